Context: an optimization exercise on an open-source flow, tuned for small area. The choices shown serve that exercise and are no tape-out recipe.
At most, simulation tests tie the RTL to the original design; equivalence was not proved.
Order is by start time. A run may have started before the one above it ended, and the first run may already hold edits.
Not every run is shown, and edits may drop behaviour that the tests do not exercise.
Only the layout flow was run in runs 8 to 11; the RTL was not checked for function there.
Power is estimated from default activity; no workload was simulated. The clock port is modelled as an ideal driver; clocking choices that lean on that would not hold on a real chip.

$ cat flow/design.v
`timescale 1ns/10fs
module baud_generator(
  input            clk    ,
  input            rst_n  ,       
  input  [15:0]    baud_config_i ,
  output reg       en_16x_baud_o
);
  reg    [15:0]    baud_count;
  always @(posedge clk or negedge rst_n) begin
    if(!rst_n) begin
      en_16x_baud_o <= 1'b0;
      baud_count    <= 16'd0;
    end
    else if(baud_count == (baud_config_i-1)) begin
      baud_count    <= 16'd0;
      en_16x_baud_o <= 1'b1;
    end
    else begin
      baud_count    <= baud_count + 1;
      en_16x_baud_o <= 1'b0;
    end
  end
endmodule
`timescale 1ns/10fs
module bbfifo_16x8_mem (
  input                clk  ,
  input                rst_n,   
  input                wen_i   , 
  input   [7:0]        wdata_i , 
  input   [3:0]        waddr_i , 
  input   [3:0]        raddr_i , 
  output reg  [7:0]    rdata_o  
);
  reg  [7:0]       mregs0 ;
  reg  [7:0]       mregs1 ;
  reg  [7:0]       mregs2 ;
  reg  [7:0]       mregs3 ;  
  reg  [7:0]       mregs4 ;
  reg  [7:0]       mregs5 ;  
  reg  [7:0]       mregs6 ;
  reg  [7:0]       mregs7 ;  
  reg  [7:0]       mregs8 ;
  reg  [7:0]       mregs9 ;
  reg  [7:0]       mregsa ;
  reg  [7:0]       mregsb ;  
  reg  [7:0]       mregsc ;
  reg  [7:0]       mregsd ;  
  reg  [7:0]       mregse ;
  reg  [7:0]       mregsf ;
  always @(*) begin
    case (raddr_i[3:0])                        
      4'h0 :  rdata_o = mregs0 ;            
      4'h1 :  rdata_o = mregs1 ;            
      4'h2 :  rdata_o = mregs2 ;            
      4'h3 :  rdata_o = mregs3 ;            
      4'h4 :  rdata_o = mregs4 ;            
      4'h5 :  rdata_o = mregs5 ;            
      4'h6 :  rdata_o = mregs6 ;            
      4'h7 :  rdata_o = mregs7 ;            
      4'h8 :  rdata_o = mregs8 ;            
      4'h9 :  rdata_o = mregs9 ;            
      4'ha :  rdata_o = mregsa ;            
      4'hb :  rdata_o = mregsb ;            
      4'hc :  rdata_o = mregsc ;            
      4'hd :  rdata_o = mregsd ;            
      4'he :  rdata_o = mregse ;            
      4'hf :  rdata_o = mregsf ;            
    endcase                                    
  end  
  always @(posedge clk or negedge rst_n) begin
    if(!rst_n) begin
      mregs0  <= 8'h0 ;            
      mregs1  <= 8'h0 ;            
      mregs2  <= 8'h0 ;            
      mregs3  <= 8'h0 ;            
      mregs4  <= 8'h0 ;            
      mregs5  <= 8'h0 ;            
      mregs6  <= 8'h0 ;            
      mregs7  <= 8'h0 ;            
      mregs8  <= 8'h0 ;            
      mregs9  <= 8'h0 ;            
      mregsa  <= 8'h0 ;            
      mregsb  <= 8'h0 ;            
      mregsc  <= 8'h0 ;            
      mregsd  <= 8'h0 ;            
      mregse  <= 8'h0 ;            
      mregsf  <= 8'h0 ;                  
    end
    else if(wen_i == 1'b1) begin
      case (waddr_i[3:0])
        4'h0 :  mregs0  <= wdata_i ;
        4'h1 :  mregs1  <= wdata_i ;
        4'h2 :  mregs2  <= wdata_i ;
        4'h3 :  mregs3  <= wdata_i ;
        4'h4 :  mregs4  <= wdata_i ;
        4'h5 :  mregs5  <= wdata_i ;
        4'h6 :  mregs6  <= wdata_i ;
        4'h7 :  mregs7  <= wdata_i ;
        4'h8 :  mregs8  <= wdata_i ;
        4'h9 :  mregs9  <= wdata_i ;
        4'ha :  mregsa  <= wdata_i ;
        4'hb :  mregsb  <= wdata_i ;
        4'hc :  mregsc  <= wdata_i ;
        4'hd :  mregsd  <= wdata_i ;
        4'he :  mregse  <= wdata_i ;
        4'hf :  mregsf  <= wdata_i ;  
      endcase  
    end  
  end
endmodule
`timescale 1ns/10fs
module bbfifo_16x8(
  input          clk   ,
  input          rst_n ,       
  input          read_i    ,       
  input          write_i   ,       
  input  [7:0]   data_in_i ,
  output [7:0]   data_out_o      ,    
  output         data_present_o  ,
  output         full_o    ,
  output         hfull_o   ,   
  output         afull_o   ,   
  output         aempty_o      
);
reg [4:0] rptr;
reg [4:0] wptr;
wire  full ;
wire  empty;
wire  hfull;
wire  aempty;
wire  afull ;
assign full_o     = full;
assign hfull_o    = hfull;
assign data_present_o = ~empty;
assign afull_o  = afull;
assign aempty_o = aempty;
bbfifo_16x8_mem bbfifo_16x8_mem (
  .clk        (clk ),
  .rst_n      (rst_n ),    
  .wen_i      (write_i&(~full) ), 
  .wdata_i    (data_in_i ), 
  .waddr_i    (wptr[3:0] ), 
  .raddr_i    (rptr[3:0] ), 
  .rdata_o    (data_out_o )
);
always @(posedge clk or negedge rst_n)
  if(!rst_n)	
  	rptr <= 5'b0;
  else if(read_i && (!empty))
  	rptr <= rptr + 5'b1;
always @(posedge clk or negedge rst_n)
  if(!rst_n)
	  wptr <= 5'b0;
  else if(write_i && (!full))
  	wptr <= wptr + 5'b1;
assign full      = ((wptr[3:0] == rptr[3:0]) && (wptr[4] != rptr[4]));
assign empty     = (wptr[4:0] == rptr[4:0]);
wire [4:0] rptr_pl1 = rptr + 5'b1;
wire [4:0] wptr_pl8 = wptr + 5'h8;
wire [4:0] wptr_pl1 = wptr + 5'b1;
assign hfull    = ((wptr_pl8[3:0] == rptr[3:0]) && (wptr_pl8[4] != rptr[4]));   
assign afull  = ((wptr_pl1[3:0] == rptr[3:0]) && (wptr_pl1[4] != rptr[4]));
assign aempty = (wptr[4:0] == rptr_pl1[4:0]);
endmodule
`timescale 1ns/10fs
module kcuart_rx(
  input            clk    ,
  input            rst_n  ,       
  input            msb_first_i      ,    
  input            parity_en_i      ,    
  input            start_polarity_i ,    
  input            en_16x_baud_i ,
  input            serial_in_i   ,
  output reg [7:0] data_out_o  ,
  output reg       data_strobe_o      
);
  wire [3:0] bit_count_p1;
  reg  [3:0] bit_count;
  wire [3:0] baud_count_p1;
  reg  [3:0] baud_count;
  reg        serial_in_d1, serial_in_d2, serial_in_d3;
  wire       calculated_parity;
  reg        start_bit, stop_bit;
  wire       mismatch_parity;
  reg  [8:0] received_data;
  wire [7:0] par_data;
  reg        rx_active;
  reg        stop_condtion;
  wire       break_condition;
  wire       start_polarity = start_polarity_i;
  wire       stop_polarity = ~start_polarity;
  always @(posedge clk or negedge rst_n) begin
    if(!rst_n)
      {serial_in_d1, serial_in_d2, serial_in_d3} <= 3'b0;
    else
      {serial_in_d1, serial_in_d2, serial_in_d3} <= {serial_in_i, serial_in_d1, serial_in_d2};
  end
  wire   serial_negedge = (serial_in_d2 == 1'b0 && serial_in_d3 == 1'b1);
  wire   serial_posedge = (serial_in_d2 == 1'b1 && serial_in_d3 == 1'b0);
  wire   start_condition = (start_polarity == 1'b0) ? (serial_negedge == 1'b1 && bit_count[3:0] == 4'd0 && rx_active == 1'b0)
                                                    : (serial_posedge == 1'b1 && bit_count[3:0] == 4'd0 && rx_active == 1'b0);    
  always @(posedge clk or negedge rst_n) begin
    if(!rst_n)
      rx_active <= 1'b0;
    else if(start_condition == 1'b1)
      rx_active <= 1'b1;
    else if(bit_count == 4'd1 && start_bit != start_polarity)   
      rx_active <= 1'b0;
    else if(stop_condtion == 1'b1)
      rx_active <= 1'b0;
  end
  assign baud_count_p1 = baud_count + 1;
  always @(posedge clk or negedge rst_n) begin
    if(!rst_n)
      baud_count <= 4'd0;
    else if(en_16x_baud_i == 1'b1 && rx_active == 1'b1)
      baud_count <= baud_count_p1;
    else if(rx_active == 1'b0)
      baud_count <= 4'd0;
  end
  wire [3:0] bit_num = (parity_en_i == 1'b0) ? 10 : 11;
  assign bit_count_p1 = bit_count + 1;
  always @(posedge clk or negedge rst_n) begin
    if(!rst_n)
      bit_count <= 4'd0;
    else if(en_16x_baud_i == 1'b1 && baud_count == 4'd15 && rx_active == 1'b1) begin
      if(bit_count < (bit_num - 1))
        bit_count <= bit_count_p1;
      else if(bit_count >= (bit_num - 1))
        bit_count <= 4'd0;
    end
    else if(rx_active == 1'b0)
      bit_count <= 4'd0;
  end
  always @(posedge clk or negedge rst_n) begin
    if(!rst_n)
      stop_condtion <= 0;
    else 
      stop_condtion <= (baud_count == 4'd8 && bit_count == (bit_num - 1) && en_16x_baud_i == 1'b1) ? 1 : 0; 
  end
  always @(posedge clk or negedge rst_n) begin
    if(!rst_n) begin
      received_data <= 9'h0;
      start_bit     <= 1'b1;
      stop_bit      <= 1'b1;
    end
    else if(en_16x_baud_i == 1'b1 && baud_count == 4'd8 && rx_active == 1'b1) begin
      case(bit_count)
        4'd0:  start_bit        <= serial_in_d3 ;  
        4'd1:  received_data[0] <= serial_in_d3 ;
        4'd2:  received_data[1] <= serial_in_d3 ;
        4'd3:  received_data[2] <= serial_in_d3 ;
        4'd4:  received_data[3] <= serial_in_d3 ;
        4'd5:  received_data[4] <= serial_in_d3 ;
        4'd6:  received_data[5] <= serial_in_d3 ;
        4'd7:  received_data[6] <= serial_in_d3 ;
        4'd8:  received_data[7] <= serial_in_d3 ;
        4'd9:  
          if(parity_en_i == 1'b1)
            received_data[8] <= serial_in_d3 ; 
          else
            stop_bit         <= serial_in_d3 ;
        4'd10: 
          if(parity_en_i == 1'b1)
            stop_bit <= serial_in_d3 ;
      endcase
    end
    else if(rx_active == 1'b0) begin
      received_data <= 9'h0;
      start_bit     <= start_polarity;
      stop_bit      <= stop_polarity;
    end
  end
  assign break_condition = (stop_bit != stop_polarity && bit_count == (bit_num - 1)) ? 1 : 0;
  assign par_data[7:0] = (msb_first_i == 1'b0) ? received_data[7:0] : {received_data[0], received_data[1], received_data[2],
                           received_data[3], received_data[4], received_data[5], received_data[6], received_data[7]};
  assign calculated_parity = ^received_data[7:0];
  assign mismatch_parity = (parity_en_i == 1'b1 && calculated_parity != received_data[8]) ? 1'b1 : 1'b0;
  always @(posedge clk or negedge rst_n) begin
    if(!rst_n) 
      data_strobe_o <= 1'b0;
    else 
      data_strobe_o <= (stop_condtion == 1'b1 && break_condition == 1'b0 && mismatch_parity == 1'b0);
  end
  always @(posedge clk or negedge rst_n) begin
    if(!rst_n) 
      data_out_o <= 8'h0;
    else if(stop_condtion == 1'b1)
      data_out_o <= par_data[7:0];
  end
endmodule
`timescale 1ns/10fs
module kcuart_tx(
  input          clk     ,
  input          rst_n   ,       
  input          msb_first_i      ,     
  input          parity_en_i      ,     
  input          start_polarity_i ,     
  input  [7:0]   data_in_i        ,
  input          send_character_i ,
  input          en_16x_baud_i   ,
  output reg     serial_out_o     ,
  output reg     tx_complete_o      
);
  wire [3:0]      bit_count_p1;
  reg  [3:0]      bit_count;
  wire [3:0]      baud_count_p1;
  reg  [3:0]      baud_count;
  wire       start_polarity = start_polarity_i;
  wire       stop_polarity = ~start_polarity;
  assign baud_count_p1 = baud_count + 1;
  always @(posedge clk or negedge rst_n) begin
    if(!rst_n)
      baud_count <= 4'd0;
    else if(send_character_i == 1'b0)
      baud_count <= 4'd0;
    else if(en_16x_baud_i == 1'b1)
      baud_count <= baud_count_p1;
  end
  wire [3:0] bit_num = (parity_en_i == 1'b0) ? 10 : 11;
  assign bit_count_p1 = bit_count + 1;
  always @(posedge clk or negedge rst_n) begin
    if(!rst_n)
      bit_count <= 4'd0;
    else if(en_16x_baud_i == 1'b1 && baud_count == 4'd15) begin
      if(bit_count < (bit_num - 1) && send_character_i == 1'b1)
        bit_count <= bit_count_p1;
      else if(send_character_i == 1'b0 || bit_count >= (bit_num - 1))
        bit_count <= 4'd0;
    end
  end
  wire         parity_bit = ^data_in_i[7:0];
  wire [8:0]   data_sent = (msb_first_i == 1'b0) ? {parity_bit, data_in_i[7:0]} : {parity_bit, data_in_i[0], data_in_i[1],
                                  data_in_i[2], data_in_i[3], data_in_i[4], data_in_i[5], data_in_i[6], data_in_i[7]};
  always @(posedge clk or negedge rst_n) begin
    if(!rst_n)
      serial_out_o <= 1'b1;
    else if(en_16x_baud_i == 1'b1) begin
      if(baud_count == 4'b0 && send_character_i == 1'b1) 
        case(bit_count)
          4'd0:  serial_out_o <= start_polarity;  
          4'd1:  serial_out_o <= data_sent[0];
          4'd2:  serial_out_o <= data_sent[1];
          4'd3:  serial_out_o <= data_sent[2];
          4'd4:  serial_out_o <= data_sent[3];
          4'd5:  serial_out_o <= data_sent[4];
          4'd6:  serial_out_o <= data_sent[5];
          4'd7:  serial_out_o <= data_sent[6];
          4'd8:  serial_out_o <= data_sent[7];
          4'd9:  
            if(parity_en_i == 1'b1) 
              serial_out_o <= data_sent[8];
            else
              serial_out_o <= stop_polarity;    
          default: serial_out_o <= stop_polarity;
        endcase
      else if(send_character_i == 1'b0)
        serial_out_o <= stop_polarity;
    end
  end
  always @(posedge clk or negedge rst_n) begin
    if(!rst_n)
      tx_complete_o <= 1'b0;
    else if(en_16x_baud_i == 1'b1) begin
      if(bit_count == (bit_num - 1) && baud_count == 4'd15)
        tx_complete_o <= 1'b1;
      else
        tx_complete_o <= 1'b0;
    end
    else
      tx_complete_o <= 1'b0;
  end
endmodule
`timescale 1ns/10fs
module uart_rx(
  input          clk      ,
  input          rst_n    ,       
  input          msb_first_i       ,       
  input          parity_en_i       ,       
  input          start_polarity_i  ,       
  input          serial_in_i       ,
  output [7:0]   data_out_o        ,
  input          read_buffer_i     ,
  input          reset_buffer_i    ,                     
  input          en_16x_baud_i    ,
  output         buffer_data_present_o ,
  output         buffer_full_o         ,
  output         buffer_hfull_o    ,
  output         buffer_afull_o,
  output         buffer_aempty_o    
);
  wire  reset_buffer_n = rst_n & (~reset_buffer_i);
  wire  [7:0] rx_data;
  wire  data_strobe;
  bbfifo_16x8 bbfifo_16x8(
    .clk              (clk),
    .rst_n            (reset_buffer_n),      
    .read_i           (read_buffer_i),      
    .write_i          (data_strobe),      
    .data_in_i        (rx_data),
    .data_out_o       (data_out_o ),    
    .data_present_o   (buffer_data_present_o),
    .full_o           (buffer_full_o),
    .hfull_o          (buffer_hfull_o),
    .afull_o          (buffer_afull_o),
    .aempty_o         (buffer_aempty_o)    
  );                                
  kcuart_rx kcuart_rx(
    .clk              (clk)    ,
    .rst_n            (rst_n)  ,    
    .parity_en_i      (parity_en_i),    
    .msb_first_i      (msb_first_i),                          
    .start_polarity_i (start_polarity_i),
    .serial_in_i      (serial_in_i ),
    .en_16x_baud_i    (en_16x_baud_i ),
    .data_out_o       (rx_data ),
    .data_strobe_o    (data_strobe )  
  );
endmodule
`timescale 1ns/10fs
module uart_tx(
  input          clk      ,
  input          rst_n    ,       
  input          msb_first_i       ,    
  input          parity_en_i       ,    
  input          start_polarity_i  ,    
  input  [7:0]   data_in_i         ,
  input          write_buffer_i    ,       
  input          reset_buffer_i    ,       
  input          en_16x_baud_i    ,
  output         serial_out_o        ,
  output         buffer_full_o       ,
  output         buffer_hfull_o  ,
  output         buffer_afull_o,
  output         buffer_aempty_o  
);
  wire  reset_buffer_n = rst_n & (~reset_buffer_i);
  wire  tx_complete;
  wire  data_present;
  wire  [7:0] fifo_dout;
  bbfifo_16x8 bbfifo_16x8(
    .clk              (clk),
    .rst_n            (reset_buffer_n),      
    .read_i           (tx_complete),      
    .write_i          (write_buffer_i),      
    .data_in_i        (data_in_i),
    .data_out_o       (fifo_dout),    
    .data_present_o   (data_present),
    .full_o           (buffer_full_o),
    .hfull_o          (buffer_hfull_o),
    .afull_o          (buffer_afull_o),
    .aempty_o         (buffer_aempty_o)
  );                                
  kcuart_tx kcuart_tx(
    .clk              (clk),
    .rst_n            (rst_n),    
    .parity_en_i      (parity_en_i),    
    .msb_first_i      (msb_first_i),                          
    .start_polarity_i (start_polarity_i),
    .data_in_i        (fifo_dout),
    .send_character_i (data_present),
    .en_16x_baud_i    (en_16x_baud_i),
    .serial_out_o     (serial_out_o),
    .tx_complete_o    (tx_complete)  
  );
endmodule
`timescale 1ns/10fs
module uart_regs(
  input                bus2ip_clk      ,
  input                bus2ip_rst_n    ,
  input  [15:0]        bus2ip_addr_i   ,
  input  [15:0]        bus2ip_data_i   ,
  input                bus2ip_rd_ce_i  ,     
  input                bus2ip_wr_ce_i  ,     
  output reg [15:0]    ip2bus_data_o   ,
  input                rx_buffer_data_present_i ,
  input                rx_buffer_full_i         ,
  input                rx_buffer_hfull_i    ,
  input                rx_buffer_afull_i  ,
  input                rx_buffer_aempty_i ,
  input                tx_buffer_full_i       ,
  input                tx_buffer_hfull_i  ,
  input                tx_buffer_afull_i,
  input                tx_buffer_aempty_i,
  output reg           parity_en_o         ,       
  output reg           msb_first_o         ,       
  output reg           start_polarity_o    ,       
  output reg           reset_buffer_o      ,       
  output reg [15:0]    baud_config_o
);
  parameter BASEADDR = 4'h0;
  reg    reset_buffer, reset_buffer_d1, reset_buffer_d2;
  always @(*) begin
    ip2bus_data_o[15:0] = 16'h0;
    if(bus2ip_rd_ce_i == 1'b1 && bus2ip_addr_i[15:12] == BASEADDR) begin
      case(bus2ip_addr_i[11:0])
        12'h000:    ip2bus_data_o[15:0] = baud_config_o[15:0]; 
        12'h001:    ip2bus_data_o[15:0] = {13'b0, parity_en_o, msb_first_o, start_polarity_o};
        12'h003:    ip2bus_data_o[15:0] = {7'b0, rx_buffer_data_present_i, rx_buffer_full_i, rx_buffer_hfull_i,
	               rx_buffer_afull_i, rx_buffer_aempty_i,	tx_buffer_full_i, tx_buffer_hfull_i, 
		       tx_buffer_afull_i, tx_buffer_aempty_i};
        default:    ip2bus_data_o = 16'h0;
      endcase
    end
  end
  always @(posedge bus2ip_clk or negedge bus2ip_rst_n) begin
    if(!bus2ip_rst_n) begin
      baud_config_o[15:0] <= 16'd68;          
      parity_en_o         <= 1'b0;
      msb_first_o         <= 1'b0;
      start_polarity_o    <= 1'b0;
      reset_buffer        <= 1'b0;
    end
    else if(bus2ip_wr_ce_i == 1'b1 && bus2ip_addr_i[15:12] == BASEADDR) begin
      case(bus2ip_addr_i[11:0])
        12'h000:   baud_config_o[15:0]        <= bus2ip_data_i[15:0];
        12'h001:   {parity_en_o, msb_first_o, start_polarity_o} <= bus2ip_data_i[2:0] ;
        12'h002:   reset_buffer               <= bus2ip_data_i[0]   ;
      endcase
    end
    else
      reset_buffer       <= 1'b0;
  end
  always @(posedge bus2ip_clk or negedge bus2ip_rst_n) begin
    if(!bus2ip_rst_n) begin
      {reset_buffer_d1, reset_buffer_d2} <= 2'b0;
      reset_buffer_o  <= 1'b0;
    end
    else begin
      {reset_buffer_d1, reset_buffer_d2} <= {reset_buffer, reset_buffer_d1};
      reset_buffer_o  <= (reset_buffer | reset_buffer_d1) & (~reset_buffer_d2);
    end
  end
endmodule
`timescale 1ns/10fs
module bus_master(
  input                  clk               ,
  input                  rst_n             ,       
  input                  en_16x_baud_i        ,
  input  [7:0]           rx_data_out_i            ,
  output                 rx_read_buffer_o         ,
  input                  rx_buffer_data_present_i ,
  input                  rx_buffer_full_i         ,
  input                  rx_buffer_hfull_i    ,
  input                  rx_buffer_afull_i  ,
  input                  rx_buffer_aempty_i ,
  output reg [7:0]       tx_data_in_o           ,
  output reg             tx_write_buffer_o      ,       
  input                  tx_buffer_full_i       ,
  input                  tx_buffer_hfull_i  ,  
  input                  tx_buffer_afull_i,
  input                  tx_buffer_aempty_i,  
  output                 bus2ip_clk      ,
  output                 bus2ip_rst_n    ,
  output  [15:0]         bus2ip_addr_o   ,
  output  [15:0]         bus2ip_data_o   ,
  output                 bus2ip_rd_ce_o  ,     
  output                 bus2ip_wr_ce_o  ,     
  input   [15:0]         ip2bus_data_i
);
  parameter SOF = 8'haa;
  parameter EOF = 8'hd5;
  parameter TIMEOUT_VALUE = 12'd3200;   
  wire          get_sof_p1;
  reg           get_sof_done;
  wire          get_eof_p1;
  reg           get_eof_done;
  wire [7:0]    rx_data;
  reg  [11:0]   baud_timer;
  reg  [5:0]    byte_count;
  reg  [5:0]    expected_count;
  always @(posedge clk or negedge rst_n) begin
    if(!rst_n)
      baud_timer <= 12'd0;
    else if(rx_buffer_data_present_i == 1'b1 || get_eof_done == 1'b1)
      baud_timer <= 12'd0;
    else if(en_16x_baud_i == 1'b1 && baud_timer < TIMEOUT_VALUE)
      baud_timer <= baud_timer + 1;
  end
  wire baud_timeout = (baud_timer == TIMEOUT_VALUE) ? 1 : 0;
  assign rx_data[7:0] = (rx_buffer_data_present_i == 1'b1) ? rx_data_out_i[7:0] : 8'h0;
  assign get_sof_p1 = (rx_data[7:0] == SOF) ? 1 : 0;
  assign get_eof_p1 = (rx_data[7:0] == EOF && byte_count == expected_count) ? 1 : 0;
  always @(posedge clk or negedge rst_n) begin
    if(!rst_n) 
      get_sof_done <= 1'b0;
    else if(baud_timeout == 1'b1 || (get_eof_done == 1'b0 && get_eof_p1 == 1'b1))
      get_sof_done <= 1'b0;
    else if(get_sof_p1 == 1'b1)
      get_sof_done <= 1'b1;
  end 
  always @(posedge clk or negedge rst_n) begin
    if(!rst_n) 
      get_eof_done <= 1'b0;
    else if(get_sof_done == 1'b0 && get_sof_p1 == 1'b1)
      get_eof_done <= 1'b0;
    else if(get_eof_p1 == 1'b1)
      get_eof_done <= 1'b1;
  end
  always @(posedge clk or negedge rst_n) begin
    if(!rst_n) 
      byte_count <= 6'd0;
    else if(get_sof_done == 1'b0 && get_sof_p1 == 1'b1)
      byte_count <= 6'd1;
    else if(rx_buffer_data_present_i == 1'b1 && get_eof_p1 == 1'b0 && get_eof_done == 1'b0)
      byte_count <= byte_count + 1;
    else if(baud_timeout == 1'b1 || get_eof_done == 1'b1)
      byte_count <= 6'd0;
  end
  wire [3:0]    opcode;
  reg           write_reg;
  reg           read_reg;
  reg  [3:0]    burst_len;  
  wire [4:0]    burst_len_p1;
  reg  [15:0]   base_addr;
  assign opcode[3:0] = rx_data_out_i[7:4];
  assign burst_len_p1 = burst_len + 1;
  always @(posedge clk or negedge rst_n) begin
    if(!rst_n) begin
      write_reg <= 1'b0;
      read_reg  <= 1'b0;
    end
    else if(get_sof_done == 1'b0 && get_sof_p1 == 1'b1) begin
      write_reg <= 1'b0;
      read_reg  <= 1'b0;
    end
    else if(byte_count[5:0] == 6'd1 && rx_buffer_data_present_i == 1'b1) begin
      if(opcode[3:0] == 4'b0000)
        read_reg  <= 1'b1;
      else 
        read_reg  <= 1'b0;
      if(opcode[3:0] == 4'b0001)
        write_reg <= 1'b1;
      else
        write_reg <= 1'b0;
    end
  end
  always @(posedge clk or negedge rst_n) begin
    if(!rst_n) 
      burst_len[3:0] <= 4'h0;
    else if(get_sof_done == 1'b0 && get_sof_p1 == 1'b1)
      burst_len[3:0] <= 4'h0;
    else if(byte_count[5:0] == 6'd1 && rx_buffer_data_present_i == 1'b1)
      burst_len[3:0] <= rx_data_out_i[3:0];
  end
  always @(posedge clk or negedge rst_n) begin
    if(!rst_n) 
      base_addr[15:0] <= 16'h0;
    else if(get_sof_done == 1'b0 && get_sof_p1 == 1'b1)
      base_addr[15:0] <= 16'h0;
    else if(byte_count[5:0] == 6'd2 && rx_buffer_data_present_i == 1'b1)
      base_addr[15:8] <= rx_data_out_i[7:0];
    else if(byte_count[5:0] == 6'd3 && rx_buffer_data_present_i == 1'b1)
      base_addr[7:0] <= rx_data_out_i[7:0];
  end
  always @(posedge clk or negedge rst_n) begin
    if(!rst_n) 
      expected_count[5:0] <= 6'd63;
    else if(read_reg == 1'b1)
      expected_count[5:0] <= 6'd5;
    else if(write_reg == 1'b1)
      expected_count[5:0] <= 6'd5 + {burst_len_p1, 1'b0};
  end
  reg  [15:0]  write_data0;
  reg  [15:0]  write_data1;
  reg  [15:0]  write_data2;
  reg  [15:0]  write_data3;
  reg  [15:0]  write_data4;
  reg  [15:0]  write_data5;
  reg  [15:0]  write_data6;
  reg  [15:0]  write_data7;
  reg  [15:0]  write_data8;
  reg  [15:0]  write_data9;
  reg  [15:0]  write_dataa;
  reg  [15:0]  write_datab;
  reg  [15:0]  write_datac;
  reg  [15:0]  write_datad;
  reg  [15:0]  write_datae;
  reg  [15:0]  write_dataf;
  always @(posedge clk or negedge rst_n) begin
    if(!rst_n) begin
      write_data0 <= 16'h0;
      write_data1 <= 16'h0;
      write_data2 <= 16'h0;
      write_data3 <= 16'h0;
      write_data4 <= 16'h0;
      write_data5 <= 16'h0;
      write_data6 <= 16'h0;
      write_data7 <= 16'h0;
      write_data8 <= 16'h0;
      write_data9 <= 16'h0;
      write_dataa <= 16'h0;
      write_datab <= 16'h0;
      write_datac <= 16'h0;
      write_datad <= 16'h0;
      write_datae <= 16'h0;
      write_dataf <= 16'h0;
    end 
    else if(get_sof_done == 1'b0 && get_sof_p1 == 1'b1) begin
      write_data0 <= 16'h0;
      write_data1 <= 16'h0;
      write_data2 <= 16'h0;
      write_data3 <= 16'h0;
      write_data4 <= 16'h0;
      write_data5 <= 16'h0;
      write_data6 <= 16'h0;
      write_data7 <= 16'h0;
      write_data8 <= 16'h0;
      write_data9 <= 16'h0;
      write_dataa <= 16'h0;
      write_datab <= 16'h0;
      write_datac <= 16'h0;
      write_datad <= 16'h0;
      write_datae <= 16'h0;
      write_dataf <= 16'h0;
    end
    else if(rx_buffer_data_present_i == 1'b1 && write_reg == 1'b1) begin
      case(byte_count[5:0])
        6'd4:     write_data0[15:8] <= rx_data_out_i;  
        6'd5:     write_data0[7:0]  <= rx_data_out_i;
        6'd6:     write_data1[15:8] <= rx_data_out_i;  
        6'd7:     write_data1[7:0]  <= rx_data_out_i;
        6'd8:     write_data2[15:8] <= rx_data_out_i;  
        6'd9:     write_data2[7:0]  <= rx_data_out_i;
        6'd10:    write_data3[15:8] <= rx_data_out_i;  
        6'd11:    write_data3[7:0]  <= rx_data_out_i;
        6'd12:    write_data4[15:8] <= rx_data_out_i;  
        6'd13:    write_data4[7:0]  <= rx_data_out_i;
        6'd14:    write_data5[15:8] <= rx_data_out_i;  
        6'd15:    write_data5[7:0]  <= rx_data_out_i;
        6'd16:    write_data6[15:8] <= rx_data_out_i;  
        6'd17:    write_data6[7:0]  <= rx_data_out_i;
        6'd18:    write_data7[15:8] <= rx_data_out_i;  
        6'd19:    write_data7[7:0]  <= rx_data_out_i;
        6'd20:    write_data8[15:8] <= rx_data_out_i;  
        6'd21:    write_data8[7:0]  <= rx_data_out_i;
        6'd22:    write_data9[15:8] <= rx_data_out_i;  
        6'd23:    write_data9[7:0]  <= rx_data_out_i;
        6'd24:    write_dataa[15:8] <= rx_data_out_i;  
        6'd25:    write_dataa[7:0]  <= rx_data_out_i;
        6'd26:    write_datab[15:8] <= rx_data_out_i;  
        6'd27:    write_datab[7:0]  <= rx_data_out_i;
        6'd28:    write_datac[15:8] <= rx_data_out_i;  
        6'd29:    write_datac[7:0]  <= rx_data_out_i;
        6'd30:    write_datad[15:8] <= rx_data_out_i;  
        6'd31:    write_datad[7:0]  <= rx_data_out_i;
        6'd32:    write_datae[15:8] <= rx_data_out_i;  
        6'd33:    write_datae[7:0]  <= rx_data_out_i;
        6'd34:    write_dataf[15:8] <= rx_data_out_i;  
        6'd35:    write_dataf[7:0]  <= rx_data_out_i;
      endcase
    end
  end
  reg  [7:0]  calculated_fcs;
  wire [7:0]  received_fcs = rx_data_out_i;
  reg         fcs_matched;
  always @(posedge clk or negedge rst_n) begin
    if(!rst_n) 
      calculated_fcs <= 8'h0;
    else if(get_sof_done == 1'b0 && get_sof_p1 == 1'b1)
      calculated_fcs <= 8'h0;
    else if(byte_count > 0 && rx_buffer_data_present_i == 1'b1)
      calculated_fcs <= calculated_fcs ^ rx_data_out_i;
  end
  always @(posedge clk or negedge rst_n) begin
    if(!rst_n) 
      fcs_matched <= 1'b0;
    else if(get_sof_done == 1'b0 && get_sof_p1 == 1'b1)
      fcs_matched <= 1'b0;
    else if(byte_count == (expected_count-1) && rx_buffer_data_present_i == 1'b1)
      fcs_matched <= (calculated_fcs[7:0] == received_fcs[7:0]);
  end
  reg         write_in_progress;
  reg  [3:0]  write_count;
  reg         write_toggle;   
  reg  [15:0] write_addr;
  reg         write_enable;
  reg  [15:0] write_data; 
  always @(posedge clk or negedge rst_n) begin
    if(!rst_n) 
      write_in_progress <= 1'b0;
    else if(fcs_matched == 1'b1 && write_reg == 1'b1 && get_eof_done == 1'b0 && get_eof_p1 == 1'b1)
      write_in_progress <= 1'b1;
    else if(write_count == burst_len && write_toggle == 1'b1)
      write_in_progress <= 1'b0;
  end
  always @(posedge clk or negedge rst_n) begin
    if(!rst_n) 
      write_toggle <= 1'b0;
    else if(get_sof_done == 1'b0 && get_sof_p1 == 1'b1)
      write_toggle <= 1'b0;
    else if(write_in_progress == 1'b1)
      write_toggle <= ~write_toggle;
  end
  always @(posedge clk or negedge rst_n) begin
    if(!rst_n) 
      write_count <= 4'h0;
    else if(get_sof_done == 1'b0 && get_sof_p1 == 1'b1)
      write_count <= 4'h0;
    else if(write_in_progress == 1'b1 && write_toggle == 1'b1)
      write_count <= write_count + 1;
  end
  always @(posedge clk or negedge rst_n) begin
    if(!rst_n) 
      write_addr <= 16'h0;
    else
      write_addr <= base_addr + {12'h0, write_count};
  end
  always @(posedge clk or negedge rst_n) begin
    if(!rst_n) 
      write_enable <= 1'b0;
    else if(write_in_progress == 1'b1)
      write_enable <= 1'b1;
    else
      write_enable <= 1'b0;
  end
  always @(posedge clk or negedge rst_n) begin
    if(!rst_n) 
      write_data <= 16'h0;
    else if(write_in_progress == 1'b1)
      case(write_count)
        4'h0:    write_data <= write_data0;
        4'h1:    write_data <= write_data1;
        4'h2:    write_data <= write_data2;
        4'h3:    write_data <= write_data3;
        4'h4:    write_data <= write_data4;
        4'h5:    write_data <= write_data5;
        4'h6:    write_data <= write_data6;
        4'h7:    write_data <= write_data7;
        4'h8:    write_data <= write_data8;
        4'h9:    write_data <= write_data9;
        4'ha:    write_data <= write_dataa;
        4'hb:    write_data <= write_datab;
        4'hc:    write_data <= write_datac;
        4'hd:    write_data <= write_datad;
        4'he:    write_data <= write_datae;
        4'hf:    write_data <= write_dataf;
      endcase
  end
  reg         read_in_progress;
  reg  [3:0]  read_count;
  reg         read_toggle;   
  reg  [15:0] read_addr;
  reg         read_enable;
  reg  [15:0] read_data0; 
  reg  [15:0] read_data1;
  reg  [15:0] read_data2;
  reg  [15:0] read_data3;
  reg  [15:0] read_data4;
  reg  [15:0] read_data5;
  reg  [15:0] read_data6;
  reg  [15:0] read_data7;
  reg  [15:0] read_data8;
  reg  [15:0] read_data9;
  reg  [15:0] read_dataa;
  reg  [15:0] read_datab;
  reg  [15:0] read_datac;
  reg  [15:0] read_datad;
  reg  [15:0] read_datae;
  reg  [15:0] read_dataf;
  always @(posedge clk or negedge rst_n) begin
    if(!rst_n) 
      read_in_progress <= 1'b0;
    else if(fcs_matched == 1'b1 && read_reg == 1'b1 && get_eof_done == 1'b0 && get_eof_p1 == 1'b1)
      read_in_progress <= 1'b1;
    else if(read_count == burst_len && read_toggle == 1'b1)
      read_in_progress <= 1'b0;
  end
  always @(posedge clk or negedge rst_n) begin
    if(!rst_n) 
      read_toggle <= 1'b0;
    else if(get_sof_done == 1'b0 && get_sof_p1 == 1'b1)
      read_toggle <= 1'b0;
    else if(read_in_progress == 1'b1)
      read_toggle <= ~read_toggle;
  end
  always @(posedge clk or negedge rst_n) begin
    if(!rst_n) 
      read_count <= 4'h0;
    else if(get_sof_done == 1'b0 && get_sof_p1 == 1'b1)
      read_count <= 4'h0;
    else if(read_in_progress == 1'b1 && read_toggle == 1'b1)
      read_count <= read_count + 1;
  end
  always @(posedge clk or negedge rst_n) begin
    if(!rst_n) 
      read_addr <= 16'h0;
    else
      read_addr <= base_addr + {12'h0, read_count};
  end
  always @(posedge clk or negedge rst_n) begin
    if(!rst_n) 
      read_enable <= 1'b0;
    else if(read_in_progress == 1'b1)
      read_enable <= 1'b1;
    else
      read_enable <= 1'b0;
  end
  reg         read_in_progress_d1, read_in_progress_d2;
  reg  [3:0]  read_count_d1, read_count_d2;
  reg         read_toggle_d1, read_toggle_d2;   
  always @(posedge clk or negedge rst_n) begin
    if(!rst_n) begin
      {read_in_progress_d1, read_in_progress_d2} <= 2'b0;
      {read_count_d1, read_count_d2}             <= 8'h0;
      {read_toggle_d1, read_toggle_d2}           <= 2'b0;
    end
    else begin
      {read_in_progress_d1, read_in_progress_d2} <= {read_in_progress, read_in_progress_d1};
      {read_count_d1, read_count_d2}             <= {read_count, read_count_d1}            ;
      {read_toggle_d1, read_toggle_d2}           <= {read_toggle, read_toggle_d1}          ;
    end
  end
  always @(posedge clk or negedge rst_n) begin
    if(!rst_n) begin
      read_data0 <= 16'h0;
      read_data1 <= 16'h0;
      read_data2 <= 16'h0;
      read_data3 <= 16'h0;
      read_data4 <= 16'h0;
      read_data5 <= 16'h0;
      read_data6 <= 16'h0;
      read_data7 <= 16'h0;
      read_data8 <= 16'h0;
      read_data9 <= 16'h0;
      read_dataa <= 16'h0;
      read_datab <= 16'h0;
      read_datac <= 16'h0;
      read_datad <= 16'h0;
      read_datae <= 16'h0;
      read_dataf <= 16'h0;
    end
    else if(read_in_progress_d2 == 1'b1 && read_toggle_d2 == 1'b0) begin
      case(read_count_d2)
        4'h0:    read_data0 <= ip2bus_data_i;
        4'h1:    read_data1 <= ip2bus_data_i;
        4'h2:    read_data2 <= ip2bus_data_i;
        4'h3:    read_data3 <= ip2bus_data_i;
        4'h4:    read_data4 <= ip2bus_data_i;
        4'h5:    read_data5 <= ip2bus_data_i;
        4'h6:    read_data6 <= ip2bus_data_i;
        4'h7:    read_data7 <= ip2bus_data_i;
        4'h8:    read_data8 <= ip2bus_data_i;
        4'h9:    read_data9 <= ip2bus_data_i;
        4'ha:    read_dataa <= ip2bus_data_i;
        4'hb:    read_datab <= ip2bus_data_i;
        4'hc:    read_datac <= ip2bus_data_i;
        4'hd:    read_datad <= ip2bus_data_i;
        4'he:    read_datae <= ip2bus_data_i;
        4'hf:    read_dataf <= ip2bus_data_i;
      endcase
    end
  end
  reg    get_eof_done_d1;
  always @(posedge clk or negedge rst_n) begin
    if(!rst_n) 
      get_eof_done_d1 <= 1'b0;
    else
      get_eof_done_d1 <= get_eof_done;
  end
  assign rx_read_buffer_o = (write_in_progress || read_in_progress || (get_eof_done & (~get_eof_done_d1))) ? 1'b0 : rx_buffer_data_present_i;
  reg         tx_start;
  reg         tx_in_progress;
  reg  [5:0]  tx_count; 
  reg  [3:0]  tx_burst_len, tx_burst_len_z1;
  reg  [15:0] tx_base_addr, tx_base_addr_z1;
  wire [4:0] tx_burst_len_p1 = tx_burst_len_z1 + 1;
  wire [5:0] tx_byte_len = {tx_burst_len_p1, 1'b0};
  always @(posedge clk or negedge rst_n) begin
    if(!rst_n) begin
      tx_start <= 1'b0;
      tx_burst_len <= 4'h0;
      tx_base_addr <= 16'h0;
    end
    else if(read_in_progress_d2 == 1'b1 && read_in_progress_d1 == 1'b0) begin
      tx_start <= 1'b1;
      tx_burst_len <= burst_len;
      tx_base_addr <= base_addr;
    end
    else if(tx_in_progress == 1'b0) begin
      tx_start <= 1'b0;
      tx_burst_len <= 4'h0;
      tx_base_addr <= 16'h0;
    end
  end
  always @(posedge clk or negedge rst_n) begin
    if(!rst_n) begin
      tx_in_progress <= 1'b0;
      tx_burst_len_z1 <= 4'h0;
      tx_base_addr_z1 <= 16'h0;
    end
    else if(tx_start == 1'b1 && tx_in_progress == 1'b0) begin
      tx_in_progress <= 1'b1;
      tx_burst_len_z1 <= tx_burst_len;
      tx_base_addr_z1 <= tx_base_addr;
    end
    else if(tx_count == (tx_byte_len+5) && tx_buffer_full_i == 1'b0 && tx_buffer_afull_i == 1'b0) begin
      tx_in_progress <= 1'b0;
      tx_burst_len_z1 <= 4'h0;
      tx_base_addr_z1 <= 16'h0;
    end
  end
  wire [5:0] tx_count_p1 = tx_count + 1;
  always @(posedge clk or negedge rst_n) begin
    if(!rst_n) 
      tx_count <= 6'h0;
    else if(tx_in_progress == 1'b1 && tx_buffer_full_i == 1'b0 && tx_buffer_afull_i == 1'b0)
      tx_count <= tx_count_p1;
    else if(tx_in_progress == 1'b0)
      tx_count <= 6'h0;
  end
  reg   [7:0]   tx_data_in_p1;
  reg   [7:0]   tx_fcs;
  always @(*) begin
    tx_data_in_p1 = 8'h0;
    if(tx_in_progress == 1'b1 && tx_buffer_full_i == 1'b0 && tx_buffer_afull_i == 1'b0) begin
      case(tx_count)
        6'd0   :  tx_data_in_p1 = 8'haa;
        6'd1   :  tx_data_in_p1 = {4'b0, tx_burst_len_z1};
        6'd2   :  tx_data_in_p1 = tx_base_addr_z1[15:8];
        6'd3   :  tx_data_in_p1 = tx_base_addr_z1[7:0];
        6'd4   :  tx_data_in_p1 = read_data0[15:8];
        6'd5   :  tx_data_in_p1 = read_data0[7:0];
        6'd6   :  tx_data_in_p1 = read_data1[15:8];
        6'd7   :  tx_data_in_p1 = read_data1[7:0];
        6'd8   :  tx_data_in_p1 = read_data2[15:8];
        6'd9   :  tx_data_in_p1 = read_data2[7:0];
        6'd10  :  tx_data_in_p1 = read_data3[15:8];
        6'd11  :  tx_data_in_p1 = read_data3[7:0];
        6'd12  :  tx_data_in_p1 = read_data4[15:8];
        6'd13  :  tx_data_in_p1 = read_data4[7:0];
        6'd14  :  tx_data_in_p1 = read_data5[15:8];
        6'd15  :  tx_data_in_p1 = read_data5[7:0];
        6'd16  :  tx_data_in_p1 = read_data6[15:8];
        6'd17  :  tx_data_in_p1 = read_data6[7:0];
        6'd18  :  tx_data_in_p1 = read_data7[15:8];
        6'd19  :  tx_data_in_p1 = read_data7[7:0];
        6'd20  :  tx_data_in_p1 = read_data8[15:8];
        6'd21  :  tx_data_in_p1 = read_data8[7:0];
        6'd22  :  tx_data_in_p1 = read_data9[15:8];
        6'd23  :  tx_data_in_p1 = read_data9[7:0];
        6'd24  :  tx_data_in_p1 = read_dataa[15:8];
        6'd25  :  tx_data_in_p1 = read_dataa[7:0];
        6'd26  :  tx_data_in_p1 = read_datab[15:8];
        6'd27  :  tx_data_in_p1 = read_datab[7:0];
        6'd28  :  tx_data_in_p1 = read_datac[15:8];
        6'd29  :  tx_data_in_p1 = read_datac[7:0];
        6'd30  :  tx_data_in_p1 = read_datad[15:8];
        6'd31  :  tx_data_in_p1 = read_datad[7:0];
        6'd32  :  tx_data_in_p1 = read_datae[15:8];
        6'd33  :  tx_data_in_p1 = read_datae[7:0];
        6'd34  :  tx_data_in_p1 = read_dataf[15:8];
        6'd35  :  tx_data_in_p1 = read_dataf[7:0];
      endcase
    end
  end
  reg  tx_in_progress_d1;
  always @(posedge clk or negedge rst_n) begin
    if(!rst_n) 
      tx_in_progress_d1 <= 0;
    else
      tx_in_progress_d1 <= tx_in_progress;
   end
  always @(posedge clk or negedge rst_n) begin
    if(!rst_n) 
      tx_fcs <= 8'h0;
    else if(tx_in_progress == 1'b1 && tx_in_progress_d1 == 1'b1 && tx_buffer_full_i == 1'b0 && tx_buffer_afull_i == 1'b0)
      tx_fcs <= tx_data_in_p1[7:0] ^ tx_fcs;
    else if(tx_in_progress == 1'b0)
      tx_fcs <= 8'h0;
  end
  always @(posedge clk or negedge rst_n) begin
    if(!rst_n) 
      tx_data_in_o <= 8'h0;
    else if(tx_in_progress == 1'b1 && tx_buffer_full_i == 1'b0 && tx_buffer_afull_i == 1'b0 && tx_count == (tx_byte_len+4))
      tx_data_in_o <= tx_fcs;
    else if(tx_in_progress == 1'b1 && tx_buffer_full_i == 1'b0 && tx_buffer_afull_i == 1'b0 && tx_count == (tx_byte_len+5))
      tx_data_in_o <= 8'hd5;
    else
      tx_data_in_o <= tx_data_in_p1;
  end
  always @(posedge clk or negedge rst_n) begin
    if(!rst_n) 
      tx_write_buffer_o <= 1'b0;
    else if(tx_in_progress == 1'b1 && tx_buffer_full_i == 1'b0 && tx_buffer_afull_i == 1'b0)
      tx_write_buffer_o <= 1'b1;
    else 
      tx_write_buffer_o <= 1'b0;
  end
  reg write_in_progress_d1;
  always @(posedge clk or negedge rst_n) begin
    if(!rst_n) 
      write_in_progress_d1 <= 0;
    else
      write_in_progress_d1 <= write_in_progress;
  end
  assign bus2ip_clk     = clk; 
  assign bus2ip_rst_n   = rst_n;
  assign bus2ip_addr_o  = (write_in_progress == 1'b1 || write_in_progress_d1 == 1'b1) ? write_addr : read_addr;
  assign bus2ip_data_o  = write_data;
  assign bus2ip_rd_ce_o = read_enable;
  assign bus2ip_wr_ce_o = write_enable;
endmodule
`timescale 1ns/10fs
module uart_core(
  input                  clk     ,
  input                  rst_n   ,       
  input                  serial_in_i     ,
  output                 serial_out_o    ,  
  output  [15:0]         bus2ip_addr_o   ,
  output  [15:0]         bus2ip_data_o   ,
  output                 bus2ip_rd_ce_o  ,     
  output                 bus2ip_wr_ce_o  ,     
  input   [15:0]         ip2bus_data_i
);
  wire          parity_en ; 
  wire          msb_first ; 
  wire          start_polarity;
  wire          en_16x_baud;
  wire          reset_buffer;
  wire [7:0]    rx_data_out ;
  wire          rx_read_buffer;
  wire          rx_buffer_data_present;
  wire          rx_buffer_full;
  wire          rx_buffer_hfull;
  wire          rx_buffer_afull;
  wire          rx_buffer_aempty;  
  wire  [7:0]   tx_data_in         ; 
  wire          tx_write_buffer    ; 
  wire          tx_buffer_full     ; 
  wire          tx_buffer_hfull;
  wire          tx_buffer_afull;
  wire          tx_buffer_aempty; 
  wire  [15:0]  baud_config  ;
  wire          bus2ip_clk   ;
  wire          bus2ip_rst_n ;
  wire  [15:0]  bus2ip_addr  ; 
  wire  [15:0]  bus2ip_data  ; 
  wire          bus2ip_rd_ce ; 
  wire          bus2ip_wr_ce ; 
  wire  [15:0]  ip2bus_data  ; 
  uart_rx uart_rx(
    .clk                   (clk ),
    .rst_n                 (rst_n ),     
    .parity_en_i           (parity_en ),     
    .msb_first_i           (msb_first ),     
    .start_polarity_i      (start_polarity),
    .serial_in_i           (serial_in_i ),
    .data_out_o            (rx_data_out ),
    .read_buffer_i         (rx_read_buffer ),
    .reset_buffer_i        (reset_buffer ),                     
    .en_16x_baud_i         (en_16x_baud ),
    .buffer_data_present_o (rx_buffer_data_present ),
    .buffer_full_o         (rx_buffer_full ),
    .buffer_hfull_o        (rx_buffer_hfull ),
    .buffer_afull_o        (rx_buffer_afull ),
    .buffer_aempty_o       (rx_buffer_aempty )     
  );
  uart_tx uart_tx(
    .clk                   (clk ) , 
    .rst_n                 (rst_n ) , 
    .parity_en_i           (parity_en ) , 
    .msb_first_i           (msb_first ) , 
    .start_polarity_i      (start_polarity),
    .data_in_i             (tx_data_in ) , 
    .write_buffer_i        (tx_write_buffer ) , 
    .reset_buffer_i        (reset_buffer ) , 
    .en_16x_baud_i         (en_16x_baud ) , 
    .serial_out_o          (serial_out_o ) , 
    .buffer_full_o         (tx_buffer_full ) , 
    .buffer_hfull_o        (tx_buffer_hfull ),
    .buffer_afull_o        (tx_buffer_afull ),
    .buffer_aempty_o       (tx_buffer_aempty )         
  );
 baud_generator  baud_generator(
    .clk                   (clk )   ,
    .rst_n                 (rst_n)  ,
    .baud_config_i         (baud_config )  ,
    .en_16x_baud_o         (en_16x_baud )
  );
 uart_regs  uart_regs(
    .bus2ip_clk            (bus2ip_clk   ),
    .bus2ip_rst_n          (bus2ip_rst_n ),
    .bus2ip_addr_i         (bus2ip_addr  ),
    .bus2ip_data_i         (bus2ip_data  ),
    .bus2ip_rd_ce_i        (bus2ip_rd_ce ),
    .bus2ip_wr_ce_i        (bus2ip_wr_ce ),
    .ip2bus_data_o         (ip2bus_data  ),
    .rx_buffer_data_present_i (rx_buffer_data_present  ) ,
    .rx_buffer_full_i         (rx_buffer_full          ) ,
    .rx_buffer_hfull_i        (rx_buffer_hfull     ) ,
    .rx_buffer_afull_i        (rx_buffer_afull  ) ,
    .rx_buffer_aempty_i       (rx_buffer_aempty ) ,    
    .tx_buffer_full_i         (tx_buffer_full          ) ,
    .tx_buffer_hfull_i        (tx_buffer_hfull     ) ,
    .tx_buffer_afull_i        (tx_buffer_afull),
    .tx_buffer_aempty_i       (tx_buffer_aempty),   
    .parity_en_o            (parity_en    ) ,     
    .msb_first_o            (msb_first    ) ,    
    .start_polarity_o       (start_polarity),
    .reset_buffer_o         (reset_buffer ) ,   
    .baud_config_o          (baud_config  ) 
  );
 bus_master  bus_master(
    .clk                    (clk        ),
    .rst_n                  (rst_n      ),      
    .en_16x_baud_i          (en_16x_baud   ),
    .rx_data_out_i           (rx_data_out            ) ,
    .rx_read_buffer_o        (rx_read_buffer         ) ,
    .rx_buffer_data_present_i(rx_buffer_data_present ) ,
    .rx_buffer_full_i        (rx_buffer_full         ) ,
    .rx_buffer_hfull_i       (rx_buffer_hfull    ) ,
    .rx_buffer_afull_i       (rx_buffer_afull  ) ,
    .rx_buffer_aempty_i      (rx_buffer_aempty ) ,
    .tx_data_in_o            (tx_data_in          ) ,
    .tx_write_buffer_o       (tx_write_buffer     ) ,
    .tx_buffer_full_i        (tx_buffer_full      ) ,
    .tx_buffer_hfull_i       (tx_buffer_hfull ) , 
    .tx_buffer_afull_i       (tx_buffer_afull),
    .tx_buffer_aempty_i      (tx_buffer_aempty),   
    .bus2ip_clk              (bus2ip_clk    ) ,
    .bus2ip_rst_n            (bus2ip_rst_n  ) ,
    .bus2ip_addr_o           (bus2ip_addr   ) ,
    .bus2ip_data_o           (bus2ip_data   ) ,
    .bus2ip_rd_ce_o          (bus2ip_rd_ce  ) ,  
    .bus2ip_wr_ce_o          (bus2ip_wr_ce  ) , 
    .ip2bus_data_i           (ip2bus_data_i ) 
  );
  assign bus2ip_addr_o   = bus2ip_addr; 
  assign bus2ip_data_o   = bus2ip_data; 
  assign bus2ip_rd_ce_o  = bus2ip_rd_ce;    
  assign bus2ip_wr_ce_o  = bus2ip_wr_ce;    
endmodule
$ cat flow/run.sh
#!/bin/bash
# synth_recipe.tcl (not shown) runs the flow's synth.tcl, then flattens the netlist and writes it again
# the make line also repeats each setting of config.mk as NAME=value (left out here)
make -C /OpenROAD-flow-scripts/flow DESIGN_CONFIG=/design/flow/config.mk WORK_HOME=/design/flow/orfs CLKGATE_MAP_FILE= SYNTH_SCRIPT=/design/flow/synth_recipe.tcl finish
$ cat flow/config.mk
export PLATFORM = sky130hd
export DESIGN_NAME = uart_core
export DESIGN_NICKNAME = uart_core
export VERILOG_FILES = /design/flow/design.v
export SDC_FILE = /design/flow/constraint.sdc
export NUM_CORES = 4
export LEC_CHECK = 0
export CAP_MARGIN = 20
export CORE_MARGIN = 2
export CORE_UTILIZATION = 40
export SLEW_MARGIN = 20
$ cat flow/constraint.sdc
create_clock -name core_clock -period 8.0 [get_ports {clk}]
set_input_delay 1.6000 -clock core_clock [delete_from_list [all_inputs] [get_ports {clk}]]
set_output_delay 1.6000 -clock core_clock [all_outputs]
set_load 0.01 [all_outputs]
==> metrics.md, run 1 <==
| Metric | Value |
|---|---|
| Delay-heaviest family, CP | simple AND/OR/NAND/NOR gates |
| Clock share of power | 0.491 |
| Switching Share | 0.2190 |
| Antenna violations before repair | 1 |
| Comb pwr share | 0.017 |
| Outcome | finished clean |
| Layout Skew | 0.03717 ns |
| Fmax | 0.1891 GHz |
| Dpl ws | 2.819 ns |
| Synthesized Nets | 4460 |
| Root Driver | clkbuf_16 |
| Design area | 0.05575 mm^2 |
| HP Class | flop to flop |
| Worst slew margin | 0.2083 |
| Avg Vias per Cell | 5.840 |
| Post-synth EDFFs | 0 |
| First-pass GRT wire length | 218300 um |
| Synth cell count leaders | 1057 x dfrtp_1, 560 x mux2_2, 436 x nand2_1 |
| CTS max path bufs | 3 |
| Std-Cell Rows | 129 |
| Biggest cell delay along the critical path | 0.71 ns |
| ANT cells | 0 |
| Area Overhead vs Synth | 12.37% |
| Seq cells post-synth | 1067 |
| Worst skew pair latency | 0.74 ns |
| Htree depth | 3 |
| Tmin final | 5.287 ns |
| Fin Hold WS | 0.3481 ns |
| Worst Setup Path Type | flop to flop |
| WL per Instance | 23.49 um |
| Top_reg_cell synth | dfrtp_1 |
| Vias in the first global route | 34410 |
| Cell taking the most area after synthesis | dfrtp_1 |
| Internal power | 8.688 mW |
| Cell mode on critical path | buf_4 |
| Post-synthesis cell type count | 85 |
| Sw power | 2.436 mW |
| Filler instances | 11440 |
| CP Buf/Inv Count | 3 |
| GP Congestion | 0.8603 |
| Die width | 356.2 um |
| Final HPWL DP | 89130 um |
| Die Height | 356.2 um |
| Critical Path, Cell by Cell | inv_1 > ha_1 > or3_1 > or2_1 > o21ai_0 > o22ai_4 > buf_4 > nand2_1 > or4_1 > nor2_4 > buf_4 > nor2_1 |
| GRT Util Overall | 0.2228 |
| CP Data Arrival Time | 5.84 ns |
| Count leader, synth | dfrtp_1 |
| Final WS setup | 2.713 ns |
| Post-CTS Resized | 0 |
| Avg Inst Size Synth | 11.33 um^2 |
| Core Area | 0.1233 mm^2 |
| CP Capture Type | flop |
| VDD IR max | 181.9 uV |
| Vias | 35320 |
| Power Density | 199.5 mW/mm^2 |
| Layout cells sized above 1 | 0.2040 |
| Static Leak | 26.16 nW |
| TritonCTS clock tree | done |
| Seq/Total Area, Yosys | 0.5384 |
| Synthesized area | 0.04962 mm^2 |
| Max-cap viol count | 0 |
| Num ports | 54 |
| TNS Setup | 0 ns |
| CP Launch Type | flop |
| Hold buffer count at cts | 0 |
| Cts bufs inserted | 110 |
| Worst EP required | 8.56 ns |
| Worst-path clk slew | 0.06 ns |
| CTS sink cnt | 1067 |
| Final worst-path cycle share | 0.6609 |
| Final-report hold violation count | 0 |
| Initial DRT Pass Iterations | 7 |
| Placed Instance Area | 0.05174 mm^2 |
| Share of the synthesized area in the top cell type | 0.5331 |
| Antenna-violating nets left | 0 |
| Post-route core utilization | 0.4521 |
| Unrepaired setup endpoints after global routing | false |
| Post-Route WL | 142100 um |
| Critical Path Slowest Stage Cell | ha_1 |
| Ys Warns | 7 |
| Residual DRC | 0 |
| Fin. max-slew vios | 0 |
| Final setup fails | 0 |
| Critical Path Fanout Max | 65 |
| Die area | 0.1269 mm^2 |
| Seq pwr share | 0.492 |
| Largest net degree at the start of global routing | 160 |
| Asr flop ratio synth | 1.000 |
| Initial core utilization | 0.4023 |
| Post-CTS Setup Bufs | 0 |
| Nets | 4398 |
| Synth Instances | 4378 |
| IO buf count | 53 |
| Synth area leaders | dfrtp_1 53%, mux2_2 13%, mux2i_1 3.4%, nand2_1 3.3%, a22oi_1 2.7% |
| Drt first-iter violations | 3240 |
| Worst-margin pin slew | 1.183 ns |
| GRT overflow | 0 |
## stage by stage
step | std cells | power, mW
global route | 6048 | 11.50
floorplan | 4378 | 5.637
detailed placement | 5834 | 5.769
finish | 6048 | 11.12
CTS | 6041 | 11.23
global placement | 5832 | 5.765
## worst paths after layout
kind                                                  start                                            end  slack (ns)  cells after the start
min in group asynchronous          uart_regs.reset_buffer_o  uart_tx.bbfifo_16x8.bbfifo_16x8_mem.mregsc[4]        0.39                      1
worst max register to register  uart_rx.bbfifo_16x8.rptr[1]                      bus_master.write_dataa[5]        2.71                     12
max in group asynchronous                             rst_n                      bus_master.write_datac[5]        5.24                      3
worst min register to register  bus_master.read_count_d1[0]                    bus_master.read_count_d2[0]        0.35                      0
worst min-delay path            bus_master.read_count_d1[0]                    bus_master.read_count_d2[0]        0.35                      0
worst max-delay path            uart_rx.bbfifo_16x8.rptr[1]                      bus_master.write_dataa[5]        2.71                     12
## power by group through the flow
stage	Combinational (mW)	Sequential, mW	Clock (mW)
floorplan	0.0777	5.56	0
global placement	0.196	5.57	0
detailed placement	0.199	5.57	0
CTS	0.199	5.47	5.56
global route	0.221	5.47	5.80
finish	0.191	5.47	5.46
## cells by family after synthesis
logic type,Yosys count,synth area share
DFF,1067,0.5384
buffers and inverters,376,0.03031
and+or+nand+nor,1220,0.1141
AOI/OAI and AO/OA,743,0.1079
adders and majority gates,63,0.01619
xor gates and xnor gates,178,0.03142
muxes,731,0.1616
## cell type report
| cell class | count | area (um^2) | share of cell area |
|---|---|---|---|
| Clock buffer | 153 | 3206 | 0.05750 |
| Clock inverter | 54 | 670.6 | 0.01203 |
| Inverter | 60 | 225.2 | 0.004039 |
| Multi-Input combinational cell | 2935 | 21560 | 0.3868 |
| Sequential cell | 1067 | 26710 | 0.4792 |
| Tap cell | 1637 | 2048 | 0.03674 |
| Timing Repair Buffer | 142 | 1326 | 0.02379 |
## routing by layer
| layer | up-vias | track usage | wire [um] |
|---|---|---|---|
| li1 | 15720 | - | - |
| met1 | 18230 | 0.3265 | 65020 |
| met2 | 1134 | 0.3406 | 64110 |
| met3 | 249 | 0.03647 | 8925 |
| met4 | 0 | 0.06295 | 4043 |
| met5 | - | 0 | 0 |
## cells in the final DEF (no fill, tap or decap), types with 29 or more instances in the layout
cell type        instances
o21ai_0                 79
nand3_1                176
buf_4                   75
mux2_2                 560
a22oi_1                181
o22ai_1                147
and2_1                  29
xor2_1                  78
a22o_1                  51
clkdlybuf4s50_1         52
nand4_1                 70
xnor2_1                100
nor2_1                 309
a221oi_1                57
mux2i_1                171
clkbuf_16              111
dfrtp_1               1056
a222oi_1                34
inv_1                   58
ha_1                    61
a21oi_1                 62
nand2_1                436
==> run 2: changes to the inputs <==
==> flow/design.v (replaced) <==
`timescale 1ns/10fs
module baud_generator(
  input            clk    ,
  input            rst_n  ,       
  input  [15:0]    baud_config_i ,
  output reg       en_16x_baud_o
);
  reg    [15:0]    baud_count;
  wire   [15:0]    baud_count_p1 = baud_count + 16'd1;
  always @(posedge clk or negedge rst_n) begin
    if(!rst_n) begin
      en_16x_baud_o <= 1'b0;
      baud_count    <= 16'd0;
    end
    else if(baud_count_p1 == baud_config_i) begin
      baud_count    <= 16'd0;
      en_16x_baud_o <= 1'b1;
    end
    else begin
      baud_count    <= baud_count_p1;
      en_16x_baud_o <= 1'b0;
    end
  end
endmodule
`timescale 1ns/10fs
module bbfifo_16x8_mem (
  input                clk  ,
  input                wen_i   , 
  input   [7:0]        wdata_i , 
  input   [3:0]        waddr_i , 
  input   [3:0]        raddr_i , 
  output  [7:0]        rdata_o  
);
  reg  [7:0]       mregs [0:15];
  assign rdata_o = mregs[raddr_i];
  always @(posedge clk) begin
    if(wen_i == 1'b1)
      mregs[waddr_i] <= wdata_i;
  end
endmodule
`timescale 1ns/10fs
module bbfifo_16x8(
  input          clk   ,
  input          rst_n ,       
  input          read_i    ,       
  input          write_i   ,       
  input  [7:0]   data_in_i ,
  output [7:0]   data_out_o      ,    
  output         data_present_o  ,
  output         full_o    ,
  output         afull_o       
);
reg [4:0] rptr;
reg [4:0] wptr;
wire  full ;
wire  empty;
assign full_o     = full;
assign data_present_o = ~empty;
bbfifo_16x8_mem bbfifo_16x8_mem (
  .clk        (clk ),
  .wen_i      (write_i&(~full) ), 
  .wdata_i    (data_in_i ), 
  .waddr_i    (wptr[3:0] ), 
  .raddr_i    (rptr[3:0] ), 
  .rdata_o    (data_out_o )
);
always @(posedge clk or negedge rst_n)
  if(!rst_n)	
  	rptr <= 5'b0;
  else if(read_i && (!empty))
  	rptr <= rptr + 5'b1;
always @(posedge clk or negedge rst_n)
  if(!rst_n)
	  wptr <= 5'b0;
  else if(write_i && (!full))
  	wptr <= wptr + 5'b1;
wire [4:0] diff = wptr - rptr;
assign full    = (diff == 5'd16);
assign empty   = (diff == 5'd0);
assign afull_o = (diff == 5'd15);
endmodule
`timescale 1ns/10fs
module kcuart_rx(
  input            clk    ,
  input            rst_n  ,       
  input            msb_first_i      ,    
  input            parity_en_i      ,    
  input            start_polarity_i ,    
  input            en_16x_baud_i ,
  input            serial_in_i   ,
  output reg [7:0] data_out_o  ,
  output reg       data_strobe_o      
);
  wire [3:0] bit_count_p1;
  reg  [3:0] bit_count;
  wire [3:0] baud_count_p1;
  reg  [3:0] baud_count;
  reg        serial_in_d1, serial_in_d2, serial_in_d3;
  wire       calculated_parity;
  reg        start_bit, stop_bit;
  wire       mismatch_parity;
  reg  [8:0] received_data;
  wire [7:0] par_data;
  reg        rx_active;
  reg        stop_condtion;
  wire       break_condition;
  wire       start_polarity = start_polarity_i;
  wire       stop_polarity = ~start_polarity;
  always @(posedge clk or negedge rst_n) begin
    if(!rst_n)
      {serial_in_d1, serial_in_d2, serial_in_d3} <= 3'b0;
    else
      {serial_in_d1, serial_in_d2, serial_in_d3} <= {serial_in_i, serial_in_d1, serial_in_d2};
  end
  wire   serial_negedge = (serial_in_d2 == 1'b0 && serial_in_d3 == 1'b1);
  wire   serial_posedge = (serial_in_d2 == 1'b1 && serial_in_d3 == 1'b0);
  wire   start_condition = (start_polarity == 1'b0) ? (serial_negedge == 1'b1 && bit_count[3:0] == 4'd0 && rx_active == 1'b0)
                                                    : (serial_posedge == 1'b1 && bit_count[3:0] == 4'd0 && rx_active == 1'b0);    
  always @(posedge clk or negedge rst_n) begin
    if(!rst_n)
      rx_active <= 1'b0;
    else if(start_condition == 1'b1)
      rx_active <= 1'b1;
    else if(bit_count == 4'd1 && start_bit != start_polarity)   
      rx_active <= 1'b0;
    else if(stop_condtion == 1'b1)
      rx_active <= 1'b0;
  end
  assign baud_count_p1 = baud_count + 1;
  always @(posedge clk or negedge rst_n) begin
    if(!rst_n)
      baud_count <= 4'd0;
    else if(en_16x_baud_i == 1'b1 && rx_active == 1'b1)
      baud_count <= baud_count_p1;
    else if(rx_active == 1'b0)
      baud_count <= 4'd0;
  end
  wire [3:0] bit_num = (parity_en_i == 1'b0) ? 10 : 11;
  assign bit_count_p1 = bit_count + 1;
  always @(posedge clk or negedge rst_n) begin
    if(!rst_n)
      bit_count <= 4'd0;
    else if(en_16x_baud_i == 1'b1 && baud_count == 4'd15 && rx_active == 1'b1) begin
      if(bit_count < (bit_num - 1))
        bit_count <= bit_count_p1;
      else if(bit_count >= (bit_num - 1))
        bit_count <= 4'd0;
    end
    else if(rx_active == 1'b0)
      bit_count <= 4'd0;
  end
  always @(posedge clk or negedge rst_n) begin
    if(!rst_n)
      stop_condtion <= 0;
    else 
      stop_condtion <= (baud_count == 4'd8 && bit_count == (bit_num - 1) && en_16x_baud_i == 1'b1) ? 1 : 0; 
  end
  always @(posedge clk or negedge rst_n) begin
    if(!rst_n) begin
      received_data <= 9'h0;
      start_bit     <= 1'b1;
      stop_bit      <= 1'b1;
    end
    else if(en_16x_baud_i == 1'b1 && baud_count == 4'd8 && rx_active == 1'b1) begin
      case(bit_count)
        4'd0:  start_bit        <= serial_in_d3 ;  
        4'd1:  received_data[0] <= serial_in_d3 ;
        4'd2:  received_data[1] <= serial_in_d3 ;
        4'd3:  received_data[2] <= serial_in_d3 ;
        4'd4:  received_data[3] <= serial_in_d3 ;
        4'd5:  received_data[4] <= serial_in_d3 ;
        4'd6:  received_data[5] <= serial_in_d3 ;
        4'd7:  received_data[6] <= serial_in_d3 ;
        4'd8:  received_data[7] <= serial_in_d3 ;
        4'd9:  
          if(parity_en_i == 1'b1)
            received_data[8] <= serial_in_d3 ; 
          else
            stop_bit         <= serial_in_d3 ;
        4'd10: 
          if(parity_en_i == 1'b1)
            stop_bit <= serial_in_d3 ;
      endcase
    end
    else if(rx_active == 1'b0) begin
      received_data <= 9'h0;
      start_bit     <= start_polarity;
      stop_bit      <= stop_polarity;
    end
  end
  assign break_condition = (stop_bit != stop_polarity && bit_count == (bit_num - 1)) ? 1 : 0;
  assign par_data[7:0] = (msb_first_i == 1'b0) ? received_data[7:0] : {received_data[0], received_data[1], received_data[2],
                           received_data[3], received_data[4], received_data[5], received_data[6], received_data[7]};
  assign calculated_parity = ^received_data[7:0];
  assign mismatch_parity = (parity_en_i == 1'b1 && calculated_parity != received_data[8]) ? 1'b1 : 1'b0;
  always @(posedge clk or negedge rst_n) begin
    if(!rst_n) 
      data_strobe_o <= 1'b0;
    else 
      data_strobe_o <= (stop_condtion == 1'b1 && break_condition == 1'b0 && mismatch_parity == 1'b0);
  end
  always @(posedge clk) begin
    if(stop_condtion == 1'b1)
      data_out_o <= par_data[7:0];
  end
endmodule
`timescale 1ns/10fs
module kcuart_tx(
  input          clk     ,
  input          rst_n   ,       
  input          msb_first_i      ,     
  input          parity_en_i      ,     
  input          start_polarity_i ,     
  input  [7:0]   data_in_i        ,
  input          send_character_i ,
  input          en_16x_baud_i   ,
  output reg     serial_out_o     ,
  output reg     tx_complete_o      
);
  wire [3:0]      bit_count_p1;
  reg  [3:0]      bit_count;
  wire [3:0]      baud_count_p1;
  reg  [3:0]      baud_count;
  wire       start_polarity = start_polarity_i;
  wire       stop_polarity = ~start_polarity;
  assign baud_count_p1 = baud_count + 1;
  always @(posedge clk or negedge rst_n) begin
    if(!rst_n)
      baud_count <= 4'd0;
    else if(send_character_i == 1'b0)
      baud_count <= 4'd0;
    else if(en_16x_baud_i == 1'b1)
      baud_count <= baud_count_p1;
  end
  wire [3:0] bit_num = (parity_en_i == 1'b0) ? 10 : 11;
  assign bit_count_p1 = bit_count + 1;
  always @(posedge clk or negedge rst_n) begin
    if(!rst_n)
      bit_count <= 4'd0;
    else if(en_16x_baud_i == 1'b1 && baud_count == 4'd15) begin
      if(bit_count < (bit_num - 1) && send_character_i == 1'b1)
        bit_count <= bit_count_p1;
      else if(send_character_i == 1'b0 || bit_count >= (bit_num - 1))
        bit_count <= 4'd0;
    end
  end
  wire         parity_bit = ^data_in_i[7:0];
  wire [8:0]   data_sent = (msb_first_i == 1'b0) ? {parity_bit, data_in_i[7:0]} : {parity_bit, data_in_i[0], data_in_i[1],
                                  data_in_i[2], data_in_i[3], data_in_i[4], data_in_i[5], data_in_i[6], data_in_i[7]};
  always @(posedge clk or negedge rst_n) begin
    if(!rst_n)
      serial_out_o <= 1'b1;
    else if(en_16x_baud_i == 1'b1) begin
      if(baud_count == 4'b0 && send_character_i == 1'b1) 
        case(bit_count)
          4'd0:  serial_out_o <= start_polarity;  
          4'd1:  serial_out_o <= data_sent[0];
          4'd2:  serial_out_o <= data_sent[1];
          4'd3:  serial_out_o <= data_sent[2];
          4'd4:  serial_out_o <= data_sent[3];
          4'd5:  serial_out_o <= data_sent[4];
          4'd6:  serial_out_o <= data_sent[5];
          4'd7:  serial_out_o <= data_sent[6];
          4'd8:  serial_out_o <= data_sent[7];
          4'd9:  
            if(parity_en_i == 1'b1) 
              serial_out_o <= data_sent[8];
            else
              serial_out_o <= stop_polarity;    
          default: serial_out_o <= stop_polarity;
        endcase
      else if(send_character_i == 1'b0)
        serial_out_o <= stop_polarity;
    end
  end
  always @(posedge clk or negedge rst_n) begin
    if(!rst_n)
      tx_complete_o <= 1'b0;
    else if(en_16x_baud_i == 1'b1) begin
      if(bit_count == (bit_num - 1) && baud_count == 4'd15)
        tx_complete_o <= 1'b1;
      else
        tx_complete_o <= 1'b0;
    end
    else
      tx_complete_o <= 1'b0;
  end
endmodule
`timescale 1ns/10fs
module uart_rx(
  input          clk      ,
  input          rst_n    ,       
  input          msb_first_i       ,       
  input          parity_en_i       ,       
  input          start_polarity_i  ,       
  input          serial_in_i       ,
  output [7:0]   data_out_o        ,
  input          read_buffer_i     ,
  input          reset_buffer_i    ,                     
  input          en_16x_baud_i    ,
  output reg     buffer_data_present_o
);
  wire  reset_buffer_n = rst_n & (~reset_buffer_i);
  wire  data_strobe;
  always @(posedge clk or negedge reset_buffer_n) begin
    if(!reset_buffer_n)
      buffer_data_present_o <= 1'b0;
    else if(data_strobe)
      buffer_data_present_o <= 1'b1;
    else if(read_buffer_i)
      buffer_data_present_o <= 1'b0;
  end
  kcuart_rx kcuart_rx(
    .clk              (clk)    ,
    .rst_n            (rst_n)  ,    
    .parity_en_i      (parity_en_i),    
    .msb_first_i      (msb_first_i),                          
    .start_polarity_i (start_polarity_i),
    .serial_in_i      (serial_in_i ),
    .en_16x_baud_i    (en_16x_baud_i ),
    .data_out_o       (data_out_o ),
    .data_strobe_o    (data_strobe )  
  );
endmodule
`timescale 1ns/10fs
module uart_tx(
  input          clk      ,
  input          rst_n    ,       
  input          msb_first_i       ,    
  input          parity_en_i       ,    
  input          start_polarity_i  ,    
  input  [7:0]   data_in_i         ,
  input          write_buffer_i    ,       
  input          reset_buffer_i    ,       
  input          en_16x_baud_i    ,
  output         serial_out_o        ,
  output         buffer_full_o       ,
  output         buffer_afull_o
);
  wire  reset_buffer_n = rst_n & (~reset_buffer_i);
  wire  tx_complete;
  wire  data_present;
  wire  [7:0] fifo_dout;
  bbfifo_16x8 bbfifo_16x8(
    .clk              (clk),
    .rst_n            (reset_buffer_n),      
    .read_i           (tx_complete),      
    .write_i          (write_buffer_i),      
    .data_in_i        (data_in_i),
    .data_out_o       (fifo_dout),    
    .data_present_o   (data_present),
    .full_o           (buffer_full_o),
    .afull_o          (buffer_afull_o)
  );                                
  kcuart_tx kcuart_tx(
    .clk              (clk),
    .rst_n            (rst_n),    
    .parity_en_i      (parity_en_i),    
    .msb_first_i      (msb_first_i),                          
    .start_polarity_i (start_polarity_i),
    .data_in_i        (fifo_dout),
    .send_character_i (data_present),
    .en_16x_baud_i    (en_16x_baud_i),
    .serial_out_o     (serial_out_o),
    .tx_complete_o    (tx_complete)  
  );
endmodule
`timescale 1ns/10fs
module uart_regs(
  input                bus2ip_clk      ,
  input                bus2ip_rst_n    ,
  input  [15:0]        bus2ip_addr_i   ,
  input  [15:0]        bus2ip_data_i   ,
  input                bus2ip_wr_ce_i  ,     
  output reg           parity_en_o         ,       
  output reg           msb_first_o         ,       
  output reg           start_polarity_o    ,       
  output reg           reset_buffer_o      ,       
  output reg [15:0]    baud_config_o
);
  parameter BASEADDR = 4'h0;
  reg    reset_buffer, reset_buffer_d1, reset_buffer_d2;
  always @(posedge bus2ip_clk or negedge bus2ip_rst_n) begin
    if(!bus2ip_rst_n) begin
      baud_config_o[15:0] <= 16'd68;          
      parity_en_o         <= 1'b0;
      msb_first_o         <= 1'b0;
      start_polarity_o    <= 1'b0;
      reset_buffer        <= 1'b0;
    end
    else if(bus2ip_wr_ce_i == 1'b1 && bus2ip_addr_i[15:12] == BASEADDR) begin
      case(bus2ip_addr_i[11:0])
        12'h000:   baud_config_o[15:0]        <= bus2ip_data_i[15:0];
        12'h001:   {parity_en_o, msb_first_o, start_polarity_o} <= bus2ip_data_i[2:0] ;
        12'h002:   reset_buffer               <= bus2ip_data_i[0]   ;
      endcase
    end
    else
      reset_buffer       <= 1'b0;
  end
  always @(posedge bus2ip_clk or negedge bus2ip_rst_n) begin
    if(!bus2ip_rst_n) begin
      {reset_buffer_d1, reset_buffer_d2} <= 2'b0;
      reset_buffer_o  <= 1'b0;
    end
    else begin
      {reset_buffer_d1, reset_buffer_d2} <= {reset_buffer, reset_buffer_d1};
      reset_buffer_o  <= (reset_buffer | reset_buffer_d1) & (~reset_buffer_d2);
    end
  end
endmodule
`timescale 1ns/10fs
module bus_master(
  input                  clk               ,
  input                  rst_n             ,       
  input                  en_16x_baud_i        ,
  input  [7:0]           rx_data_out_i            ,
  output                 rx_read_buffer_o         ,
  input                  rx_buffer_data_present_i ,
  output reg [7:0]       tx_data_in_o           ,
  output reg             tx_write_buffer_o      ,       
  input                  tx_buffer_full_i       ,
  input                  tx_buffer_afull_i,
  output  [15:0]         bus2ip_addr_o   ,
  output  [15:0]         bus2ip_data_o   ,
  output                 bus2ip_rd_ce_o  ,     
  output                 bus2ip_wr_ce_o  ,     
  input   [15:0]         ip2bus_data_i
);
  parameter SOF = 8'haa;
  parameter EOF = 8'hd5;
  parameter TIMEOUT_VALUE = 12'd3200;   
  wire          present = rx_buffer_data_present_i;
  wire          get_sof_p1;
  reg           get_sof_done;
  wire          get_eof_p1;
  reg           get_eof_done;
  reg  [11:0]   baud_timer;
  reg  [5:0]    byte_count;
  reg  [5:0]    expected_count;
  wire [5:0]    byte_count_p1 = byte_count + 6'd1;
  always @(posedge clk or negedge rst_n) begin
    if(!rst_n)
      baud_timer <= 12'd0;
    else if(present == 1'b1 || get_eof_done == 1'b1)
      baud_timer <= 12'd0;
    else if(en_16x_baud_i == 1'b1 && baud_timer < TIMEOUT_VALUE)
      baud_timer <= baud_timer + 12'd1;
  end
  wire baud_timeout = (baud_timer == TIMEOUT_VALUE);
  assign get_sof_p1 = present && (rx_data_out_i == SOF);
  assign get_eof_p1 = present && (rx_data_out_i == EOF) && (byte_count == expected_count);
  wire   sof = (get_sof_done == 1'b0 && get_sof_p1 == 1'b1);
  always @(posedge clk or negedge rst_n) begin
    if(!rst_n)
      get_sof_done <= 1'b0;
    else if(baud_timeout == 1'b1 || (get_eof_done == 1'b0 && get_eof_p1 == 1'b1))
      get_sof_done <= 1'b0;
    else if(get_sof_p1 == 1'b1)
      get_sof_done <= 1'b1;
  end
  always @(posedge clk or negedge rst_n) begin
    if(!rst_n)
      get_eof_done <= 1'b0;
    else if(sof)
      get_eof_done <= 1'b0;
    else if(get_eof_p1 == 1'b1)
      get_eof_done <= 1'b1;
  end
  always @(posedge clk or negedge rst_n) begin
    if(!rst_n)
      byte_count <= 6'd0;
    else if(sof)
      byte_count <= 6'd1;
    else if(present == 1'b1 && get_eof_p1 == 1'b0 && get_eof_done == 1'b0)
      byte_count <= byte_count_p1;
    else if(baud_timeout == 1'b1 || get_eof_done == 1'b1)
      byte_count <= 6'd0;
  end
  wire [3:0]    opcode = rx_data_out_i[7:4];
  reg           write_reg;
  reg           read_reg;
  reg  [3:0]    burst_len;  
  reg  [15:0]   base_addr;
  always @(posedge clk or negedge rst_n) begin
    if(!rst_n) begin
      write_reg <= 1'b0;
      read_reg  <= 1'b0;
    end
    else if(sof) begin
      write_reg <= 1'b0;
      read_reg  <= 1'b0;
    end
    else if(byte_count == 6'd1 && present == 1'b1) begin
      read_reg  <= (opcode == 4'b0000);
      write_reg <= (opcode == 4'b0001);
    end
  end
  always @(posedge clk) begin
    if(byte_count == 6'd1 && present == 1'b1)
      burst_len <= rx_data_out_i[3:0];
  end
  always @(posedge clk) begin
    if(byte_count == 6'd2 && present == 1'b1)
      base_addr[15:8] <= rx_data_out_i;
    if(byte_count == 6'd3 && present == 1'b1)
      base_addr[7:0]  <= rx_data_out_i;
  end
  always @(posedge clk or negedge rst_n) begin
    if(!rst_n)
      expected_count <= 6'd63;
    else if(read_reg == 1'b1)
      expected_count <= 6'd5;
    else if(write_reg == 1'b1)
      expected_count <= {1'b0, burst_len, 1'b1} + 6'd6;
  end
  reg  [7:0]   wdata_hi [0:15];
  reg  [7:0]   wdata_lo [0:15];
  wire [5:0]   wpos = byte_count - 6'd4;
  always @(posedge clk) begin
    if(present == 1'b1 && write_reg == 1'b1 && !sof && byte_count >= 6'd4 && byte_count <= 6'd35) begin
      if(wpos[0] == 1'b0)
        wdata_hi[wpos[4:1]] <= rx_data_out_i;
      else
        wdata_lo[wpos[4:1]] <= rx_data_out_i;
    end
  end
  reg  [7:0]  calculated_fcs;
  reg         fcs_matched;
  always @(posedge clk or negedge rst_n) begin
    if(!rst_n)
      calculated_fcs <= 8'h0;
    else if(sof)
      calculated_fcs <= 8'h0;
    else if(byte_count != 6'd0 && present == 1'b1)
      calculated_fcs <= calculated_fcs ^ rx_data_out_i;
  end
  always @(posedge clk or negedge rst_n) begin
    if(!rst_n)
      fcs_matched <= 1'b0;
    else if(sof)
      fcs_matched <= 1'b0;
    else if(byte_count_p1 == expected_count && present == 1'b1)
      fcs_matched <= (calculated_fcs == rx_data_out_i);
  end
  reg         write_in_progress;
  reg  [4:0]  write_step;
  reg         write_enable;
  always @(posedge clk or negedge rst_n) begin
    if(!rst_n)
      write_in_progress <= 1'b0;
    else if(fcs_matched == 1'b1 && write_reg == 1'b1 && get_eof_done == 1'b0 && get_eof_p1 == 1'b1)
      write_in_progress <= 1'b1;
    else if(write_step == {burst_len, 1'b1})
      write_in_progress <= 1'b0;
  end
  always @(posedge clk or negedge rst_n) begin
    if(!rst_n)
      write_step <= 5'd0;
    else if(sof)
      write_step <= 5'd0;
    else if(write_in_progress == 1'b1)
      write_step <= write_step + 5'd1;
  end
  always @(posedge clk or negedge rst_n) begin
    if(!rst_n)
      write_enable <= 1'b0;
    else
      write_enable <= write_in_progress;
  end
  reg         read_in_progress;
  reg  [4:0]  read_step;
  reg         read_enable;
  reg         read_enable_d1;
  reg  [15:0] read_data [0:15];
  always @(posedge clk or negedge rst_n) begin
    if(!rst_n)
      read_in_progress <= 1'b0;
    else if(fcs_matched == 1'b1 && read_reg == 1'b1 && get_eof_done == 1'b0 && get_eof_p1 == 1'b1)
      read_in_progress <= 1'b1;
    else if(read_step == {burst_len, 1'b1})
      read_in_progress <= 1'b0;
  end
  always @(posedge clk or negedge rst_n) begin
    if(!rst_n)
      read_step <= 5'd0;
    else if(sof)
      read_step <= 5'd0;
    else if(read_in_progress == 1'b1)
      read_step <= read_step + 5'd1;
  end
  always @(posedge clk or negedge rst_n) begin
    if(!rst_n) begin
      read_enable    <= 1'b0;
      read_enable_d1 <= 1'b0;
    end
    else begin
      read_enable    <= read_in_progress;
      read_enable_d1 <= read_enable;
    end
  end
  wire [4:0]  write_step_m1 = write_step - 5'd1;
  wire [4:0]  read_step_m1  = read_step - 5'd1;
  always @(posedge clk) begin
    if(read_enable == 1'b1 && read_step[0] == 1'b0)
      read_data[read_step_m1[4:1]] <= ip2bus_data_i;
  end
  reg    get_eof_done_d1;
  always @(posedge clk or negedge rst_n) begin
    if(!rst_n)
      get_eof_done_d1 <= 1'b0;
    else
      get_eof_done_d1 <= get_eof_done;
  end
  assign rx_read_buffer_o = (write_in_progress || read_in_progress || (get_eof_done & (~get_eof_done_d1))) ? 1'b0 : present;
  reg         tx_start;
  reg         tx_in_progress;
  reg  [5:0]  tx_count;
  reg  [3:0]  tx_burst_len, tx_burst_len_z1;
  reg  [15:0] tx_base_addr, tx_base_addr_z1;
  wire [5:0]  tx_last = {1'b0, tx_burst_len_z1, 1'b1} + 6'd6;    
  wire        tx_ok = (tx_buffer_full_i == 1'b0 && tx_buffer_afull_i == 1'b0);
  wire        read_done = (read_enable_d1 == 1'b1 && read_enable == 1'b0);
  always @(posedge clk or negedge rst_n) begin
    if(!rst_n)
      tx_start <= 1'b0;
    else if(read_done)
      tx_start <= 1'b1;
    else if(tx_in_progress == 1'b0)
      tx_start <= 1'b0;
  end
  always @(posedge clk) begin
    if(read_done) begin
      tx_burst_len <= burst_len;
      tx_base_addr <= base_addr;
    end
  end
  always @(posedge clk or negedge rst_n) begin
    if(!rst_n)
      tx_in_progress <= 1'b0;
    else if(tx_start == 1'b1 && tx_in_progress == 1'b0)
      tx_in_progress <= 1'b1;
    else if(tx_count == tx_last && tx_ok)
      tx_in_progress <= 1'b0;
  end
  always @(posedge clk) begin
    if(tx_start == 1'b1 && tx_in_progress == 1'b0) begin
      tx_burst_len_z1 <= tx_burst_len;
      tx_base_addr_z1 <= tx_base_addr;
    end
  end
  always @(posedge clk or negedge rst_n) begin
    if(!rst_n)
      tx_count <= 6'h0;
    else if(tx_in_progress == 1'b1 && tx_ok)
      tx_count <= tx_count + 6'd1;
    else if(tx_in_progress == 1'b0)
      tx_count <= 6'h0;
  end
  wire [3:0]  tx_word = tx_count[4:1] - 4'd2;
  wire [15:0] tx_rd   = read_data[tx_word];
  reg  [7:0]  tx_byte;
  always @(*) begin
    case(tx_count)
      6'd0   :  tx_byte = 8'haa;
      6'd1   :  tx_byte = {4'b0, tx_burst_len_z1};
      6'd2   :  tx_byte = tx_base_addr_z1[15:8];
      6'd3   :  tx_byte = tx_base_addr_z1[7:0];
      default:  tx_byte = tx_count[0] ? tx_rd[7:0] : tx_rd[15:8];
    endcase
  end
  reg  tx_in_progress_d1;
  reg  [7:0] tx_fcs;
  always @(posedge clk or negedge rst_n) begin
    if(!rst_n)
      tx_in_progress_d1 <= 0;
    else
      tx_in_progress_d1 <= tx_in_progress;
   end
  always @(posedge clk or negedge rst_n) begin
    if(!rst_n)
      tx_fcs <= 8'h0;
    else if(tx_in_progress == 1'b1 && tx_in_progress_d1 == 1'b1 && tx_ok)
      tx_fcs <= tx_byte ^ tx_fcs;
    else if(tx_in_progress == 1'b0)
      tx_fcs <= 8'h0;
  end
  always @(posedge clk) begin
    if(tx_count == tx_last - 6'd1)
      tx_data_in_o <= tx_fcs;
    else if(tx_count == tx_last)
      tx_data_in_o <= 8'hd5;
    else
      tx_data_in_o <= tx_byte;
  end
  always @(posedge clk or negedge rst_n) begin
    if(!rst_n)
      tx_write_buffer_o <= 1'b0;
    else
      tx_write_buffer_o <= tx_in_progress && tx_ok;
  end
  wire [3:0]  bus_word = write_enable ? write_step_m1[4:1] : read_step_m1[4:1];
  assign bus2ip_addr_o  = base_addr + {12'h0, bus_word};
  assign bus2ip_data_o  = {wdata_hi[write_step_m1[4:1]], wdata_lo[write_step_m1[4:1]]};
  assign bus2ip_rd_ce_o = read_enable;
  assign bus2ip_wr_ce_o = write_enable;
endmodule
`timescale 1ns/10fs
module uart_core(
  input                  clk     ,
  input                  rst_n   ,       
  input                  serial_in_i     ,
  output                 serial_out_o    ,  
  output  [15:0]         bus2ip_addr_o   ,
  output  [15:0]         bus2ip_data_o   ,
  output                 bus2ip_rd_ce_o  ,     
  output                 bus2ip_wr_ce_o  ,     
  input   [15:0]         ip2bus_data_i
);
  wire          parity_en ; 
  wire          msb_first ; 
  wire          start_polarity;
  wire          en_16x_baud;
  wire          reset_buffer;
  wire [7:0]    rx_data_out ;
  wire          rx_read_buffer;
  wire          rx_buffer_data_present;
  wire  [7:0]   tx_data_in         ; 
  wire          tx_write_buffer    ; 
  wire          tx_buffer_full     ; 
  wire          tx_buffer_afull;
  wire  [15:0]  baud_config  ;
  uart_rx uart_rx(
    .clk                   (clk ),
    .rst_n                 (rst_n ),     
    .parity_en_i           (parity_en ),     
    .msb_first_i           (msb_first ),     
    .start_polarity_i      (start_polarity),
    .serial_in_i           (serial_in_i ),
    .data_out_o            (rx_data_out ),
    .read_buffer_i         (rx_read_buffer ),
    .reset_buffer_i        (reset_buffer ),                     
    .en_16x_baud_i         (en_16x_baud ),
    .buffer_data_present_o (rx_buffer_data_present )
  );
  uart_tx uart_tx(
    .clk                   (clk ) , 
    .rst_n                 (rst_n ) , 
    .parity_en_i           (parity_en ) , 
    .msb_first_i           (msb_first ) , 
    .start_polarity_i      (start_polarity),
    .data_in_i             (tx_data_in ) , 
    .write_buffer_i        (tx_write_buffer ) , 
    .reset_buffer_i        (reset_buffer ) , 
    .en_16x_baud_i         (en_16x_baud ) , 
    .serial_out_o          (serial_out_o ) , 
    .buffer_full_o         (tx_buffer_full ) , 
    .buffer_afull_o        (tx_buffer_afull )
  );
  baud_generator  baud_generator(
    .clk                   (clk )   ,
    .rst_n                 (rst_n)  ,
    .baud_config_i         (baud_config )  ,
    .en_16x_baud_o         (en_16x_baud )
  );
  uart_regs  uart_regs(
    .bus2ip_clk            (clk   ),
    .bus2ip_rst_n          (rst_n ),
    .bus2ip_addr_i         (bus2ip_addr_o  ),
    .bus2ip_data_i         (bus2ip_data_o  ),
    .bus2ip_wr_ce_i        (bus2ip_wr_ce_o ),
    .parity_en_o           (parity_en    ) ,     
    .msb_first_o           (msb_first    ) ,    
    .start_polarity_o      (start_polarity),
    .reset_buffer_o        (reset_buffer ) ,   
    .baud_config_o         (baud_config  ) 
  );
  bus_master  bus_master(
    .clk                     (clk        ),
    .rst_n                   (rst_n      ),      
    .en_16x_baud_i           (en_16x_baud   ),
    .rx_data_out_i           (rx_data_out            ) ,
    .rx_read_buffer_o        (rx_read_buffer         ) ,
    .rx_buffer_data_present_i(rx_buffer_data_present ) ,
    .tx_data_in_o            (tx_data_in          ) ,
    .tx_write_buffer_o       (tx_write_buffer     ) ,
    .tx_buffer_full_i        (tx_buffer_full      ) ,
    .tx_buffer_afull_i       (tx_buffer_afull),
    .bus2ip_addr_o           (bus2ip_addr_o   ) ,
    .bus2ip_data_o           (bus2ip_data_o   ) ,
    .bus2ip_rd_ce_o          (bus2ip_rd_ce_o  ) ,  
    .bus2ip_wr_ce_o          (bus2ip_wr_ce_o  ) , 
    .ip2bus_data_i           (ip2bus_data_i ) 
  );
endmodule
==> run 2 against run 1 <==
Net effect: count of clock-buffer cells in the layout down 33; still clean; critical path depth up 1; sequential share of layout area up 13 points; synthesized cell count down 52%; critical endpoint is now bus2ip_addr_o[14]; die area down 26%.
==> metrics.md, run 2 <==
| Metric | Value |
|---|---|
| Outcome | finished clean |
| Most common cell after layout, fill and taps aside | edfxtp_1 |
| Final setup fails | 0 |
| CTS sink cnt | 872 |
| Layout Skew | 0.03184 ns |
| Die Height | 306.6 um |
| Synth cell count leaders | 708 x edfxtp_1, 166 x mux4_2, 164 x nor2_1 |
| Final worst-path cycle share | 0.7598 |
| Most frequent cells in the layout | 708 x edfxtp_1, 166 x mux4_2, 145 x nor2_1, 143 x dfrtp_1, 96 x nand2_1 |
| GRT Util Overall | 0.1752 |
| HP Class | flop to flop |
| Final HPWL DP | 49990 um |
| Worst slew margin | 0.2264 |
| IO buf count | 53 |
| Post-CTS Resized | 0 |
| Largest net degree at the start of global routing | 79 |
| Ys Warns | 8 |
| FF/Latch Area | 0.02534 mm^2 |
| Layout cells sized above 1 | 0.1870 |
| Asr flop ratio synth | 0.1789 |
| Placed cells | 3304 |
| Seq cells post-synth | 872 |
| Top_reg_cell synth | edfxtp_1 |
| Cts bufs inserted | 92 |
| Multi-input logic area | 0.01076 mm^2 |
| Worst EP required | 6.40 ns |
| Synth area leaders | edfxtp_1 58%, mux4_2 10%, dfrtp_1 10%, xnor2_1 2.2%, ha_1 1.8% |
| Initial DRT Pass Iterations | 5 |
| CP Capture Type | output port |
| Num ports | 54 |
| Seq/Total Area, Yosys | 0.6916 |
| Avg Vias per Cell | 5.493 |
| Hold buffer count at cts | 0 |
| Post-synth EDFFs | 708 |
| Vias | 19100 |
| Antenna violations before repair | 2 |
| Die area | 0.09403 mm^2 |
| Count leader, synth | edfxtp_1 |
| Nets | 2297 |
| Post-CTS Setup Bufs | 0 |
| GP Congestion | 0.8081 |
| Worst skew pair latency | 0.67 ns |
| TNS Setup | 0 ns |
| Worst-margin pin slew | 1.156 ns |
| Synthesized area | 0.03664 mm^2 |
| Max-cap viol count | 0 |
| WL per Instance | 23.41 um |
| Synth Instances | 2118 |
| Critical Path Fanout Max | 35 |
| Cell taking the most area after synthesis | edfxtp_1 |
| Residual DRC | 0 |
| Post-Route WL | 81390 um |
| Fin. max-slew vios | 0 |
| Std-Cell Rows | 110 |
| Initial core utilization | 0.4051 |
| Final-report hold violation count | 0 |
| Die width | 306.6 um |
| Htree depth | 3 |
| CTS max path bufs | 3 |
| Max reg flops | 256 |
| Unrepaired setup endpoints after global routing | false |
| Tmin final | 6.078 ns |
| Avg Inst Size Synth | 17.30 um^2 |
| Worst-path clk slew | 0.06 ns |
| CP Data Arrival Time | 4.48 ns |
| Layout Cells excl Fill | 3477 |
| Area Overhead vs Synth | 13.66% |
| TritonCTS clock tree | done |
| First-pass GRT wire length | 123600 um |
| Antenna-violating nets left | 0 |
| Drt first-iter violations | 1717 |
| Filler instances | 7585 |
| Worst Setup Path Type | flop to output port |
| Root Driver | clkbuf_16 |
| Fmax | 0.1645 GHz |
| CP Launch Type | flop |
| Core Area | 0.09042 mm^2 |
| Synthesized Nets | 2192 |
| Post-synthesis cell type count | 81 |
| Share of the synthesized area in the top cell type | 0.5803 |
| GRT overflow | 0 |
| Vias in the first global route | 19630 |
run 2: layout make-up:
cell class | count | area share
Timing Repair Buffer | 99 | 0.02133
Inverter | 57 | 0.005138
Antenna cell | 1 | 0.00006010
Clock inverter | 51 | 0.01202
Clock buffer | 120 | 0.05901
Tap cell | 1176 | 0.03534
Sequential cell | 872 | 0.6086
Multi-Input combinational cell | 1101 | 0.2585
run 2: per-stage QoR:
step	worst slack (ns)	hold slack, ns	util	instance area (um^2)
floorplan	3.029	0.3312	-	36640
global placement	2.661	0.3394	0.4274	38650
detailed placement	2.583	0.3404	0.4274	38650
CTS	1.820	0.3535	0.4601	41610
global route	1.544	0.3635	0.4605	41640
finish	1.922	0.3498	0.4605	41640
run 2: kinds of logic after synthesis:
family | share of synthesized area
buffers and inverters | 0.01752
AO/OA/AOI/OAI | 0.02766
AND/OR/NAND/NOR | 0.06533
flip-flops | 0.6916
adder cells (fa/ha/maj) | 0.01919
XOR/XNOR | 0.03887
multiplexers | 0.1398
run 2: worst max-delay path, stage by stage, from the launching register on:
cell and delay, ns:
dfrtp_1 0.45, inv_1 0.12, ha_4 0.77, mux2i_1 0.20, ha_1 0.25, inv_1 0.07
fa_1 0.19, nor2b_1 0.06, o21a_1 0.17, or2_2 0.40, nand3_1 0.14, xor2_1 0.27
inv_1 0.20, clkdlybuf4s50_1 0.53
run 2: worst paths after layout:
path / startpoint / end / slack [ns] / depth (start not counted)
max: bus_master.write_step[0] / bus2ip_addr_o[14] / 1.92 / 13
min: uart_rx.kcuart_rx.serial_in_d1 / uart_rx.kcuart_rx.serial_in_d2 / 0.35 / 0
max reg2reg: bus_master.write_step[0] / uart_regs.baud_config_o[8] / 3.01 / 15
min reg2reg: uart_rx.kcuart_rx.serial_in_d1 / uart_rx.kcuart_rx.serial_in_d2 / 0.35 / 0
max in group asynchronous: rst_n / bus_master.tx_count[1] / 5.74 / 2
min in group asynchronous: uart_regs.reset_buffer_o / uart_rx.buffer_data_present_o / 0.42 / 1
run 2: metal layers:
metal | part of all wire | vias up | track usage
li1 | - | 8441 | -
met2 | 0.49 | 532 | 0.2862
met5 | 0 | - | 0
met3 | 0.058 | 124 | 0.03088
met1 | 0.43 | 10000 | 0.2415
met4 | 0.023 | 0 | 0.05176
Power of run 2 is not shown: the default activity estimate is doubtful for this run.
==> run 3: changes to the inputs <==
--- a/flow/design.v
+++ b/flow/design.v
@@ -514,17 +514,41 @@
     else if(write_reg == 1'b1)
       expected_count <= {1'b0, burst_len, 1'b1} + 6'd6;
   end
-  reg  [7:0]   wdata_hi [0:15];
-  reg  [7:0]   wdata_lo [0:15];
+  reg  [15:0]  wring [0:15];
+  reg  [3:0]   wphase;
+  reg          wpend;
+  reg          wpend_hi;
+  reg  [3:0]   wpend_word;
   wire [5:0]   wpos = byte_count - 6'd4;
+  wire         wcapture = present == 1'b1 && write_reg == 1'b1 && !sof && byte_count >= 6'd4 && byte_count <= 6'd35;
+  wire         winsert  = wpend && (wpend_word == wphase);
+  always @(posedge clk or negedge rst_n) begin
+    if(!rst_n)
+      wphase <= 4'd0;
+    else
+      wphase <= wphase + 4'd1;
+  end
+  always @(posedge clk or negedge rst_n) begin
+    if(!rst_n)
+      wpend <= 1'b0;
+    else if(wcapture)
+      wpend <= 1'b1;
+    else if(winsert)
+      wpend <= 1'b0;
+  end
   always @(posedge clk) begin
-    if(present == 1'b1 && write_reg == 1'b1 && !sof && byte_count >= 6'd4 && byte_count <= 6'd35) begin
-      if(wpos[0] == 1'b0)
-        wdata_hi[wpos[4:1]] <= rx_data_out_i;
-      else
-        wdata_lo[wpos[4:1]] <= rx_data_out_i;
+    if(wcapture) begin
+      wpend_hi   <= ~wpos[0];
+      wpend_word <= wpos[4:1];
     end
   end
+  integer k;
+  always @(posedge clk) begin
+    for(k = 0; k < 15; k = k + 1)
+      wring[k] <= wring[k+1];
+    wring[15][15:8] <= (winsert && wpend_hi)  ? rx_data_out_i : wring[0][15:8];
+    wring[15][7:0]  <= (winsert && !wpend_hi) ? rx_data_out_i : wring[0][7:0];
+  end
   reg  [7:0]  calculated_fcs;
   reg         fcs_matched;
   always @(posedge clk or negedge rst_n) begin
@@ -701,7 +725,8 @@
   end
   wire [3:0]  bus_word = write_enable ? write_step_m1[4:1] : read_step_m1[4:1];
   assign bus2ip_addr_o  = base_addr + {12'h0, bus_word};
-  assign bus2ip_data_o  = {wdata_hi[write_step_m1[4:1]], wdata_lo[write_step_m1[4:1]]};
+  wire [3:0]  wring_pos = write_step_m1[4:1] - wphase;
+  assign bus2ip_data_o  = wring[wring_pos];
   assign bus2ip_rd_ce_o = read_enable;
   assign bus2ip_wr_ce_o = write_enable;
 endmodule
==> run 3 against run 2 <==
Net effect: clock skew increased by 0.017 ns; die area decreased by 5.3%; first-iteration DRC count decreased by 11%; worst setup slack got worse by 0.96 ns; maximum frequency decreased by 14%; critical endpoint is now bus2ip_data_o[3]; highest routed layer unchanged.
==> metrics.md, run 3 <==
| Metric | Value |
|---|---|
| First-pass GRT wire length | 122700 um |
| Largest net degree at the start of global routing | 70 |
| ANT cells | 0 |
| Htree depth | 3 |
| Final HPWL DP | 50660 um |
| Cts bufs inserted | 92 |
| Count leader, synth | edfxtp_1 |
| GRT Util Overall | 0.1768 |
| CP Data Arrival Time | 5.44 ns |
| Unrepaired setup endpoints after global routing | false |
| CP Launch Point | bus_master.write_step[0] |
| TritonCTS clock tree | done |
| Synth Area in Adders | 0.02194 |
| Std-Cell Rows | 107 |
| Synthesized area | 0.03467 mm^2 |
| Antenna violations before repair | 0 |
| Fin Hold WS | 0.3191 ns |
| Antenna-violating nets left | 0 |
| Share of the synthesized area in the top cell type | 0.3959 |
| Worst-path clk slew | 0.06 ns |
| TNS Setup | 0 ns |
| Residual DRC | 0 |
| Most frequent cells in the layout | 457 x edfxtp_1, 264 x dfxtp_1, 148 x dfrtp_1, 145 x nor2_1, 121 x nand2_1 |
| Worst Setup Path Type | flop to output port |
| Worst slew margin | 0.2831 |
| Most common cell after layout, fill and taps aside | edfxtp_1 |
| WL per Instance | 21.39 um |
| CTS sink cnt | 882 |
| Synthesized Nets | 2465 |
| RR Endpoint | uart_regs.baud_config_o[4] |
| Tmin final | 7.038 ns |
| GRT overflow | 0 |
| Fmax | 0.1421 GHz |
| Post-CTS Setup Bufs | 0 |
| Drt first-iter violations | 1526 |
| Layout cells sized above 1 | 0.1612 |
| Cell taking the most area after synthesis | edfxtp_1 |
| Filler instances | 7395 |
| Biggest cell delay along the critical path | 0.84 ns |
| Worst EP required | 6.40 ns |
| Ys Warns | 9 |
| Top_reg_cell synth | edfxtp_1 |
| Avg Vias per Cell | 5.415 |
| IO buf count | 53 |
| Max-cap viol count | 0 |
| Synth Area in Simple Gates | 0.07684 |
| Die Height | 298.4 um |
| Nets | 2536 |
| Synth Instances | 2387 |
| Critical Path, Cell by Cell | inv_1 > ha_1 > ha_2 > clkinv_1 > nor2_1 > buf_4 > a221oi_1 > a21oi_1 > a211oi_1 > o21ai_0 > clkdlybuf4s50_1 |
| Initial core utilization | 0.4052 |
| CP Capture Type | output port |
| Final worst-path cycle share | 0.8798 |
| Avg Inst Size Synth | 14.52 um^2 |
| Die width | 298.4 um |
| R2R Setup Slk | 3.30 ns |
| Critical Path Fanout Max | 34 |
| GP Congestion | 0.8560 |
| Worst-margin pin slew | 1.075 ns |
| Post-route core utilization | 0.4649 |
| Num ports | 54 |
| Vias | 19940 |
| Asr flop ratio synth | 0.1825 |
| Post-Route WL | 78750 um |
| Seq cells post-synth | 882 |
| CP Depth | 11 |
| Post-synth EDFFs | 457 |
| Seq/Total Area, Yosys | 0.6649 |
| Root Driver | clkbuf_16 |
| Main combinational cell family by area after synthesis | multiplexers |
| Delay-heaviest family, CP | buffers and inverters |
| Synth area leaders | edfxtp_1 40%, dfxtp_1 15%, dfrtp_1 11%, mux4_2 6.6%, mux2i_1 2.3% |
| Mux contribution to synthesized area | 0.1097 |
| Critical Path Slowest Stage Cell | clkinv_1 |
| Final-report hold violation count | 0 |
| Synth cell count leaders | 457 x edfxtp_1, 264 x dfxtp_1, 161 x nor2_1 |
| Post-Synth XOR/XNOR Area | 0.04331 |
| Hold buffer count at cts | 0 |
| Worst skew pair latency | 0.66 ns |
| Fin. max-slew vios | 0 |
| Vias in the first global route | 20680 |
| CP Buf/Inv Count | 4 |
| Core Area | 0.08555 mm^2 |
| Final setup fails | 0 |
| Reg2reg path depth | 15 |
| Synth Area in Compound Gates | 0.06071 |
| CP endpoint | bus2ip_data_o[3] |
| Initial DRT Pass Iterations | 7 |
| Outcome | finished clean |
| Area Overhead vs Synth | 14.74% |
| Post-CTS Resized | 0 |
| Layout Skew | 0.04847 ns |
| Post-synthesis cell type count | 80 |
| Worst R2R Start | bus_master.write_step[0] |
| HP Class | flop to flop |
| CP Launch Type | flop |
| Die area | 0.08904 mm^2 |
| CTS max path bufs | 3 |
-- run 3: cell count changes in the layout (fill, tap and decap cells not counted), sizes merged, moves of 19 or more --
cell and delta:
a21oi +50, a221oi +30, a31oi +19, dfxtp +256, edfxtp -251, mux2 +33
mux2i +38, mux4 -88, nand2 +25, o21ai +38
-- run 3: worst min path at each step --
stage,from,to,cells after the start
after floorplan,bus_master.wring[7][12],bus_master.wring[6][12],0
after global placement,uart_regs.reset_buffer_o,uart_rx.buffer_data_present_o,2
after detailed placement,bus_master.wring[6][6],bus_master.wring[5][6],0
after CTS,bus_master.wring[2][10],bus_master.wring[1][10],0
after global routing,bus_master.wring[2][10],bus_master.wring[1][10],0
final,bus_master.wring[2][10],bus_master.wring[1][10],0
-- run 3: final cells by class --
class,count,area [um^2],area share
timing repair buffer,94,849.6,0.02136
multi-input combinational,1327,10930,0.2749
sequential,882,23060,0.5797
clock inverter,46,580.6,0.01460
inverter,61,229.0,0.005757
clock buffer,128,2694,0.06773
tap,1144,1431,0.03599
-- run 3: metal layers --
metal / vias up / GRT usage / wire length, um
li1: 9034 / - / -
met1: 10230 / 0.2353 / 34320
met2: 526 / 0.2918 / 38150
met3: 148 / 0.02690 / 3516
met4: 0 / 0.07011 / 2758
met5: - / 0 / 0
-- run 3: stage by stage --
step                cells  instance area, um^2  setup WS, ns
global route         3682                39770        0.6932
detailed placement   3507                36490         1.669
finish               3682                39770        0.9617
global placement     3507                36490         1.674
CTS                  3681                39760        0.9706
floorplan            2387                34670         3.298
-- run 3: logic make-up after synthesis --
| logic type | count (synthesis) |
|---|---|
| simple gates | 544 |
| compound gates | 312 |
| flops | 882 |
| buf+inv | 178 |
| fa+ha+maj | 59 |
| xor+xnor | 169 |
| mux | 243 |
Power of run 3 is not shown: the default activity estimate is doubtful for this run.
==> run 4: changes to the inputs <==
--- a/flow/config.mk
+++ b/flow/config.mk
@@ -5,7 +5,10 @@
 export SDC_FILE = /design/flow/constraint.sdc
 export NUM_CORES = 4
 export LEC_CHECK = 0
+export ABC_AREA = 1
 export CAP_MARGIN = 20
 export CORE_MARGIN = 2
-export CORE_UTILIZATION = 40
+export CORE_UTILIZATION = 55
+export CTS_BUF_LIST = sky130_fd_sc_hd__clkbuf_4 sky130_fd_sc_hd__clkbuf_8
+export CTS_CLUSTER_SIZE = 24
 export SLEW_MARGIN = 20
==> run 4 against run 3 <==
Net effect: via count increased by 31%; flip-flop and latch count stayed put; still clean; global-route usage rose by 9.6 points; worst hold slack worse by 0.017 ns.
==> metrics.md, run 4 <==
| Metric | Value |
|---|---|
| Worst slew margin | 0.2706 |
| Final WS setup | 0.7901 ns |
| Worst-path clk slew | 0.06 ns |
| Antenna violations before repair | 1 |
| Initial core utilization | 0.5548 |
| GP Congestion | 0.8785 |
| Area Overhead vs Synth | 12.53% |
| Tmin final | 7.210 ns |
| WL per Instance | 19.06 um |
| Critical Path Fanout Max | 15 |
| Cts bufs inserted | 141 |
| Nets | 3926 |
| Share of the synthesized area in the top cell type | 0.3769 |
| Die width | 261.3 um |
| Multi-input logic area | 0.01109 mm^2 |
| Critical Path, Cell by Cell | inv_1 > ha_1 > ha_1 > fa_1 > inv_1 > nor2_1 > inv_1 > nor2_2 > nand2_1 > nand2_1 > inv_1 > nand2_1 > nor2_1 > a21boi_0 > clkdlybuf4s50_1 |
| TNS Setup | 0 ns |
| Unrepaired setup endpoints after global routing | false |
| Layout cells sized above 1 | 0.09430 |
| Post-Route WL | 92090 um |
| Count leader, synth | nand2_1 |
| Worst skew pair latency | 0.78 ns |
| IO buf count | 53 |
| Biggest cell delay along the critical path | 0.88 ns |
| GRT Util Overall | 0.2731 |
| Post-synthesis cell type count | 64 |
| Worst Setup Path Type | flop to output port |
| Layout Skew | 0.03553 ns |
| Worst EP required | 6.40 ns |
| Asr flop ratio synth | 0.1825 |
| Most frequent cells in the layout | 1026 x nand2_1, 472 x inv_1, 457 x edfxtp_1, 285 x nand3_1, 264 x dfxtp_1 |
| Synth area leaders | edfxtp_1 38%, dfxtp_1 15%, nand2_1 11%, dfrtp_1 10%, inv_1 4.9% |
| Synth Instances | 3723 |
| Initial DRT Pass Iterations | 6 |
| Seq cells post-synth | 882 |
| Final-report hold violation count | 0 |
| Design area | 0.04097 mm^2 |
| Cell mode on critical path | inv_1 |
| Synth cell count leaders | 1026 x nand2_1, 472 x inv_1, 457 x edfxtp_1 |
| Die Height | 261.3 um |
| Vias in the first global route | 25420 |
| Htree depth | 4 |
| CP Launch Type | flop |
| Avg Inst Size Synth | 9.779 um^2 |
| Critical Path Slowest Stage Cell | nor2_2 |
| Dpl ws | 1.644 ns |
| Top_reg_cell synth | edfxtp_1 |
| Fmax | 0.1387 GHz |
| Post-CTS Resized | 0 |
| Outcome | finished clean |
| Ys Warns | 9 |
| Die area | 0.06827 mm^2 |
| CTS max path bufs | 3 |
| GRT overflow | 0 |
| Final HPWL DP | 57530 um |
| CP Capture Type | output port |
| HP Class | flop to async pin |
| First-pass GRT wire length | 142100 um |
| Placed Instance Area | 0.03794 mm^2 |
| Max-cap viol count | 0 |
| CTS sink cnt | 882 |
| Core Area | 0.06563 mm^2 |
| Std-Cell Rows | 94 |
| Fin. max-slew vios | 0 |
| Num ports | 54 |
| Synthesized Nets | 3801 |
| Avg Vias per Cell | 5.403 |
| Cell taking the most area after synthesis | edfxtp_1 |
| Antenna-violating nets left | 0 |
| Filler instances | 5479 |
| TritonCTS clock tree | done |
| Drt first-iter violations | 2213 |
| Most common cell after layout, fill and taps aside | nand2_1 |
| Largest net degree at the start of global routing | 93 |
| FF/Latch Area | 0.02306 mm^2 |
| Post-synth EDFFs | 457 |
| Synthesized area | 0.03641 mm^2 |
| Final worst-path cycle share | 0.9012 |
| Final setup fails | 0 |
| Residual DRC | 0 |
| Hold buffer count at cts | 0 |
| Root Driver | clkbuf_8 |
| Post-CTS Setup Bufs | 0 |
| Vias | 26110 |
| Worst-margin pin slew | 1.090 ns |
| Seq/Total Area, Yosys | 0.6331 |
| CP Data Arrival Time | 5.61 ns |
run 4: critical path: cells and delay by family (launching register included):
| kind | cells | cell delay [ns] |
|---|---|---|
| fa+ha+maj | 3 | 1.21 |
| simple gates | 6 | 1.78 |
| compound gates | 1 | 0.30 |
| buf+inv | 5 | 1.13 |
| flops | 1 | 0.39 |
run 4: final timing paths:
check | from | to | slack [ns] | cells after the start
max | bus_master.write_step[1] | bus2ip_data_o[1] | 0.79 | 15
max in group asynchronous | rst_n | bus_master.tx_count[1] | 5.58 | 2
max reg2reg | bus_master.write_step[1] | uart_regs.baud_config_o[7] | 3.50 | 17
min reg2reg | uart_regs.reset_buffer_o | uart_tx.bbfifo_16x8.wptr[1] | 0.30 | 2
min in group core_clock | bus_master.wring[1][10] | bus_master.wring[0][10] | 0.32 | 0
min | uart_regs.reset_buffer_o | uart_tx.bbfifo_16x8.wptr[1] | 0.30 | 2
run 4: logic make-up (layout without fill, tap and decap cells):
family	after synthesis	in the layout	share of synthesized area
muxes	1	1	0.0003093
xor gates and xnor gates	98	98	0.02357
AOI/OAI and AO/OA	384	384	0.06554
and+or+nand+nor	1698	1698	0.1931
other	0	2	0
DFF	882	882	0.6331
adders and majority gates	59	59	0.02089
buffers and inverters	601	844	0.06354
run 4: area by class of cell:
type | count | share of cell area
sequential | 882 | 0.5628
inverter | 485 | 0.04450
multi-input combinational | 2240 | 0.2708
clock buffer | 220 | 0.06688
timing repair buffer | 98 | 0.02153
clock inverter | 41 | 0.007055
antenna | 2 | 0.0001222
tap | 864 | 0.02639
run 4: through the flow:
| stage | hold WS [ns] | util | cells |
|---|---|---|---|
| after floorplan | 0.3308 | - | 3723 |
| after global placement | 0.3269 | 0.5777 | 4568 |
| after detailed placement | 0.3269 | 0.5780 | 4569 |
| after CTS | 0.2973 | 0.6242 | 4830 |
| after global routing | 0.3111 | 0.6243 | 4832 |
| final | 0.3020 | 0.6243 | 4832 |
run 4: routing by layer:
layer,routed length (um),track usage
met3,5625,0.04646
met4,2805,0.1050
met2,43110,0.4399
met1,40540,0.3728
met5,0,0
Power of run 4 is not shown: the default activity estimate is doubtful for this run.
==> run 5: changes to the inputs <==
==> flow/flow/run.sh (new file) <==
#!/bin/bash
set -o pipefail
export CTS_ARGS="-sink_clustering_enable -repair_clock_nets -dont_use_dummy_load"
export BUFFER_PORTS_ARGS="-buffer_cell sky130_fd_sc_hd__buf_1"
bash standard.sh > standard.log 2>&1
==> flow/standard.sh (new file) <==
#!/bin/bash
# synth_recipe.tcl (not shown) runs the flow's synth.tcl, then flattens the netlist and writes it again
# the make line also repeats each setting of config.mk as NAME=value (left out here)
make -C /OpenROAD-flow-scripts/flow DESIGN_CONFIG=/design/flow/config.mk WORK_HOME=/design/flow/orfs CLKGATE_MAP_FILE= SYNTH_SCRIPT=/design/flow/synth_recipe.tcl "${@:-finish}"
==> flow/config.mk (replaced) <==
export PLATFORM = sky130hd
export DESIGN_NAME = uart_core
export DESIGN_NICKNAME = uart_core
export VERILOG_FILES = /design/flow/design.v
export SDC_FILE = /design/flow/constraint.sdc
export NUM_CORES = 4
export LEC_CHECK = 0
export CAP_MARGIN = 20
export CORE_MARGIN = 2
export CORE_UTILIZATION = 40
export SLEW_MARGIN = 20
removed: flow/run.sh
==> run 5 against run 4 <==
Net effect: worst hold slack got worse by 0.016 ns; flip-flop and latch count unchanged; still clean on timing, DRC and antenna; non-clock buffer count down 8; worst setup slack improved by 0.87 ns.
==> metrics.md, run 5 <==
| Metric | Value |
|---|---|
| Avg Inst Size Synth | 14.52 um^2 |
| Worst-margin pin slew | 1.121 ns |
| CTS sink cnt | 882 |
| Synthesized area | 0.03467 mm^2 |
| Htree depth | 3 |
| Final-report hold violation count | 0 |
| Hold buffer count at cts | 0 |
| Synth cell count leaders | 457 x edfxtp_1, 264 x dfxtp_1, 161 x nor2_1 |
| Worst EP required | 6.40 ns |
| Post-CTS Resized | 0 |
| Std-Cell Rows | 107 |
| Post-synthesis cell type count | 80 |
| Seq cells post-synth | 882 |
| GRT Util Overall | 0.1746 |
| GRT busiest layer | met2 |
| GRT overflow | 0 |
| Antenna violations before repair | 1 |
| Synth Instances | 2387 |
| Die area | 0.08904 mm^2 |
| Avg Vias per Cell | 5.450 |
| Layout cells sized above 1 | 0.1414 |
| Max-cap viol count | 0 |
| Seq/Total Area, Yosys | 0.6649 |
| GP Congestion | 0.8548 |
| Worst skew pair latency | 0.67 ns |
| Drt first-iter violations | 1475 |
| Met2 Use GR | 0.2949 |
| Initial DRT Pass Iterations | 9 |
| TritonCTS clock tree | done |
| Cell taking the most area after synthesis | edfxtp_1 |
| Fmax | 0.1577 GHz |
| Core Area | 0.08555 mm^2 |
| Asr flop ratio synth | 0.1825 |
| Outcome | finished clean |
| First-pass GRT wire length | 121000 um |
| Met3 Track Usage GR | 0.02530 |
| Nets | 2534 |
| Synthesized Nets | 2465 |
| CP Data Arrival Time | 4.74 ns |
| Layout Skew | 0.09239 ns |
| Num ports | 54 |
| Vias in the first global route | 20460 |
| Final HPWL DP | 50320 um |
| Residual DRC | 0 |
| Synth area leaders | edfxtp_1 40%, dfxtp_1 15%, dfrtp_1 11%, mux4_2 6.6%, mux2i_1 2.3% |
| Critical Path Fanout Max | 19 |
| Final setup fails | 0 |
| Antenna-violating nets left | 0 |
| CTS max path bufs | 3 |
| Count leader, synth | edfxtp_1 |
| Most common cell after layout, fill and taps aside | edfxtp_1 |
| HP Class | flop to flop |
| Fin. max-slew vios | 0 |
| Final worst-path cycle share | 0.7928 |
| Die width | 298.4 um |
| Post-CTS Setup Bufs | 0 |
| Cts bufs inserted | 94 |
| Area Overhead vs Synth | 11.07% |
| TNS Setup | 0 ns |
| Die Height | 298.4 um |
| CP Capture Type | output port |
| CP Launch Type | flop |
| Worst-path clk slew | 0.06 ns |
| WL per Instance | 21.65 um |
| Share of the synthesized area in the top cell type | 0.3959 |
| Top_reg_cell synth | edfxtp_1 |
| IO buf count | 53 |
| Ys Warns | 9 |
| GRT met1 Usage | 0.2307 |
| Most frequent cells in the layout | 457 x edfxtp_1, 264 x dfxtp_1, 148 x dfrtp_1, 145 x nor2_1, 121 x nand2_1 |
| Post-Route WL | 77910 um |
| Initial core utilization | 0.4052 |
| Tmin final | 6.342 ns |
| Worst Setup Path Type | flop to output port |
| Unrepaired setup endpoints after global routing | false |
| Worst slew margin | 0.2509 |
| Root Driver | clkbuf_16 |
| Vias | 19610 |
| Post-synth EDFFs | 457 |
| Largest net degree at the start of global routing | 152 |
==> run 5: cell types whose count changed in the layout (fill, tap and decap cells not counted), sizes merged, moves of 30 or more <==
cell           delta
o21ai            -59
nand2           -905
inv             -429
xnor2            +56
clkdlybuf4s50    -52
buf              +43
mux2             +61
nor2            -124
o221ai           -30
clkbuf          -125
and2             +37
nand3           -235
mux4            +103
mux2i            +78
==> run 5: cells by family after synthesis <==
logic type | Yosys count | share of synthesized area
xor+xnor | 169 | 0.04331
flops | 882 | 0.6649
buf+inv | 178 | 0.02259
fa+ha+maj | 59 | 0.02194
simple gates | 544 | 0.07684
compound gates | 312 | 0.06071
mux | 243 | 0.1097
==> run 5: cell type report <==
cell class	instances	area (um^2)
diodes	1	2.502
clock buffers	94	2352
fillers	7471	47040
inverters	61	229.0
multi-input cells	1327	10940
flip-flops and latches	882	23060
well taps	1144	1431
repair buffers	90	493.0
==> run 5: through the flow <==
stage                     hold WS (ns)  cells  area, um^2  setup slack, ns    util
after CTS                       0.2839   3598       38490            1.528  0.4499
final                           0.2858   3599       38500            1.658  0.4501
after floorplan                 0.3232   2387       34670            3.298       -
after global routing            0.2991   3599       38500            1.362  0.4501
after detailed placement        0.3218   3504       36130            2.192  0.4224
after global placement          0.3160   3504       36130            2.252  0.4224
==> run 5: routing by layer <==
layer / part of all wire / up-vias
met5: 0 / -
met4: 0.030 / 0
met3: 0.043 / 152
met2: 0.49 / 495
met1: 0.43 / 10020
li1: - / 8945
==> run 5: worst paths after layout <==
path | slack (ns) | depth (start not counted) | startpoint | endpoint
min in group asynchronous | 0.30 | 2 | uart_regs.reset_buffer_o | uart_tx.bbfifo_16x8.wptr[4]
max in group asynchronous | 5.93 | 4 | rst_n | uart_tx.bbfifo_16x8.rptr[0]
hold reg to reg | 0.29 | 0 | bus_master.wring[10][6] | bus_master.wring[9][6]
setup / recovery | 1.66 | 11 | bus_master.write_step[0] | bus2ip_data_o[3]
setup reg to reg | 3.33 | 15 | bus_master.write_step[0] | uart_regs.baud_config_o[14]
hold / removal | 0.29 | 0 | bus_master.wring[10][6] | bus_master.wring[9][6]
==> run 5: critical path: stages, from the launching register on <==
cell,delay [ns]
dfrtp_1,0.44
inv_1,0.07
ha_1,0.35
ha_2,0.61
clkinv_1,0.66
nor2_1,0.76
buf_4,0.30
a221oi_1,0.10
a21oi_1,0.18
a211oi_1,0.06
o21ai_0,0.38
buf_1,0.21
Power of run 5 is not shown: the default activity estimate is doubtful for this run.
==> run 6: changes to the inputs <==
==> flow/run.sh (new file) <==
#!/bin/bash
# synth_recipe.tcl (not shown) runs the flow's synth.tcl, then flattens the netlist and writes it again
# the make line also repeats each setting of config.mk as NAME=value (left out here)
make -C /OpenROAD-flow-scripts/flow DESIGN_CONFIG=/design/flow/config.mk WORK_HOME=/design/flow/orfs CLKGATE_MAP_FILE= SYNTH_SCRIPT=/design/flow/synth_recipe.tcl finish
--- a/flow/config.mk
+++ b/flow/config.mk
@@ -7,5 +7,7 @@
 export LEC_CHECK = 0
 export CAP_MARGIN = 20
 export CORE_MARGIN = 2
-export CORE_UTILIZATION = 40
+export CORE_UTILIZATION = 60
+export CTS_CLUSTER_DIAMETER = 60
+export CTS_CLUSTER_SIZE = 28
 export SLEW_MARGIN = 20
removed: flow/flow/run.sh
removed: flow/standard.sh
==> run 6 against run 5 <==
Net effect: sequential share of layout area increased by 1.1 points; cell count decreased by 10%; non-clock buffer count increased by 6; via count decreased by 0.85%; still clean; area after synthesis unchanged; first-iteration DRC count increased by 14%; count of clock-buffer cells in the layout decreased by 36; worst setup slack got worse by 0.19 ns; synthesized cell count unchanged.
==> metrics.md, run 6 <==
| Metric | Value |
|---|---|
| Outcome | finished clean |
| Vias | 19450 |
| Fin. max-slew vios | 0 |
| Cell taking the most area after synthesis | edfxtp_1 |
| Post-CTS Resized | 0 |
| Hold buffer count at cts | 0 |
| Avg Vias per Cell | 6.034 |
| Residual DRC | 0 |
| Worst Setup Path Type | flop to output port |
| Unrepaired setup endpoints after global routing | false |
| Vias in the first global route | 19630 |
| Cts bufs inserted | 50 |
| Drt first-iter violations | 1681 |
| Antenna-violating nets left | 0 |
| CTS sink cnt | 882 |
| Die Height | 244.4 um |
| CP Data Arrival Time | 4.93 ns |
| R2R Setup Slk | 3.59 ns |
| Post-Route WL | 74530 um |
| Nets | 2496 |
| Final HPWL DP | 48680 um |
| Max-cap viol count | 0 |
| Hold depth | 0 |
| Post-synth EDFFs | 457 |
| Seq cells post-synth | 882 |
| Largest net degree at the start of global routing | 75 |
| Share of the synthesized area in the top cell type | 0.3959 |
| Htree depth | 2 |
| Synth area leaders | edfxtp_1 40%, dfxtp_1 15%, dfrtp_1 11%, mux4_2 6.6%, mux2i_1 2.3% |
| Top_reg_cell synth | edfxtp_1 |
| Post-CTS Setup Bufs | 0 |
| GRT overflow | 0 |
| Initial DRT Pass Iterations | 5 |
| GRT Util Overall | 0.2555 |
| CTS max path bufs | 3 |
| Count leader, synth | edfxtp_1 |
| First-pass GRT wire length | 116500 um |
| Initial core utilization | 0.6043 |
| Critical Path Fanout Max | 22 |
| Final worst-path cycle share | 0.8165 |
| Dpl ws | 1.971 ns |
| Final setup fails | 0 |
| Num ports | 54 |
| Synth cell count leaders | 457 x edfxtp_1, 264 x dfxtp_1, 161 x nor2_1 |
| Filler instances | 4128 |
| Worst skew pair latency | 0.63 ns |
| CP Launch Type | flop |
| Antenna violations before repair | 2 |
| Reg2reg path depth | 15 |
| Tmin final | 6.532 ns |
| TritonCTS clock tree | done |
| Fmax | 0.1531 GHz |
| Worst EP required | 6.40 ns |
| Layout cells sized above 1 | 0.1400 |
| Root Driver | clkbuf_16 |
| Core Area | 0.05737 mm^2 |
| Worst slew margin | 0.2974 |
| Area Overhead vs Synth | 9.063% |
| Layout Skew | 0.02986 ns |
| Avg Inst Size Synth | 14.52 um^2 |
| Synthesized area | 0.03467 mm^2 |
| Die width | 244.4 um |
| Ys Warns | 9 |
| Synth Instances | 2387 |
| TNS Setup | 0 ns |
| Most frequent cells in the layout | 457 x edfxtp_1, 264 x dfxtp_1, 149 x nor2_1, 148 x dfrtp_1, 121 x nand2_1 |
| Post-synthesis cell type count | 80 |
| Synthesized Nets | 2465 |
| ANT cells | 0 |
| Most common cell after layout, fill and taps aside | edfxtp_1 |
| Worst-path clk slew | 0.10 ns |
| IO buf count | 53 |
| Final-report hold violation count | 0 |
| GP Congestion | 0.8313 |
| Seq/Total Area, Yosys | 0.6649 |
| CP Capture Type | output port |
| WL per Instance | 23.12 um |
| HP Class | flop to flop |
| Worst-margin pin slew | 1.050 ns |
| Die area | 0.05971 mm^2 |
| Post-route core utilization | 0.6591 |
| Final WS setup | 1.468 ns |
| Std-Cell Rows | 88 |
| Asr flop ratio synth | 0.1825 |
-- run 6: cell counts after synthesis --
No cell type changed its count.
-- run 6: cell type report --
cell class              instances  area, um^2  area share
clock inverters                34       451.7     0.01195
flip-flops and latches        882       23060      0.6098
inverters                      61       229.0    0.006056
clock buffers                  58        1328     0.03511
multi-input cells            1327       10930      0.2891
well taps                     765       957.2     0.02532
repair buffers                 96       854.6     0.02260
-- run 6: kinds of logic (layout without fill, tap and decap cells) --
kind of cell / count (synthesis) / after routing / share of synthesized area
flops: 882 / 882 / 0.6649
simple gates: 544 / 544 / 0.07684
compound gates: 312 / 312 / 0.06071
mux: 243 / 243 / 0.1097
buf+inv: 178 / 249 / 0.02259
xor+xnor: 169 / 169 / 0.04331
fa+ha+maj: 59 / 59 / 0.02194
-- run 6: path summary, 6_finish.rpt --
path,start,endpoint
worst max-delay path,bus_master.write_step[0],bus2ip_data_o[8]
worst min-delay path,bus_master.wring[5][3],bus_master.wring[4][3]
worst max register to register,bus_master.write_step[0],uart_regs.baud_config_o[14]
worst min register to register,bus_master.wring[5][3],bus_master.wring[4][3]
max in group asynchronous,rst_n,uart_tx.bbfifo_16x8.rptr[0]
min in group asynchronous,uart_regs.reset_buffer_o,uart_rx.buffer_data_present_o
-- run 6: per-layer routing --
layer | track usage | vias to the layer above | routed length (um)
met5 | 0 | - | 0
met4 | 0.06905 | 0 | 1932
met3 | 0.03687 | 115 | 4277
met2 | 0.4154 | 534 | 35840
met1 | 0.3652 | 9894 | 32480
li1 | - | 8904 | -
-- run 6: through the flow --
stage / cells / instance area (um^2) / hold WS, ns
after global placement: 3130 / 36000 / 0.3274
after global routing: 3223 / 37810 / 0.3517
after detailed placement: 3130 / 36010 / 0.3338
final: 3223 / 37810 / 0.3397
after CTS: 3222 / 37790 / 0.3404
after floorplan: 2387 / 34670 / 0.3232
-- run 6: worst max-delay path: stages, from the launching register on --
cell and delay [ns]:
dfrtp_1 0.46, inv_1 0.07, ha_1 0.33, ha_2 0.22
fa_2 0.42, xor2_4 0.61, buf_4 0.39, mux2i_1 0.11
mux4_2 0.49, a21oi_1 0.16, nor2_1 0.05, a21oi_1 0.34
clkdlybuf4s50_1 0.62
Power of run 6 is not shown: the default activity estimate is doubtful for this run.
==> run 7: changes to the inputs <==
==> flow/flow/run.sh (new file) <==
#!/bin/bash
set -o pipefail
export CTS_ARGS="-sink_clustering_enable -repair_clock_nets -dont_use_dummy_load -sink_clustering_size 28 -sink_clustering_max_diameter 60"
export BUFFER_PORTS_ARGS="-buffer_cell sky130_fd_sc_hd__buf_1"
bash standard.sh > standard.log 2>&1
==> flow/standard.sh (new file) <==
#!/bin/bash
# synth_recipe.tcl (not shown) runs the flow's synth.tcl, then flattens the netlist and writes it again
# the make line also repeats each setting of config.mk as NAME=value (left out here)
make -C /OpenROAD-flow-scripts/flow DESIGN_CONFIG=/design/flow/config.mk WORK_HOME=/design/flow/orfs CLKGATE_MAP_FILE= SYNTH_SCRIPT=/design/flow/synth_recipe.tcl "${@:-finish}"
--- a/flow/config.mk
+++ b/flow/config.mk
@@ -8,6 +8,4 @@
 export CAP_MARGIN = 20
 export CORE_MARGIN = 2
 export CORE_UTILIZATION = 60
-export CTS_CLUSTER_DIAMETER = 60
-export CTS_CLUSTER_SIZE = 28
 export SLEW_MARGIN = 20
removed: flow/run.sh
==> run 7 against run 6 <==
Net effect: register-to-register slack worse by 0.16 ns; worst hold slack lost 0.043 ns; via count down 0.57%; global-route usage up 0.31 points; count of clock-buffer cells in the layout decreased by 7; non-clock buffer count is 2 lower; synthesized cell count did not move; critical path type unchanged.
==> metrics.md, run 7 <==
| Metric | Value |
|---|---|
| Core Area | 0.05737 mm^2 |
| Seq cells post-synth | 882 |
| Seq/Total Area, Yosys | 0.6649 |
| CP Data Arrival Time | 4.99 ns |
| Num ports | 54 |
| Std-Cell Rows | 88 |
| Layout Cells excl Fill | 3180 |
| HP Class | flop to flop |
| Asr flop ratio synth | 0.1825 |
| Post-CTS Resized | 0 |
| Top_reg_cell synth | edfxtp_1 |
| ANT cells | 0 |
| Nets | 2495 |
| Synth area leaders | edfxtp_1 40%, dfxtp_1 15%, dfrtp_1 11%, mux4_2 6.6%, mux2i_1 2.3% |
| Initial core utilization | 0.6043 |
| Ys Warns | 9 |
| Share of the synthesized area in the top cell type | 0.3959 |
| Worst skew pair latency | 0.64 ns |
| Synthesized Nets | 2465 |
| Residual DRC | 0 |
| Worst-margin pin slew | 1.057 ns |
| Fmax | 0.1517 GHz |
| Most frequent cells in the layout | 457 x edfxtp_1, 264 x dfxtp_1, 148 x dfrtp_1, 145 x nor2_1, 121 x nand2_1 |
| Post-Route WL | 75310 um |
| Final worst-path cycle share | 0.8238 |
| Worst slew margin | 0.2954 |
| CP Launch Type | flop |
| Vias in the first global route | 19640 |
| CP Buf/Inv Count | 3 |
| Placed cells | 3129 |
| Post-synthesis cell type count | 80 |
| Post-synth EDFFs | 457 |
| Critical Path Fanout Max | 34 |
| Worst-path clk slew | 0.10 ns |
| Htree depth | 2 |
| Antenna-violating nets left | 0 |
| Layout cells sized above 1 | 0.1284 |
| GRT Util Overall | 0.2586 |
| TNS Setup | 0 ns |
| Layout Skew | 0.06830 ns |
| Count leader, synth | edfxtp_1 |
| Final-report hold violation count | 0 |
| TritonCTS clock tree | done |
| Synthesized area | 0.03467 mm^2 |
| Root Driver | clkbuf_16 |
| First-pass GRT wire length | 117400 um |
| Delay-heaviest family, CP | adder cells |
| Most common cell after layout, fill and taps aside | edfxtp_1 |
| Final setup fails | 0 |
| Critical Path, Cell by Cell | inv_1 > ha_1 > ha_2 > clkinv_1 > nor2_2 > nand3_1 > o31ai_1 > a21oi_1 > o221ai_1 > o21a_1 > buf_1 |
| Cts bufs inserted | 51 |
| GP Congestion | 0.8578 |
| Avg Inst Size Synth | 14.52 um^2 |
| Die area | 0.05971 mm^2 |
| Die width | 244.4 um |
| IO buf count | 53 |
| CP Capture Type | output port |
| Biggest cell delay along the critical path | 0.91 ns |
| Die Height | 244.4 um |
| Synth cell count leaders | 457 x edfxtp_1, 264 x dfxtp_1, 161 x nor2_1 |
| Synth Instances | 2387 |
| CTS sink cnt | 882 |
| Antenna violations before repair | 2 |
| Avg Vias per Cell | 6.081 |
| Max-cap viol count | 0 |
| Worst Setup Path Type | flop to output port |
| Largest net degree at the start of global routing | 71 |
| Vias | 19340 |
| Unrepaired setup endpoints after global routing | false |
| Post-CTS Setup Bufs | 0 |
| Hold buffer count at cts | 0 |
| Area Overhead vs Synth | 6.649% |
| Filler instances | 4187 |
| Outcome | finished clean |
| Initial DRT Pass Iterations | 6 |
| CTS max path bufs | 3 |
| WL per Instance | 23.68 um |
| Post-route core utilization | 0.6445 |
| GRT overflow | 0 |
| Drt first-iter violations | 1632 |
| Cell taking the most area after synthesis | edfxtp_1 |
| Critical Path Slowest Stage Cell | nor2_2 |
| Fin. max-slew vios | 0 |
| Tmin final | 6.590 ns |
| Worst EP required | 6.40 ns |
| Final HPWL DP | 49490 um |
==> run 7: cell counts after synthesis <==
Identical to the previous run, type by type.
==> run 7: cell families after synthesis <==
| family | after synthesis | synth area share |
|---|---|---|
| adder cells (fa/ha/maj) | 59 | 0.02194 |
| AND/OR/NAND/NOR | 544 | 0.07684 |
| AO/OA/AOI/OAI | 312 | 0.06071 |
| flip-flops | 882 | 0.6649 |
| XOR/XNOR | 169 | 0.04331 |
| multiplexers | 243 | 0.1097 |
| buffers and inverters | 178 | 0.02259 |
==> run 7: worst register-to-register path, delay by kind of cell (launching register included) <==
| kind | cells | cell delay [ns] |
|---|---|---|
| DFF | 1 | 0.46 |
| AOI/OAI and AO/OA | 5 | 1.09 |
| muxes | 1 | 0.42 |
| and+or+nand+nor | 5 | 1.56 |
| adders and majority gates | 2 | 0.50 |
| xor gates and xnor gates | 1 | 0.36 |
| buffers and inverters | 1 | 0.07 |
==> run 7: cell type report <==
class	instances	area, um^2	area share
Timing Repair Buffer	94	510.5	0.01381
Sequential cell	882	23060	0.6236
Tap cell	765	957.2	0.02589
Inverter	61	229.0	0.006193
Clock buffer	51	1276	0.03452
Multi-Input combinational cell	1327	10940	0.2960
==> run 7: through the flow <==
stage / setup slack (ns) / hold WS (ns) / area, um^2
after global routing: 1.103 / 0.2936 / 36970
after global placement: 2.134 / 0.3284 / 35670
after CTS: 1.390 / 0.2901 / 36960
final: 1.410 / 0.2972 / 36970
after floorplan: 3.298 / 0.3232 / 34670
after detailed placement: 2.048 / 0.3309 / 35680
==> run 7: layer usage <==
layer  GRT usage  vias up  share of wire
met5           0        -        0.00027
met4     0.06582        2          0.024
met3     0.03764      109          0.053
met2      0.4135      484           0.47
met1      0.3775     9891           0.45
li1            -     8850              -
==> run 7: worst paths after layout <==
check | depth (start not counted) | slack, ns | to | from
worst max-delay path | 11 | 1.41 | bus2ip_data_o[4] | bus_master.write_step[0]
worst min-delay path | 0 | 0.30 | bus_master.wring[4][1] | bus_master.wring[5][1]
worst max register to register | 15 | 3.43 | uart_regs.baud_config_o[4] | bus_master.write_step[0]
worst min register to register | 0 | 0.30 | bus_master.wring[4][1] | bus_master.wring[5][1]
max in group asynchronous | 3 | 4.92 | uart_rx.kcuart_rx.received_data[3] | rst_n
min in group asynchronous | 1 | 0.55 | uart_rx.buffer_data_present_o | uart_regs.reset_buffer_o
Power of run 7 is not shown: the default activity estimate is doubtful for this run.
==> run 8: changes to the inputs <==
--- a/flow/design.v
+++ b/flow/design.v
@@ -44,6 +44,8 @@
   input          rst_n ,       
   input          read_i    ,       
   input          write_i   ,       
+  input          store_i   ,       
+  input          clear_i   ,       
   input  [7:0]   data_in_i ,
   output [7:0]   data_out_o      ,    
   output         data_present_o  ,
@@ -56,11 +58,12 @@
 wire  empty;
 assign full_o     = full;
 assign data_present_o = ~empty;
+wire [3:0] store_addr = wptr[3:0] + {3'b0, write_i & ~clear_i};
 bbfifo_16x8_mem bbfifo_16x8_mem (
   .clk        (clk ),
-  .wen_i      (write_i&(~full) ), 
+  .wen_i      (store_i ), 
   .wdata_i    (data_in_i ), 
-  .waddr_i    (wptr[3:0] ), 
+  .waddr_i    (store_addr ), 
   .raddr_i    (rptr[3:0] ), 
   .rdata_o    (data_out_o )
 );
@@ -155,26 +158,20 @@
     else 
       stop_condtion <= (baud_count == 4'd8 && bit_count == (bit_num - 1) && en_16x_baud_i == 1'b1) ? 1 : 0; 
   end
+  reg  [7:0] data_bits;
+  reg        parity_bit;
   always @(posedge clk or negedge rst_n) begin
     if(!rst_n) begin
-      received_data <= 9'h0;
+      parity_bit    <= 1'b0;
       start_bit     <= 1'b1;
       stop_bit      <= 1'b1;
     end
     else if(en_16x_baud_i == 1'b1 && baud_count == 4'd8 && rx_active == 1'b1) begin
       case(bit_count)
         4'd0:  start_bit        <= serial_in_d3 ;  
-        4'd1:  received_data[0] <= serial_in_d3 ;
-        4'd2:  received_data[1] <= serial_in_d3 ;
-        4'd3:  received_data[2] <= serial_in_d3 ;
-        4'd4:  received_data[3] <= serial_in_d3 ;
-        4'd5:  received_data[4] <= serial_in_d3 ;
-        4'd6:  received_data[5] <= serial_in_d3 ;
-        4'd7:  received_data[6] <= serial_in_d3 ;
-        4'd8:  received_data[7] <= serial_in_d3 ;
         4'd9:  
           if(parity_en_i == 1'b1)
-            received_data[8] <= serial_in_d3 ; 
+            parity_bit <= serial_in_d3 ; 
           else
             stop_bit         <= serial_in_d3 ;
         4'd10: 
@@ -183,11 +180,26 @@
       endcase
     end
     else if(rx_active == 1'b0) begin
-      received_data <= 9'h0;
+      parity_bit    <= 1'b0;
       start_bit     <= start_polarity;
       stop_bit      <= stop_polarity;
     end
   end
+  always @(posedge clk) begin
+    if(en_16x_baud_i == 1'b1 && baud_count == 4'd8 && rx_active == 1'b1) begin
+      case(bit_count)
+        4'd1:  data_bits[0] <= serial_in_d3 ;
+        4'd2:  data_bits[1] <= serial_in_d3 ;
+        4'd3:  data_bits[2] <= serial_in_d3 ;
+        4'd4:  data_bits[3] <= serial_in_d3 ;
+        4'd5:  data_bits[4] <= serial_in_d3 ;
+        4'd6:  data_bits[5] <= serial_in_d3 ;
+        4'd7:  data_bits[6] <= serial_in_d3 ;
+        4'd8:  data_bits[7] <= serial_in_d3 ;
+      endcase
+    end
+  end
+  always @(*) received_data = {parity_bit, data_bits};
   assign break_condition = (stop_bit != stop_polarity && bit_count == (bit_num - 1)) ? 1 : 0;
   assign par_data[7:0] = (msb_first_i == 1'b0) ? received_data[7:0] : {received_data[0], received_data[1], received_data[2],
                            received_data[3], received_data[4], received_data[5], received_data[6], received_data[7]};
@@ -199,10 +211,7 @@
     else 
       data_strobe_o <= (stop_condtion == 1'b1 && break_condition == 1'b0 && mismatch_parity == 1'b0);
   end
-  always @(posedge clk) begin
-    if(stop_condtion == 1'b1)
-      data_out_o <= par_data[7:0];
-  end
+  always @(*) data_out_o = par_data;
 endmodule
 `timescale 1ns/10fs
 module kcuart_tx(
@@ -331,6 +340,7 @@
   input          start_polarity_i  ,    
   input  [7:0]   data_in_i         ,
   input          write_buffer_i    ,       
+  input          write_now_i       ,       
   input          reset_buffer_i    ,       
   input          en_16x_baud_i    ,
   output         serial_out_o        ,
@@ -345,7 +355,9 @@
     .clk              (clk),
     .rst_n            (reset_buffer_n),      
     .read_i           (tx_complete),      
-    .write_i          (write_buffer_i),      
+    .write_i          (write_buffer_i),
+    .store_i          (write_now_i),
+    .clear_i          (reset_buffer_i),      
     .data_in_i        (data_in_i),
     .data_out_o       (fifo_dout),    
     .data_present_o   (data_present),
@@ -419,6 +431,7 @@
   input                  rx_buffer_data_present_i ,
   output reg [7:0]       tx_data_in_o           ,
   output reg             tx_write_buffer_o      ,       
+  output                 tx_write_now_o         ,
   input                  tx_buffer_full_i       ,
   input                  tx_buffer_afull_i,
   output  [15:0]         bus2ip_addr_o   ,
@@ -673,10 +686,8 @@
       tx_base_addr_z1 <= tx_base_addr;
     end
   end
-  always @(posedge clk or negedge rst_n) begin
-    if(!rst_n)
-      tx_count <= 6'h0;
-    else if(tx_in_progress == 1'b1 && tx_ok)
+  always @(posedge clk) begin
+    if(tx_in_progress == 1'b1 && tx_ok)
       tx_count <= tx_count + 6'd1;
     else if(tx_in_progress == 1'b0)
       tx_count <= 6'h0;
@@ -701,27 +712,26 @@
     else
       tx_in_progress_d1 <= tx_in_progress;
    end
-  always @(posedge clk or negedge rst_n) begin
-    if(!rst_n)
-      tx_fcs <= 8'h0;
-    else if(tx_in_progress == 1'b1 && tx_in_progress_d1 == 1'b1 && tx_ok)
+  always @(posedge clk) begin
+    if(tx_in_progress == 1'b1 && tx_in_progress_d1 == 1'b1 && tx_ok)
       tx_fcs <= tx_byte ^ tx_fcs;
     else if(tx_in_progress == 1'b0)
       tx_fcs <= 8'h0;
   end
-  always @(posedge clk) begin
+  always @(*) begin
     if(tx_count == tx_last - 6'd1)
-      tx_data_in_o <= tx_fcs;
+      tx_data_in_o = tx_fcs;
     else if(tx_count == tx_last)
-      tx_data_in_o <= 8'hd5;
+      tx_data_in_o = 8'hd5;
     else
-      tx_data_in_o <= tx_byte;
+      tx_data_in_o = tx_byte;
   end
+  assign tx_write_now_o = tx_in_progress && tx_ok;
   always @(posedge clk or negedge rst_n) begin
     if(!rst_n)
       tx_write_buffer_o <= 1'b0;
     else
-      tx_write_buffer_o <= tx_in_progress && tx_ok;
+      tx_write_buffer_o <= tx_write_now_o;
   end
   wire [3:0]  bus_word = write_enable ? write_step_m1[4:1] : read_step_m1[4:1];
   assign bus2ip_addr_o  = base_addr + {12'h0, bus_word};
@@ -752,6 +762,7 @@
   wire          rx_buffer_data_present;
   wire  [7:0]   tx_data_in         ; 
   wire          tx_write_buffer    ; 
+  wire          tx_write_now       ; 
   wire          tx_buffer_full     ; 
   wire          tx_buffer_afull;
   wire  [15:0]  baud_config  ;
@@ -776,6 +787,7 @@
     .start_polarity_i      (start_polarity),
     .data_in_i             (tx_data_in ) , 
     .write_buffer_i        (tx_write_buffer ) , 
+    .write_now_i           (tx_write_now ) , 
     .reset_buffer_i        (reset_buffer ) , 
     .en_16x_baud_i         (en_16x_baud ) , 
     .serial_out_o          (serial_out_o ) , 
@@ -809,6 +821,7 @@
     .rx_buffer_data_present_i(rx_buffer_data_present ) ,
     .tx_data_in_o            (tx_data_in          ) ,
     .tx_write_buffer_o       (tx_write_buffer     ) ,
+    .tx_write_now_o          (tx_write_now        ) ,
     .tx_buffer_full_i        (tx_buffer_full      ) ,
     .tx_buffer_afull_i       (tx_buffer_afull),
     .bus2ip_addr_o           (bus2ip_addr_o   ) ,
==> run 8 against run 7 <==
Net effect: die area is 0.92% lower; worst hold slack worse by 0.043 ns; clock skew is 0.0035 ns higher; cell area is 0.72% lower; flip-flop and latch count is 16 lower; critical path depth is 1 higher; via count is 0.18% lower; utilization is 0.52 points higher; first-iteration DRC count is 1.7% higher; critical path type unchanged; largest cell class unchanged.
==> metrics.md, run 8 <==
| Metric | Value |
|---|---|
| Layout Skew | 0.07182 ns |
| First-pass GRT wire length | 115400 um |
| TNS Setup | 0 ns |
| Worst EP required | 6.40 ns |
| CP Data Arrival Time | 4.99 ns |
| Cell mode on critical path | a21oi_1 |
| Worst skew pair latency | 0.64 ns |
| Antenna violations before repair | 0 |
| Final-report hold violation count | 0 |
| Std-Cell Rows | 87 |
| Post-CTS Resized | 0 |
| Worst slew margin | 0.2902 |
| Most common cell after layout, fill and taps aside | edfxtp_1 |
| WL per Instance | 23.35 um |
| Delay-heaviest family, CP | adder cells |
| Asr flop ratio synth | 0.1605 |
| Unrepaired setup endpoints after global routing | false |
| Top_reg_cell synth | edfxtp_1 |
| Critical Path Slowest Stage Cell | fa_2 |
| Die area | 0.05917 mm^2 |
| Residual DRC | 0 |
| GP Congestion | 0.8910 |
| Htree depth | 2 |
| Vias | 19300 |
| Antenna-violating nets left | 0 |
| Worst Setup Path Type | flop to output port |
| Die width | 243.2 um |
| Hold buffer count at cts | 0 |
| Reg2reg path depth | 14 |
| Cell taking the most area after synthesis | edfxtp_1 |
| Nets | 2495 |
| Num ports | 54 |
| Largest net degree at the start of global routing | 81 |
| Layout cells sized above 1 | 0.1188 |
| Cts bufs inserted | 49 |
| RR Endpoint | uart_regs.baud_config_o[3] |
| Synthesized Nets | 2444 |
| CP Capture Type | output port |
| Die Height | 243.2 um |
| Max-cap viol count | 0 |
| Post-CTS Setup Bufs | 0 |
| Synth cell count leaders | 471 x edfxtp_1, 256 x dfxtp_1, 190 x nor2_1 |
| Final setup fails | 0 |
| Synth area leaders | edfxtp_1 41%, dfxtp_1 15%, dfrtp_1 9.4%, mux4_2 6.7%, xnor2_1 2.3% |
| Biggest cell delay along the critical path | 0.92 ns |
| Initial DRT Pass Iterations | 6 |
| Core Area | 0.05650 mm^2 |
| Tmin final | 6.593 ns |
| Avg Inst Size Synth | 14.51 um^2 |
| Design area | 0.03671 mm^2 |
| Post-synthesis cell type count | 82 |
| Critical Path, Cell by Cell | inv_1 > ha_1 > ha_2 > fa_2 > buf_4 > nand2b_1 > nor2_1 > a21oi_1 > nand3_1 > o21ai_0 > a21oi_1 > buf_1 |
| Placed Instance Area | 0.03545 mm^2 |
| Seq/Total Area, Yosys | 0.6627 |
| Fmax | 0.1517 GHz |
| CTS sink cnt | 866 |
| TritonCTS clock tree | done |
| Outcome | finished clean |
| Worst-path clk slew | 0.09 ns |
| Fin. max-slew vios | 0 |
| Final HPWL DP | 48260 um |
| Critical Path Fanout Max | 24 |
| Vias in the first global route | 19720 |
| ANT cells | 0 |
| HP Class | flop to async pin |
| Most frequent cells in the layout | 471 x edfxtp_1, 256 x dfxtp_1, 172 x nor2_1, 138 x nand2_1, 128 x dfrtp_1 |
| Worst-margin pin slew | 1.061 ns |
| GRT overflow | 0 |
| Share of the synthesized area in the top cell type | 0.4118 |
| Root Driver | clkbuf_16 |
| R2R Setup Slk | 3.38 ns |
| Seq cells post-synth | 866 |
| Post-synth EDFFs | 471 |
| Initial core utilization | 0.6079 |
| GRT Util Overall | 0.2534 |
| CP Launch Type | flop |
| Synth Instances | 2367 |
| Drt first-iter violations | 1659 |
| Area Overhead vs Synth | 6.882% |
| Avg Vias per Cell | 6.085 |
| Count leader, synth | edfxtp_1 |
| Ys Warns | 9 |
| Synthesized area | 0.03434 mm^2 |
| CP Buf/Inv Count | 3 |
| Fin Hold WS | 0.2543 ns |
| CTS max path bufs | 3 |
| IO buf count | 53 |
| Final worst-path cycle share | 0.8241 |
| Worst R2R Start | bus_master.read_step[0] |
| Post-Route WL | 74070 um |
run 8: through the flow:
stage,utilization,std cells,setup slack [ns]
2_1_floorplan,-,2367,3.190
6_report,0.6497,3172,1.407
4_1_cts,0.6493,3171,1.394
5_1_grt,0.6497,3172,1.090
3_5_place_dp,0.6276,3122,2.069
3_3_place_gp,0.6273,3120,2.182
run 8: layer usage:
layer  wire length, um  GRT usage  vias to the layer above
met5                 0          0                        -
met4              1902    0.06983                        0
met3              3377    0.03240                      116
met2             37230     0.4328                      492
met1             31560     0.3451                     9830
li1                  -          -                     8864
run 8: worst register-to-register path, stage by stage (launching register included):
cell and delay (ns):
dfrtp_1 0.45, inv_1 0.11, ha_1 0.35, mux2i_1 0.26
ha_1 0.25, inv_1 0.06, fa_1 0.40, nor2b_1 0.15
o21ai_1 0.12, a211oi_1 0.29, xnor2_1 0.22, and3_1 0.25
nand4_1 0.15, or4_1 0.90, mux2_2 0.53
run 8: cell type report:
cell class	instances	area, um^2
clock buffers	49	1226
fillers	4122	19790
inverters	70	262.8
multi-input cells	1330	10950
flip-flops and latches	866	22760
well taps	756	945.9
repair buffers	101	564.3
run 8: kinds of logic (layout without fill, tap and decap cells):
| kind of cell | after synthesis | count (layout) | synth area share |
|---|---|---|---|
| xor gates and xnor gates | 173 | 173 | 0.04514 |
| and+or+nand+nor | 579 | 579 | 0.08103 |
| adders and majority gates | 58 | 58 | 0.02179 |
| AOI/OAI and AO/OA | 301 | 301 | 0.05829 |
| buffers and inverters | 171 | 220 | 0.02164 |
| DFF | 866 | 866 | 0.6627 |
| muxes | 219 | 219 | 0.1094 |
run 8: worst max path at each step:
| stage | from | to | cells past startpoint |
|---|---|---|---|
| 2_1_floorplan | bus_master.write_step[0] | bus2ip_data_o[2] | 12 |
| 3_3_place_gp | bus_master.write_step[0] | bus2ip_data_o[4] | 12 |
| 3_5_place_dp | bus_master.write_step[0] | bus2ip_data_o[4] | 12 |
| 4_1_cts | bus_master.write_step[0] | bus2ip_data_o[4] | 12 |
| 5_1_grt | bus_master.write_step[0] | bus2ip_data_o[4] | 12 |
| 6_report | bus_master.write_step[0] | bus2ip_data_o[4] | 12 |
Power of run 8 is not shown: the default activity estimate is doubtful for this run.
==> run 9: changes to the inputs <==
==> flow/flow/run.sh (replaced) <==
#!/bin/bash
set -o pipefail
export CTS_ARGS="-sink_clustering_enable -repair_clock_nets -dont_use_dummy_load -sink_clustering_size 32 -sink_clustering_max_diameter 50"
export BUFFER_PORTS_ARGS="-buffer_cell sky130_fd_sc_hd__buf_1"
bash standard.sh > standard.log 2>&1
--- a/flow/config.mk
+++ b/flow/config.mk
@@ -5,7 +5,7 @@
 export SDC_FILE = /design/flow/constraint.sdc
 export NUM_CORES = 4
 export LEC_CHECK = 0
-export CAP_MARGIN = 20
+export CAP_MARGIN = 5
 export CORE_MARGIN = 2
 export CORE_UTILIZATION = 60
-export SLEW_MARGIN = 20
+export SLEW_MARGIN = 5
==> run 9 against run 8 <==
Net effect: utilization grew 0.83 points; register-to-register slack about the same; critical path type unchanged; worst hold slack better by 0.045 ns; global-route usage increased by 0.41 points; die area is the same; critical path depth fell by 1; clock skew shrank 0.017 ns; still clean on timing, DRC and antenna; synthesized cell count unchanged.
==> metrics.md, run 9 <==
| Metric | Value |
|---|---|
| Num ports | 54 |
| Max-cap viol count | 0 |
| Seq/Total Area, Yosys | 0.6627 |
| GRT Util Overall | 0.2575 |
| CTS sink cnt | 866 |
| Synth area leaders | edfxtp_1 41%, dfxtp_1 15%, dfrtp_1 9.4%, mux4_2 6.7%, xnor2_1 2.3% |
| Cts bufs inserted | 69 |
| TritonCTS clock tree | done |
| IO buf count | 53 |
| CP Capture Type | output port |
| Outcome | finished clean |
| Avg Vias per Cell | 6.103 |
| Unrepaired setup endpoints after global routing | false |
| Met2 Use GR | 0.4308 |
| Final setup fails | 0 |
| Layout cells sized above 1 | 0.1233 |
| Final worst-path cycle share | 0.8217 |
| Biggest cell delay along the critical path | 0.84 ns |
| Tmin final | 6.573 ns |
| Final-report hold violation count | 0 |
| Critical Path Slowest Stage Cell | nor2_1 |
| CP Launch Type | flop |
| Critical Path, Cell by Cell | inv_1 > ha_1 > xnor2_1 > fa_2 > or2_2 > nor2_1 > a222oi_1 > nand2_1 > o21ai_0 > a21oi_1 > buf_1 |
| Synthesized area | 0.03434 mm^2 |
| Post-CTS Resized | 0 |
| Synth Area in Adders | 0.02179 |
| Antenna-violating nets left | 0 |
| Cell taking the most area after synthesis | edfxtp_1 |
| Post-CTS Setup Bufs | 0 |
| CTS max path bufs | 3 |
| Std-Cell Rows | 87 |
| Die area | 0.05917 mm^2 |
| Vias | 19470 |
| Worst slew margin | 0.1609 |
| Critical Path Fanout Max | 24 |
| Layout Skew | 0.05441 ns |
| Top_reg_cell synth | edfxtp_1 |
| Most frequent cells in the layout | 471 x edfxtp_1, 256 x dfxtp_1, 173 x nor2_1, 138 x nand2_1, 128 x dfrtp_1 |
| Post-synth EDFFs | 471 |
| Nets | 2512 |
| Initial core utilization | 0.6079 |
| Vias in the first global route | 19850 |
| Core Area | 0.05650 mm^2 |
| Die Height | 243.2 um |
| CP Buf/Inv Count | 2 |
| Antenna violations before repair | 2 |
| Worst-path clk slew | 0.06 ns |
| Multi-input logic area | 0.01093 mm^2 |
| Ys Warns | 9 |
| Synth Area in Compound Gates | 0.05829 |
| Root Driver | clkbuf_16 |
| Largest net degree at the start of global routing | 81 |
| Most common cell after layout, fill and taps aside | edfxtp_1 |
| Avg Inst Size Synth | 14.51 um^2 |
| Asr flop ratio synth | 0.1605 |
| HP Class | flop to async pin |
| Fmax | 0.1521 GHz |
| GRT busiest layer | met2 |
| Mux contribution to synthesized area | 0.1094 |
| Die width | 243.2 um |
| Synth Area in Simple Gates | 0.08103 |
| Residual DRC | 0 |
| Worst-margin pin slew | 1.224 ns |
| FF/Latch Area | 0.02276 mm^2 |
| First-pass GRT wire length | 116400 um |
| Post-Route WL | 74870 um |
| Worst skew pair latency | 0.62 ns |
| Htree depth | 3 |
| Synthesized Nets | 2444 |
| Worst EP required | 6.40 ns |
| Hold buffer count at cts | 0 |
| Synth Instances | 2367 |
| TNS Setup | 0 ns |
| GP Congestion | 0.8910 |
| Main combinational cell family by area after synthesis | multiplexers |
| GRT overflow | 0 |
| Area Overhead vs Synth | 8.245% |
| Drt first-iter violations | 1801 |
| GRT met1 Usage | 0.3490 |
| Synth cell count leaders | 471 x edfxtp_1, 256 x dfxtp_1, 190 x nor2_1 |
| Initial DRT Pass Iterations | 8 |
| Seq cells post-synth | 866 |
| Post-Synth XOR/XNOR Area | 0.04514 |
| WL per Instance | 23.46 um |
| CP Data Arrival Time | 4.97 ns |
| Share of the synthesized area in the top cell type | 0.4118 |
| Fin. max-slew vios | 0 |
| Filler instances | 4067 |
| Worst Setup Path Type | flop to output port |
| Count leader, synth | edfxtp_1 |
| Post-synthesis cell type count | 82 |
| Delay-heaviest family, CP | simple AND/OR/NAND/NOR gates |
| Final HPWL DP | 48220 um |
| Met3 Track Usage GR | 0.03704 |
==> run 9: path summary, 6_finish.rpt <==
| kind | from | end | slack (ns) | depth (start not counted) |
|---|---|---|---|---|
| hold / removal | uart_regs.reset_buffer_o | uart_rx.buffer_data_present_o | 0.30 | 1 |
| setup reg to reg | bus_master.read_step[0] | uart_regs.baud_config_o[3] | 3.39 | 14 |
| hold reg to reg | uart_regs.reset_buffer_o | uart_rx.buffer_data_present_o | 0.30 | 1 |
| max in group asynchronous | rst_n | uart_rx.kcuart_rx.serial_in_d3 | 5.35 | 2 |
| min in group core_clock | bus_master.wring[10][14] | bus_master.wring[9][14] | 0.31 | 0 |
| setup / recovery | bus_master.write_step[0] | bus2ip_data_o[10] | 1.43 | 11 |
==> run 9: per-layer routing <==
metal / share of wire / routed length [um]
met3: 0.053 / 3955
met4: 0.030 / 2228
met5: 0 / 0
met1: 0.42 / 31600
met2: 0.50 / 37090
==> run 9: cells by family (layout without fill, tap and decap cells) <==
family / Yosys count / after routing
compound gates: 301 / 301
simple gates: 579 / 579
other cells: 0 / 2
mux: 219 / 219
buf+inv: 171 / 237
flops: 866 / 866
xor+xnor: 173 / 173
fa+ha+maj: 58 / 58
==> run 9: metrics by stage <==
step	setup slack [ns]	instances	utilization	cell area (um^2)	hold slack [ns]
floorplan	3.190	2367	-	34340	0.3236
global placement	2.182	3120	0.6273	35440	0.2961
detailed placement	2.063	3120	0.6273	35440	0.2872
CTS	1.434	3189	0.6579	37170	0.2888
global route	1.146	3191	0.6580	37170	0.3170
finish	1.427	3191	0.6580	37170	0.2994
==> run 9: worst register-to-register path, cell delays in order (launching register included) <==
cell and delay, ns:
dfrtp_1 0.45, inv_1 0.12, ha_1 0.36, mux2i_1 0.28
ha_1 0.25, inv_1 0.06, fa_1 0.40, nor2b_1 0.15
o21ai_1 0.13, a211oi_1 0.30, xnor2_1 0.21, and3_1 0.24
nand4_1 0.14, or4_1 0.89, mux2_2 0.53
==> run 9: layout make-up <==
type / count / area share
antenna: 2 / 0.0001346
clock buffer: 69 / 0.04645
inverter: 70 / 0.007068
multi-input combinational: 1330 / 0.2941
sequential: 866 / 0.6123
tap: 756 / 0.02545
timing repair buffer: 98 / 0.01454
Power of run 9 is not shown: the default activity estimate is doubtful for this run.
==> run 10: changes to the inputs <==
==> flow/flow/run.sh (replaced) <==
#!/bin/bash
set -o pipefail
export CTS_ARGS="-sink_clustering_enable -repair_clock_nets -dont_use_dummy_load -sink_clustering_size 34 -sink_clustering_max_diameter 70"
export BUFFER_PORTS_ARGS="-buffer_cell sky130_fd_sc_hd__buf_1"
bash standard.sh > standard.log 2>&1
--- a/flow/config.mk
+++ b/flow/config.mk
@@ -5,7 +5,7 @@
 export SDC_FILE = /design/flow/constraint.sdc
 export NUM_CORES = 4
 export LEC_CHECK = 0
-export CAP_MARGIN = 5
+export CAP_MARGIN = 20
 export CORE_MARGIN = 2
 export CORE_UTILIZATION = 60
-export SLEW_MARGIN = 5
+export SLEW_MARGIN = 20
==> run 10 against run 9 <==
Net effect: flip-flop and latch count unchanged; sequential share of layout area increased by 1.1 points; utilization decreased by 1.1 points; via count decreased by 1.2%; critical path depth increased by 1; still clean on timing, DRC and antenna; cell count decreased by 0.81%; die area unchanged; cell area decreased by 1.7%; critical endpoint is now bus2ip_data_o[4]; area after synthesis unchanged.
==> metrics.md, run 10 <==
| Metric | Value |
|---|---|
| Outcome | finished clean |
| Synthesized area | 0.03434 mm^2 |
| Cell taking the most area after synthesis | edfxtp_1 |
| Residual DRC | 0 |
| ANT cells | 0 |
| Avg Vias per Cell | 6.081 |
| Mux contribution to synthesized area | 0.1094 |
| Max-cap viol count | 0 |
| Post-CTS Resized | 0 |
| Most frequent cells in the layout | 471 x edfxtp_1, 256 x dfxtp_1, 172 x nor2_1, 138 x nand2_1, 128 x dfrtp_1 |
| Die Height | 243.2 um |
| Asr flop ratio synth | 0.1605 |
| CP Capture Type | output port |
| Worst-path clk slew | 0.08 ns |
| Final-report hold violation count | 0 |
| Vias | 19250 |
| Post-route core utilization | 0.6466 |
| Post-Synth XOR/XNOR Area | 0.04514 |
| Filler instances | 4149 |
| CP Data Arrival Time | 4.92 ns |
| Std-Cell Rows | 87 |
| CP Launch Type | flop |
| Synth Area in Compound Gates | 0.05829 |
| Area Overhead vs Synth | 6.372% |
| Antenna violations before repair | 0 |
| Post-Route WL | 73700 um |
| Nets | 2488 |
| Main combinational cell family by area after synthesis | multiplexers |
| Synth Area in Simple Gates | 0.08103 |
| Fmax | 0.1533 GHz |
| Final worst-path cycle share | 0.8155 |
| Vias in the first global route | 19500 |
| Synth Instances | 2367 |
| Fin. max-slew vios | 0 |
| Initial core utilization | 0.6079 |
| HP Class | flop to async pin |
| Avg Inst Size Synth | 14.51 um^2 |
| Antenna-violating nets left | 0 |
| Die area | 0.05917 mm^2 |
| Count leader, synth | edfxtp_1 |
| Ys Warns | 9 |
| Htree depth | 2 |
| Final HPWL DP | 48260 um |
| Synthesized Nets | 2444 |
| GP Congestion | 0.8910 |
| Worst skew pair latency | 0.62 ns |
| Critical Path Fanout Max | 24 |
| Layout cells sized above 1 | 0.1162 |
| Seq/Total Area, Yosys | 0.6627 |
| Share of the synthesized area in the top cell type | 0.4118 |
| Worst Setup Path Type | flop to output port |
| Placed Instance Area | 0.03545 mm^2 |
| Drt first-iter violations | 1617 |
| Initial DRT Pass Iterations | 6 |
| Post-synthesis cell type count | 82 |
| Tmin final | 6.524 ns |
| Worst EP required | 6.40 ns |
| Final setup fails | 0 |
| Post-CTS Setup Bufs | 0 |
| Layout Skew | 0.07335 ns |
| Worst-margin pin slew | 1.073 ns |
| Num ports | 54 |
| CTS sink cnt | 866 |
| Post-synth EDFFs | 471 |
| Synth cell count leaders | 471 x edfxtp_1, 256 x dfxtp_1, 190 x nor2_1 |
| Most common cell after layout, fill and taps aside | edfxtp_1 |
| Top_reg_cell synth | edfxtp_1 |
| Design area | 0.03653 mm^2 |
| Unrepaired setup endpoints after global routing | false |
| Seq cells post-synth | 866 |
| Hold buffer count at cts | 0 |
| TNS Setup | 0 ns |
| Largest net degree at the start of global routing | 81 |
| IO buf count | 53 |
| GRT Util Overall | 0.2520 |
| Core Area | 0.05650 mm^2 |
| Cts bufs inserted | 42 |
| Die width | 243.2 um |
| GRT overflow | 0 |
| First-pass GRT wire length | 114700 um |
| Root Driver | clkbuf_16 |
| TritonCTS clock tree | done |
| Synth Area in Adders | 0.02179 |
| WL per Instance | 23.28 um |
| Synth area leaders | edfxtp_1 41%, dfxtp_1 15%, dfrtp_1 9.4%, mux4_2 6.7%, xnor2_1 2.3% |
| CTS max path bufs | 3 |
| Worst slew margin | 0.2817 |
## run 10: cell counts after synthesis
No cell type changed its count.
## run 10: area by class of cell
cell class              instances  area, um^2  share of cell area
well taps                     756       945.9             0.02589
clock buffers                  42        1051             0.02877
multi-input cells            1330       10950              0.2996
flip-flops and latches        866       22760              0.6231
inverters                      70       262.8            0.007193
repair buffers                101       564.3             0.01545
## run 10: stage by stage
stage,setup WS [ns],std cells,hold WS (ns)
4_1_cts,1.449,3164,0.2835
2_1_floorplan,3.190,2367,0.3236
5_1_grt,1.145,3165,0.2824
6_report,1.476,3165,0.2778
3_5_place_dp,2.069,3122,0.2823
3_3_place_gp,2.182,3120,0.2961
## run 10: worst max-delay path, stage by stage (launching register included)
cell and delay (ns):
dfrtp_1 0.43, inv_1 0.09, ha_1 0.34, ha_2 0.21, fa_2 0.91, buf_4 0.36
nand2b_1 0.15, nor2_1 0.75, a21oi_1 0.17, nand3_1 0.11, o21ai_0 0.09, a21oi_1 0.53
buf_1 0.21
## run 10: final timing paths
check                                    startpoint                            end  depth (start not counted)  slack (ns)
setup / recovery           bus_master.write_step[0]               bus2ip_data_o[4]                         12        1.48
hold / removal             uart_regs.reset_buffer_o  uart_rx.buffer_data_present_o                          1        0.28
setup reg to reg           bus_master.write_step[0]     uart_regs.baud_config_o[3]                         13        3.43
hold reg to reg            uart_regs.reset_buffer_o  uart_rx.buffer_data_present_o                          1        0.28
max in group asynchronous                     rst_n        bus_master.read_step[1]                          2        5.67
min in group core_clock      bus_master.wring[6][0]         bus_master.wring[5][0]                          0        0.28
## run 10: kinds of logic (layout without fill, tap and decap cells)
family | count (synthesis) | in the layout
DFF | 866 | 866
muxes | 219 | 219
xor gates and xnor gates | 173 | 173
and+or+nand+nor | 579 | 579
buffers and inverters | 171 | 213
adders and majority gates | 58 | 58
AOI/OAI and AO/OA | 301 | 301
## run 10: per-layer routing
metal  up-vias  track usage  share of wire
met5         -            0              0
met4         0      0.06442          0.024
met3       104      0.02941          0.042
met2       483       0.4312           0.50
met1      9817       0.3464           0.43
li1       8843            -              -
Power of run 10 is not shown: the default activity estimate is doubtful for this run.
==> run 11: changes to the inputs <==
==> flow/flow/run.sh (replaced) <==
#!/bin/bash
set -o pipefail
export CTS_ARGS="-sink_clustering_enable -repair_clock_nets -dont_use_dummy_load -sink_clustering_size 30 -sink_clustering_max_diameter 100"
export BUFFER_PORTS_ARGS="-buffer_cell sky130_fd_sc_hd__buf_1"
bash standard.sh > standard.log 2>&1
==> run 11 against run 10 <==
Net effect: still clean; non-clock buffer count did not move; cell area fell by 0.48%; worst hold slack gained 0.030 ns; synthesized cell count did not move; global-route usage barely moved; count of clock-buffer cells in the layout fell by 7; sequential share of layout area increased by 0.30 points; critical endpoint is now bus2ip_data_o[10].
==> metrics.md, run 11 <==
| Metric | Value |
|---|---|
| Critical Path Fanout Max | 24 |
| WL met2 | 36810 um |
| Fin. max-slew vios | 0 |
| Share of the synthesized area in the top cell type | 0.4118 |
| Worst skew pair latency | 0.61 ns |
| Synth area leaders | edfxtp_1 41%, dfxtp_1 15%, dfrtp_1 9.4%, mux4_2 6.7%, xnor2_1 2.3% |
| Fmax | 0.1526 GHz |
| WL per Instance | 23.33 um |
| Die area | 0.05917 mm^2 |
| Post-synthesis cell type count | 82 |
| Residual DRC | 0 |
| Final worst-path cycle share | 0.8193 |
| Final HPWL DP | 48260 um |
| Placed cells | 3122 |
| Die Height | 243.2 um |
| Layout Cells excl Fill | 3158 |
| Num ports | 54 |
| IO buf count | 53 |
| CTS max path bufs | 3 |
| Post-CTS Setup Bufs | 0 |
| Layout cells sized above 1 | 0.1137 |
| FF/Latch Area | 0.02276 mm^2 |
| Post-Route WL | 73680 um |
| Cell taking the most area after synthesis | edfxtp_1 |
| Worst-margin pin slew | 1.069 ns |
| Root Driver | clkbuf_16 |
| Max-cap viol count | 0 |
| Seq/Total Area, Yosys | 0.6627 |
| GP Congestion | 0.8910 |
| Std-Cell Rows | 87 |
| Synth cell count leaders | 471 x edfxtp_1, 256 x dfxtp_1, 190 x nor2_1 |
| Seq cells post-synth | 866 |
| CTS sink cnt | 866 |
| Synthesized area | 0.03434 mm^2 |
| Largest net degree at the start of global routing | 81 |
| GRT overflow | 0 |
| Avg Inst Size Synth | 14.51 um^2 |
| Worst R2R Start | bus_master.write_step[0] |
| Worst EP required | 6.40 ns |
| Die width | 243.2 um |
| CP Data Arrival Time | 4.95 ns |
| Layout Skew | 0.05661 ns |
| HP Class | flop to async pin |
| Core Area | 0.05650 mm^2 |
| Count leader, synth | edfxtp_1 |
| Routed met3 length | 2875 um |
| GRT Util Overall | 0.2522 |
| Asr flop ratio synth | 0.1605 |
| Worst-path clk slew | 0.11 ns |
| Worst slew margin | 0.2848 |
| Most frequent cells in the layout | 471 x edfxtp_1, 256 x dfxtp_1, 172 x nor2_1, 138 x nand2_1, 128 x dfrtp_1 |
| Antenna-violating nets left | 0 |
| Synthesized Nets | 2444 |
| Multi-input logic area | 0.01095 mm^2 |
| First-pass GRT wire length | 114700 um |
| Synth Instances | 2367 |
| Worst Setup Path Type | flop to output port |
| Cts bufs inserted | 35 |
| Tmin final | 6.555 ns |
| Top Metal Used | met4 |
| Unrepaired setup endpoints after global routing | false |
| Htree depth | 2 |
| Nets | 2481 |
| ANT cells | 0 |
| Area Overhead vs Synth | 5.862% |
| Avg Vias per Cell | 6.069 |
| RR Endpoint | uart_regs.baud_config_o[3] |
| Hold buffer count at cts | 0 |
| Reg2reg path depth | 13 |
| Most common cell after layout, fill and taps aside | edfxtp_1 |
| R2R Setup Slk | 3.40 ns |
| TritonCTS clock tree | done |
| Initial DRT Pass Iterations | 5 |
| Ys Warns | 9 |
| CP Launch Type | flop |
| Outcome | finished clean |
| WL met1 | 32020 um |
| Vias in the first global route | 19510 |
| Antenna violations before repair | 0 |
| Post-synth EDFFs | 471 |
| Final-report hold violation count | 0 |
| Post-CTS Resized | 0 |
| CP Capture Type | output port |
| Vias | 19170 |
| Drt first-iter violations | 1609 |
| Filler instances | 4169 |
| Initial core utilization | 0.6079 |
| Final setup fails | 0 |
| TNS Setup | 0 ns |
| Top_reg_cell synth | edfxtp_1 |
[run 11: how the worst max path moves through the flow]
stage | from | end | slack (ns) | cells past startpoint
after global placement | bus_master.write_step[0] | bus2ip_data_o[4] | 2.18 | 12
final | bus_master.write_step[0] | bus2ip_data_o[10] | 1.45 | 11
after floorplan | bus_master.write_step[0] | bus2ip_data_o[2] | 3.19 | 12
after detailed placement | bus_master.write_step[0] | bus2ip_data_o[4] | 2.07 | 12
after global routing | bus_master.write_step[0] | bus2ip_data_o[4] | 1.13 | 12
after CTS | bus_master.write_step[0] | bus2ip_data_o[4] | 1.43 | 12
[run 11: cell families after synthesis]
| logic type | after synthesis | share of synthesized area |
|---|---|---|
| AND/OR/NAND/NOR | 579 | 0.08103 |
| adder cells (fa/ha/maj) | 58 | 0.02179 |
| multiplexers | 219 | 0.1094 |
| XOR/XNOR | 173 | 0.04514 |
| flip-flops | 866 | 0.6627 |
| AO/OA/AOI/OAI | 301 | 0.05829 |
| buffers and inverters | 171 | 0.02164 |
[run 11: area by class of cell]
class	instances	share of cell area
Sequential cell	866	0.6261
Clock buffer	35	0.02409
Timing Repair Buffer	101	0.01552
Inverter	70	0.007227
Tap cell	756	0.02602
Multi-Input combinational cell	1330	0.3011
[run 11: routing by layer]
layer	up-vias	track usage
met5	-	0
met3	101	0.02621
met4	0	0.07470
met2	475	0.4298
met1	9759	0.3461
li1	8830	-
[run 11: stage by stage]
step	setup WS, ns	instance area, um^2	hold slack, ns	utilization
global placement	2.182	35440	0.2961	0.6273
CTS	1.427	36330	0.2888	0.6431
floorplan	3.190	34340	0.3236	-
finish	1.445	36350	0.3080	0.6435
detailed placement	2.069	35450	0.2823	0.6276
global route	1.127	36350	0.3221	0.6435
[run 11: worst max-delay path, cell delays in order (launching register included)]
cell,delay (ns)
dfrtp_1,0.44
inv_1,0.09
ha_1,0.22
xnor2_1,0.41
fa_2,0.76
or2_2,0.46
nor2_1,0.83
a222oi_1,0.27
nand2_1,0.10
o21ai_0,0.07
a21oi_1,0.51
buf_1,0.23
Power of run 11 is not shown: the default activity estimate is doubtful for this run.
==> run 12: changes to the inputs <==
--- a/flow/design.v
+++ b/flow/design.v
@@ -58,7 +58,9 @@
 wire  empty;
 assign full_o     = full;
 assign data_present_o = ~empty;
-wire [3:0] store_addr = wptr[3:0] + {3'b0, write_i & ~clear_i};
+wire [4:0] rptr_p1 = rptr + 5'b1;
+wire [4:0] wptr_p1 = wptr + 5'b1;
+wire [3:0] store_addr = (write_i & ~clear_i) ? wptr_p1[3:0] : wptr[3:0];
 bbfifo_16x8_mem bbfifo_16x8_mem (
   .clk        (clk ),
   .wen_i      (store_i ), 
@@ -71,16 +73,16 @@
   if(!rst_n)	
   	rptr <= 5'b0;
   else if(read_i && (!empty))
-  	rptr <= rptr + 5'b1;
+  	rptr <= rptr_p1;
 always @(posedge clk or negedge rst_n)
   if(!rst_n)
 	  wptr <= 5'b0;
   else if(write_i && (!full))
-  	wptr <= wptr + 5'b1;
-wire [4:0] diff = wptr - rptr;
-assign full    = (diff == 5'd16);
-assign empty   = (diff == 5'd0);
-assign afull_o = (diff == 5'd15);
+  	wptr <= wptr_p1;
+wire same_slot = (wptr[3:0] == rptr[3:0]);
+assign full    = same_slot && (wptr[4] != rptr[4]);
+assign empty   = same_slot && (wptr[4] == rptr[4]);
+assign afull_o = (wptr_p1[3:0] == rptr[3:0]) && (wptr_p1[4] != rptr[4]);
 endmodule
 `timescale 1ns/10fs
 module kcuart_rx(
@@ -449,6 +451,7 @@
   wire          get_eof_p1;
   reg           get_eof_done;
   reg  [11:0]   baud_timer;
+  wire          baud_timeout = (baud_timer == TIMEOUT_VALUE);
   reg  [5:0]    byte_count;
   reg  [5:0]    expected_count;
   wire [5:0]    byte_count_p1 = byte_count + 6'd1;
@@ -457,10 +460,9 @@
       baud_timer <= 12'd0;
     else if(present == 1'b1 || get_eof_done == 1'b1)
       baud_timer <= 12'd0;
-    else if(en_16x_baud_i == 1'b1 && baud_timer < TIMEOUT_VALUE)
+    else if(en_16x_baud_i == 1'b1 && !baud_timeout)    
       baud_timer <= baud_timer + 12'd1;
   end
-  wire baud_timeout = (baud_timer == TIMEOUT_VALUE);
   assign get_sof_p1 = present && (rx_data_out_i == SOF);
   assign get_eof_p1 = present && (rx_data_out_i == EOF) && (byte_count == expected_count);
   wire   sof = (get_sof_done == 1'b0 && get_sof_p1 == 1'b1);
@@ -588,14 +590,14 @@
       write_in_progress <= 1'b0;
     else if(fcs_matched == 1'b1 && write_reg == 1'b1 && get_eof_done == 1'b0 && get_eof_p1 == 1'b1)
       write_in_progress <= 1'b1;
-    else if(write_step == {burst_len, 1'b1})
+    else if(write_step == {burst_len, 1'b0})
       write_in_progress <= 1'b0;
   end
   always @(posedge clk or negedge rst_n) begin
     if(!rst_n)
-      write_step <= 5'd0;
+      write_step <= 5'd31;
     else if(sof)
-      write_step <= 5'd0;
+      write_step <= 5'd31;
     else if(write_in_progress == 1'b1)
       write_step <= write_step + 5'd1;
   end
@@ -615,14 +617,14 @@
       read_in_progress <= 1'b0;
     else if(fcs_matched == 1'b1 && read_reg == 1'b1 && get_eof_done == 1'b0 && get_eof_p1 == 1'b1)
       read_in_progress <= 1'b1;
-    else if(read_step == {burst_len, 1'b1})
+    else if(read_step == {burst_len, 1'b0})
       read_in_progress <= 1'b0;
   end
   always @(posedge clk or negedge rst_n) begin
     if(!rst_n)
-      read_step <= 5'd0;
+      read_step <= 5'd31;
     else if(sof)
-      read_step <= 5'd0;
+      read_step <= 5'd31;
     else if(read_in_progress == 1'b1)
       read_step <= read_step + 5'd1;
   end
@@ -636,11 +638,9 @@
       read_enable_d1 <= read_enable;
     end
   end
-  wire [4:0]  write_step_m1 = write_step - 5'd1;
-  wire [4:0]  read_step_m1  = read_step - 5'd1;
   always @(posedge clk) begin
-    if(read_enable == 1'b1 && read_step[0] == 1'b0)
-      read_data[read_step_m1[4:1]] <= ip2bus_data_i;
+    if(read_enable == 1'b1 && read_step[0] == 1'b1)
+      read_data[read_step[4:1]] <= ip2bus_data_i;
   end
   reg    get_eof_done_d1;
   always @(posedge clk or negedge rst_n) begin
@@ -733,9 +733,9 @@
     else
       tx_write_buffer_o <= tx_write_now_o;
   end
-  wire [3:0]  bus_word = write_enable ? write_step_m1[4:1] : read_step_m1[4:1];
+  wire [3:0]  bus_word = write_enable ? write_step[4:1] : read_step[4:1];
   assign bus2ip_addr_o  = base_addr + {12'h0, bus_word};
-  wire [3:0]  wring_pos = write_step_m1[4:1] - wphase;
+  wire [3:0]  wring_pos = write_step[4:1] - wphase;
   assign bus2ip_data_o  = wring[wring_pos];
   assign bus2ip_rd_ce_o = read_enable;
   assign bus2ip_wr_ce_o = write_enable;
==> run 12 against run 11 <==
Net effect: count of clock-buffer cells in the layout is 1 higher; cell count hardly changed; global-route usage is 0.73 points higher; cell area is 0.26% lower; flip-flop and latch count stayed put; clock skew is 0.022 ns higher; utilization hardly changed; highest routed layer unchanged.
==> metrics.md, run 12 <==
| Metric | Value |
|---|---|
| Outcome | finished clean |
| Final-report hold violation count | 0 |
| Post-Route WL | 75030 um |
| Drt first-iter violations | 1587 |
| Most common cell after layout, fill and taps aside | edfxtp_1 |
| Share of the synthesized area in the top cell type | 0.4137 |
| Post-CTS Setup Bufs | 0 |
| Critical Path Slowest Stage Cell | xnor2_2 |
| Initial core utilization | 0.6062 |
| Tmin final | 6.426 ns |
| Biggest cell delay along the critical path | 0.71 ns |
| Vias | 19280 |
| Die Height | 242.7 um |
| Cts bufs inserted | 36 |
| TNS Setup | 0 ns |
| Post-synth EDFFs | 471 |
| Fin. max-slew vios | 0 |
| Worst-margin pin slew | 1.135 ns |
| Post-synthesis cell type count | 88 |
| Avg Vias per Cell | 6.099 |
| GRT Util Overall | 0.2595 |
| Layout cells sized above 1 | 0.1277 |
| Die width | 242.7 um |
| IO buf count | 53 |
| Most frequent cells in the layout | 471 x edfxtp_1, 256 x dfxtp_1, 169 x nor2_1, 164 x nand2_1, 118 x dfrtp_1 |
| Seq/Total Area, Yosys | 0.6662 |
| Area Overhead vs Synth | 6.076% |
| Synthesized area | 0.03418 mm^2 |
| Final HPWL DP | 49350 um |
| First-pass GRT wire length | 117000 um |
| Top Metal Used | met4 |
| Antenna violations before repair | 0 |
| Layout Cells excl Fill | 3161 |
| Vias in the first global route | 19450 |
| Critical Path, Cell by Cell | inv_1 > ha_1 > inv_1 > fa_1 > xnor2_2 > buf_4 > nand2_1 > nor3_1 > buf_4 > a22oi_1 > o21ai_0 > a2111oi_0 > a31oi_1 > buf_1 |
| Fmax | 0.1556 GHz |
| Worst EP required | 6.40 ns |
| Core Area | 0.05639 mm^2 |
| Routed met3 length | 3607 um |
| Cell taking the most area after synthesis | edfxtp_1 |
| Synthesized Nets | 2432 |
| Final worst-path cycle share | 0.8032 |
| Worst slew margin | 0.2435 |
| Initial DRT Pass Iterations | 7 |
| GRT overflow | 0 |
| Root Driver | clkbuf_16 |
| Placed cells | 3123 |
| Critical Path Fanout Max | 21 |
| CTS sink cnt | 866 |
| WL met1 | 31570 um |
| Synth area leaders | edfxtp_1 41%, dfxtp_1 15%, dfrtp_1 8.7%, mux4_2 6.9%, xnor2_1 2.5% |
| Std-Cell Rows | 87 |
| Residual DRC | 0 |
| Htree depth | 2 |
| Nets | 2475 |
| Post-route core utilization | 0.6431 |
| CP Launch Type | flop |
| Hold buffer count at cts | 0 |
| Worst Setup Path Type | flop to output port |
| Max-cap viol count | 0 |
| Unrepaired setup endpoints after global routing | false |
| Count leader, synth | edfxtp_1 |
| Ys Warns | 9 |
| CP Data Arrival Time | 4.83 ns |
| Layout Skew | 0.07834 ns |
| Avg Inst Size Synth | 14.46 um^2 |
| Largest net degree at the start of global routing | 71 |
| Synth cell count leaders | 471 x edfxtp_1, 256 x dfxtp_1, 182 x nor2_1 |
| Seq cells post-synth | 866 |
| ANT cells | 0 |
| Worst skew pair latency | 0.63 ns |
| CP Capture Type | output port |
| Post-CTS Resized | 0 |
| WL per Instance | 23.74 um |
| Final setup fails | 0 |
| Synth Instances | 2364 |
| WL met2 | 38230 um |
| Worst-path clk slew | 0.10 ns |
| Antenna-violating nets left | 0 |
| Die area | 0.05890 mm^2 |
| TritonCTS clock tree | done |
| CTS max path bufs | 3 |
| GP Congestion | 0.8840 |
| Num ports | 54 |
| HP Class | flop to flop |
| Top_reg_cell synth | edfxtp_1 |
| Asr flop ratio synth | 0.1605 |
[run 12: cell count changes after synthesis, moves of 11 or more]
cell     previous run  this run
mux4_1             15         0
buf_1              18         4
xor2_1             80        68
a22oi_1            18        35
nand2_1           138       164
mux2_2             35        24
and3_1             26        10
o21ai_0            63        52
buf_2              22        36
a21oi_1            75        64
[run 12: layout make-up]
cell class / count / area, um^2
Inverter: 67 / 251.5
Fill cell: 4238 / 20130
Sequential cell: 866 / 22770
Clock buffer: 36 / 900.9
Multi-Input combinational cell: 1330 / 10790
Tap cell: 756 / 945.9
Timing Repair Buffer: 106 / 604.3
[run 12: critical path, delay by kind of cell, from the launching register on]
family	cells	cell delay, ns
buffers and inverters	5	1.04
AND/OR/NAND/NOR	2	0.76
XOR/XNOR	1	0.71
adder cells (fa/ha/maj)	2	0.68
AO/OA/AOI/OAI	4	0.62
flip-flops	1	0.41
[run 12: cells by family (layout without fill, tap and decap cells)]
kind of cell	count (synthesis)	after routing	share of synthesized area
simple gates	596	596	0.08484
xor+xnor	167	167	0.04323
buf+inv	168	209	0.02163
fa+ha+maj	49	49	0.01837
mux	214	214	0.1031
flops	866	866	0.6662
compound gates	304	304	0.06270
[run 12: metal layers]
| metal | track usage | up-vias |
|---|---|---|
| li1 | - | 8834 |
| met1 | 0.3556 | 9817 |
| met2 | 0.4472 | 529 |
| met3 | 0.02831 | 98 |
| met4 | 0.06730 | 0 |
| met5 | 0 | - |
[run 12: final timing paths]
kind | from | end | slack, ns | cells past startpoint
min | bus_master.wring[1][8] | bus_master.wring[0][8] | 0.32 | 0
min reg2reg | bus_master.wring[1][8] | bus_master.wring[0][8] | 0.32 | 0
max in group asynchronous | rst_n | bus_master.baud_timer[4] | 6.13 | 2
min in group asynchronous | uart_regs.reset_buffer_o | uart_tx.bbfifo_16x8.wptr[1] | 0.51 | 1
max reg2reg | bus_master.write_step[1] | uart_regs.baud_config_o[12] | 3.75 | 14
max | bus_master.write_step[1] | bus2ip_data_o[12] | 1.57 | 14
[run 12: per-stage QoR]
| step | setup slack [ns] | hold slack, ns | cell area, um^2 |
|---|---|---|---|
| floorplan | 3.626 | 0.3226 | 34180 |
| global placement | 2.182 | 0.3318 | 35320 |
| detailed placement | 2.148 | 0.3339 | 35330 |
| CTS | 1.470 | 0.3139 | 36230 |
| global route | 1.280 | 0.3130 | 36260 |
| finish | 1.574 | 0.3152 | 36260 |
Power of run 12 is not shown: the default activity estimate is doubtful for this run.
==> run 13: changes to the inputs <==
--- a/flow/config.mk
+++ b/flow/config.mk
@@ -7,5 +7,6 @@
 export LEC_CHECK = 0
 export CAP_MARGIN = 20
 export CORE_MARGIN = 2
-export CORE_UTILIZATION = 60
+export CORE_UTILIZATION = 70
+export PLACE_DENSITY = 0.75
 export SLEW_MARGIN = 20
==> run 13 against run 12 <==
Net effect: cell area fell by 0.64%; synthesized cell count did not move; sequential share of layout area rose by 0.40 points; maximum frequency rose by 1.0%; utilization rose by 11 points; still clean; highest routed layer unchanged.
==> metrics.md, run 13 <==
| Metric | Value |
|---|---|
| Std-Cell Rows | 80 |
| Num ports | 54 |
| Area Overhead vs Synth | 5.399% |
| Layout Skew | 0.04510 ns |
| Seq/Total Area, Yosys | 0.6662 |
| IO buf count | 53 |
| Top_reg_cell synth | edfxtp_1 |
| Antenna-violating nets left | 0 |
| Share of the synthesized area in the top cell type | 0.4137 |
| Final worst-path cycle share | 0.7951 |
| R2R Setup Slk | 3.70 ns |
| Htree depth | 2 |
| HP Class | flop to async pin |
| Seq cells post-synth | 866 |
| GP Congestion | 0.9086 |
| RR Endpoint | uart_regs.baud_config_o[12] |
| Worst-path clk slew | 0.11 ns |
| Most frequent cells in the layout | 471 x edfxtp_1, 256 x dfxtp_1, 170 x nor2_1, 164 x nand2_1, 118 x dfrtp_1 |
| Initial DRT Pass Iterations | 6 |
| First-pass GRT wire length | 114200 um |
| CTS sink cnt | 866 |
| TNS Setup | 0 ns |
| Biggest cell delay along the critical path | 1.02 ns |
| Post-CTS Setup Bufs | 0 |
| TritonCTS clock tree | done |
| Ys Warns | 9 |
| Fmax | 0.1572 GHz |
| Worst-margin pin slew | 1.158 ns |
| Synth cell count leaders | 471 x edfxtp_1, 256 x dfxtp_1, 182 x nor2_1 |
| CP Data Arrival Time | 4.76 ns |
| Layout cells sized above 1 | 0.1265 |
| Die width | 225.0 um |
| Critical Path, Cell by Cell | inv_1 > ha_1 > inv_1 > fa_1 > xnor2_2 > nand3_1 > a31oi_1 > buf_1 |
| Most common cell after layout, fill and taps aside | edfxtp_1 |
| Cts bufs inserted | 34 |
| Post-synth EDFFs | 471 |
| CTS max path bufs | 3 |
| Worst skew pair latency | 0.60 ns |
| Antenna violations before repair | 1 |
| Unrepaired setup endpoints after global routing | false |
| Core Area | 0.04795 mm^2 |
| Cell taking the most area after synthesis | edfxtp_1 |
| Synthesized area | 0.03418 mm^2 |
| Worst EP required | 6.40 ns |
| Vias in the first global route | 19710 |
| Nets | 2474 |
| Post-synthesis cell type count | 88 |
| Die Height | 225.0 um |
| Final-report hold violation count | 0 |
| Filler instances | 2948 |
| Critical Path Slowest Stage Cell | nand3_1 |
| Final setup fails | 0 |
| Tmin final | 6.361 ns |
| Initial core utilization | 0.7130 |
| Synth Instances | 2364 |
| Root Driver | clkbuf_16 |
| Reg2reg path depth | 13 |
| Avg Vias per Cell | 6.494 |
| Critical Path Fanout Max | 21 |
| Post-Route WL | 74380 um |
| WL per Instance | 24.63 um |
| Synth area leaders | edfxtp_1 41%, dfxtp_1 15%, dfrtp_1 8.7%, mux4_2 6.9%, xnor2_1 2.5% |
| Post-CTS Resized | 0 |
| Largest net degree at the start of global routing | 68 |
| CP Launch Type | flop |
| Asr flop ratio synth | 0.1605 |
| Worst slew margin | 0.2279 |
| Synthesized Nets | 2432 |
| Worst R2R Start | bus_master.write_step[1] |
| Final HPWL DP | 49050 um |
| Outcome | finished clean |
| Count leader, synth | edfxtp_1 |
| Fin. max-slew vios | 0 |
| CP Capture Type | output port |
| Vias | 19610 |
| Worst Setup Path Type | flop to output port |
| Die area | 0.05062 mm^2 |
| Avg Inst Size Synth | 14.46 um^2 |
| GRT Util Overall | 0.3001 |
| Max-cap viol count | 0 |
| Hold buffer count at cts | 0 |
| Cell mode on critical path | inv_1 |
| Drt first-iter violations | 2176 |
| GRT overflow | 0 |
| Residual DRC | 0 |
## run 13: cell type report
type                       instances  area [um^2]  share of cell area
antenna                            1        2.502          0.00006945
clock buffer                      34        850.8             0.02361
inverter                          67        251.5            0.006980
multi-input combinational       1330        10770              0.2990
sequential                       866        22770              0.6321
tap                              615        769.5             0.02136
timing repair buffer             107        608.1             0.01688
## run 13: cells by family (layout without fill, tap and decap cells)
family	Yosys count	after routing	share of synthesized area
fa+ha+maj	49	49	0.01837
xor+xnor	167	167	0.04323
flops	866	866	0.6662
mux	214	214	0.1031
compound gates	304	304	0.06270
simple gates	596	596	0.08484
other cells	0	1	0
buf+inv	168	208	0.02163
## run 13: routing by layer
layer  vias to the layer above  part of all wire  global-route usage
met2                       814              0.50              0.5106
met1                      9820              0.40              0.4062
met3                       162             0.068             0.03572
met4                         0             0.034              0.1047
met5                         -                 0                   0
li1                       8816                 -                   -
## run 13: worst max-delay path: cells and delay by family, from the launching register on
kind            cells  cell delay (ns)
compound gates      1             0.89
xor+xnor            1             0.83
fa+ha+maj           2             0.68
buf+inv             3             0.36
flops               1             0.41
simple gates        1             1.02
## run 13: worst max-delay path by stage
stage,start,to,depth (start not counted)
after floorplan,bus_master.write_step[1],bus2ip_data_o[8],12
after detailed placement,bus_master.write_step[1],bus2ip_data_o[6],8
final,bus_master.write_step[1],bus2ip_data_o[6],8
after CTS,bus_master.write_step[1],bus2ip_data_o[6],8
after global placement,bus_master.write_step[1],bus2ip_data_o[6],8
after global routing,bus_master.write_step[1],bus2ip_data_o[3],10
## run 13: stage by stage
stage	setup slack, ns	utilization	hold slack (ns)	area [um^2]	cells
final	1.639	0.7515	0.3109	36030	3020
after CTS	1.714	0.7513	0.3263	36020	3019
after global placement	2.440	0.7335	0.3254	35170	2985
after detailed placement	2.336	0.7335	0.3133	35170	2985
after floorplan	3.626	-	0.3226	34180	2364
after global routing	1.448	0.7515	0.3453	36030	3020
Power of run 13 is not shown: the default activity estimate is doubtful for this run.
==> run 14: changes to the inputs <==
==> flow/config.mk (replaced) <==
export PLATFORM = sky130hd
export DESIGN_NAME = uart_core
export DESIGN_NICKNAME = uart_core
export VERILOG_FILES = /design/flow/design.v
export SDC_FILE = /design/flow/constraint.sdc
export NUM_CORES = 4
export LEC_CHECK = 0
export CAP_MARGIN = 0
export CORE_MARGIN = 2
export CORE_UTILIZATION = 65
export SLEW_MARGIN = 0
==> run 14 against run 13 <==
Net effect: area after synthesis is the same; cell count grew 2.4%; highest routed layer unchanged; wire length shrank 0.20%; worst setup slack gained 0.15 ns; count of clock-buffer cells in the layout grew 1.
==> metrics.md, run 14 <==
| Metric | Value |
|---|---|
| Outcome | finished clean |
| Final worst-path cycle share | 0.7761 |
| Worst-path clk slew | 0.11 ns |
| TritonCTS clock tree | done |
| Layout Cells excl Fill | 3092 |
| Synth Instances | 2364 |
| Critical Path Fanout Max | 43 |
| Post-CTS Resized | 0 |
| Synth cell count leaders | 471 x edfxtp_1, 256 x dfxtp_1, 182 x nor2_1 |
| Die Height | 233.3 um |
| Fin. max-slew vios | 0 |
| Vias in the first global route | 19390 |
| Unrepaired setup endpoints after global routing | false |
| GRT Util Overall | 0.2785 |
| Layout cells sized above 1 | 0.1260 |
| Worst EP required | 6.40 ns |
| CP Capture Type | output port |
| Core Area | 0.05224 mm^2 |
| Area Overhead vs Synth | 5.699% |
| Residual DRC | 0 |
| Share of the synthesized area in the top cell type | 0.4137 |
| Filler instances | 3490 |
| Antenna violations before repair | 0 |
| CTS sink cnt | 866 |
| Cell taking the most area after synthesis | edfxtp_1 |
| Final-report hold violation count | 0 |
| Post-CTS Setup Bufs | 0 |
| Delay-heaviest family, CP | simple AND/OR/NAND/NOR gates |
| Placed cells | 3057 |
| GRT met1 Usage | 0.3810 |
| Root Driver | clkbuf_16 |
| Most common cell after layout, fill and taps aside | edfxtp_1 |
| Die area | 0.05444 mm^2 |
| Seq cells post-synth | 866 |
| Worst skew pair latency | 0.62 ns |
| GP Congestion | 0.9231 |
| Largest net degree at the start of global routing | 67 |
| Vias | 19550 |
| Multi-input logic area | 0.01077 mm^2 |
| CP Launch Type | flop |
| Met3 Track Usage GR | 0.03503 |
| FF/Latch Area | 0.02277 mm^2 |
| Worst-margin pin slew | 1.304 ns |
| CP Data Arrival Time | 4.61 ns |
| Final HPWL DP | 49070 um |
| Seq/Total Area, Yosys | 0.6662 |
| Drt first-iter violations | 1930 |
| Avg Vias per Cell | 6.322 |
| Tmin final | 6.209 ns |
| Avg Inst Size Synth | 14.46 um^2 |
| Max-cap viol count | 0 |
| GRT busiest layer | met2 |
| Top_reg_cell synth | edfxtp_1 |
| Worst slew margin | 0.1059 |
| Biggest cell delay along the critical path | 0.89 ns |
| Critical Path, Cell by Cell | ha_1 > nor2b_1 > o21ai_1 > nand3_4 > nand2_4 > nand3_1 > o211ai_1 > a211oi_1 > a31oi_1 > buf_1 |
| Final setup fails | 0 |
| WL per Instance | 24.01 um |
| Synth area leaders | edfxtp_1 41%, dfxtp_1 15%, dfrtp_1 8.7%, mux4_2 6.9%, xnor2_1 2.5% |
| Std-Cell Rows | 84 |
| Fin Hold WS | 0.2850 ns |
| Post-route core utilization | 0.6917 |
| Post-synth EDFFs | 471 |
| IO buf count | 53 |
| Synthesized Nets | 2432 |
| Hold buffer count at cts | 0 |
| TNS Setup | 0 ns |
| Asr flop ratio synth | 0.1605 |
| Worst Setup Path Type | flop to output port |
| Post-Route WL | 74230 um |
| HP Class | flop to flop |
| Initial core utilization | 0.6544 |
| Antenna-violating nets left | 0 |
| Die width | 233.3 um |
| CTS max path bufs | 3 |
| Htree depth | 2 |
| Num ports | 54 |
| CP Buf/Inv Count | 1 |
| Count leader, synth | edfxtp_1 |
| Synthesized area | 0.03418 mm^2 |
| Cts bufs inserted | 35 |
| Ys Warns | 9 |
| Fmax | 0.1611 GHz |
| First-pass GRT wire length | 114400 um |
| GRT overflow | 0 |
| Most frequent cells in the layout | 471 x edfxtp_1, 256 x dfxtp_1, 170 x nor2_1, 164 x nand2_1, 118 x dfrtp_1 |
| Met2 Use GR | 0.4620 |
| Post-synthesis cell type count | 88 |
| Layout Skew | 0.06775 ns |
| Nets | 2474 |
| Initial DRT Pass Iterations | 7 |
| ANT cells | 0 |
| Critical Path Slowest Stage Cell | nand3_1 |
run 14: cells by family after synthesis:
family / after synthesis / synth area share
buffers and inverters: 168 / 0.02163
flip-flops: 866 / 0.6662
AND/OR/NAND/NOR: 596 / 0.08484
adder cells (fa/ha/maj): 49 / 0.01837
multiplexers: 214 / 0.1031
AO/OA/AOI/OAI: 304 / 0.06270
XOR/XNOR: 167 / 0.04323
run 14: layout make-up:
| cell class | instances | share of cell area |
|---|---|---|
| clock buffer | 35 | 0.02424 |
| inverter | 67 | 0.006960 |
| timing repair buffer | 106 | 0.01662 |
| tap | 688 | 0.02382 |
| multi-input combinational | 1330 | 0.2981 |
| sequential | 866 | 0.6303 |
run 14: per-layer routing:
layer,vias to the layer above,wire [um]
met2,672,36720
met5,-,0
met4,0,2755
met3,131,4242
met1,9952,30510
li1,8794,-
run 14: worst paths after layout:
check,end,cells after the start,slack (ns),startpoint
max,bus2ip_data_o[3],10,1.79,bus_master.write_step[2]
min in group asynchronous,uart_rx.buffer_data_present_o,1,0.40,uart_regs.reset_buffer_o
max reg2reg,bus_master.wpend,8,3.65,uart_regs.msb_first_o
min,bus_master.wring[1][11],0,0.29,bus_master.wring[2][11]
max in group asynchronous,bus_master.fcs_matched,3,5.37,rst_n
min reg2reg,bus_master.wring[1][11],0,0.29,bus_master.wring[2][11]
run 14: through the flow:
stage | area, um^2 | setup slack [ns]
floorplan | 34180 | 3.626
global placement | 35250 | 2.514
detailed placement | 35250 | 2.459
CTS | 36130 | 1.808
global route | 36130 | 1.489
finish | 36130 | 1.791
run 14: worst register-to-register path: cells and delay by family, from the launching register on:
kind / cells / cell delay (ns)
DFF: 1 / 0.98
AOI/OAI and AO/OA: 1 / 0.24
muxes: 1 / 0.80
buffers and inverters: 1 / 0.34
and+or+nand+nor: 5 / 1.89
Power of run 14 is not shown: the default activity estimate is doubtful for this run.
==> run 15: changes to the inputs <==
==> flow/config.mk (replaced) <==
export PLATFORM = sky130hd
export DESIGN_NAME = uart_core
export DESIGN_NICKNAME = uart_core
export VERILOG_FILES = /design/flow/design.v
export SDC_FILE = /design/flow/constraint.sdc
export NUM_CORES = 4
export LEC_CHECK = 0
export CAP_MARGIN = 20
export CORE_MARGIN = 2
export CORE_UTILIZATION = 60
export GPL_ROUTABILITY_DRIVEN = 0
export GPL_TIMING_DRIVEN = 0
export SLEW_MARGIN = 20
==> run 15 against run 14 <==
Net effect: still clean; via count increased by 1.6%; critical path depth grew 1; worst hold slack worse by 0.014 ns; cell count up 4.4%; utilization shrank 4.3 points; area after synthesis stayed put; critical endpoint is now bus2ip_data_o[6]; highest routed layer unchanged.
==> metrics.md, run 15 <==
| Metric | Value |
|---|---|
| Cell mode on critical path | inv_1 |
| Critical Path Fanout Max | 10 |
| CP Buf/Inv Count | 5 |
| Hold buffer count at cts | 0 |
| Biggest cell delay along the critical path | 0.83 ns |
| Post-CTS Setup Bufs | 0 |
| CP Capture Type | output port |
| Std-Cell Rows | 87 |
| Worst Setup Path Type | flop to output port |
| Cell taking the most area after synthesis | edfxtp_1 |
| Final setup fails | 0 |
| Residual DRC | 0 |
| Nets | 2541 |
| Final worst-path cycle share | 0.8245 |
| Reg2reg path depth | 10 |
| CTS max path bufs | 3 |
| Die area | 0.05890 mm^2 |
| Seq/Total Area, Yosys | 0.6662 |
| Placed Instance Area | 0.03566 mm^2 |
| Final HPWL DP | 54070 um |
| HP Class | flop to flop |
| Top_reg_cell synth | edfxtp_1 |
| Core Area | 0.05639 mm^2 |
| Multi-input logic area | 0.01082 mm^2 |
| Avg Vias per Cell | 6.154 |
| Die width | 242.7 um |
| Synthesized area | 0.03418 mm^2 |
| Worst-margin pin slew | 1.127 ns |
| Filler instances | 4241 |
| Cts bufs inserted | 36 |
| Count leader, synth | edfxtp_1 |
| Dpl ws | 2.174 ns |
| First-pass GRT wire length | 122400 um |
| CP Data Arrival Time | 5.00 ns |
| Fin. max-slew vios | 0 |
| Post-CTS Resized | 0 |
| ANT cells | 0 |
| Tmin final | 6.596 ns |
| Antenna violations before repair | 0 |
| CP Launch Type | flop |
| Post-Route WL | 79960 um |
| Vias in the first global route | 19880 |
| Drt first-iter violations | 1869 |
| TritonCTS clock tree | done |
| CTS sink cnt | 866 |
| Critical Path Slowest Stage Cell | a21oi_1 |
| Antenna-violating nets left | 0 |
| Unrepaired setup endpoints after global routing | false |
| Area Overhead vs Synth | 6.987% |
| Synthesized Nets | 2432 |
| Largest net degree at the start of global routing | 34 |
| Worst-path clk slew | 0.12 ns |
| Most common cell after layout, fill and taps aside | edfxtp_1 |
| Worst skew pair latency | 0.63 ns |
| Worst EP required | 6.40 ns |
| Num ports | 54 |
| Asr flop ratio synth | 0.1605 |
| Max-cap viol count | 0 |
| Synth area leaders | edfxtp_1 41%, dfxtp_1 15%, dfrtp_1 8.7%, mux4_2 6.9%, xnor2_1 2.5% |
| Layout cells sized above 1 | 0.1295 |
| WL per Instance | 24.78 um |
| Delay-heaviest family, CP | compound AO/OA/AOI/OAI gates |
| Ys Warns | 9 |
| Final WS setup | 1.404 ns |
| Share of the synthesized area in the top cell type | 0.4137 |
| FF/Latch Area | 0.02277 mm^2 |
| Design area | 0.03657 mm^2 |
| IO buf count | 53 |
| CP Depth | 11 |
| Synth cell count leaders | 471 x edfxtp_1, 256 x dfxtp_1, 182 x nor2_1 |
| Outcome | finished clean |
| GRT Util Overall | 0.2746 |
| Fin Hold WS | 0.2712 ns |
| Initial DRT Pass Iterations | 6 |
| Seq cells post-synth | 866 |
| Post-synth EDFFs | 471 |
| Final-report hold violation count | 0 |
| Htree depth | 2 |
| Most frequent cells in the layout | 471 x edfxtp_1, 256 x dfxtp_1, 168 x nor2_1, 164 x nand2_1, 119 x dfrtp_1 |
| Vias | 19860 |
| Synth Instances | 2364 |
| Initial core utilization | 0.6062 |
| Die Height | 242.7 um |
| Root Driver | clkbuf_16 |
| GRT overflow | 0 |
| Fmax | 0.1516 GHz |
| Critical Path, Cell by Cell | inv_1 > ha_1 > inv_1 > fa_1 > clkbuf_1 > nand3_1 > a21oi_1 > buf_2 > a222oi_1 > a31oi_1 > buf_1 |
| Hold depth | 0 |
| Layout Skew | 0.09929 ns |
| Avg Inst Size Synth | 14.46 um^2 |
| Worst slew margin | 0.2434 |
| Post-synthesis cell type count | 88 |
[run 15: cell counts after synthesis]
No cell type changed its count.
[run 15: path summary, 6_finish.rpt]
check,end,slack (ns),start
setup reg to reg,uart_tx.bbfifo_16x8.bbfifo_16x8_mem.mregs[12][2],3.12,bus_master.tx_count[2]
hold reg to reg,bus_master.wring[1][5],0.27,bus_master.wring[2][5]
min in group asynchronous,uart_tx.bbfifo_16x8.rptr[4],0.49,uart_regs.reset_buffer_o
hold / removal,bus_master.wring[1][5],0.27,bus_master.wring[2][5]
max in group asynchronous,uart_tx.bbfifo_16x8.rptr[3],5.70,rst_n
setup / recovery,bus2ip_data_o[6],1.40,bus_master.write_step[1]
[run 15: routing by layer]
layer,up-vias,global-route usage,wire [um]
met5,-,0,0
met4,0,0.07669,2350
met3,124,0.03582,4834
met2,690,0.4573,38790
met1,10100,0.3847,33980
li1,8941,-,-
[run 15: area by class of cell]
type | instances | share of cell area
sequential | 866 | 0.6226
multi-input combinational | 1330 | 0.2959
tap | 756 | 0.02586
clock buffer | 36 | 0.02463
buffer | 101 | 0.01334
timing repair buffer | 71 | 0.01074
inverter | 67 | 0.006876
[run 15: logic make-up (layout without fill, tap and decap cells)]
kind of cell | Yosys count | count (layout) | share of synthesized area
AO/OA/AOI/OAI | 304 | 304 | 0.06270
XOR/XNOR | 167 | 167 | 0.04323
adder cells (fa/ha/maj) | 49 | 49 | 0.01837
buffers and inverters | 168 | 275 | 0.02163
flip-flops | 866 | 866 | 0.6662
multiplexers | 214 | 214 | 0.1031
AND/OR/NAND/NOR | 596 | 596 | 0.08484
[run 15: per-stage QoR]
step	cells	setup TNS [ns]	utilization
floorplan	2364	0	-
detailed placement	3191	0	0.6324
finish	3227	0	0.6486
global placement	3173	-55.29	0.6265
global route	3227	0	0.6486
CTS	3227	0	0.6484
Power of run 15 is not shown: the default activity estimate is doubtful for this run.
==> run 16: changes to the inputs <==
==> flow/flow/run.sh (replaced) <==
#!/bin/bash
set -o pipefail
export CTS_ARGS="-sink_clustering_enable -repair_clock_nets -dont_use_dummy_load -sink_clustering_size 32 -sink_clustering_max_diameter 90"
export BUFFER_PORTS_ARGS="-buffer_cell sky130_fd_sc_hd__buf_1"
bash standard.sh > standard.log 2>&1
--- a/flow/config.mk
+++ b/flow/config.mk
@@ -8,6 +8,4 @@
 export CAP_MARGIN = 20
 export CORE_MARGIN = 2
 export CORE_UTILIZATION = 60
-export GPL_ROUTABILITY_DRIVEN = 0
-export GPL_TIMING_DRIVEN = 0
 export SLEW_MARGIN = 20
==> run 16 against run 15 <==
Net effect: sequential share of layout area is 0.58 points higher; critical endpoint is now bus2ip_data_o[12]; first-iteration DRC count is 19% lower; still clean; highest routed layer unchanged; critical path depth is 3 higher; cell count is 2.1% lower; via count is 3.2% lower.
==> metrics.md, run 16 <==
| Metric | Value |
|---|---|
| Outcome | finished clean |
| Worst R2R Start | bus_master.write_step[1] |
| WL per Instance | 23.79 um |
| Synthesized area | 0.03418 mm^2 |
| Final worst-path cycle share | 0.7987 |
| GRT Util Overall | 0.2592 |
| Num ports | 54 |
| Most common cell after layout, fill and taps aside | edfxtp_1 |
| Htree depth | 2 |
| IO buf count | 53 |
| Critical Path Fanout Max | 21 |
| Hold Crit Start | bus_master.wring[9][4] |
| Fin. max-slew vios | 0 |
| Layout cells sized above 1 | 0.1273 |
| Die Height | 242.7 um |
| Tmin final | 6.389 ns |
| ANT cells | 0 |
| Unrepaired setup endpoints after global routing | false |
| Cts bufs inserted | 35 |
| Placed Instance Area | 0.03533 mm^2 |
| HP Class | flop to flop |
| Top_reg_cell synth | edfxtp_1 |
| Synth Instances | 2364 |
| TritonCTS clock tree | done |
| Worst Setup Path Type | flop to output port |
| Worst EP required | 6.40 ns |
| Drt first-iter violations | 1515 |
| Dpl ws | 2.148 ns |
| Post-CTS Resized | 0 |
| TNS Setup | 0 ns |
| Fmax | 0.1565 GHz |
| CTS sink cnt | 866 |
| Avg Vias per Cell | 6.081 |
| Reg2reg path depth | 12 |
| Seq/Total Area, Yosys | 0.6662 |
| Initial DRT Pass Iterations | 5 |
| Final HPWL DP | 49350 um |
| Seq cells post-synth | 866 |
| Most frequent cells in the layout | 471 x edfxtp_1, 256 x dfxtp_1, 169 x nor2_1, 164 x nand2_1, 118 x dfrtp_1 |
| Synthesized Nets | 2432 |
| Largest net degree at the start of global routing | 71 |
| Std-Cell Rows | 87 |
| GRT overflow | 0 |
| Critical Path, Cell by Cell | inv_1 > ha_1 > inv_1 > fa_1 > xnor2_2 > buf_4 > nand2_1 > nor3_1 > buf_4 > a22oi_1 > o21ai_0 > a2111oi_0 > a31oi_1 > buf_1 |
| Post-synthesis cell type count | 88 |
| GP Congestion | 0.8840 |
| Layout Skew | 0.06865 ns |
| Critical Path Slowest Stage Cell | xnor2_2 |
| Worst-margin pin slew | 1.141 ns |
| Cell taking the most area after synthesis | edfxtp_1 |
| Final-report hold violation count | 0 |
| Worst slew margin | 0.2391 |
| R2R Setup Slk | 3.77 ns |
| Antenna-violating nets left | 0 |
| Area Overhead vs Synth | 6.003% |
| CP Launch Type | flop |
| Worst skew pair latency | 0.62 ns |
| Ys Warns | 9 |
| Final WS setup | 1.611 ns |
| Hold depth | 0 |
| Core Area | 0.05639 mm^2 |
| Worst-path clk slew | 0.12 ns |
| Die width | 242.7 um |
| Hold endpoint | bus_master.wring[8][4] |
| Nets | 2474 |
| Design area | 0.03624 mm^2 |
| Max-cap viol count | 0 |
| Count leader, synth | edfxtp_1 |
| Synth area leaders | edfxtp_1 41%, dfxtp_1 15%, dfrtp_1 8.7%, mux4_2 6.9%, xnor2_1 2.5% |
| Vias in the first global route | 19410 |
| Initial core utilization | 0.6062 |
| Final setup fails | 0 |
| CP Capture Type | output port |
| Die area | 0.05890 mm^2 |
| First-pass GRT wire length | 116800 um |
| Post-CTS Setup Bufs | 0 |
| Synth cell count leaders | 471 x edfxtp_1, 256 x dfxtp_1, 182 x nor2_1 |
| Root Driver | clkbuf_16 |
| CTS max path bufs | 3 |
| Hold buffer count at cts | 0 |
| Post-synth EDFFs | 471 |
| CP Data Arrival Time | 4.79 ns |
| RR Endpoint | uart_regs.baud_config_o[6] |
| Asr flop ratio synth | 0.1605 |
| Vias | 19220 |
| Biggest cell delay along the critical path | 0.71 ns |
| Antenna violations before repair | 0 |
| Post-Route WL | 75190 um |
| Avg Inst Size Synth | 14.46 um^2 |
| Residual DRC | 0 |
| Share of the synthesized area in the top cell type | 0.4137 |
## run 16: kinds of logic after synthesis
group | share of synthesized area
flip-flops | 0.6662
AND/OR/NAND/NOR | 0.08484
AO/OA/AOI/OAI | 0.06270
multiplexers | 0.1031
buffers and inverters | 0.02163
XOR/XNOR | 0.04323
adder cells (fa/ha/maj) | 0.01837
## run 16: per-stage QoR
step             util  instances  hold slack [ns]
6_report       0.6426       3160           0.3246
5_1_grt        0.6426       3160           0.3368
3_5_place_dp   0.6266       3123           0.3339
4_1_cts        0.6421       3158           0.3304
3_3_place_gp   0.6264       3123           0.3318
2_1_floorplan       -       2364           0.3226
## run 16: cell type report
cell class	count	area, um^2
Multi-Input combinational cell	1330	10790
Sequential cell	866	22770
Inverter	67	251.5
Tap cell	756	945.9
Clock buffer	35	875.8
Fill cell	4247	20150
Timing Repair Buffer	106	604.3
## run 16: how the worst max path moves through the flow
stage                             startpoint                end  cells after the start
floorplan           bus_master.write_step[1]   bus2ip_data_o[8]                     12
global placement    bus_master.write_step[1]  bus2ip_data_o[10]                     12
detailed placement  bus_master.write_step[1]  bus2ip_data_o[10]                     14
CTS                 bus_master.write_step[1]  bus2ip_data_o[10]                     14
global route        bus_master.write_step[1]  bus2ip_data_o[12]                     14
finish              bus_master.write_step[1]  bus2ip_data_o[12]                     14
## run 16: routing by layer
metal	up-vias	track usage	wire (um)	part of all wire
met2	532	0.4477	38050	0.51
met3	98	0.02720	3482	0.046
li1	8824	-	-	-
met4	0	0.06875	1739	0.023
met5	-	0	0	0
met1	9763	0.3546	31910	0.42
## run 16: critical path, delay by kind of cell (launching register included)
| kind | cells | cell delay [ns] |
|---|---|---|
| adder cells (fa/ha/maj) | 2 | 0.68 |
| XOR/XNOR | 1 | 0.71 |
| AND/OR/NAND/NOR | 2 | 0.74 |
| AO/OA/AOI/OAI | 4 | 0.61 |
| flip-flops | 1 | 0.41 |
| buffers and inverters | 5 | 1.02 |
Power of run 16 is not shown: the default activity estimate is doubtful for this run.
==> run 17: changes to the inputs <==
==> flow/flow/run.sh (replaced) <==
#!/bin/bash
set -o pipefail
export CTS_ARGS="-sink_clustering_enable -repair_clock_nets -dont_use_dummy_load -sink_clustering_size 36 -sink_clustering_max_diameter 70"
export BUFFER_PORTS_ARGS="-buffer_cell sky130_fd_sc_hd__buf_1"
bash standard.sh > standard.log 2>&1
--- a/flow/config.mk
+++ b/flow/config.mk
@@ -7,5 +7,6 @@
 export LEC_CHECK = 0
 export CAP_MARGIN = 20
 export CORE_MARGIN = 2
-export CORE_UTILIZATION = 60
+export CORE_UTILIZATION = 70
+export PLACE_DENSITY = 0.8
 export SLEW_MARGIN = 20
==> run 17 against run 16 <==
Net effect: area after synthesis is the same; die area fell by 14%; highest routed layer unchanged; via count up 3.2%; largest cell class unchanged.
==> metrics.md, run 17 <==
| Metric | Value |
|---|---|
| Worst Setup Path Type | flop to output port |
| Synthesized area | 0.03418 mm^2 |
| GRT overflow | 0 |
| Synth cell count leaders | 471 x edfxtp_1, 256 x dfxtp_1, 182 x nor2_1 |
| Post-CTS Resized | 0 |
| CP Launch Type | flop |
| Fin. max-slew vios | 0 |
| Die width | 225.0 um |
| Antenna violations before repair | 1 |
| Worst-path clk slew | 0.12 ns |
| Hold endpoint | bus_master.wring[1][8] |
| Worst R2R Start | uart_regs.msb_first_o |
| Layout cells sized above 1 | 0.1292 |
| Post-CTS Setup Bufs | 0 |
| Std-Cell Rows | 80 |
| Initial core utilization | 0.7130 |
| R2R Setup Slk | 3.76 ns |
| Vias | 19830 |
| Worst skew pair latency | 0.61 ns |
| Layout Skew | 0.06330 ns |
| Synth area leaders | edfxtp_1 41%, dfxtp_1 15%, dfrtp_1 8.7%, mux4_2 6.9%, xnor2_1 2.5% |
| CTS sink cnt | 866 |
| Avg Vias per Cell | 6.556 |
| Core Area | 0.04795 mm^2 |
| CP Data Arrival Time | 4.30 ns |
| Final setup fails | 0 |
| Synth Instances | 2364 |
| IO buf count | 53 |
| Post-Route WL | 74520 um |
| Hold Crit Start | bus_master.wring[2][8] |
| Num ports | 54 |
| Top_reg_cell synth | edfxtp_1 |
| Final worst-path cycle share | 0.7374 |
| Unrepaired setup endpoints after global routing | false |
| Cell taking the most area after synthesis | edfxtp_1 |
| Die area | 0.05062 mm^2 |
| Area Overhead vs Synth | 5.812% |
| TritonCTS clock tree | done |
| Asr flop ratio synth | 0.1605 |
| Critical Path Fanout Max | 24 |
| RR Endpoint | bus_master.wpend |
| CTS max path bufs | 3 |
| Htree depth | 2 |
| First-pass GRT wire length | 115700 um |
| Worst EP required | 6.40 ns |
| Share of the synthesized area in the top cell type | 0.4137 |
| Seq cells post-synth | 866 |
| TNS Setup | 0 ns |
| Worst slew margin | 0.3419 |
| Hold depth | 0 |
| Nets | 2478 |
| Fmax | 0.1695 GHz |
| Die Height | 225.0 um |
| Post-synth EDFFs | 471 |
| Antenna-violating nets left | 0 |
| Reg2reg path depth | 8 |
| Root Driver | clkbuf_16 |
| Final HPWL DP | 49930 um |
| Max-cap viol count | 0 |
| Synthesized Nets | 2432 |
| Initial DRT Pass Iterations | 7 |
| Outcome | finished clean |
| CP Capture Type | output port |
| Worst-margin pin slew | 0.9861 ns |
| GRT Util Overall | 0.3023 |
| Avg Inst Size Synth | 14.46 um^2 |
| GP Congestion | 0.9137 |
| Hold buffer count at cts | 0 |
| Count leader, synth | edfxtp_1 |
| Drt first-iter violations | 1930 |
| HP Class | flop to flop |
| Largest net degree at the start of global routing | 56 |
| Cts bufs inserted | 38 |
| Seq/Total Area, Yosys | 0.6662 |
| Ys Warns | 9 |
| Most frequent cells in the layout | 471 x edfxtp_1, 256 x dfxtp_1, 168 x nor2_1, 164 x nand2_1, 118 x dfrtp_1 |
| Post-synthesis cell type count | 88 |
| WL per Instance | 24.64 um |
| Vias in the first global route | 20120 |
| Final-report hold violation count | 0 |
| Tmin final | 5.899 ns |
| Residual DRC | 0 |
| Most common cell after layout, fill and taps aside | edfxtp_1 |
## run 17: cell count changes in the layout (fill, tap and decap cells not counted), moves of 2 or more
cell,previous run,this run
nor3_2,4,6
buf_4,52,50
clkbuf_16,35,38
buf_8,0,2
nor2_4,0,2
## run 17: worst max-delay path by stage
stage                                   from               end
global placement    bus_master.write_step[1]  bus2ip_data_o[4]
global route        bus_master.write_step[1]  bus2ip_data_o[6]
finish              bus_master.write_step[1]  bus2ip_data_o[6]
detailed placement  bus_master.write_step[1]  bus2ip_data_o[4]
floorplan           bus_master.write_step[1]  bus2ip_data_o[8]
CTS                 bus_master.write_step[1]  bus2ip_data_o[4]
## run 17: cell type report
class / instances / area, um^2
flip-flops and latches: 866 / 22770
fillers: 2861 / 11780
multi-input cells: 1330 / 10790
clock buffers: 38 / 950.9
well taps: 615 / 769.5
repair buffers: 107 / 630.6
inverters: 67 / 251.5
diodes: 1 / 2.502
## run 17: per-stage QoR
stage | setup slack, ns | hold WS, ns | area, um^2 | instances | util
global route | 1.856 | 0.2900 | 36170 | 3023 | 0.7544
floorplan | 3.626 | 0.3226 | 34180 | 2364 | -
finish | 2.101 | 0.2872 | 36170 | 3024 | 0.7544
detailed placement | 2.831 | 0.3346 | 35210 | 2985 | 0.7344
global placement | 2.468 | 0.3307 | 35140 | 2981 | 0.7329
CTS | 2.192 | 0.2942 | 36160 | 3023 | 0.7542
## run 17: critical path, stage by stage (launching register included)
cell	delay, ns
dfstp_2	0.40
inv_1	0.07
ha_1	0.17
inv_1	0.07
fa_1	0.53
buf_4	0.27
nor2b_1	0.70
nand2_1	0.51
a21o_1	0.30
o2111ai_1	0.10
a2111oi_0	0.11
a31oi_1	0.30
buf_1	0.19
## run 17: per-layer routing
metal  part of all wire  track usage
met1               0.39       0.3995
met2               0.50       0.5166
met3              0.064      0.03638
met4              0.045       0.1224
met5                  0            0
## run 17: kinds of logic after synthesis
kind of cell,Yosys count,share of synthesized area
buffers and inverters,168,0.02163
and+or+nand+nor,596,0.08484
xor gates and xnor gates,167,0.04323
adders and majority gates,49,0.01837
DFF,866,0.6662
AOI/OAI and AO/OA,304,0.06270
muxes,214,0.1031
Power of run 17 is not shown: the default activity estimate is doubtful for this run.
==> run 18: changes to the inputs <==
==> flow/flow/run.sh (replaced) <==
#!/bin/bash
set -o pipefail
export CTS_ARGS="-sink_clustering_enable -repair_clock_nets -dont_use_dummy_load -sink_clustering_size 30 -sink_clustering_max_diameter 100"
export BUFFER_PORTS_ARGS="-buffer_cell sky130_fd_sc_hd__buf_1"
bash standard.sh > standard.log 2>&1
--- a/flow/config.mk
+++ b/flow/config.mk
@@ -7,6 +7,6 @@
 export LEC_CHECK = 0
 export CAP_MARGIN = 20
 export CORE_MARGIN = 2
-export CORE_UTILIZATION = 70
-export PLACE_DENSITY = 0.8
+export CORE_UTILIZATION = 60
+export PLACE_DENSITY = 0.7
 export SLEW_MARGIN = 20
==> run 18 against run 17 <==
Net effect: worst hold slack improved by 0.010 ns; die area increased by 16%; cell area about the same; worst setup slack got worse by 0.44 ns; critical path depth decreased by 1; highest routed layer unchanged; clock skew decreased by 0.015 ns; cell count increased by 4.4%; area after synthesis unchanged; flip-flop and latch count unchanged; global-route usage decreased by 4.8 points.
==> metrics.md, run 18 <==
| Metric | Value |
|---|---|
| Htree depth | 2 |
| Worst-path clk slew | 0.11 ns |
| Synthesized area | 0.03418 mm^2 |
| Post-Route WL | 74370 um |
| Fmax | 0.1577 GHz |
| Antenna-violating nets left | 0 |
| TNS Setup | 0 ns |
| Hold buffer count at cts | 0 |
| Vias in the first global route | 19500 |
| Post-CTS Resized | 0 |
| CP Capture Type | output port |
| CP Launch Type | flop |
| WL per Instance | 23.56 um |
| Unrepaired setup endpoints after global routing | false |
| Fin. max-slew vios | 0 |
| Worst R2R Start | bus_master.write_step[1] |
| Layout Skew | 0.04833 ns |
| Cell mode on critical path | inv_1 |
| Final setup fails | 0 |
| HP Class | flop to flop |
| Ys Warns | 9 |
| Die width | 242.7 um |
| GRT overflow | 0 |
| Max-cap viol count | 0 |
| Final-report hold violation count | 0 |
| Drt first-iter violations | 1699 |
| Count leader, synth | edfxtp_1 |
| Placed Instance Area | 0.03532 mm^2 |
| Most frequent cells in the layout | 471 x edfxtp_1, 256 x dfxtp_1, 170 x nor2_1, 164 x nand2_1, 118 x dfrtp_1 |
| Outcome | finished clean |
| Seq/Total Area, Yosys | 0.6662 |
| Residual DRC | 0 |
| Critical Path, Cell by Cell | inv_1 > ha_1 > inv_1 > fa_1 > nor2b_1 > nand2_1 > a21o_1 > o2111ai_1 > a2111oi_0 > a31oi_1 > buf_1 |
| Reg2reg path depth | 12 |
| Critical Path Fanout Max | 24 |
| Final HPWL DP | 48900 um |
| Antenna violations before repair | 0 |
| Initial DRT Pass Iterations | 8 |
| Std-Cell Rows | 87 |
| GP Congestion | 0.8750 |
| Worst Setup Path Type | flop to output port |
| Seq cells post-synth | 866 |
| Post-synth EDFFs | 471 |
| Nets | 2470 |
| Share of the synthesized area in the top cell type | 0.4137 |
| CP Data Arrival Time | 4.74 ns |
| Avg Vias per Cell | 6.183 |
| Die area | 0.05890 mm^2 |
| CTS sink cnt | 866 |
| Synth Instances | 2364 |
| Synth area leaders | edfxtp_1 41%, dfxtp_1 15%, dfrtp_1 8.7%, mux4_2 6.9%, xnor2_1 2.5% |
| Synth cell count leaders | 471 x edfxtp_1, 256 x dfxtp_1, 182 x nor2_1 |
| ANT cells | 0 |
| IO buf count | 53 |
| Cts bufs inserted | 35 |
| Final worst-path cycle share | 0.7929 |
| Worst-margin pin slew | 1.083 ns |
| Layout cells sized above 1 | 0.1267 |
| Critical Path Slowest Stage Cell | fa_1 |
| Fin Hold WS | 0.2974 ns |
| Biggest cell delay along the critical path | 1.24 ns |
| Vias | 19520 |
| First-pass GRT wire length | 114800 um |
| Hold depth | 0 |
| Worst skew pair latency | 0.60 ns |
| Die Height | 242.7 um |
| Design area | 0.03621 mm^2 |
| Tmin final | 6.343 ns |
| Hold Crit Start | bus_master.wring[1][11] |
| Top_reg_cell synth | edfxtp_1 |
| Worst EP required | 6.40 ns |
| Largest net degree at the start of global routing | 74 |
| Most common cell after layout, fill and taps aside | edfxtp_1 |
| Num ports | 54 |
| Worst slew margin | 0.2725 |
| TritonCTS clock tree | done |
| Post-synthesis cell type count | 88 |
| CP Launch Point | bus_master.write_step[1] |
| Post-CTS Setup Bufs | 0 |
| Filler instances | 4135 |
| GRT Util Overall | 0.2539 |
| Initial core utilization | 0.6062 |
| Area Overhead vs Synth | 5.915% |
| Root Driver | clkbuf_16 |
| Cell taking the most area after synthesis | edfxtp_1 |
| CTS max path bufs | 3 |
| Asr flop ratio synth | 0.1605 |
| Synthesized Nets | 2432 |
| Avg Inst Size Synth | 14.46 um^2 |
| Core Area | 0.05639 mm^2 |
==> run 18: final timing paths <==
kind / to / slack (ns)
worst min-delay path: bus_master.wring[0][11] / 0.30
worst max register to register: uart_regs.baud_config_o[4] / 3.74
min in group asynchronous: uart_rx.buffer_data_present_o / 0.46
max in group asynchronous: baud_generator.baud_count[13] / 5.41
worst max-delay path: bus2ip_data_o[6] / 1.66
worst min register to register: bus_master.wring[0][11] / 0.30
==> run 18: area by class of cell <==
type / count / area (um^2) / area share
clock buffers: 35 / 875.8 / 0.02419
multi-input cells: 1330 / 10790 / 0.2980
repair buffers: 102 / 570.5 / 0.01576
flip-flops and latches: 866 / 22770 / 0.6290
well taps: 756 / 945.9 / 0.02613
inverters: 67 / 251.5 / 0.006946
==> run 18: cells by family (layout without fill, tap and decap cells) <==
family | Yosys count | after routing | synth area share
AOI/OAI and AO/OA | 304 | 304 | 0.06270
xor gates and xnor gates | 167 | 167 | 0.04323
adders and majority gates | 49 | 49 | 0.01837
buffers and inverters | 168 | 204 | 0.02163
DFF | 866 | 866 | 0.6662
muxes | 214 | 214 | 0.1031
and+or+nand+nor | 596 | 596 | 0.08484
==> run 18: metrics by stage <==
stage	setup WS, ns	util	cells
4_1_cts	1.672	0.6419	3156
3_5_place_dp	2.329	0.6264	3121
2_1_floorplan	3.626	-	2364
3_3_place_gp	2.427	0.6263	3121
5_1_grt	1.438	0.6421	3156
6_report	1.657	0.6421	3156
==> run 18: worst max-delay path, delay by kind of cell (launching register included) <==
family / cells / cell delay, ns
compound gates: 4 / 0.82
fa+ha+maj: 2 / 1.42
simple gates: 2 / 1.18
flops: 1 / 0.41
buf+inv: 3 / 0.34
==> run 18: routing by layer <==
layer  part of all wire  track usage  vias to the layer above
met4              0.035      0.08571                        0
met5                  0            0                        -
li1                   -            -                     8808
met2               0.50       0.4302                      713
met3              0.059      0.02609                      137
met1               0.41       0.3478                     9857
Power of run 18 is not shown: the default activity estimate is doubtful for this run.
==> run 19: changes to the inputs <==
==> flow/flow/run.sh (replaced) <==
#!/bin/bash
set -o pipefail
export CTS_ARGS="-sink_clustering_enable -repair_clock_nets -dont_use_dummy_load -root_buf sky130_fd_sc_hd__clkbuf_16 -buf_list sky130_fd_sc_hd__clkbuf_8 -sink_clustering_size 20 -sink_clustering_max_diameter 80"
export BUFFER_PORTS_ARGS="-buffer_cell sky130_fd_sc_hd__buf_1"
bash standard.sh > standard.log 2>&1
==> run 19 against run 18 <==
Net effect: area after synthesis unchanged; worst hold slack better by 0.027 ns; via count barely moved; critical path depth is 1 higher; flip-flop and latch count stayed put; cell area fell by 0.36%; die area is the same; non-clock buffer count is the same; first-iteration DRC count increased by 5.7%; highest routed layer unchanged; register-to-register slack worse by 0.02 ns.
==> metrics.md, run 19 <==
| Metric | Value |
|---|---|
| Worst-path clk slew | 0.12 ns |
| Vias | 19520 |
| GP Congestion | 0.8750 |
| Post-Route WL | 74650 um |
| HP Class | flop to flop |
| Final worst-path cycle share | 0.7925 |
| Outcome | finished clean |
| Unrepaired setup endpoints after global routing | false |
| Vias in the first global route | 19620 |
| Core Area | 0.05639 mm^2 |
| Synthesized Nets | 2432 |
| Area Overhead vs Synth | 5.531% |
| Synth Instances | 2364 |
| Die area | 0.05890 mm^2 |
| Fin Hold WS | 0.3239 ns |
| Critical Path Slowest Stage Cell | fa_1 |
| Layout cells sized above 1 | 0.1321 |
| Htree depth | 2 |
| Post-CTS Setup Bufs | 0 |
| Post-synth EDFFs | 471 |
| Num ports | 54 |
| Hold buffer count at cts | 0 |
| CP Data Arrival Time | 4.74 ns |
| Initial core utilization | 0.6062 |
| GRT overflow | 0 |
| IO buf count | 53 |
| Nets | 2485 |
| Seq cells post-synth | 866 |
| Worst slew margin | 0.2706 |
| Residual DRC | 0 |
| Worst-margin pin slew | 1.086 ns |
| Final setup fails | 0 |
| Critical Path, Cell by Cell | inv_1 > ha_1 > inv_1 > fa_1 > nor2_1 > nand2_1 > nor3_1 > buf_4 > a222oi_1 > o211a_1 > a31oi_1 > buf_1 |
| Cell mode on critical path | inv_1 |
| Initial DRT Pass Iterations | 5 |
| Synth cell count leaders | 471 x edfxtp_1, 256 x dfxtp_1, 182 x nor2_1 |
| WL per Instance | 23.54 um |
| Post-CTS Resized | 0 |
| Drt first-iter violations | 1795 |
| Share of the synthesized area in the top cell type | 0.4137 |
| Post-synthesis cell type count | 88 |
| Ys Warns | 9 |
| TritonCTS clock tree | done |
| Synthesized area | 0.03418 mm^2 |
| CP Capture Type | output port |
| CP Launch Type | flop |
| Cts bufs inserted | 50 |
| Count leader, synth | edfxtp_1 |
| Filler instances | 4171 |
| TNS Setup | 0 ns |
| Root Driver | clkbuf_16 |
| CTS sink cnt | 866 |
| Final-report hold violation count | 0 |
| Cell taking the most area after synthesis | edfxtp_1 |
| Final HPWL DP | 48900 um |
| Synth area leaders | edfxtp_1 41%, dfxtp_1 15%, dfrtp_1 8.7%, mux4_2 6.9%, xnor2_1 2.5% |
| Fin. max-slew vios | 0 |
| Worst Setup Path Type | flop to output port |
| Antenna violations before repair | 0 |
| Most common cell after layout, fill and taps aside | edfxtp_1 |
| Std-Cell Rows | 87 |
| Worst EP required | 6.40 ns |
| Top_reg_cell synth | edfxtp_1 |
| Critical Path Fanout Max | 24 |
| Most frequent cells in the layout | 471 x edfxtp_1, 256 x dfxtp_1, 170 x nor2_1, 164 x nand2_1, 118 x dfrtp_1 |
| First-pass GRT wire length | 115100 um |
| Avg Inst Size Synth | 14.46 um^2 |
| Die width | 242.7 um |
| Layout Skew | 0.04615 ns |
| ANT cells | 0 |
| Tmin final | 6.340 ns |
| Largest net degree at the start of global routing | 74 |
| Die Height | 242.7 um |
| Post-route core utilization | 0.6398 |
| Asr flop ratio synth | 0.1605 |
| Biggest cell delay along the critical path | 0.76 ns |
| Max-cap viol count | 0 |
| GRT Util Overall | 0.2545 |
| Fmax | 0.1577 GHz |
| Antenna-violating nets left | 0 |
| Worst skew pair latency | 0.61 ns |
| CTS max path bufs | 3 |
| Avg Vias per Cell | 6.155 |
| Seq/Total Area, Yosys | 0.6662 |
## run 19: cell counts after synthesis
No cell type changed its count.
## run 19: final cells by class
cell class | count | area (um^2) | share of cell area
Tap cell | 756 | 945.9 | 0.02622
Sequential cell | 866 | 22770 | 0.6313
Inverter | 67 | 251.5 | 0.006971
Clock buffer | 50 | 744.5 | 0.02064
Multi-Input combinational cell | 1330 | 10790 | 0.2991
Timing Repair Buffer | 102 | 570.5 | 0.01582
## run 19: per-layer routing
| layer | wire length [um] | global-route usage | vias up |
|---|---|---|---|
| li1 | - | - | 8822 |
| met1 | 30890 | 0.3472 | 9910 |
| met2 | 37450 | 0.4339 | 662 |
| met3 | 4120 | 0.02853 | 123 |
| met4 | 2191 | 0.07975 | 0 |
| met5 | 0 | 0 | - |
## run 19: path summary, 6_finish.rpt
kind / start / to / slack (ns) / depth (start not counted)
worst max-delay path: bus_master.write_step[1] / bus2ip_data_o[4] / 1.66 / 12
worst min-delay path: bus_master.wring[9][6] / bus_master.wring[8][6] / 0.32 / 0
worst max register to register: bus_master.write_step[1] / uart_regs.baud_config_o[4] / 3.72 / 12
worst min register to register: bus_master.wring[9][6] / bus_master.wring[8][6] / 0.32 / 0
max in group asynchronous: rst_n / uart_regs.baud_config_o[13] / 5.42 / 3
min in group asynchronous: uart_regs.reset_buffer_o / uart_tx.bbfifo_16x8.rptr[2] / 0.47 / 1
## run 19: kinds of logic (layout without fill, tap and decap cells)
family | Yosys count | in the layout | synth area share
AOI/OAI and AO/OA | 304 | 304 | 0.06270
xor gates and xnor gates | 167 | 167 | 0.04323
adders and majority gates | 49 | 49 | 0.01837
buffers and inverters | 168 | 219 | 0.02163
DFF | 866 | 866 | 0.6662
muxes | 214 | 214 | 0.1031
and+or+nand+nor | 596 | 596 | 0.08484
## run 19: through the flow
step / worst slack [ns] / std cells / instance area, um^2
floorplan: 3.626 / 2364 / 34180
global placement: 2.427 / 3121 / 35310
detailed placement: 2.329 / 3121 / 35320
CTS: 1.688 / 3171 / 36060
global route: 1.422 / 3171 / 36070
finish: 1.660 / 3171 / 36070
## run 19: worst max-delay path, delay by kind of cell, from the launching register on
kind / cells / cell delay (ns)
AO/OA/AOI/OAI: 3 / 0.76
adder cells (fa/ha/maj): 2 / 0.97
buffers and inverters: 4 / 0.67
flip-flops: 1 / 0.58
AND/OR/NAND/NOR: 3 / 1.17
Power of run 19 is not shown: the default activity estimate is doubtful for this run.
==> run 20: changes to the inputs <==
==> flow/flow/run.sh (replaced) <==
#!/bin/bash
set -o pipefail
export CTS_ARGS="-sink_clustering_enable -repair_clock_nets -dont_use_dummy_load -root_buf sky130_fd_sc_hd__clkbuf_16 -buf_list sky130_fd_sc_hd__clkbuf_8 -sink_clustering_size 16 -sink_clustering_max_diameter 60"
export BUFFER_PORTS_ARGS="-buffer_cell sky130_fd_sc_hd__buf_1"
bash standard.sh > standard.log 2>&1
==> run 20 against run 19 <==
Net effect: area after synthesis is the same; synthesized cell count is the same; worst setup slack lost 0.0072 ns; cell area grew 0.77%; via count grew 0.46%; sequential share of layout area shrank 0.48 points; register-to-register slack is essentially flat; first-iteration DRC count grew 4.2%; utilization grew 0.49 points; wire length is essentially flat; cell count grew 0.54%; critical path type unchanged; critical endpoint unchanged; largest cell class unchanged.
==> metrics.md, run 20 <==
| Metric | Value |
|---|---|
| Synthesized area | 0.03418 mm^2 |
| Cts bufs inserted | 67 |
| TritonCTS clock tree | done |
| Worst Setup Path Type | flop to output port |
| Initial DRT Pass Iterations | 8 |
| Die area | 0.05890 mm^2 |
| Layout Skew | 0.06522 ns |
| First-pass GRT wire length | 115500 um |
| Worst skew pair latency | 0.60 ns |
| Asr flop ratio synth | 0.1605 |
| Synth area leaders | edfxtp_1 41%, dfxtp_1 15%, dfrtp_1 8.7%, mux4_2 6.9%, xnor2_1 2.5% |
| Final-report hold violation count | 0 |
| R2R Setup Slk | 3.71 ns |
| Worst EP required | 6.40 ns |
| Post-CTS Resized | 0 |
| Seq cells post-synth | 866 |
| Synth Instances | 2364 |
| Worst-margin pin slew | 1.056 ns |
| CP Capture Type | output port |
| Worst-path clk slew | 0.09 ns |
| Outcome | finished clean |
| Drt first-iter violations | 1871 |
| Post-synthesis cell type count | 88 |
| Nets | 2502 |
| GP Congestion | 0.8750 |
| Die width | 242.7 um |
| Max-cap viol count | 0 |
| Area Overhead vs Synth | 6.347% |
| Root Driver | clkbuf_16 |
| Final setup fails | 0 |
| ANT cells | 0 |
| Post-synth EDFFs | 471 |
| Largest net degree at the start of global routing | 74 |
| Vias in the first global route | 19850 |
| Worst slew margin | 0.2906 |
| Tmin final | 6.347 ns |
| Filler instances | 4132 |
| GRT Util Overall | 0.2566 |
| Final worst-path cycle share | 0.7934 |
| Final HPWL DP | 48900 um |
| Share of the synthesized area in the top cell type | 0.4137 |
| Initial core utilization | 0.6062 |
| Most frequent cells in the layout | 471 x edfxtp_1, 256 x dfxtp_1, 170 x nor2_1, 164 x nand2_1, 118 x dfrtp_1 |
| Cell taking the most area after synthesis | edfxtp_1 |
| Ys Warns | 9 |
| Post-CTS Setup Bufs | 0 |
| Synth cell count leaders | 471 x edfxtp_1, 256 x dfxtp_1, 182 x nor2_1 |
| Num ports | 54 |
| Residual DRC | 0 |
| Fmax | 0.1576 GHz |
| WL per Instance | 23.44 um |
| Post-Route WL | 74720 um |
| GRT overflow | 0 |
| Vias | 19610 |
| Seq/Total Area, Yosys | 0.6662 |
| HP Class | flop to flop |
| CP Launch Type | flop |
| CTS max path bufs | 3 |
| Layout cells sized above 1 | 0.1382 |
| Critical Path Fanout Max | 24 |
| Die Height | 242.7 um |
| CTS sink cnt | 866 |
| Avg Inst Size Synth | 14.46 um^2 |
| Top_reg_cell synth | edfxtp_1 |
| Antenna-violating nets left | 0 |
| CP Data Arrival Time | 4.75 ns |
| Core Area | 0.05639 mm^2 |
| Fin. max-slew vios | 0 |
| Synthesized Nets | 2432 |
| TNS Setup | 0 ns |
| Std-Cell Rows | 87 |
| Unrepaired setup endpoints after global routing | false |
| Avg Vias per Cell | 6.150 |
| Antenna violations before repair | 0 |
| IO buf count | 53 |
| Most common cell after layout, fill and taps aside | edfxtp_1 |
| Htree depth | 3 |
| Count leader, synth | edfxtp_1 |
| Hold buffer count at cts | 0 |
-- run 20: kinds of logic (layout without fill, tap and decap cells) --
group | after synthesis | after routing | share of synthesized area
fa+ha+maj | 49 | 49 | 0.01837
simple gates | 596 | 596 | 0.08484
mux | 214 | 214 | 0.1031
compound gates | 304 | 304 | 0.06270
xor+xnor | 167 | 167 | 0.04323
flops | 866 | 866 | 0.6662
buf+inv | 168 | 236 | 0.02163
-- run 20: worst paths after layout --
check,startpoint,end,cells past startpoint
max,bus_master.write_step[1],bus2ip_data_o[4],12
min,bus_master.wring[11][14],bus_master.wring[10][14],0
max reg2reg,bus_master.write_step[1],uart_regs.baud_config_o[4],12
min reg2reg,bus_master.wring[11][14],bus_master.wring[10][14],0
max in group asynchronous,rst_n,bus_master.calculated_fcs[5],3
min in group asynchronous,uart_regs.reset_buffer_o,uart_tx.bbfifo_16x8.rptr[2],1
-- run 20: metal layers --
| metal | vias up | GRT usage | part of all wire | wire length [um] |
|---|---|---|---|---|
| li1 | 8861 | - | - | - |
| met2 | 705 | 0.4317 | 0.49 | 36960 |
| met5 | - | 0 | 0 | 0 |
| met1 | 9880 | 0.3444 | 0.41 | 30460 |
| met3 | 160 | 0.03582 | 0.062 | 4666 |
| met4 | 0 | 0.09383 | 0.035 | 2632 |
-- run 20: critical path: stages (launching register included) --
cell      delay, ns
dfstp_2        0.58
inv_1          0.07
ha_1           0.21
inv_1          0.08
fa_1           0.76
nor2_1         0.40
nand2_1        0.10
nor3_1         0.71
buf_4          0.31
a222oi_1       0.12
o211a_1        0.15
a31oi_1        0.46
buf_1          0.21
-- run 20: area by class of cell --
class,count,area (um^2),share of cell area
Tap cell,756,945.9,0.02602
Inverter,67,251.5,0.006918
Sequential cell,866,22770,0.6264
Multi-Input combinational cell,1330,10790,0.2968
Timing Repair Buffer,102,570.5,0.01569
Clock buffer,67,1023,0.02815
-- run 20: metrics by stage --
step	hold slack, ns	utilization	cells	setup WS [ns]	instance area, um^2
floorplan	0.3226	-	2364	3.626	34180
global placement	0.3304	0.6263	3121	2.427	35310
detailed placement	0.3350	0.6264	3121	2.329	35320
CTS	0.3377	0.6445	3188	1.650	36340
global route	0.3402	0.6447	3188	1.420	36350
finish	0.3360	0.6447	3188	1.653	36350
Power of run 20 is not shown: the default activity estimate is doubtful for this run.

## separate check: timing with driven ports
Ports are ideal in the flow. The routed layouts listed here were re-timed in OpenROAD.
Step 1, drivers: a clkbuf_16 drives clk and a buf_2 each remaining input, both assumed.
Step 2 moves the port delays by t, midway between the first and last clock arrival at a register: inputs arrive t later, outputs are due t later. That takes back most of the time a late clock gives input paths.
Three values: ideal ports, drivers, drivers and shift; two values: the first two.
run | t (ns) | setup slack, ns | worst data-port slew with drivers (ns)
run 1 | 0.795 | 2.713 / 2.713 / 2.713 | 0.08
run 2 | 0.718 | 1.922 / 1.854 / 2.572 | 0.08
run 3 | 0.700 | 0.962 / 0.897 / 1.597 | 0.07
run 4 | 0.822 | 0.790 / 0.733 / 1.555 | 0.09
run 5 | 0.686 | 1.658 / 1.594 / 2.280 | 0.08
run 6 | 0.685 | 1.468 / 1.403 / 2.088 | 0.07
run 7 | 0.661 | 1.410 / 1.347 / 2.009 | 0.06
run 8 | 0.660 | 1.407 / 1.344 / 2.005 | 0.07
run 9 | 0.653 | 1.427 / 1.365 / 2.018 | 0.10
run 10 | 0.650 | 1.476 / 1.414 / 2.064 | 0.07
run 11 | 0.637 | 1.445 / 1.383 / 2.021 | 0.07
run 12 | 0.658 | 1.574 / 1.505 / 2.163 | 0.07
run 13 | 0.639 | 1.639 / 1.579 / 2.218 | 0.09
run 14 | 0.653 | 1.791 / 1.726 / 2.379 | 0.07
run 15 | 0.639 | 1.404 / 1.341 / 1.980 | 0.08
run 16 | 0.645 | 1.611 / 1.547 / 2.192 | 0.08
run 17 | 0.640 | 2.101 / 2.045 / 2.685 | 0.08
run 18 | 0.636 | 1.657 / 1.595 / 2.231 | 0.07
run 19 | 0.640 | 1.660 / 1.596 / 2.236 | 0.07
run 20 | 0.633 | 1.653 / 1.588 / 2.222 | 0.07
After both steps setup and hold are still met in every run listed.
